This is an optimization exercise on Yosys and OpenROAD, whose aim is small area, a short achievable clock period and few clock cycles, not a production implementation.
RTL that was checked went through simulation tests only; none was proved equivalent to the original.
Order is by start time. A run may have started before the one above it ended, and the first run may already hold edits.
The series may have gaps, and a smaller design here may also do less where the tests do not look.
Only the layout flow was run in run 3; the RTL was not checked for function there.

$ cat design/flow/design.v
module core #(                              
	parameter ADDR_W = 32,
	parameter INST_W = 32,
	parameter DATA_W = 32
)(
	input                   i_clk,
	input                   i_rst_n,
	output reg [ ADDR_W-1 : 0 ] o_i_addr,
	input  [ INST_W-1 : 0 ] i_i_inst,
	output reg                 o_d_wen,
	output reg [ ADDR_W-1 : 0 ] o_d_addr,
	output reg [ DATA_W-1 : 0 ] o_d_wdata,
	input  [ DATA_W-1 : 0 ] i_d_rdata,
	output  [    1 : 0 ] o_status,
	output               o_status_valid 
);
parameter 	STATE_IDLE 		= 	3'd0, 
			STATE_FETCH		=	3'd1,  
			STATE_DECODE 	=	3'd2,  
			STATE_COMPUTE 	=	3'd3,  
			STATE_LOAD    	=   3'd4,  
			STATE_WRITE		=	3'd5,  
			STATE_PC 		=	3'd6,  
			STATE_FINISH 	=	3'd7;
integer idx;
reg [DATA_W-1:0] reg_file[0:DATA_W-1];
reg [DATA_W-1:0] reg_file_w;
wire [DATA_W-1:0] u_tmp1, u_tmp2;
wire signed[DATA_W-1:0] tmp1, tmp2;
wire [DATA_W:0] overflow ;
assign overflow = u_tmp1 + u_tmp2;
reg [2:0] cur_state, nx_state;
wire [5:0 ] opcode;
wire [4:0 ] rtype_s3, rtype_s2, rtype_s1;
wire [4:0 ] itype_s2, itype_s1;
wire [15:0] itype_im;
reg  [1:0 ] inst_type;
reg [1:0] o_status_w;
reg [ ADDR_W-1 : 0 ] o_i_addr_w;
reg [ ADDR_W-1 : 0 ] o_d_addr_w;
assign opcode = i_i_inst[31:26];
assign rtype_s2 = i_i_inst[25:21];
assign rtype_s3 = i_i_inst[20:16];
assign rtype_s1 = i_i_inst[15:11];
assign itype_s2 = i_i_inst[25:21];
assign itype_s1 = i_i_inst[20:16];
assign itype_im = i_i_inst[15:0];
assign tmp1 = ( inst_type == 0 )? reg_file[rtype_s2] : reg_file[itype_s2];
assign tmp2 = ( inst_type == 0 )? reg_file[rtype_s3] : ( itype_im[15] )? {16'hffff,itype_im} : itype_im ;
assign u_tmp1 = ( inst_type == 0 )? reg_file[rtype_s2] : reg_file[itype_s2];
assign u_tmp2 = ( inst_type == 0 )? reg_file[rtype_s3] : itype_im;
always @( * ) begin
	case( opcode ) 
	1, 2, 3, 4, 8, 9, 10, 13 : 	inst_type = 0;
	5, 6, 7, 11, 12  : 								inst_type = 1;
	14: 																	inst_type = 3;
	default: 																	inst_type = 3;
	endcase
end
always @( * ) begin
	case( opcode )
	1, 5 : reg_file_w = tmp1 + tmp2;
	2 : 			reg_file_w = tmp1 - tmp2;
	3 : 			reg_file_w = u_tmp1 + u_tmp2;
	4 : 			reg_file_w = u_tmp1 - u_tmp2;
	6 : 			reg_file_w = i_d_rdata;
	8 : 			reg_file_w = tmp1 & tmp2;
	9 : 			reg_file_w = tmp1 | tmp2;
	10 : 			reg_file_w = ~(tmp1 | tmp2);
	13 : 			reg_file_w = ( tmp1 < tmp2 )? 1 : 0; 
	default : 			reg_file_w = 0;
	endcase
end
always @( posedge i_clk or negedge i_rst_n ) begin
	if( !i_rst_n ) begin
		for( idx=0 ; idx<DATA_W ; idx=idx+1 ) reg_file[idx] <= 'd0;
	end
	else if( cur_state == STATE_COMPUTE && opcode != 6 && opcode != 7 ) begin
		if( inst_type == 0 ) reg_file[rtype_s1] <= reg_file_w;
		else if( inst_type == 1 ) reg_file[itype_s1] <= reg_file_w;
	end
	else if( cur_state == STATE_WRITE && opcode == 6 ) reg_file[itype_s1] <= reg_file_w;
end
always @( * ) begin
	case( opcode ) 
	11 : o_i_addr_w = ( reg_file[itype_s1] == reg_file[itype_s2] )? o_i_addr + itype_im + 4 : o_i_addr + 4;
	12 : o_i_addr_w = ( reg_file[itype_s1] != reg_file[itype_s2] )? o_i_addr + itype_im + 4 : o_i_addr + 4;
	default: o_i_addr_w = o_i_addr + 4;
	endcase
end
always @( * ) begin
	if( opcode == 6 || opcode == 7 ) o_d_addr_w = tmp1 + tmp2;
	else o_d_addr_w = 0;
end
assign o_status = o_status_w;
assign o_status_valid = ( cur_state == STATE_PC || cur_state == STATE_FINISH );
always @( * ) begin
	if( opcode == 14 ) o_status_w = 3;
	else o_status_w = ( cur_state == STATE_FINISH  )?2 : inst_type;
end
always @( posedge i_clk or negedge i_rst_n ) begin
	if( !i_rst_n ) o_i_addr <= 0;
	else if( cur_state == STATE_PC ) o_i_addr <= o_i_addr_w;
end
always @( posedge i_clk or negedge i_rst_n ) begin
	if( !i_rst_n ) o_d_addr <= 0;
	else if( nx_state == STATE_LOAD ) o_d_addr <= o_d_addr_w[7:0];
end
always @( posedge i_clk or negedge i_rst_n ) begin
	if( !i_rst_n ) begin
		o_d_wdata <= 0;
		o_d_wen <= 0;
	end
	else if( nx_state == STATE_WRITE && opcode == 7 )begin
		o_d_wdata <= reg_file[itype_s1];
		o_d_wen <= 1;
	end
	else begin
		o_d_wdata <= 0;
		o_d_wen <= 0;
	end
end
always @( posedge i_clk or negedge i_rst_n ) begin
	if( !i_rst_n ) cur_state <= STATE_IDLE;
	else cur_state <= nx_state;
end
always @( * ) begin
	case( cur_state )
	STATE_IDLE: 	nx_state = STATE_FETCH;
	STATE_FETCH: 	nx_state = STATE_DECODE;
	STATE_DECODE: 	begin
		case( opcode ) 
		1, 5 : begin
			if( (~tmp1[31] & ~tmp2[31] & reg_file_w[31]) || ( tmp1[31] & tmp2[31] & ~reg_file_w[31] )) 
				nx_state = STATE_FINISH;
			else 
				nx_state = STATE_COMPUTE;
		end
		2 : begin
			if( ( tmp1[31] & ~tmp2[31] & ~reg_file_w[31]) || (~tmp1[31] & tmp2[31] & reg_file_w[31]) ) 
				nx_state = STATE_FINISH;
			else 
				nx_state = STATE_COMPUTE;
		end
		3 : nx_state = ( overflow  > 32'hffffffff )? STATE_FINISH : STATE_COMPUTE;
		4 : nx_state = ( u_tmp1 < u_tmp2 )? STATE_FINISH : STATE_COMPUTE;
		6, 7: nx_state = ( ( u_tmp1 + u_tmp2 ) > 32'd255 )? STATE_FINISH : STATE_LOAD;
		11, 12: nx_state = STATE_PC;
		14: nx_state = STATE_FINISH;
		default: nx_state = STATE_COMPUTE;
		endcase
	end
	STATE_COMPUTE: nx_state = STATE_PC;
	STATE_LOAD: nx_state = STATE_WRITE;   
	STATE_WRITE: nx_state = STATE_PC;	
	STATE_PC: begin
		if( opcode == 11 || opcode == 12 )  nx_state = ( o_i_addr_w > 32'd1023 )? STATE_FINISH : STATE_FETCH;
		else nx_state = STATE_FETCH; 
	end
	STATE_FINISH: nx_state = STATE_FINISH; 
	endcase
end
endmodule
$ cat design/flow/run.sh
#!/bin/bash
# synth_recipe.tcl (not shown) runs the flow's synth.tcl, then flattens the netlist and writes it again
# the make line also repeats each setting of config.mk as NAME=value (left out here)
make -C /OpenROAD-flow-scripts/flow DESIGN_CONFIG=/design/flow/config.mk WORK_HOME=/design/flow/orfs CLKGATE_MAP_FILE= SYNTH_SCRIPT=/design/flow/synth_recipe.tcl finish
$ cat design/flow/config.mk
export PLATFORM = sky130hd
export DESIGN_NAME = core
export DESIGN_NICKNAME = core
export VERILOG_FILES = /design/flow/design.v
export SDC_FILE = /design/flow/constraint.sdc
export NUM_CORES = 4
export LEC_CHECK = 0
export CAP_MARGIN = 20
export CORE_MARGIN = 2
export CORE_UTILIZATION = 40
export SLEW_MARGIN = 20
$ cat design/flow/constraint.sdc
create_clock -name core_clock -period 12.0 [get_ports {i_clk}]
set_input_delay 2.4000 -clock core_clock [delete_from_list [all_inputs] [get_ports {i_clk}]]
set_output_delay 2.4000 -clock core_clock [all_outputs]
set_load 0.01 [all_outputs]
==> results by group, run 1 <==
Drt
  – WL final: roughly 380000 um
  – Drt wl/cell: 38.4 um
  – Vias: roughly 71k
  – Routed vias/inst: approximately 7
  – # DRC: 0
  – Iter 0 DRT Violations: approximately 14k
  – 1st-pass router iterations: 10
  – Antenna-violating nets left: 0

Yosys
  – Post-synth EDFFs: 0
  – Syn_area_per_cell: a little over 8 sq um
  – Flops & latches, synth: around 1.1k
  – Post-synthesis cell type count: 84
  – Synth top area share: roughly 43%
  – Sequential share of the synthesized area: a little over two fifths
  – Ys flop type: dfrtp_1
  – Biggest area consumer among synthesized cells: dfrtp_1
  – Async SR Flop Fraction: 100%
  – YS warnings: 2
  – Synthesized instance count: 7763
  – Mapped cell area: around 64000 sq um
  – Leading post-synthesis cells by cell area: dfrtp_1, a21oi_1, nor2_1, nand3_1, a22oi_1

GRT
  – First-pass GRT wire length: about 520000 um
  – Largest net degree at the start of global routing: ~170
  – Vias in the first global route: ~65k
  – GRT Total Usage: 45.2%
  – Gr ovfl total: 0
  – Initial antenna violation count: 45

CTS
  – Clock-pin slew on the worst setup and hold paths: 0.06 ns
  – H-tree lvl count: 3
  – Clk latency of the worst-skew pair: 0.82 ns
  – Bufs on Longest Clock Path: 3
  – Clock sink count: between 1k and 1.5k
  – Root Driver: clkbuf_16
  – Hold_buf cts: 0
  – Cts bufs inserted: between 100 and 150
  – Setup bufs post-CTS: 0
  – CTS resizes: 0
  – CTS tree: yes

Timing
  – RSZ-0062 raised after global routing: no
  – Final hold violations: 0
  – Worst setup margin: 1.40 ns
  – Period minus WS final: about 11 ns
  – Worst slew pin tran: 1.26 ns
  – Final slew viol count: 0
  – Max-slew headroom: 15.5%
  – Max Clock Skew: approximately 0.058 ns
  – Part of the cycle the worst path needs: between 80% and 90%
  – Fin Setup TNS: 0 ns
  – Setup violators final: 0
  – Achievable clock frequency: roughly 94 MHz

Die
  – Placeable Area: around 160000 sq um
  – I/O pin total: 166
  – Initial core utilization: between 40% and 50%
  – Die Span X: slightly above 400 um
  – Row Count: roughly 150
  – Chip height: a little over 400 um
  – Area of the die: approximately 160000 sq um

Setup path
  – CP endpoint kind: flop
  – Critical path type: in -> reg
  – Startpoint Class: input port
  – CP Cell Sequence: buf_2 > buf_4 > and3b_2 > buf_4 > a22oi_1 > o211ai_1 > o32a_1 > xor2_1 > nor4_2 > buf_4 > nand4_1 > o31ai_1 > a21o_1 > a31oi_1 > or4b_1 > or4_4 > o31ai_4 > o221ai_4 > buf_4 > nor4b_2
  – Most numerous cell on the critical path: buf_4
  – Worst Path Buf+Inv: 5
  – Required time worst endpoint: between 10 and 15 ns
  – Crit path arrival time: between 10 and 15 ns
  – CP peak stage delay: around 0.73 ns
  – CP max stage cell: o211ai_1
  – Family with the most delay on the worst path: compound AO/OA/AOI/OAI gates
  – Critical Path Fanout Max: 31

Placed design
  – Placer Congestion: ~1.1
  – Pre-CTS WS: between 1 and 1.5 ns
  – Number of port buffers: roughly 140
  – Post-DP HPWL: around 250000 um

Cells and area
  – Register area: 27500 sq um
  – P&R area growth vs syn: 14.1%
  – Nets: approximately 7.9k
  – Filler Cell Count: ~16k
  – Multi-input logic area: between 30000 and 40000 sq um
  – Most frequent cells in the layout: dfrtp_1, nor2_1, a21oi_1
  – Ratio of cells with drive above 1 in the final layout: 10.0%
  – Most common cell after layout, fill and taps aside: dfrtp_1

Run status
  – Status: no timing/DRC/antenna violations

Run
  – Max cap viols: 0

Worst hold path
  – Hold Path Class: reg -> reg
-- layer usage --
metal | vias to the layer above | routed length (um) | track usage [%]
met2 | 6707 | 151000 | 62.7
met3 | 2079 | 58900 | 19.8
li1 | 28000 | - | -
met4 | 46 | 35500 | 32.4
met1 | 34100 | 135000 | 55.6
met5 | - | 625 | 1.22
-- Yosys cell counts, types with 38 or more instances --
| library cell | count |
|---|---|
| a221o_1 | 38 |
| dfrtp_1 | 1100 |
| ha_1 | 163 |
| xnor2_1 | 68 |
| a31oi_1 | 66 |
| inv_1 | 163 |
| nand2b_1 | 43 |
| and3_1 | 271 |
| o21ai_0 | 246 |
| a2111oi_0 | 88 |
| nand3_1 | 736 |
| a22o_1 | 48 |
| a22oi_1 | 354 |
| nor2_1 | 1166 |
| buf_2 | 47 |
| nor3_1 | 80 |
| clkbuf_1 | 628 |
| nand2_1 | 340 |
| nand4_1 | 248 |
| a21oi_1 | 1075 |
-- through the flow --
stage	std cells	utilization [%]	hold WS, ns	area, sq um
after floorplan	7786	-	0.455	64500
after global placement	9671	43.1	0.483	69000
after detailed placement	9673	43.1	0.495	69100
after CTS	9893	45.8	0.508	73300
after global routing	9898	45.8	0.516	73400
final	9928	45.9	0.505	73500
-- kinds of logic (layout without fill, tap and decap cells) --
logic type               count (synthesis)  count (layout)  share of synthesized area [%]
AO/OA/AOI/OAI                         2268            2268                           22.1
XOR/XNOR                               100             100                           1.36
adder cells (fa/ha/maj)                166             166                           3.26
buffers and inverters                  904             852                           5.57
flip-flops                            1100            1100                           42.7
multiplexers                            44              44                          0.723
other                                    1              58                        0.00582
AND/OR/NAND/NOR                       3180            3180                           24.2
-- sequential cells by signal (all words and copies together) (netlist names) --
name       count
o_i_addr      32
reg_file    1024
o_d_wen        1
o_d_wdata     32
o_d_addr       8
cur_state      3
-- final cells by class --
type                    count  area share (%)
well taps                2160            3.68
clock inverters            60            1.23
inverters                 164           0.838
flip-flops and latches   1100            37.5
repair buffers            468            5.49
multi-input cells        5782            46.6
diodes                     34           0.116
clock buffers             160            4.58
-- final timing paths --
kind                                        startpoint                    endpoint  slack (ns)  depth (start not counted)
max reg2reg                reg_file[21][5]$_DFFE_PN0P_     o_d_addr[5]$_DFFE_PN0N_        3.94                         26
min                            o_d_addr[2]$_DFFE_PN0N_     o_d_addr[2]$_DFFE_PN0N_        0.50                          1
max in group asynchronous                      i_rst_n  reg_file[4][9]$_DFFE_PN0P_        7.78                          3
min in group asynchronous                      i_rst_n     o_i_addr[6]$_DFFE_PN0P_        1.66                          1
min reg2reg                    o_d_addr[2]$_DFFE_PN0N_     o_d_addr[2]$_DFFE_PN0N_        0.50                          1
max                                       i_i_inst[16]     o_d_wdata[19]$_DFF_PN0_        1.40                         20
-- worst reg2reg max path: cells and delay by family, from the launching register on --
kind / cells / cell delay (ns)
adder cells (fa/ha/maj): 1 / 0.27
multiplexers: 1 / 0.35
AO/OA/AOI/OAI: 10 / 3.08
buffers and inverters: 3 / 0.62
XOR/XNOR: 1 / 0.16
AND/OR/NAND/NOR: 10 / 3.05
flip-flops: 1 / 0.43
Testbench counts, summed over its fixed seeds: cycles 145,171.
Power of run 1 is not shown: the default activity estimate is doubtful for this run.
==> inputs of run 2 (changes only) <==
==> design/flow/design.v (replaced) <==
module core #(                              
	parameter ADDR_W = 32,
	parameter INST_W = 32,
	parameter DATA_W = 32
)(
	input                   i_clk,
	input                   i_rst_n,
	output     [ ADDR_W-1 : 0 ] o_i_addr,
	input      [ INST_W-1 : 0 ] i_i_inst,
	output reg                  o_d_wen,
	output     [ ADDR_W-1 : 0 ] o_d_addr,
	output     [ DATA_W-1 : 0 ] o_d_wdata,
	input      [ DATA_W-1 : 0 ] i_d_rdata,
	output reg [    1 : 0 ] o_status,
	output reg              o_status_valid
);
reg  [9:0]  pc_f;           
reg         f_valid;
reg  [9:0]  pc_i;           
reg         i_valid;
reg         halt;
reg  [31:0] ir;
reg  [9:0]  pc_r;
reg         r_valid;
reg         x_valid;
reg  [31:0] x_a, x_b;
reg  [15:0] x_imm;
reg  [4:0]  x_rd;
reg         x_wr, x_lw, x_sw, x_eof, x_oor, x_itype;
reg         x_add, x_sub, x_addu, x_subu, x_and, x_or, x_nor, x_slt;
reg         x_fwd_a, x_fwd_b;
reg  [31:0] m_res;
reg  [4:0]  m_rd;
reg         m_wen, m_lw;
reg  [5:0]  d_addr;
reg  [31:0] w_res;
reg  [4:0]  w_rd;
reg         w_wen, w_lw;
reg         pend2;
reg  [31:0] rf [0:31];
reg  [31:0] rfv;
assign o_i_addr  = {22'd0, pc_f};
assign o_d_addr  = {24'd0, d_addr, 2'b00};
assign o_d_wdata = m_res;
wire [3:0]  op   = ir[29:26];
wire [4:0]  rs   = ir[25:21];
wire [4:0]  rt   = ir[20:16];
wire [4:0]  rdf  = ir[15:11];
wire [15:0] imm  = ir[15:0];
wire d_add  = (op == 4'd1);
wire d_sub  = (op == 4'd2);
wire d_addu = (op == 4'd3);
wire d_subu = (op == 4'd4);
wire d_addi = (op == 4'd5);
wire d_lw   = (op == 4'd6);
wire d_sw   = (op == 4'd7);
wire d_and  = (op == 4'd8);
wire d_or   = (op == 4'd9);
wire d_nor  = (op == 4'd10);
wire d_beq  = (op == 4'd11);
wire d_bne  = (op == 4'd12);
wire d_slt  = (op == 4'd13);
wire d_eof  = (op == 4'd14);
wire d_rtype  = d_add | d_sub | d_addu | d_subu | d_and | d_or | d_nor | d_slt;
wire d_br     = d_beq | d_bne;
wire d_use_rs = ~d_eof;
wire d_use_rt = d_rtype | d_sw | d_br;
wire d_wr     = d_rtype | d_addi | d_lw;
wire [4:0] d_rd = d_rtype ? rdf : rt;
wire [31:0] rd_rs = rf[rs] & {32{rfv[rs]}};
wire [31:0] rd_rt = rf[rt] & {32{rfv[rt]}};
wire m_hit_s = m_wen & ~m_lw & (m_rd == rs);
wire m_hit_t = m_wen & ~m_lw & (m_rd == rt);
wire w_hit_s = w_wen & (w_rd == rs);
wire w_hit_t = w_wen & (w_rd == rt);
wire [31:0] v_rs = m_hit_s ? m_res : (w_hit_s & ~w_lw) ? w_res : rd_rs;
wire [31:0] v_rt = m_hit_t ? m_res : (w_hit_t & ~w_lw) ? w_res : rd_rt;
wire [31:0] a_rs = (~m_hit_s & w_hit_s & w_lw) ? i_d_rdata : v_rs;
wire [31:0] a_rt = (~m_hit_t & w_hit_t & w_lw) ? i_d_rdata : v_rt;
wire x_hit_s = x_valid & x_wr & (x_rd == rs);
wire x_hit_t = x_valid & x_wr & (x_rd == rt);
wire ml_s    = m_wen & m_lw & (m_rd == rs);
wire ml_t    = m_wen & m_lw & (m_rd == rt);
wire wl_s    = w_wen & w_lw & (w_rd == rs);
wire wl_t    = w_wen & w_lw & (w_rd == rt);
wire hz_s = d_use_rs & ((x_hit_s & (x_lw | d_br)) | ml_s | (wl_s & d_br & ~m_hit_s));
wire hz_t = d_use_rt & ((x_hit_t & (x_lw | d_br)) | ml_t | (wl_t & d_br & ~m_hit_t));
wire stall = r_valid & (hz_s | hz_t);
wire        eq     = (v_rs == v_rt);
wire        taken  = d_beq ? eq : ~eq;
wire [16:0] tgt    = {7'd0, pc_r} + 17'd4 + {1'b0, imm};
wire [10:0] seq    = {1'b0, pc_r} + 11'd4;
wire        oor    = taken ? (tgt[16:10] != 7'd0) : seq[10];
wire [31:0] xa = x_fwd_a ? m_res : x_a;
wire [31:0] xb = x_fwd_b ? m_res : x_b;
wire        x_inv = x_sub | x_subu | x_slt;
wire [31:0] bop   = x_inv ? ~xb : xb;
wire [32:0] sum   = {1'b0, xa} + {1'b0, bop} + {32'd0, x_inv};
wire        sovf  = (xa[31] == bop[31]) & (sum[31] != xa[31]);
wire        lt    = (xa[31] != xb[31]) ? xa[31] : sum[31];
wire [8:0]  alo   = {1'b0, xa[7:0]} + {1'b0, x_imm[7:0]};
wire [31:0] bz    = {16'd0, x_imm};
wire [31:0] axb   = xa ^ bz;
wire [31:0] aob   = xa | bz;
wire        a_ok  = (axb[8] == alo[8]) & (axb[31:9] == aob[30:8]);
wire x_err = (x_add | x_sub) & sovf
           | x_addu & sum[32]
           | x_subu & ~sum[32]
           | (x_lw | x_sw) & ~a_ok;
reg [31:0] x_res;
always @(*) begin
	x_res = sum[31:0];
	if (x_and) x_res = xa & xb;
	if (x_or)  x_res = xa | xb;
	if (x_nor) x_res = ~(xa | xb);
	if (x_slt) x_res = {31'd0, lt};
	if (x_sw)  x_res = xb;
end
wire kill = x_valid & (x_eof | x_err);
wire r_go     = r_valid & ~stall & ~kill;
wire redirect = r_go & d_br & taken & (imm != 16'd0);
wire r_stop   = r_go & (d_eof | (d_br & oor));
wire stop     = kill | r_stop | halt;
wire refetch  = stall & i_valid;
always @(posedge i_clk or negedge i_rst_n) begin
	if (!i_rst_n) begin
		pc_f    <= 10'd0;
		f_valid <= 1'b1;
		pc_i    <= 10'd0;
		i_valid <= 1'b0;
		halt    <= 1'b0;
		r_valid <= 1'b0;
		x_valid <= 1'b0;
		m_wen   <= 1'b0;
		w_wen   <= 1'b0;
		o_d_wen <= 1'b0;
		o_status_valid <= 1'b0;
		pend2   <= 1'b0;
	end else begin
		halt    <= stop;
		f_valid <= ~stop;
		pc_i    <= pc_f;
		if (redirect)      pc_f <= tgt[9:0];
		else if (refetch)  pc_f <= pc_i;
		else               pc_f <= pc_f + 10'd4;
		i_valid <= f_valid & ~stop & ~redirect & ~refetch;
		if (stop)        r_valid <= 1'b0;
		else if (~stall) r_valid <= i_valid & ~redirect;
		x_valid <= r_go;
		m_wen   <= x_valid & x_wr & ~x_err;
		w_wen   <= m_wen;
		o_d_wen <= x_valid & x_sw & ~x_err;
		o_status_valid <= x_valid | pend2;
		pend2   <= x_valid & x_oor;
	end
end
always @(posedge i_clk) begin
	if (~stall) begin
		ir   <= i_i_inst;
		pc_r <= pc_i;
	end
	x_a     <= a_rs;
	x_b     <= d_addi ? {{16{imm[15]}}, imm} : a_rt;
	x_imm   <= imm;
	x_rd    <= d_rd;
	x_wr    <= d_wr;
	x_lw    <= d_lw;
	x_sw    <= d_sw;
	x_eof   <= d_eof;
	x_oor   <= d_br & oor;
	x_itype <= d_addi | d_lw | d_sw | d_br;
	x_add   <= d_add | d_addi;
	x_sub   <= d_sub;
	x_addu  <= d_addu;
	x_subu  <= d_subu;
	x_and   <= d_and;
	x_or    <= d_or;
	x_nor   <= d_nor;
	x_slt   <= d_slt;
	x_fwd_a <= x_hit_s;
	x_fwd_b <= x_hit_t & ~d_addi;
	m_res   <= x_res;
	m_rd    <= x_rd;
	m_lw    <= x_lw;
	d_addr  <= alo[7:2];
	w_res   <= m_res;
	w_rd    <= m_rd;
	w_lw    <= m_lw;
	if (x_valid)
		o_status <= x_err ? 2'd2 : x_eof ? 2'd3 : {1'b0, x_itype};
	else
		o_status <= 2'd2;
end
wire [31:0] w_data = w_lw ? i_d_rdata : w_res;
always @(posedge i_clk) begin
	if (w_wen) rf[w_rd] <= w_data;
end
always @(posedge i_clk or negedge i_rst_n) begin
	if (!i_rst_n) rfv <= 32'd0;
	else if (w_wen) rfv[w_rd] <= 1'b1;
end
endmodule
==> run 2 against run 1 <==
Effect of this change:
- cell area fell by 1.1%
- worst hold slack got worse by 0.13 ns
- count of clock-buffer cells in the layout rose by 40
- die area fell by 0.35%
- core utilization fell by 0.16 points
- synthesized cell count fell by 46%
- sequential cell count rose by 221
- register-to-register slack improved by 1.1 ns
- critical path type is now reg -> reg
- largest cell class is now sequential cells
==> results by group, run 2 <==
CTS
  – Cts bufs inserted: 141 (+18%)
  – Clock-pin slew on the worst setup and hold paths: 0.06 ns (about the same)
  – Setup bufs post-CTS: 0 (unchanged)
  – Hold_buf cts: 0 (unchanged)
  – Clock sink count: 1321 (+20%)
  – Bufs on Longest Clock Path: 3 (unchanged)
  – CTS resizes: 0 (unchanged)
  – CTS tree: yes
  – Root Driver: clkbuf_16
  – H-tree lvl count: 4 (+1)
  – Clk latency of the worst-skew pair: 0.79 ns (-0.03 ns)

Setup path
  – Required time worst endpoint: 12.67 ns (-0.02 ns)
  – CP endpoint kind: flop
  – Crit path arrival time: 7.67 ns (-3.63 ns)
  – R2R cell count: 14 (-46%)
  – Critical path type: reg -> reg
  – Critical Path Fanout Max: 66 (+110%)
  – Startpoint Class: flop

Yosys
  – Mapped cell area: 64200 sq um (-0.35%)
  – Post-synth EDFFs: 1064 (+1064)
  – Post-synthesis cell type count: 86 (+2.4%)
  – Most frequent cells after synthesis: edfxtp_1, mux4_2, mux2i_1
  – Flops & latches, synth: 1321 (+20%)
  – Leading post-synthesis cells by cell area: edfxtp_1, mux4_2, dfxtp_1, mux2i_1, dfrtp_1
  – Most frequent cell after synthesis: edfxtp_1
  – YS warnings: 1 (-1)
  – Biggest area consumer among synthesized cells: edfxtp_1
  – Async SR Flop Fraction: 4.69% (-95 points)
  – Synth top area share: 49.8% (+7.0 points)
  – Syn_area_per_cell: 15.3 sq um (+85%)
  – Synthesized instance count: 4187 (-46%)
  – Sequential share of the synthesized area: 58.3% (+16 points)
  – Ys flop type: edfxtp_1

Drt
  – Routed vias/inst: 6.23 (-13%)
  – # DRC: 0 (unchanged)
  – Drt wl/cell: 31.2 um (-19%)
  – WL final: 202000 um (-47%)
  – Antenna-violating nets left: 0 (unchanged)
  – 1st-pass router iterations: 6 (-4)
  – Vias: 40.3k (-43%)
  – Iter 0 DRT Violations: 4917 (-65%)

Timing
  – WHS: 0.376 ns (-0.128 ns)
  – Final hold violations: 0 (unchanged)
  – Achievable clock frequency: 143 MHz (+51%)
  – Fin Setup TNS: 0 ns (unchanged)
  – Max-slew headroom: 18.3% (+2.8 points)
  – Max Clock Skew: 0.0317 ns (-0.0262 ns)
  – RSZ-0062 raised after global routing: no
  – Period minus WS final: 7.00 ns (-3.60 ns)
  – Setup violators final: 0 (unchanged)
  – Final slew viol count: 0 (unchanged)
  – Part of the cycle the worst path needs: 58.3% (-30 points)
  – Worst slew pin tran: 1.21 ns (-0.0431 ns)

Cells and area
  – Max reg flops: 1024 (unchanged)
  – Multi-input logic area: 25400 sq um (-26%)
  – Register area: 37400 sq um (+36%)
  – Most frequent cells in the layout: edfxtp_1, mux4_2, mux2i_1
  – P&R area growth vs syn: 13.2%
  – Ratio of cells with drive above 1 in the final layout: 22.6% (+13 points)
  – Nets: 4420 (-44%)
  – Most common cell after layout, fill and taps aside: edfxtp_1
  – Fin util: 45.7% (-0.16 points)
  – Reg with most FFs: rf
  – Filler Cell Count: 13.7k (-13%)

Worst hold path
  – Hold path cells: 0 (-1)
  – Hold Path Class: reg -> reg

Die
  – Die Span X: 405 um (-0.17%)
  – Area of the die: 164000 sq um (-0.35%)
  – Initial core utilization: 40.4% (+0.18 points)
  – I/O pin total: 166 (unchanged)
  – Chip height: 405 um (-0.17%)
  – Placeable Area: 159000 sq um (-0.79%)
  – Row Count: 146 (-0.68%)

GRT
  – Initial antenna violation count: 13 (-71%)
  – GRT Total Usage: 24.4% (-21 points)
  – Vias in the first global route: 39.8k (-39%)
  – Gr ovfl total: 0 (unchanged)
  – First-pass GRT wire length: 286000 um (-45%)
  – Largest net degree at the start of global routing: 106 (-39%)

Placed design
  – Post-DP HPWL: 122000 um (-51%)
  – Placer Congestion: 0.885 (-18%)
  – Number of port buffers: 115 (-18%)

Run status
  – Status: no timing/DRC/antenna violations

Run
  – Max cap viols: 0 (unchanged)
-- run 2: cell count changes in the layout (fill, tap and decap cells not counted), sizes merged, moves of 100 or more --
cell / before / now
a21oi: 1075 / 108
and3: 271 / 14
a22oi: 354 / 118
o21ai: 246 / 137
nand2: 340 / 240
dfrtp: 1100 / 61
dfxtp: 0 / 195
edfxtp: 0 / 1064
mux2i: 24 / 311
nand3: 736 / 37
mux4: 0 / 449
buf: 338 / 122
nand4: 248 / 25
nor2: 1166 / 135
-- run 2: critical path, cell delays in order (launching register included) --
cell and delay, ns:
dfxtp_4 0.71, buf_12 0.46, nor2b_2 0.37, buf_4 0.49, a22o_1 0.23, nor3_1 0.06, nor4_1 1.05, o21ai_0 0.29
xor2_1 0.24, nor4_1 0.60, nand4_1 0.27, nor3_4 0.46, xnor2_1 0.19, nor4_4 0.85, mux2_2 0.42
-- run 2: layer usage --
metal / vias to the layer above / global-route usage (%) / share of wire (%)
met4: 10 / 9.93 / 4.0
met2: 2007 / 39.8 / 48
li1: 17000 / - / -
met1: 20900 / 32.3 / 39
met5: - / 0 / 0.032
met3: 416 / 4.43 / 8.4
-- run 2: through the flow --
| step | worst slack (ns) | cells | area [sq um] |
|---|---|---|---|
| detailed placement | 5.15 | 6207 | 67900 |
| floorplan | 6.80 | 4234 | 64300 |
| global placement | 5.16 | 6206 | 67800 |
| CTS | 5.13 | 6462 | 72600 |
| global route | 4.86 | 6464 | 72600 |
| finish | 5.00 | 6465 | 72600 |
-- run 2: logic make-up after synthesis --
family                     count (synthesis)  synth area share [%]
AOI/OAI and AO/OA                        739                  8.23
xor gates and xnor gates                 150                  2.05
adders and majority gates                 76                  1.51
buffers and inverters                    429                  3.11
DFF                                     1321                  58.3
muxes                                    847                  22.2
other                                      1               0.00584
and+or+nand+nor                          624                  4.62
-- run 2: path summary, 6_finish.rpt --
kind / from / end / slack (ns)
setup / recovery: flop / pc_f[1]$_DFFE_PN0P_ / 5.00
hold / removal: m_lw$_DFF_P_ / w_lw$_DFF_P_ / 0.38
setup reg to reg: flop / pc_f[1]$_DFFE_PN0P_ / 5.00
hold reg to reg: m_lw$_DFF_P_ / w_lw$_DFF_P_ / 0.38
max in group asynchronous: i_rst_n / rfv[10]$_DFFE_PN0P_ / 9.62
min in group asynchronous: i_rst_n / o_d_wen$_DFF_PN0_ / 1.80
-- run 2: final cells by class --
cell class	instances	area share [%]
Sequential cell	1321	51.5
Antenna cell	3	0.0103
Inverter	94	0.486
Clock buffer	200	5.62
Tap cell	2072	3.57
Multi-Input combinational cell	2484	35.0
Timing Repair Buffer	236	2.90
Clock inverter	55	0.885
Testbench counts for the RTL of run 2, summed over its fixed seeds: cycles 41,967.
Power of run 2 is not shown: the default activity estimate is doubtful for this run.
==> inputs of run 3 (changes only) <==
==> design/flow/design.v (replaced) <==
module core #(                              
	parameter ADDR_W = 32,
	parameter INST_W = 32,
	parameter DATA_W = 32
)(
	input                   i_clk,
	input                   i_rst_n,
	output     [ ADDR_W-1 : 0 ] o_i_addr,
	input      [ INST_W-1 : 0 ] i_i_inst,
	output reg                  o_d_wen,
	output     [ ADDR_W-1 : 0 ] o_d_addr,
	output     [ DATA_W-1 : 0 ] o_d_wdata,
	input      [ DATA_W-1 : 0 ] i_d_rdata,
	output reg [    1 : 0 ] o_status,
	output reg              o_status_valid
);
reg  [9:0]  pc_f;           
reg  [9:0]  pc_d;           
reg         d_valid;
reg  [9:0]  nxt_r;          
reg         halt;
reg         x_valid;
reg  [31:0] x_a, x_b;
reg  [15:0] x_imm;
reg  [4:0]  x_rd;
reg         x_wr, x_lw, x_sw, x_eof, x_itype;
reg         x_add, x_sub, x_addu, x_subu, x_and, x_or, x_nor, x_slt;
reg         x_br, x_beq;
reg  [9:0]  x_tgt, x_pc4;
reg         x_oor_t, x_oor_n;
reg         x_fwd_a, x_fwd_b;
reg  [31:0] m_res;
reg  [4:0]  m_rd;
reg         m_wen, m_lw;
reg  [5:0]  d_addr;
reg  [31:0] w_res;
reg  [4:0]  w_rd;
reg         w_wen, w_lw;
reg         pend2;
reg  [1023:0] rf;
reg  [31:0]   rfv;
assign o_i_addr  = {22'd0, pc_f};
assign o_d_addr  = {24'd0, d_addr, 2'b00};
assign o_d_wdata = m_res;
wire [3:0]  op   = i_i_inst[29:26];
wire [4:0]  rs   = i_i_inst[25:21];
wire [4:0]  rt   = i_i_inst[20:16];
wire [4:0]  rdf  = i_i_inst[15:11];
wire [15:0] imm  = i_i_inst[15:0];
wire d_add  = (op == 4'd1);
wire d_sub  = (op == 4'd2);
wire d_addu = (op == 4'd3);
wire d_subu = (op == 4'd4);
wire d_addi = (op == 4'd5);
wire d_lw   = (op == 4'd6);
wire d_sw   = (op == 4'd7);
wire d_and  = (op == 4'd8);
wire d_or   = (op == 4'd9);
wire d_nor  = (op == 4'd10);
wire d_beq  = (op == 4'd11);
wire d_bne  = (op == 4'd12);
wire d_slt  = (op == 4'd13);
wire d_eof  = (op == 4'd14);
wire d_rtype  = d_add | d_sub | d_addu | d_subu | d_and | d_or | d_nor | d_slt;
wire d_br     = d_beq | d_bne;
wire d_use_rs = ~d_eof;
wire d_use_rt = d_rtype | d_sw | d_br;
wire d_wr     = d_rtype | d_addi | d_lw;
wire [4:0] d_rd = d_rtype ? rdf : rt;
wire [31:0] sel_s = (32'd1 << rs) & rfv;
wire [31:0] sel_t = (32'd1 << rt) & rfv;
reg  [31:0] rd_rs, rd_rt;
integer k;
always @(*) begin
	rd_rs = 32'd0;
	rd_rt = 32'd0;
	for (k = 0; k < 32; k = k + 1) begin
		rd_rs = rd_rs | (rf[k*32 +: 32] & {32{sel_s[k]}});
		rd_rt = rd_rt | (rf[k*32 +: 32] & {32{sel_t[k]}});
	end
end
wire m_hit_s = m_wen & ~m_lw & (m_rd == rs);
wire m_hit_t = m_wen & ~m_lw & (m_rd == rt);
wire w_hit_s = w_wen & (w_rd == rs);
wire w_hit_t = w_wen & (w_rd == rt);
wire [31:0] w_data = w_lw ? i_d_rdata : w_res;
wire [31:0] a_rs = m_hit_s ? m_res : w_hit_s ? w_data : rd_rs;
wire [31:0] a_rt = m_hit_t ? m_res : w_hit_t ? w_data : rd_rt;
wire x_hit_s = x_valid & x_wr & (x_rd == rs);
wire x_hit_t = x_valid & x_wr & (x_rd == rt);
wire ml_s    = m_wen & m_lw & (m_rd == rs);
wire ml_t    = m_wen & m_lw & (m_rd == rt);
wire hz_s  = d_use_rs & ((x_hit_s & x_lw) | ml_s);
wire hz_t  = d_use_rt & ((x_hit_t & x_lw) | ml_t);
wire [16:0] tgt    = {7'd0, pc_d} + 17'd4 + {1'b0, imm};
wire [10:0] pc4    = {1'b0, pc_d} + 11'd4;
wire        same   = (rs == rt);
wire        guess  = d_br & (d_beq ? same : ~same);
wire [31:0] xa = x_fwd_a ? m_res : x_a;
wire [31:0] xb = x_fwd_b ? m_res : x_b;
wire        x_inv = x_sub | x_subu | x_slt;
wire [31:0] bop   = x_inv ? ~xb : xb;
wire [32:0] sum   = {1'b0, xa} + {1'b0, bop} + {32'd0, x_inv};
wire        sovf  = (xa[31] == bop[31]) & (sum[31] != xa[31]);
wire        lt    = (xa[31] != xb[31]) ? xa[31] : sum[31];
wire [8:0]  alo   = {1'b0, xa[7:0]} + {1'b0, x_imm[7:0]};
wire [31:0] bz    = {16'd0, x_imm};
wire [31:0] axb   = xa ^ bz;
wire [31:0] aob   = xa | bz;
wire        a_ok  = (axb[8] == alo[8]) & (axb[31:9] == aob[30:8]);
wire x_err = (x_add | x_sub) & sovf
           | x_addu & sum[32]
           | x_subu & ~sum[32]
           | (x_lw | x_sw) & ~a_ok;
reg [31:0] x_res;
always @(*) begin
	x_res = sum[31:0];
	if (x_and) x_res = xa & xb;
	if (x_or)  x_res = xa | xb;
	if (x_nor) x_res = ~(xa | xb);
	if (x_slt) x_res = {31'd0, lt};
	if (x_sw)  x_res = xb;
end
wire       eq     = (xa == xb);
wire       taken  = x_br & (x_beq ? eq : ~eq);
wire       x_oor  = x_br & (taken ? x_oor_t : x_oor_n);
wire [9:0] nxt    = ~x_valid ? nxt_r : taken ? x_tgt : x_pc4;
wire       xstop  = x_valid & (x_eof | x_err | x_oor);
wire d_right = d_valid & (pc_d == nxt);
wire stall   = hz_s | hz_t;
wire d_go    = d_right & ~stall & ~xstop & ~halt;
wire stop    = xstop | halt | (d_go & d_eof);
wire [9:0] want = d_go ? (guess ? tgt[9:0] : pc4[9:0])
                : d_right ? pc_d
                : nxt;
always @(posedge i_clk or negedge i_rst_n) begin
	if (!i_rst_n) begin
		pc_f    <= 10'd0;
		pc_d    <= 10'd0;
		d_valid <= 1'b0;
		nxt_r   <= 10'd0;
		halt    <= 1'b0;
		x_valid <= 1'b0;
		m_wen   <= 1'b0;
		w_wen   <= 1'b0;
		o_d_wen <= 1'b0;
		o_status_valid <= 1'b0;
		pend2   <= 1'b0;
	end else begin
		halt    <= stop;
		pc_d    <= pc_f;
		d_valid <= ~stop;
		pc_f    <= (pc_f == want) ? pc_f + 10'd4 : want;
		nxt_r   <= nxt;
		x_valid <= d_go;
		m_wen   <= x_valid & x_wr & ~x_err;
		w_wen   <= m_wen;
		o_d_wen <= x_valid & x_sw & ~x_err;
		o_status_valid <= x_valid | pend2;
		pend2   <= x_valid & x_oor;
	end
end
always @(posedge i_clk) begin
	x_a     <= a_rs;
	x_b     <= d_addi ? {{16{imm[15]}}, imm} : a_rt;
	x_imm   <= imm;
	x_rd    <= d_rd;
	x_wr    <= d_wr;
	x_lw    <= d_lw;
	x_sw    <= d_sw;
	x_eof   <= d_eof;
	x_itype <= d_addi | d_lw | d_sw | d_br;
	x_add   <= d_add | d_addi;
	x_sub   <= d_sub;
	x_addu  <= d_addu;
	x_subu  <= d_subu;
	x_and   <= d_and;
	x_or    <= d_or;
	x_nor   <= d_nor;
	x_slt   <= d_slt;
	x_br    <= d_br;
	x_beq   <= d_beq;
	x_tgt   <= tgt[9:0];
	x_pc4   <= pc4[9:0];
	x_oor_t <= (tgt[16:10] != 7'd0);
	x_oor_n <= pc4[10];
	x_fwd_a <= x_hit_s;
	x_fwd_b <= x_hit_t & ~d_addi;
	m_res   <= x_res;
	m_rd    <= x_rd;
	m_lw    <= x_lw;
	d_addr  <= alo[7:2];
	w_res   <= m_res;
	w_rd    <= m_rd;
	w_lw    <= m_lw;
	if (x_valid)
		o_status <= x_err ? 2'd2 : x_eof ? 2'd3 : {1'b0, x_itype};
	else
		o_status <= 2'd2;
end
genvar g;
generate
	for (g = 0; g < 32; g = g + 1) begin : regs
		always @(posedge i_clk) begin
			if (w_wen && w_rd == g) rf[g*32 +: 32] <= w_data;
		end
	end
endgenerate
always @(posedge i_clk or negedge i_rst_n) begin
	if (!i_rst_n) rfv <= 32'd0;
	else if (w_wen) rfv[w_rd] <= 1'b1;
end
endmodule
--- a/design/flow/config.mk
+++ b/design/flow/config.mk
@@ -6,4 +6,5 @@
 export NUM_CORES = 4
 export LEC_CHECK = 0
+export ABC_CLOCK_PERIOD_IN_PS = 3500
 export CAP_MARGIN = 20
 export CORE_MARGIN = 2
==> run 3 against run 2 <==
Effect of this change:
- still clean on timing, DRC and antenna
- fmax is 13% higher
- wire length up 32%
- worst hold slack better by 0.018 ns
- cell count increased by 3.9%
- first-iteration DRC count grew 130%
- critical path depth is 3 lower
- sequential cell count shrank 19
- count of clock-buffer cells in the layout is 36 lower
- core utilization about the same
- clock skew is 0.0071 ns higher
- synthesized cell count increased by 11%
- area after synthesis down 7.3%
- largest cell class unchanged
==> results by group, run 3 <==
Placed design
  – Number of port buffers: 115 (unchanged)
  – Post-DP HPWL: 147000 um (+21%)
  – Placer Congestion: 0.959 (+8.3%)

Setup path
  – Critical Path Fanout Max: 17 (-74%)
  – Required time worst endpoint: 12.60 ns (-0.07 ns)
  – CP endpoint kind: flop
  – CP peak stage delay: 1.02 ns (-0.03 ns)
  – Worst Path Buf+Inv: 2 (unchanged)
  – Critical path type: in -> reg
  – Startpoint Class: input port
  – Crit path arrival time: 6.82 ns (-0.85 ns)
  – CP Cell Sequence: clkdlybuf4s50_1 > and2_1 > and4b_2 > buf_4 > a22o_1 > a221oi_1 > nand4_1 > nor3_1 > nand2_1 > o211ai_1 > a31oi_1
  – CP max stage cell: nor3_1
  – Family with the most delay on the worst path: simple AND/OR/NAND/NOR gates

CTS
  – CTS tree: yes
  – H-tree lvl count: 4 (unchanged)
  – Clock sink count: 1302 (-1.4%)
  – Cts bufs inserted: 141 (unchanged)
  – Setup bufs post-CTS: 0 (unchanged)
  – Root Driver: clkbuf_16
  – Clock-pin slew on the worst setup and hold paths: 0.06 ns (about the same)
  – Clk latency of the worst-skew pair: 0.80 ns (about the same)
  – Hold_buf cts: 0 (unchanged)
  – CTS resizes: 0 (unchanged)
  – Bufs on Longest Clock Path: 3 (unchanged)

Timing
  – Worst slew pin tran: 1.31 ns (+0.0972 ns)
  – Max-slew headroom: 11.9% (-6.4 points)
  – Period minus WS final: 6.22 ns (-0.780 ns)
  – Final hold violations: 0 (unchanged)
  – Achievable clock frequency: 161 MHz (+13%)
  – Part of the cycle the worst path needs: 51.8% (-6.5 points)
  – Final slew viol count: 0 (unchanged)
  – Max Clock Skew: 0.0388 ns (+0.00709 ns)
  – RSZ-0062 raised after global routing: no
  – Fin Setup TNS: 0 ns (unchanged)
  – Setup violators final: 0 (unchanged)

Yosys
  – Synthesized instance count: 4647 (+11%)
  – Most frequent cells after synthesis: edfxtp_1, a22oi_1, clkbuf_1
  – Biggest area consumer among synthesized cells: edfxtp_1
  – Mapped cell area: 59500 sq um (-7.3%)
  – Most frequent cell after synthesis: edfxtp_1
  – Ys flop type: edfxtp_1
  – Syn_area_per_cell: 12.8 sq um (-16%)
  – Post-synth EDFFs: 1024 (-3.8%)
  – Synth top area share: 51.7% (+1.9 points)
  – Async SR Flop Fraction: 5.38% (+0.68 points)
  – Sequential share of the synthesized area: 61.6% (+3.3 points)
  – Flops & latches, synth: 1302 (-1.4%)
  – Post-synthesis cell type count: 88 (+2.3%)
  – Leading post-synthesis cells by cell area: edfxtp_1, dfxtp_1, a22oi_1, a22o_1, a221oi_1
  – YS warnings: 1 (unchanged)

Drt
  – Antenna-violating nets left: 0 (unchanged)
  – # DRC: 0 (unchanged)
  – Iter 0 DRT Violations: 11.1k (+130%)
  – 1st-pass router iterations: 10 (+4)
  – WL final: 267000 um (+32%)
  – Drt wl/cell: 39.7 um (+27%)
  – Vias: 49.2k (+22%)
  – Routed vias/inst: 7.32 (+18%)

Cells and area
  – Most frequent cells in the layout: edfxtp_1, a22oi_1, a22o_1
  – P&R area growth vs syn: 13.4%
  – Most common cell after layout, fill and taps aside: edfxtp_1
  – Ratio of cells with drive above 1 in the final layout: 11.5% (-11 points)
  – Nets: 4874 (+10%)
  – Reg with most FFs: rf
  – Max reg flops: 1024 (unchanged)

Run
  – Max cap viols: 0 (unchanged)

Die
  – Row Count: 141 (-3.4%)
  – Chip height: 390 um (-3.7%)
  – Placeable Area: 148000 sq um (-7.1%)
  – Die Span X: 390 um (-3.7%)
  – Initial core utilization: 40.3% (-0.090 points)
  – I/O pin total: 166 (unchanged)
  – Area of the die: 152000 sq um (-7.2%)

GRT
  – First-pass GRT wire length: 362000 um (+27%)
  – Vias in the first global route: 45.4k (+14%)
  – GRT Total Usage: 34.1% (+9.7 points)
  – Initial antenna violation count: 12 (-1)
  – Gr ovfl total: 0 (unchanged)
  – Largest net degree at the start of global routing: 71 (-33%)

Run status
  – Status: no timing/DRC/antenna violations

Worst hold path
  – Hold Path Class: reg -> reg
## run 3: cell count changes in the layout (fill, tap and decap cells not counted), sizes merged, moves of 42 or more
cell    delta
mux2      -42
a22oi    +400
nand2     -66
nor3      +48
a221oi   +211
mux2i    -228
and3      +62
mux4     -449
a22o     +208
o221ai    -45
ha        +64
nand4    +179
## run 3: routing by layer
| layer | routed length, um | GRT usage [%] | share of wire [%] |
|---|---|---|---|
| met5 | 406 | 0.797 | 0.15 |
| met4 | 21500 | 21.9 | 8.1 |
| met3 | 43500 | 14.2 | 16 |
| met2 | 111000 | 49.6 | 42 |
| met1 | 90300 | 41.5 | 34 |
## run 3: layout make-up
type                       count  area (sq um)
fill                       13000         80200
sequential                  1302         36700
multi-input combinational   2863         21100
clock buffer                 164          3760
tap                         1930          2410
timing repair buffer         240          2110
clock inverter                85           872
inverter                     120           450
antenna                       14          35.0
## run 3: cell families after synthesis
kind of cell | count (synthesis) | synth area share, %
other | 1 | 0.00630
XOR/XNOR | 136 | 2.00
buffers and inverters | 529 | 3.67
AO/OA/AOI/OAI | 1543 | 19.8
adder cells (fa/ha/maj) | 140 | 2.97
AND/OR/NAND/NOR | 868 | 7.67
multiplexers | 128 | 2.27
flip-flops | 1302 | 61.6
## run 3: path summary, 6_finish.rpt
kind	from	endpoint	slack (ns)	cells after the start
min in group asynchronous	i_rst_n	o_d_wen$_DFF_PN0_	1.50	1
worst min register to register	m_rd[0]$_DFF_P_	w_rd[0]$_DFF_P_	0.39	0
worst min-delay path	m_rd[0]$_DFF_P_	w_rd[0]$_DFF_P_	0.39	0
worst max-delay path	i_i_inst[18]	x_b[27]$_DFF_P_	5.78	11
max in group asynchronous	i_rst_n	rfv[19]$_DFFE_PN0P_	9.93	2
worst max register to register	x_fwd_b$_DFF_P_	pc_f[3]$_DFF_PN0_	5.84	16
## run 3: through the flow
| stage | setup WS (ns) | instance area, sq um | util, % | std cells | hold slack (ns) |
|---|---|---|---|---|---|
| global placement | 5.33 | 62700 | 42.5 | 6454 | 0.388 |
| detailed placement | 5.31 | 62700 | 42.5 | 6454 | 0.383 |
| global route | 5.53 | 67400 | 45.7 | 6705 | 0.405 |
| finish | 5.78 | 67400 | 45.7 | 6718 | 0.394 |
| CTS | 5.89 | 67300 | 45.6 | 6703 | 0.398 |
| floorplan | 6.54 | 59700 | - | 4694 | 0.355 |
## run 3: worst register-to-register path: stages (launching register included)
cell       delay (ns)
dfxtp_2          0.31
buf_4            0.48
mux2i_1          0.45
inv_1            0.16
xnor2_1          0.15
ha_1             0.38
nand3_1          0.22
a2111oi_0        0.48
o31ai_1          0.27
a2111oi_0        0.99
or2_2            0.30
mux2i_1          0.59
o32ai_4          0.20
nand4_2          0.35
o211ai_2         0.20
nand2_4          0.18
mux2_4           0.31
Power of run 3 is not shown: the default activity estimate is doubtful for this run.
==> inputs of run 4 (changes only) <==
--- a/design/flow/design.v
+++ b/design/flow/design.v
@@ -125,13 +125,25 @@
 wire       taken  = x_br & (x_beq ? eq : ~eq);
 wire       x_oor  = x_br & (taken ? x_oor_t : x_oor_n);
-wire [9:0] nxt    = ~x_valid ? nxt_r : taken ? x_tgt : x_pc4;
 wire       xstop  = x_valid & (x_eof | x_err | x_oor);
-wire d_right = d_valid & (pc_d == nxt);
-wire stall   = hz_s | hz_t;
-wire d_go    = d_right & ~stall & ~xstop & ~halt;
-wire stop    = xstop | halt | (d_go & d_eof);
-wire [9:0] want = d_go ? (guess ? tgt[9:0] : pc4[9:0])
-                : d_right ? pc_d
-                : nxt;
+wire [9:0] nxt     = ~x_valid ? nxt_r : taken ? x_tgt : x_pc4;
+wire       dq_tgt  = (pc_d == x_tgt);
+wire       dq_pc4  = (pc_d == x_pc4);
+wire       dq_nxr  = (pc_d == nxt_r);
+wire       d_right = d_valid & (~x_valid ? dq_nxr : taken ? dq_tgt : dq_pc4);
+wire       stall   = hz_s | hz_t;
+wire       d_go    = d_right & ~stall & ~xstop & ~halt;
+wire       stop    = xstop | halt | (d_go & d_eof);
+wire       fq_tgt  = (pc_f == tgt[9:0]);
+wire       fq_pc4  = (pc_f == pc4[9:0]);
+wire       fq_pcd  = (pc_f == pc_d);
+wire       fq_xtgt = (pc_f == x_tgt);
+wire       fq_xpc4 = (pc_f == x_pc4);
+wire       fq_nxr  = (pc_f == nxt_r);
+wire [9:0] pc_f4   = pc_f + 10'd4;
+wire [9:0] nf_a    = guess ? (fq_tgt ? pc_f4 : tgt[9:0]) : (fq_pc4 ? pc_f4 : pc4[9:0]);
+wire [9:0] nf_b    = fq_pcd ? pc_f4 : pc_d;
+wire [9:0] nf_c    = ~x_valid ? (fq_nxr ? pc_f4 : nxt_r)
+                   : taken ? (fq_xtgt ? pc_f4 : x_tgt) : (fq_xpc4 ? pc_f4 : x_pc4);
+wire [9:0] nf      = d_right ? (stall ? nf_b : nf_a) : nf_c;
 always @(posedge i_clk or negedge i_rst_n) begin
 	if (!i_rst_n) begin
@@ -151,5 +163,5 @@
 		pc_d    <= pc_f;
 		d_valid <= ~stop;
-		pc_f    <= (pc_f == want) ? pc_f + 10'd4 : want;
+		pc_f    <= nf;
 		nxt_r   <= nxt;
 		x_valid <= d_go;
==> design/flow/flow/run.sh (new file) <==
#!/bin/bash
# Standard ORFS layout (standard.sh), with repair_timing asked to
# leave extra setup slack so that the design runs well below the clock period.
set -euo pipefail
bash standard.sh SETUP_SLACK_MARGIN=7.5 finish > flow_make.log 2>&1
==> design/flow/standard.sh (new file) <==
#!/bin/bash
# synth_recipe.tcl (not shown) runs the flow's synth.tcl, then flattens the netlist and writes it again
# the make line also repeats each setting of config.mk as NAME=value (left out here)
make -C /OpenROAD-flow-scripts/flow DESIGN_CONFIG=/design/flow/config.mk WORK_HOME=/design/flow/orfs CLKGATE_MAP_FILE= SYNTH_SCRIPT=/design/flow/synth_recipe.tcl "${@:-finish}"
--- a/design/flow/config.mk
+++ b/design/flow/config.mk
@@ -6,5 +6,5 @@
 export NUM_CORES = 4
 export LEC_CHECK = 0
-export ABC_CLOCK_PERIOD_IN_PS = 3500
+export ABC_CLOCK_PERIOD_IN_PS = 4000
 export CAP_MARGIN = 20
 export CORE_MARGIN = 2
removed: design/flow/run.sh
==> run 4 against run 3 <==
Effect of this change:
- still clean on timing, DRC and antenna
- sequential cell count stayed put
- critical path depth is 3 higher
- synthesized cell count is 0.30% lower
- global-route usage is 0.55 points higher
- first-iteration DRC count is 7.8% lower
- worst hold slack worse by 0.029 ns
- area after synthesis is 1.7% higher
- setup slack better by 1.4 ns
- via count is 1.5% higher
- register-to-register slack better by 1.8 ns
- critical path type unchanged
==> results by group, run 4 <==
Yosys
  – Sequential share of the synthesized area: 60.6% (-1.0 points)
  – Synth top area share: 50.8% (-0.85 points)
  – Leading post-synthesis cells by cell area: edfxtp_1, a22o_1, a221oi_1, dfxtp_1, dfrtp_1
  – YS warnings: 1 (unchanged)
  – Post-synthesis cell type count: 91 (+3.4%)
  – Mapped cell area: 60500 sq um (+1.7%)
  – Post-synth EDFFs: 1024 (unchanged)
  – Async SR Flop Fraction: 5.38% (unchanged)
  – Most frequent cells after synthesis: edfxtp_1, a22o_1, a221oi_1
  – Synthesized instance count: 4633 (-0.30%)
  – Flops & latches, synth: 1302 (unchanged)
  – Syn_area_per_cell: 13.1 sq um (+2.0%)
  – Most frequent cell after synthesis: edfxtp_1
  – Biggest area consumer among synthesized cells: edfxtp_1
  – Ys flop type: edfxtp_1

Timing
  – Part of the cycle the worst path needs: 39.9% (-12 points)
  – Achievable clock frequency: 209 MHz (+30%)
  – RSZ-0062 raised after global routing: yes
  – Final slew viol count: 0 (unchanged)
  – Period minus WS final: 4.79 ns (-1.43 ns)
  – Setup violators final: 0 (unchanged)
  – Fin Setup TNS: 0 ns (unchanged)
  – Worst slew pin tran: 1.29 ns (-0.0170 ns)
  – Final hold violations: 0 (unchanged)
  – Max-slew headroom: 11.3% (-0.66 points)
  – Max Clock Skew: 0.0404 ns (+0.00165 ns)

GRT
  – Largest net degree at the start of global routing: 71 (unchanged)
  – Initial antenna violation count: 7 (-5)
  – GRT Total Usage: 34.6% (+0.55 points)
  – First-pass GRT wire length: 372000 um (+2.7%)
  – Gr ovfl total: 0 (unchanged)
  – Vias in the first global route: 46.6k (+2.5%)

Worst hold path
  – Hold Path Class: reg -> reg

Placed design
  – Placer Congestion: 0.950 (-0.95%)
  – Post-DP HPWL: 149000 um (+1.4%)
  – DP Cell Count: 6507 (+0.82%)
  – Number of port buffers: 115 (unchanged)

Cells and area
  – Nets: 4913 (+0.80%)
  – P&R area growth vs syn: 17.2%
  – Most frequent cells in the layout: edfxtp_1, a22o_1, a221oi_1
  – Reg with most FFs: rf
  – Ratio of cells with drive above 1 in the final layout: 16.3% (+4.8 points)
  – Final Non-Filler Cells: 6847 (+1.9%)
  – Max reg flops: 1024 (unchanged)
  – Fin util: 47.3% (+1.6 points)
  – Most common cell after layout, fill and taps aside: edfxtp_1
  – Filler Cell Count: 13.1k (+0.81%)

Setup path
  – Startpoint Class: input port
  – Worst r2r src: x_fwd_a$_DFF_P_
  – Worst setup path startpoint: i_i_inst[0]
  – Worst setup endpoint: pc_f[7]$_DFF_PN0_
  – Critical path type: in -> reg
  – Critical Path Fanout Max: 4 (-13)
  – Required time worst endpoint: 12.65 ns (+0.05 ns)
  – CP endpoint kind: flop
  – R2R Path End: pc_f[7]$_DFF_PN0_
  – Crit path arrival time: 5.44 ns (-1.38 ns)
  – FF-to-FF setup slack: 7.60 ns (+1.76 ns)
  – R2R cell count: 15 (-1)

Drt
  – Drt wl/cell: 40.4 um (+1.8%)
  – 1st-pass router iterations: 13 (+3)
  – WL final: 276000 um (+3.7%)
  – Antenna-violating nets left: 0 (unchanged)
  – # DRC: 0 (unchanged)
  – Iter 0 DRT Violations: 10.2k (-7.8%)
  – Vias: 49.9k (+1.5%)
  – Routed vias/inst: 7.29 (-0.42%)

Die
  – Initial core utilization: 40.3% (+0.045 points)
  – I/O pin total: 166 (unchanged)
  – Row Count: 142 (+0.71%)
  – Chip height: 393 um (+0.82%)
  – Die Span X: 393 um (+0.82%)
  – Placeable Area: 150000 sq um (+1.6%)
  – Area of the die: 154000 sq um (+1.6%)

CTS
  – Clock-pin slew on the worst setup and hold paths: 0.06 ns (about the same)
  – Hold_buf cts: 0 (unchanged)
  – Clock sink count: 1302 (unchanged)
  – Root Driver: clkbuf_16
  – Cts bufs inserted: 138 (-2.1%)
  – CTS tree: yes
  – Bufs on Longest Clock Path: 3 (unchanged)
  – H-tree lvl count: 4 (unchanged)
  – Clk latency of the worst-skew pair: 0.82 ns (+0.02 ns)

Run
  – Max cap viols: 0 (unchanged)

Run status
  – Status: no timing/DRC/antenna violations
run 4: worst max-delay path, cell delays in order:
cell and delay [ns]:
buf_4 0.15, ha_2 0.20, ha_4 0.16, inv_2 0.05, fa_2 0.23, nor2b_2 0.06, o31a_1 0.34, and3_4 0.20
or3b_4 0.36, or4b_1 0.47, nand3b_1 0.29, buf_4 0.21, a32oi_1 0.17, a31oi_1 0.14
run 4: per-layer routing:
metal | vias to the layer above | routed length [um] | GRT usage, % | part of all wire [%]
met4 | 20 | 23500 | 23.1 | 8.5
li1 | 19000 | - | - | -
met1 | 24100 | 93200 | 42.0 | 34
met5 | - | 248 | 0.287 | 0.090
met3 | 1569 | 45800 | 15.6 | 17
met2 | 5241 | 114000 | 49.3 | 41
run 4: worst min path at each step:
stage | to | depth (start not counted) | start
final | w_lw$_DFF_P_ | 0 | m_lw$_DFF_P_
after floorplan | w_lw$_DFF_P_ | 0 | m_lw$_DFF_P_
after detailed placement | w_lw$_DFF_P_ | 0 | m_lw$_DFF_P_
after CTS | w_lw$_DFF_P_ | 0 | m_lw$_DFF_P_
after global routing | w_lw$_DFF_P_ | 0 | m_lw$_DFF_P_
after global placement | w_lw$_DFF_P_ | 0 | m_lw$_DFF_P_
run 4: cells by family after synthesis:
| kind of cell | Yosys count | synth area share, % |
|---|---|---|
| multiplexers | 171 | 2.97 |
| other | 1 | 0.00620 |
| AND/OR/NAND/NOR | 725 | 6.44 |
| buffers and inverters | 568 | 3.92 |
| adder cells (fa/ha/maj) | 140 | 2.92 |
| flip-flops | 1302 | 60.6 |
| AO/OA/AOI/OAI | 1539 | 20.4 |
| XOR/XNOR | 187 | 2.73 |
run 4: layout make-up:
type                            instances  area [sq um]  share of cell area [%]
Multi-Input combinational cell       2813         23200                    32.8
Tap cell                             2016          2520                    3.56
Timing Repair Buffer                  306          3090                    4.37
Inverter                              146           548                   0.773
Antenna cell                            9          22.5                  0.0318
Clock inverter                         92          1140                    1.60
Sequential cell                      1302         36700                    51.8
Clock buffer                          163          3620                    5.11
run 4: through the flow:
stage	setup WS, ns	cell area, sq um	hold slack [ns]
2_1_floorplan	6.82	60800	0.349
3_3_place_gp	5.46	63800	0.359
3_5_place_dp	5.45	63800	0.367
4_1_cts	7.30	69800	0.365
5_1_grt	7.14	70800	0.380
6_report	7.21	70900	0.365
run 4: what timing repair did:
action / 4_1_cts / 5_1_grt
setup buffers: 25 / 45
setup endpoints to repair: 95 / 81
cloned: 2 / 4
gates resized for setup: 319 / 160
pin swaps: 45 / 43
endpoints found under the hold margin: 0 / 0
Testbench counts for the RTL of run 4, summed over its fixed seeds: cycles 39,584.
Power of run 4 is not shown: the default activity estimate is doubtful for this run.
==> inputs of run 5 (changes only) <==
--- a/design/flow/design.v
+++ b/design/flow/design.v
@@ -38,5 +38,5 @@
 reg         w_wen, w_lw;
 reg         pend2;
-reg  [1023:0] rf;
+reg  [31:0] rf [0:31];
 reg  [31:0]   rfv;
 assign o_i_addr  = {22'd0, pc_f};
@@ -68,16 +68,6 @@
 wire d_wr     = d_rtype | d_addi | d_lw;
 wire [4:0] d_rd = d_rtype ? rdf : rt;
-wire [31:0] sel_s = (32'd1 << rs) & rfv;
-wire [31:0] sel_t = (32'd1 << rt) & rfv;
-reg  [31:0] rd_rs, rd_rt;
-integer k;
-always @(*) begin
-	rd_rs = 32'd0;
-	rd_rt = 32'd0;
-	for (k = 0; k < 32; k = k + 1) begin
-		rd_rs = rd_rs | (rf[k*32 +: 32] & {32{sel_s[k]}});
-		rd_rt = rd_rt | (rf[k*32 +: 32] & {32{sel_t[k]}});
-	end
-end
+wire [31:0] rd_rs = rf[rs] & {32{rfv[rs]}};
+wire [31:0] rd_rt = rf[rt] & {32{rfv[rt]}};
 wire m_hit_s = m_wen & ~m_lw & (m_rd == rs);
 wire m_hit_t = m_wen & ~m_lw & (m_rd == rt);
@@ -211,12 +201,7 @@
 		o_status <= 2'd2;
 end
-genvar g;
-generate
-	for (g = 0; g < 32; g = g + 1) begin : regs
-		always @(posedge i_clk) begin
-			if (w_wen && w_rd == g) rf[g*32 +: 32] <= w_data;
-		end
-	end
-endgenerate
+always @(posedge i_clk) begin
+	if (w_wen) rf[w_rd] <= w_data;
+end
 always @(posedge i_clk or negedge i_rst_n) begin
 	if (!i_rst_n) rfv <= 32'd0;
==> run 5 against run 4 <==
Effect of this change:
- synthesized cell count decreased by 13%
- fmax rose by 1.3%
- wire length down 27%
- global-route usage fell by 11 points
- largest cell class unchanged
==> results by group, run 5 <==
Drt
  – Drt wl/cell: 31.2 um (-23%)
  – WL met3: 16900 um (-63%)
  – WL met1: 79600 um (-15%)
  – Antenna-violating nets left: 0 (unchanged)
  – Iter 0 DRT Violations: 4898 (-52%)
  – Vias: 39.6k (-21%)
  – # DRC: 0 (unchanged)
  – Metal2 WL: 97800 um (-14%)
  – Highest routed layer: met5
  – Routed vias/inst: 6.16 (-16%)
  – 1st-pass router iterations: 8 (-5)
  – WL final: 201000 um (-27%)

Die
  – Row Count: 148 (+4.2%)
  – Placeable Area: 162000 sq um (+8.2%)
  – I/O pin total: 166 (unchanged)
  – Chip height: 407 um (+3.7%)
  – Die Span X: 407 um (+3.7%)
  – Area of the die: 166000 sq um (+7.6%)
  – Initial core utilization: 40.1% (-0.19 points)

Setup path
  – Critical path type: in -> reg
  – Worst Path Buf+Inv: 2 (-1)
  – Startpoint Class: input port
  – R2R Path End: pc_f[4]$_DFF_PN0_
  – Family with the most delay on the worst path: adder cells
  – CP peak stage delay: 0.37 ns (-0.10 ns)
  – Required time worst endpoint: 12.65 ns (about the same)
  – Critical Path Fanout Max: 6 (+2)
  – R2R cell count: 15 (unchanged)
  – CP Cell Sequence: dlygate4sd2_1 > ha_1 > ha_4 > and2_1 > o221ai_2 > a31oi_4 > xor2_2 > xnor2_1 > nand4_1 > buf_6 > mux2_4 > a221oi_2 > a21oi_1
  – FF-to-FF setup slack: 7.47 ns (-0.13 ns)
  – Crit path arrival time: 5.38 ns (-0.06 ns)
  – Worst r2r src: x_fwd_a$_DFF_P_
  – CP max stage cell: ha_1
  – CP endpoint kind: flop
  – Worst setup path startpoint: i_i_inst[6]

Yosys
  – Synth top area share: 47.2% (-3.6 points)
  – YS warnings: 1 (unchanged)
  – Post-synthesis cell type count: 86 (-5.5%)
  – Ys flop type: edfxtp_1
  – Mapped cell area: 65100 sq um (+7.7%)
  – Leading post-synthesis cells by cell area: edfxtp_1, mux4_2, dfxtp_1, dfrtp_1, ha_1
  – Most frequent cells after synthesis: edfxtp_1, mux4_2, dfxtp_1
  – Sequential share of the synthesized area: 56.3% (-4.3 points)
  – Most frequent cell after synthesis: edfxtp_1
  – Async SR Flop Fraction: 5.38% (unchanged)
  – Synthesized instance count: 4024 (-13%)
  – Flops & latches, synth: 1302 (unchanged)
  – Biggest area consumer among synthesized cells: edfxtp_1
  – Syn_area_per_cell: 16.2 sq um (+24%)
  – Post-synth EDFFs: 1024 (unchanged)

CTS
  – H-tree lvl count: 4 (unchanged)
  – Clk latency of the worst-skew pair: 0.79 ns (-0.03 ns)
  – Clock sink count: 1302 (unchanged)
  – Clock-pin slew on the worst setup and hold paths: 0.06 ns (about the same)
  – CTS tree: yes
  – Bufs on Longest Clock Path: 3 (unchanged)
  – Hold_buf cts: 0 (unchanged)
  – Cts bufs inserted: 140 (+1.4%)
  – Root Driver: clkbuf_16

GRT
  – Gr ovfl total: 0 (unchanged)
  – GRT Total Usage: 23.8% (-11 points)
  – Largest net degree at the start of global routing: 71 (unchanged)
  – First-pass GRT wire length: 287000 um (-23%)
  – Vias in the first global route: 39.5k (-15%)
  – Initial antenna violation count: 4 (-3)

Worst hold path
  – Worst hold start: m_lw$_DFF_P_
  – Hold Path End: w_lw$_DFF_P_
  – Hold path cells: 0 (unchanged)
  – Hold Path Class: reg -> reg

Cells and area
  – Most frequent cells in the layout: edfxtp_1, mux4_2, dfxtp_1
  – Ratio of cells with drive above 1 in the final layout: 28.5% (+12 points)
  – Reg with most FFs: rf
  – Nets: 4342 (-12%)
  – P&R area growth vs syn: 15.1%
  – Most common cell after layout, fill and taps aside: edfxtp_1
  – Max reg flops: 1024 (unchanged)

Timing
  – Achievable clock frequency: 211 MHz (+1.3%)
  – Setup violators final: 0 (unchanged)
  – Final slew viol count: 0 (unchanged)
  – Fin Setup TNS: 0 ns (unchanged)
  – Max Clock Skew: 0.0273 ns (-0.0132 ns)
  – Max-slew headroom: 13.8% (+2.5 points)
  – Final hold violations: 0 (unchanged)
  – Worst slew pin tran: 1.26 ns (-0.0368 ns)
  – Period minus WS final: 4.73 ns (-0.0595 ns)
  – Part of the cycle the worst path needs: 39.4% (-0.50 points)
  – RSZ-0062 raised after global routing: yes

Run status
  – Status: no timing/DRC/antenna violations

Placed design
  – Placer Congestion: 0.907 (-4.4%)
  – Post-DP HPWL: 116000 um (-22%)
  – Number of port buffers: 115 (unchanged)

Run
  – Max cap viols: 0 (unchanged)
## run 5: cell count changes after synthesis, sizes merged, moves of 22 or more
cell / delta
mux4: +660
a221oi: -510
a22o: -488
clkbuf: -160
nand4: -123
and3: -73
nor3: -71
buf: +64
nor2: +42
o221ai: +39
a21oi: -32
o21a: +28
mux2i: +27
mux2: -22
## run 5: worst register-to-register path, cell delays in order, from the launching register on
cell and delay, ns:
dfxtp_4 0.41, buf_12 0.18, buf_12 0.15, mux2i_4 0.34, ha_4 0.27, nor4_4 0.33, nand4_1 0.35, nor2_4 0.30
mux2_4 0.37, mux2_2 0.31, mux2_4 0.28, a2111oi_4 0.48, and3_4 0.26, buf_2 0.19, a211oi_1 0.07, a21oi_1 0.16
## run 5: worst max-delay path by stage
stage	endpoint	depth (start not counted)
after global placement	x_b[25]$_DFF_P_	10
after detailed placement	x_b[17]$_DFF_P_	10
after global routing	pc_f[5]$_DFF_PN0_	16
after floorplan	pc_f[4]$_DFF_PN0_	14
after CTS	pc_f[5]$_DFF_PN0_	16
final	pc_f[4]$_DFF_PN0_	13
## run 5: cell type report
class                           instances  area (sq um)
Antenna cell                            1          2.50
Clock buffer                          190          3900
Clock inverter                         66           611
Fill cell                           13900         87300
Inverter                              160           603
Multi-Input combinational cell       2283         27400
Sequential cell                      1302         36700
Tap cell                             2175          2720
Timing Repair Buffer                  251          2960
## run 5: per-layer routing
metal	GRT usage (%)	up-vias
met5	0	-
met4	8.13	2
met3	4.67	349
met2	39.0	1931
met1	31.9	20800
li1	-	16400
## run 5: stage by stage
stage / area [sq um] / setup slack (ns) / hold WS [ns] / utilization [%] / std cells
after global placement: 68600 / 5.13 / 0.370 / 42.3 / 6111
final: 74900 / 7.27 / 0.401 / 46.2 / 6428
after floorplan: 66100 / 6.90 / 0.363 / - / 4071
after CTS: 74300 / 7.33 / 0.391 / 45.8 / 6400
after global routing: 74900 / 7.14 / 0.412 / 46.2 / 6428
after detailed placement: 68600 / 5.13 / 0.374 / 42.3 / 6111
## run 5: what timing repair did
action / 4_1_cts / 5_1_grt
pin swaps: 20 / 7
setup buffers: 19 / 22
gates cloned: 14 / 4
gates resized for setup: 157 / 67
setup endpoints to repair: 100 / 58
## run 5: logic make-up after synthesis
group,synth area share (%)
AOI/OAI and AO/OA,6.21
xor gates and xnor gates,2.52
adders and majority gates,2.67
buffers and inverters,3.21
DFF,56.3
and+or+nand+nor,3.49
other,0.00576
muxes,25.6
Testbench counts for the RTL of run 5, summed over its fixed seeds: cycles 39,584.
Power of run 5 is not shown: the default activity estimate is doubtful for this run.
==> inputs of run 6 (changes only) <==
--- a/design/flow/design.v
+++ b/design/flow/design.v
@@ -17,8 +17,11 @@
 reg  [9:0]  pc_f;           
 reg  [9:0]  pc_d;           
+reg  [10:0] d_pc4;          
 reg         d_valid;
 reg  [9:0]  nxt_r;          
-reg         halt;
+reg         stopped;        
 reg         x_valid;
+reg         x_ok_t, x_ok_n;  
+reg         p_br, p_taken;   
 reg  [31:0] x_a, x_b;
 reg  [15:0] x_imm;
@@ -43,4 +46,5 @@
 assign o_d_addr  = {24'd0, d_addr, 2'b00};
 assign o_d_wdata = m_res;
+wire x_live = x_valid & ~stopped & (p_br ? (p_taken ? x_ok_t : x_ok_n) : x_ok_n);
 wire [3:0]  op   = i_i_inst[29:26];
 wire [4:0]  rs   = i_i_inst[25:21];
@@ -77,12 +81,12 @@
 wire [31:0] a_rs = m_hit_s ? m_res : w_hit_s ? w_data : rd_rs;
 wire [31:0] a_rt = m_hit_t ? m_res : w_hit_t ? w_data : rd_rt;
-wire x_hit_s = x_valid & x_wr & (x_rd == rs);
-wire x_hit_t = x_valid & x_wr & (x_rd == rt);
+wire x_hit_s = x_live & x_wr & (x_rd == rs);
+wire x_hit_t = x_live & x_wr & (x_rd == rt);
 wire ml_s    = m_wen & m_lw & (m_rd == rs);
 wire ml_t    = m_wen & m_lw & (m_rd == rt);
 wire hz_s  = d_use_rs & ((x_hit_s & x_lw) | ml_s);
 wire hz_t  = d_use_rt & ((x_hit_t & x_lw) | ml_t);
-wire [16:0] tgt    = {7'd0, pc_d} + 17'd4 + {1'b0, imm};
-wire [10:0] pc4    = {1'b0, pc_d} + 11'd4;
+wire stall = hz_s | hz_t;
+wire [16:0] tgt    = {6'd0, d_pc4} + {1'b0, imm};
 wire        same   = (rs == rt);
 wire        guess  = d_br & (d_beq ? same : ~same);
@@ -90,6 +94,7 @@
 wire [31:0] xb = x_fwd_b ? m_res : x_b;
 wire        x_inv = x_sub | x_subu | x_slt;
-wire [31:0] bop   = x_inv ? ~xb : xb;
-wire [32:0] sum   = {1'b0, xa} + {1'b0, bop} + {32'd0, x_inv};
+wire [31:0] bop   = x_fwd_b ? (m_res ^ {32{x_inv}}) : (x_b ^ {32{x_inv}});
+wire [33:0] sum2  = {1'b0, xa, 1'b1} + {1'b0, bop, x_inv};
+wire [32:0] sum   = sum2[33:1];
 wire        sovf  = (xa[31] == bop[31]) & (sum[31] != xa[31]);
 wire        lt    = (xa[31] != xb[31]) ? xa[31] : sum[31];
@@ -113,35 +118,41 @@
 end
 wire       eq     = (xa == xb);
-wire       taken  = x_br & (x_beq ? eq : ~eq);
+wire       taken  = x_beq ? eq : ~eq;    
 wire       x_oor  = x_br & (taken ? x_oor_t : x_oor_n);
-wire       xstop  = x_valid & (x_eof | x_err | x_oor);
-wire [9:0] nxt     = ~x_valid ? nxt_r : taken ? x_tgt : x_pc4;
+wire       xstop  = x_live & (x_eof | x_err | x_oor);
+wire       xb_live = x_live & x_br;
 wire       dq_tgt  = (pc_d == x_tgt);
 wire       dq_pc4  = (pc_d == x_pc4);
 wire       dq_nxr  = (pc_d == nxt_r);
-wire       d_right = d_valid & (~x_valid ? dq_nxr : taken ? dq_tgt : dq_pc4);
-wire       stall   = hz_s | hz_t;
-wire       d_go    = d_right & ~stall & ~xstop & ~halt;
-wire       stop    = xstop | halt | (d_go & d_eof);
-wire       fq_tgt  = (pc_f == tgt[9:0]);
-wire       fq_pc4  = (pc_f == pc4[9:0]);
+wire       dr_n    = d_valid & (x_live ? dq_pc4 : dq_nxr);
+wire       dr_t    = d_valid & (x_live ? (x_br ? dq_tgt : dq_pc4) : dq_nxr);
+wire [9:0] pc_f4   = pc_f + 10'd4;
+wire [9:0] d_fdiff = pc_f - d_pc4[9:0];
+wire       fq_tgt  = (imm[9:0] == d_fdiff);
+wire       fq_pc4  = (pc_f == d_pc4[9:0]);
 wire       fq_pcd  = (pc_f == pc_d);
 wire       fq_xtgt = (pc_f == x_tgt);
 wire       fq_xpc4 = (pc_f == x_pc4);
 wire       fq_nxr  = (pc_f == nxt_r);
-wire [9:0] pc_f4   = pc_f + 10'd4;
-wire [9:0] nf_a    = guess ? (fq_tgt ? pc_f4 : tgt[9:0]) : (fq_pc4 ? pc_f4 : pc4[9:0]);
+wire [9:0] nf_a    = guess ? (fq_tgt ? pc_f4 : tgt[9:0]) : (fq_pc4 ? pc_f4 : d_pc4[9:0]);
 wire [9:0] nf_b    = fq_pcd ? pc_f4 : pc_d;
-wire [9:0] nf_c    = ~x_valid ? (fq_nxr ? pc_f4 : nxt_r)
-                   : taken ? (fq_xtgt ? pc_f4 : x_tgt) : (fq_xpc4 ? pc_f4 : x_pc4);
-wire [9:0] nf      = d_right ? (stall ? nf_b : nf_a) : nf_c;
+wire [9:0] nf_d    = stall ? nf_b : nf_a;
+wire [9:0] nf_cn   = ~x_live ? (fq_nxr ? pc_f4 : nxt_r) : (fq_xpc4 ? pc_f4 : x_pc4);
+wire [9:0] nf_ct   = ~x_live ? (fq_nxr ? pc_f4 : nxt_r)
+                   : x_br ? (fq_xtgt ? pc_f4 : x_tgt) : (fq_xpc4 ? pc_f4 : x_pc4);
+wire [9:0] nf_n    = dr_n ? nf_d : nf_cn;
+wire [9:0] nf_t    = dr_t ? nf_d : nf_ct;
+wire [9:0] nf      = taken ? nf_t : nf_n;
+wire [9:0] nxt     = ~x_live ? nxt_r : (x_br & taken) ? x_tgt : x_pc4;
 always @(posedge i_clk or negedge i_rst_n) begin
 	if (!i_rst_n) begin
 		pc_f    <= 10'd0;
 		pc_d    <= 10'd0;
+		d_pc4   <= 11'd4;
 		d_valid <= 1'b0;
 		nxt_r   <= 10'd0;
-		halt    <= 1'b0;
+		stopped <= 1'b0;
 		x_valid <= 1'b0;
+		p_br    <= 1'b0;
 		m_wen   <= 1'b0;
 		w_wen   <= 1'b0;
@@ -150,18 +161,23 @@
 		pend2   <= 1'b0;
 	end else begin
-		halt    <= stop;
+		stopped <= stopped | xstop;
+		pc_f    <= nf;
 		pc_d    <= pc_f;
-		d_valid <= ~stop;
-		pc_f    <= nf;
+		d_pc4   <= {1'b0, pc_f} + 11'd4;
+		d_valid <= 1'b1;
 		nxt_r   <= nxt;
-		x_valid <= d_go;
-		m_wen   <= x_valid & x_wr & ~x_err;
+		x_valid <= d_valid & ~stall;
+		p_br    <= xb_live;
+		m_wen   <= x_live & x_wr & ~x_err;
 		w_wen   <= m_wen;
-		o_d_wen <= x_valid & x_sw & ~x_err;
-		o_status_valid <= x_valid | pend2;
-		pend2   <= x_valid & x_oor;
+		o_d_wen <= x_live & x_sw & ~x_err;
+		o_status_valid <= x_live | pend2;
+		pend2   <= x_live & x_oor;
 	end
 end
 always @(posedge i_clk) begin
+	x_ok_t  <= dr_t;
+	x_ok_n  <= dr_n;
+	p_taken <= taken;
 	x_a     <= a_rs;
 	x_b     <= d_addi ? {{16{imm[15]}}, imm} : a_rt;
@@ -184,7 +200,7 @@
 	x_beq   <= d_beq;
 	x_tgt   <= tgt[9:0];
-	x_pc4   <= pc4[9:0];
+	x_pc4   <= d_pc4[9:0];
 	x_oor_t <= (tgt[16:10] != 7'd0);
-	x_oor_n <= pc4[10];
+	x_oor_n <= d_pc4[10];
 	x_fwd_a <= x_hit_s;
 	x_fwd_b <= x_hit_t & ~d_addi;
@@ -196,8 +212,5 @@
 	w_rd    <= m_rd;
 	w_lw    <= m_lw;
-	if (x_valid)
-		o_status <= x_err ? 2'd2 : x_eof ? 2'd3 : {1'b0, x_itype};
-	else
-		o_status <= 2'd2;
+	o_status <= ~x_live ? 2'd2 : x_err ? 2'd2 : x_eof ? 2'd3 : {1'b0, x_itype};
 end
 always @(posedge i_clk) begin
==> design/flow/flow/run.sh (replaced) <==
#!/bin/bash
# Standard ORFS layout (standard.sh) with:
#  - repair_timing asked to leave extra setup slack, so the design runs well
#    below the clock period;
#  - port buffers of a small fast cell (buf_2) rather than the default pick;
#  - a clock tree of clkbuf_8 cells.
set -euo pipefail
bash standard.sh SETUP_SLACK_MARGIN=8.0 \
  "BUFFER_PORTS_ARGS=-buffer_cell sky130_fd_sc_hd__buf_2" \
  finish > flow_make.log 2>&1
--- a/design/flow/config.mk
+++ b/design/flow/config.mk
@@ -10,3 +10,4 @@
 export CORE_MARGIN = 2
 export CORE_UTILIZATION = 40
+export CTS_BUF_LIST = sky130_fd_sc_hd__clkbuf_8
 export SLEW_MARGIN = 20
==> run 6 against run 5 <==
Effect of this change:
- register-to-register slack improved by 0.63 ns
- setup slack improved by 0.69 ns
- non-clock buffer count increased by 63
- wire length increased by 9.1%
- core utilization increased by 0.38 points
- highest routed layer unchanged
- critical endpoint is now x_a[17]$_DFF_P_
- sequential share of layout area decreased by 0.65 points
- clock skew increased by 0.024 ns
- still clean
==> results by group, run 6 <==
Run status
  – Status: no timing/DRC/antenna violations

GRT
  – Busiest grt layer: met2
  – Largest net degree at the start of global routing: 65 (-8.5%)
  – Gr ovfl total: 0 (unchanged)
  – Met1 track demand over resource: 32.2% (+0.37 points)
  – Vias in the first global route: 41.7k (+5.7%)
  – First-pass GRT wire length: 299000 um (+4.3%)
  – Met2 usage: 40.9% (+1.8 points)
  – Initial antenna violation count: 5 (+1)
  – GRT met3 Usage: 4.33% (-0.34 points)
  – GRT Total Usage: 24.7% (+0.83 points)

Placed design
  – Placer Congestion: 0.895 (-1.3%)
  – Number of port buffers: 115 (unchanged)
  – Post-DP HPWL: 118000 um (+2.0%)

Cells and area
  – Most frequent cells in the layout: edfxtp_1, mux4_2, inv_1
  – Max reg flops: 1024 (unchanged)
  – Most common cell after layout, fill and taps aside: edfxtp_1
  – Ratio of cells with drive above 1 in the final layout: 32.9% (+4.5 points)
  – Nets: 4690 (+8.0%)
  – Reg with most FFs: rf
  – P&R area growth vs syn: 15.7%

Setup path
  – Crit path arrival time: 4.88 ns (-0.50 ns)
  – Worst Path Buf+Inv: 2 (unchanged)
  – CP peak stage delay: 0.53 ns (+0.16 ns)
  – Critical Path Fanout Max: 64 (+58)
  – Worst r2r src: x_fwd_b$_DFF_P_
  – CP max stage cell: mux4_2
  – FF-to-FF setup slack: 8.10 ns (+0.63 ns)
  – Family with the most delay on the worst path: multiplexers
  – CP endpoint kind: flop
  – CP Cell Sequence: buf_16 > buf_16 > mux4_2 > mux4_2 > mux2i_1 > o221ai_1 > o21a_1
  – Required time worst endpoint: 12.84 ns (+0.19 ns)
  – Startpoint Class: input port
  – Worst setup path startpoint: i_i_inst[22]
  – Critical path type: in -> reg

CTS
  – Hold_buf cts: 0 (unchanged)
  – Bufs on Longest Clock Path: 3 (unchanged)
  – Clock sink count: 1315 (+1.0%)
  – CTS tree: yes
  – H-tree lvl count: 4 (unchanged)
  – Cts bufs inserted: 209 (+49%)
  – Root Driver: clkbuf_8
  – Clk latency of the worst-skew pair: 0.95 ns (+0.16 ns)
  – Clock-pin slew on the worst setup and hold paths: 0.06 ns (about the same)

Yosys
  – Post-synthesis mux area share: 25.3% (-0.32 points)
  – Async SR Flop Fraction: 6.08% (+0.71 points)
  – Biggest area consumer among synthesized cells: edfxtp_1
  – YS warnings: 1 (unchanged)
  – Post-synthesis compound-gate area fraction: 5.89% (-0.32 points)
  – Post-synthesis adder-cell area fraction: 2.64% (-0.032 points)
  – Flops & latches, synth: 1315 (+1.0%)
  – Syn_area_per_cell: 15.6 sq um (-3.5%)
  – Synth Area in XOR/XNOR: 2.81% (+0.29 points)
  – Mapped cell area: 66400 sq um (+1.9%)
  – Largest family of logic cells by synthesized area: multiplexers
  – Most frequent cells after synthesis: edfxtp_1, mux4_2, nor2_1
  – Simple-gate share of the synthesized area: 4.32% (+0.83 points)
  – Ys flop type: edfxtp_1
  – Most frequent cell after synthesis: edfxtp_1
  – Post-synthesis cell type count: 84 (-2.3%)
  – Synth top area share: 46.3% (-0.89 points)
  – Synthesized instance count: 4252 (+5.7%)
  – Sequential share of the synthesized area: 55.7% (-0.59 points)
  – Post-synth EDFFs: 1024 (unchanged)
  – Leading post-synthesis cells by cell area: edfxtp_1, mux4_2, dfxtp_1, dfrtp_1, ha_1

Timing
  – Max Clock Skew: 0.0510 ns (+0.0237 ns)
  – Max-slew headroom: 24.2% (+10 points)
  – RSZ-0062 raised after global routing: yes
  – Setup violators final: 0 (unchanged)
  – Part of the cycle the worst path needs: 33.7% (-5.7 points)
  – Fin Setup TNS: 0 ns (unchanged)
  – Final slew viol count: 0 (unchanged)
  – Achievable clock frequency: 248 MHz (+17%)
  – Period minus WS final: 4.04 ns (-0.690 ns)
  – Final hold violations: 0 (unchanged)
  – Worst slew pin tran: 1.11 ns (-0.152 ns)

Drt
  – Routed vias/inst: 6.21 (+0.88%)
  – WL final: 219000 um (+9.1%)
  – Iter 0 DRT Violations: 5017 (+2.4%)
  – Drt wl/cell: 32.0 um (+2.4%)
  – Vias: 42.5k (+7.5%)
  – # DRC: 0 (unchanged)
  – Antenna-violating nets left: 0 (unchanged)
  – 1st-pass router iterations: 9 (+1)

Die
  – Chip height: 411 um (+0.95%)
  – Initial core utilization: 40.3% (+0.13 points)
  – Die Span X: 411 um (+0.95%)
  – Area of the die: 169000 sq um (+1.9%)
  – Row Count: 149 (+0.68%)
  – I/O pin total: 166 (unchanged)
  – Placeable Area: 165000 sq um (+1.6%)

Worst hold path
  – Hold Path Class: reg -> reg
  – Worst hold start: m_lw$_DFF_P_

Run
  – Max cap viols: 0 (unchanged)
-- run 6: layout make-up --
type,count,area [sq um]
inverter,174,653
sequential,1315,37100
fill,14100,88000
tap,2189,2740
timing repair buffer,314,3900
clock inverter,152,768
multi-input combinational,2471,28500
clock buffer,227,3120
antenna,6,15.0
-- run 6: metal layers --
metal  wire length, um  part of all wire [%]
met1             83500                    38
met4             11100                   5.1
met5                34                 0.016
met3             19200                   8.7
met2            105000                    48
-- run 6: logic make-up after synthesis --
family,Yosys count
buf+inv,517
mux,842
flops,1315
simple gates,615
xor+xnor,211
other cells,2
compound gates,611
fa+ha+maj,139
-- run 6: repair_timing --
item	4_1_cts	5_1_grt
gates resized for setup	220	121
cloned	30	22
endpoints found under the setup margin	130	79
buffers inserted	33	40
pin swaps	6	35
-- run 6: worst paths after layout --
kind	end	cells after the start
setup / recovery	x_a[17]$_DFF_P_	7
hold / removal	w_lw$_DFF_P_	0
setup reg to reg	o_status[1]$_SDFF_PP1_	14
hold reg to reg	w_lw$_DFF_P_	0
max in group asynchronous	pc_f[9]$_DFF_PN0_	2
min in group asynchronous	pc_f[8]$_DFF_PN0_	1
-- run 6: metrics by stage --
step	worst slack (ns)	cell area, sq um	instances	hold WS [ns]	util [%]
final	7.96	76800	6848	0.378	46.6
after global routing	7.94	76700	6845	0.388	46.6
after CTS	7.91	75400	6780	0.375	45.7
after detailed placement	5.29	69400	6338	0.361	42.1
after global placement	5.28	69400	6338	0.366	42.1
after floorplan	7.57	67400	4299	0.351	-
-- run 6: worst register-to-register path: stages (launching register included) --
cell and delay, ns:
dfxtp_4 0.38, buf_12 0.17, buf_12 0.17, buf_4 0.16
mux2i_2 0.27, xor2_1 0.11, ha_2 0.38, nand4_1 0.15
or3_1 0.39, o21ai_4 0.20, and4_4 0.25, o211ai_2 0.12
and4_1 0.25, or3_4 0.42, or3_4 0.37
Testbench counts for the RTL of run 6, summed over its fixed seeds: cycles 39,584.
Power of run 6 is not shown: the default activity estimate is doubtful for this run.
==> inputs of run 7 (changes only) <==
--- a/design/flow/design.v
+++ b/design/flow/design.v
@@ -32,5 +32,6 @@
 reg  [9:0]  x_tgt, x_pc4;
 reg         x_oor_t, x_oor_n;
-reg         x_fwd_a, x_fwd_b;
+reg         x_sm_a, x_sw_a, x_sb_a, x_sr_a;
+reg         x_sm_b, x_sw_b, x_sb_b, x_sr_b, x_si_b;
 reg  [31:0] m_res;
 reg  [4:0]  m_rd;
@@ -40,4 +41,5 @@
 reg  [4:0]  w_rd;
 reg         w_wen, w_lw;
+reg  [31:0] b_res;
 reg         pend2;
 reg  [31:0] rf [0:31];
@@ -72,13 +74,11 @@
 wire d_wr     = d_rtype | d_addi | d_lw;
 wire [4:0] d_rd = d_rtype ? rdf : rt;
-wire [31:0] rd_rs = rf[rs] & {32{rfv[rs]}};
-wire [31:0] rd_rt = rf[rt] & {32{rfv[rt]}};
-wire m_hit_s = m_wen & ~m_lw & (m_rd == rs);
-wire m_hit_t = m_wen & ~m_lw & (m_rd == rt);
+wire [31:0] rd_rs = rf[rs];
+wire [31:0] rd_rt = rf[rt];
+wire [31:0] w_data = w_lw ? i_d_rdata : w_res;
+wire m_hit_s = m_wen & (m_rd == rs);
+wire m_hit_t = m_wen & (m_rd == rt);
 wire w_hit_s = w_wen & (w_rd == rs);
 wire w_hit_t = w_wen & (w_rd == rt);
-wire [31:0] w_data = w_lw ? i_d_rdata : w_res;
-wire [31:0] a_rs = m_hit_s ? m_res : w_hit_s ? w_data : rd_rs;
-wire [31:0] a_rt = m_hit_t ? m_res : w_hit_t ? w_data : rd_rt;
 wire x_hit_s = x_live & x_wr & (x_rd == rs);
 wire x_hit_t = x_live & x_wr & (x_rd == rt);
@@ -89,10 +89,13 @@
 wire stall = hz_s | hz_t;
 wire [16:0] tgt    = {6'd0, d_pc4} + {1'b0, imm};
-wire        same   = (rs == rt);
+wire        same   = (rs == rt) | ~(rfv[rs] | rfv[rt]);
 wire        guess  = d_br & (d_beq ? same : ~same);
-wire [31:0] xa = x_fwd_a ? m_res : x_a;
-wire [31:0] xb = x_fwd_b ? m_res : x_b;
+wire [31:0] xa = ({32{x_sm_a}} & m_res) | ({32{x_sw_a}} & w_res)
+               | ({32{x_sb_a}} & b_res) | ({32{x_sr_a}} & x_a);
+wire [31:0] xb = ({32{x_sm_b}} & m_res) | ({32{x_sw_b}} & w_res)
+               | ({32{x_sb_b}} & b_res) | ({32{x_sr_b}} & x_b)
+               | ({32{x_si_b}} & {{16{x_imm[15]}}, x_imm});
 wire        x_inv = x_sub | x_subu | x_slt;
-wire [31:0] bop   = x_fwd_b ? (m_res ^ {32{x_inv}}) : (x_b ^ {32{x_inv}});
+wire [31:0] bop   = xb ^ {32{x_inv}};
 wire [33:0] sum2  = {1'b0, xa, 1'b1} + {1'b0, bop, x_inv};
 wire [32:0] sum   = sum2[33:1];
@@ -180,6 +183,6 @@
 	x_ok_n  <= dr_n;
 	p_taken <= taken;
-	x_a     <= a_rs;
-	x_b     <= d_addi ? {{16{imm[15]}}, imm} : a_rt;
+	x_a     <= rd_rs;
+	x_b     <= rd_rt;
 	x_imm   <= imm;
 	x_rd    <= d_rd;
@@ -203,6 +206,13 @@
 	x_oor_t <= (tgt[16:10] != 7'd0);
 	x_oor_n <= d_pc4[10];
-	x_fwd_a <= x_hit_s;
-	x_fwd_b <= x_hit_t & ~d_addi;
+	x_sm_a  <= x_hit_s;
+	x_sw_a  <= ~x_hit_s & m_hit_s;
+	x_sb_a  <= ~x_hit_s & ~m_hit_s & w_hit_s;
+	x_sr_a  <= ~x_hit_s & ~m_hit_s & ~w_hit_s & rfv[rs];
+	x_sm_b  <= ~d_addi & x_hit_t;
+	x_sw_b  <= ~d_addi & ~x_hit_t & m_hit_t;
+	x_sb_b  <= ~d_addi & ~x_hit_t & ~m_hit_t & w_hit_t;
+	x_sr_b  <= ~d_addi & ~x_hit_t & ~m_hit_t & ~w_hit_t & rfv[rt];
+	x_si_b  <= d_addi;
 	m_res   <= x_res;
 	m_rd    <= x_rd;
@@ -212,4 +222,5 @@
 	w_rd    <= m_rd;
 	w_lw    <= m_lw;
+	b_res   <= w_data;
 	o_status <= ~x_live ? 2'd2 : x_err ? 2'd2 : x_eof ? 2'd3 : {1'b0, x_itype};
 end
==> design/flow/flow/run.sh (replaced) <==
#!/bin/bash
# Standard ORFS layout (standard.sh) with:
#  - repair_timing asked to leave extra setup slack, so the design runs well
#    below the clock period;
#  - port buffers of a small fast cell (buf_2) rather than the default pick.
# make's own output goes to flow_make.log; ORFS keeps each step's log under orfs/logs.
set -euo pipefail
bash standard.sh SETUP_SLACK_MARGIN=8.3 \
  "BUFFER_PORTS_ARGS=-buffer_cell sky130_fd_sc_hd__buf_2" \
  finish > flow_make.log 2>&1
--- a/design/flow/config.mk
+++ b/design/flow/config.mk
@@ -10,4 +10,3 @@
 export CORE_MARGIN = 2
 export CORE_UTILIZATION = 40
-export CTS_BUF_LIST = sky130_fd_sc_hd__clkbuf_8
 export SLEW_MARGIN = 20
==> run 7 against run 6 <==
Effect of this change:
- still clean
- via count shrank 2.1%
- clock skew shrank 0.011 ns
- synthesized cell count shrank 5.2%
- cell count shrank 3.2%
- fmax shrank 7.5%
- critical endpoint is now pc_f[1]$_DFFE_PN0P_
- largest cell class unchanged
- highest routed layer is now met4
==> results by group, run 7 <==
Worst hold path
  – Hold Path Class: reg -> reg
  – Hold path cells: 0 (unchanged)
  – Worst hold start: m_lw$_DFF_P_

Cells and area
  – Filler Cell Count: 13.6k (-3.9%)
  – Register area: 37900 sq um (+2.2%)
  – Max reg flops: 1024 (unchanged)
  – Most frequent cells in the layout: edfxtp_1, mux4_2, dfxtp_1
  – Nets: 4527 (-3.5%)
  – Ratio of cells with drive above 1 in the final layout: 37.1% (+4.2 points)
  – Multi-input logic area: 27900 sq um (-1.9%)
  – Reg with most FFs: rf
  – Fin util: 48.3% (+1.7 points)
  – Most common cell after layout, fill and taps aside: edfxtp_1
  – P&R area growth vs syn: 20.3%

Setup path
  – CP endpoint kind: flop
  – Family with the most delay on the worst path: compound AO/OA/AOI/OAI gates
  – R2R cell count: 15 (+1)
  – Worst setup path startpoint: i_i_inst[20]
  – CP Cell Sequence: buf_16 > buf_16 > mux2i_1 > a311o_1 > nor3_2 > a211oi_2 > a21oi_2 > mux2i_4 > nor2b_4 > buf_4 > a221o_1 > o211ai_1 > a22oi_1
  – CP max stage cell: mux2i_4
  – CP peak stage delay: 0.43 ns (-0.10 ns)
  – Worst r2r src: x_si_b$_DFF_P_
  – Most numerous cell on the critical path: buf_16
  – Required time worst endpoint: 12.67 ns (-0.17 ns)
  – Crit path arrival time: 5.04 ns (+0.16 ns)
  – Worst Path Buf+Inv: 3 (+1)
  – Startpoint Class: input port
  – Critical Path Fanout Max: 7 (-89%)
  – Critical path type: in -> reg
  – CP Depth: 13 (+6)

Yosys
  – Post-synth EDFFs: 1024 (unchanged)
  – Mapped cell area: 66000 sq um (-0.58%)
  – Flops & latches, synth: 1354 (+3.0%)
  – Syn_area_per_cell: 16.4 sq um (+4.8%)
  – Leading post-synthesis cells by cell area: edfxtp_1, mux4_2, dfxtp_1, dfrtp_1, ha_1
  – Sequential share of the synthesized area: 57.2% (+1.5 points)
  – YS warnings: 1 (unchanged)
  – Most frequent cell after synthesis: edfxtp_1
  – Async SR Flop Fraction: 5.91% (-0.18 points)
  – Ys flop type: edfxtp_1
  – Post-synthesis cell type count: 86 (+2.4%)
  – Synth top area share: 46.6% (+0.27 points)
  – Synthesized instance count: 4033 (-5.2%)
  – Biggest area consumer among synthesized cells: edfxtp_1
  – Most frequent cells after synthesis: edfxtp_1, mux4_2, dfxtp_1

Drt
  – Iter 0 DRT Violations: 5672 (+13%)
  – 1st-pass router iterations: 6 (-3)
  – Vias: 41.7k (-2.1%)
  – Routed vias/inst: 6.28 (+1.2%)
  – Drt wl/cell: 33.2 um (+3.6%)
  – Antenna-violating nets left: 0 (unchanged)
  – WL final: 220000 um (+0.33%)
  – # DRC: 0 (unchanged)

Timing
  – Max-slew headroom: 26.8% (+2.6 points)
  – RSZ-0062 raised after global routing: yes
  – Final slew viol count: 0 (unchanged)
  – Fin Setup TNS: 0 ns (unchanged)
  – Worst slew pin tran: 1.10 ns (-0.00945 ns)
  – Period minus WS final: 4.37 ns (+0.326 ns)
  – WHS: 0.364 ns (-0.0145 ns)
  – Part of the cycle the worst path needs: 36.4% (+2.7 points)
  – Setup violators final: 0 (unchanged)
  – Achievable clock frequency: 229 MHz (-7.5%)
  – Final hold violations: 0 (unchanged)
  – Worst setup margin: 7.63 ns (-0.326 ns)
  – Max Clock Skew: 0.0398 ns (-0.0112 ns)

GRT
  – Vias in the first global route: 40.5k (-2.9%)
  – Initial antenna violation count: 10 (+5)
  – Largest net degree at the start of global routing: 67 (+3.1%)
  – GRT Total Usage: 25.4% (+0.76 points)
  – First-pass GRT wire length: 304000 um (+1.6%)
  – Gr ovfl total: 0 (unchanged)

CTS
  – Clk latency of the worst-skew pair: 0.80 ns (-0.15 ns)
  – Cts bufs inserted: 141 (-33%)
  – Clock sink count: 1354 (+3.0%)
  – Root Driver: clkbuf_16
  – Hold_buf cts: 0 (unchanged)
  – Bufs on Longest Clock Path: 3 (unchanged)
  – Clock-pin slew on the worst setup and hold paths: 0.06 ns (about the same)
  – H-tree lvl count: 4 (unchanged)
  – CTS tree: yes

Die
  – Row Count: 149 (unchanged)
  – I/O pin total: 166 (unchanged)
  – Chip height: 410 um (-0.28%)
  – Die Span X: 410 um (-0.28%)
  – Initial core utilization: 40.1% (-0.14 points)
  – Placeable Area: 164000 sq um (-0.23%)
  – Area of the die: 168000 sq um (-0.57%)

Placed design
  – Placer Congestion: 0.923 (+3.0%)
  – Pre-CTS WS: 5.01 ns (-0.283 ns)
  – Number of port buffers: 115 (unchanged)
  – Post-DP HPWL: 118000 um (-0.37%)

Run status
  – Status: no timing/DRC/antenna violations

Run
  – Max cap viols: 0 (unchanged)
==> run 7: final cells by class <==
cell class	count	share of cell area (%)
clock buffers	203	5.10
inverters	122	0.621
well taps	2189	3.45
flip-flops and latches	1354	47.8
clock inverters	54	0.782
diodes	3	0.00946
repair buffers	416	7.08
repair inverters	1	0.0110
multi-input cells	2287	35.2
==> run 7: per-layer routing <==
layer / routed length [um] / vias up / track usage [%]
li1: - / 16900 / -
met1: 82300 / 21800 / 34.0
met2: 107000 / 2460 / 41.8
met3: 21900 / 447 / 4.49
met4: 9050 / 0 / 8.97
met5: 0 / - / 0
==> run 7: timing repair <==
| action | in CTS | in global routing |
|---|---|---|
| resized for setup | 379 | 154 |
| endpoints found under the setup margin | 170 | 124 |
| setup buffers | 103 | 49 |
| gates cloned | 57 | 22 |
| pin swaps | 72 | 79 |
==> run 7: metrics by stage <==
step	area (sq um)	cells
global route	79300	6626
detailed placement	69000	6138
finish	79400	6629
global placement	69000	6138
CTS	77700	6555
floorplan	67500	4080
==> run 7: cell families after synthesis <==
group / share of synthesized area (%)
AOI/OAI and AO/OA: 5.67
xor gates and xnor gates: 2.83
adders and majority gates: 2.64
buffers and inverters: 2.84
DFF: 57.2
muxes: 24.9
other: 0.0114
and+or+nand+nor: 3.90
==> run 7: worst paths after layout <==
path,end,slack (ns)
setup / recovery,pc_f[1]$_DFFE_PN0P_,7.63
hold / removal,w_lw$_DFF_P_,0.36
setup reg to reg,pc_f[1]$_DFFE_PN0P_,7.76
hold reg to reg,w_lw$_DFF_P_,0.36
max in group asynchronous,pc_f[2]$_DFF_PN0_,9.30
min in group asynchronous,d_pc4[1]$_DFF_PN0_,1.46
Testbench counts for the RTL of run 7, summed over its fixed seeds: cycles 39,205.
Power of run 7 is not shown: the default activity estimate is doubtful for this run.
==> inputs of run 8 (changes only) <==
--- a/design/flow/design.v
+++ b/design/flow/design.v
@@ -89,5 +89,5 @@
 wire stall = hz_s | hz_t;
 wire [16:0] tgt    = {6'd0, d_pc4} + {1'b0, imm};
-wire        same   = (rs == rt) | ~(rfv[rs] | rfv[rt]);
+wire        same   = (rs == rt);
 wire        guess  = d_br & (d_beq ? same : ~same);
 wire [31:0] xa = ({32{x_sm_a}} & m_res) | ({32{x_sw_a}} & w_res)
==> run 8 against run 7 <==
Effect of this change:
- sequential share of layout area is 0.56 points higher
- setup slack better by 0.36 ns
- area after synthesis hardly changed
- register-to-register slack better by 0.24 ns
- wire length is 1.6% lower
- worst hold slack better by 0.024 ns
- fmax is 9.0% higher
- via count is 0.67% lower
- global-route usage is 0.29 points lower
- first-iteration DRC count is 1.7% lower
- synthesized cell count is 0.22% lower
- critical path type is now reg -> reg
- largest cell class unchanged
==> results by group, run 8 <==
GRT
  – GRT Total Usage: 25.1% (-0.29 points)
  – Initial antenna violation count: 10 (unchanged)
  – Gr ovfl total: 0 (unchanged)
  – Vias in the first global route: 40.6k (+0.17%)
  – Largest net degree at the start of global routing: 61 (-9.0%)
  – First-pass GRT wire length: 301000 um (-0.99%)

Yosys
  – YS warnings: 1 (unchanged)
  – Synth top area share: 46.6% (about the same)
  – Async SR Flop Fraction: 5.91% (unchanged)
  – Biggest area consumer among synthesized cells: edfxtp_1
  – Ys flop type: edfxtp_1
  – Most frequent cells after synthesis: edfxtp_1, mux4_2, dfxtp_1
  – Leading post-synthesis cells by cell area: edfxtp_1, mux4_2, dfxtp_1, dfrtp_1, ha_1
  – Mapped cell area: 66000 sq um (about the same)
  – Sequential share of the synthesized area: 57.2% (about the same)
  – Post-synth EDFFs: 1024 (unchanged)
  – Post-synthesis cell type count: 82 (-4.7%)
  – Synthesized instance count: 4024 (-0.22%)
  – Flops & latches, synth: 1354 (unchanged)
  – Syn_area_per_cell: 16.4 sq um (+0.24%)
  – Most frequent cell after synthesis: edfxtp_1

Drt
  – Vias: 41.4k (-0.67%)
  – 1st-pass router iterations: 7 (+1)
  – Routed vias/inst: 6.27 (-0.15%)
  – Antenna-violating nets left: 0 (unchanged)
  – Drt wl/cell: 32.8 um (-1.1%)
  – # DRC: 0 (unchanged)
  – Iter 0 DRT Violations: 5576 (-1.7%)
  – WL final: 216000 um (-1.6%)

Worst hold path
  – Hold Path Class: reg -> reg

Cells and area
  – Most frequent cells in the layout: edfxtp_1, mux4_2, dfxtp_1
  – Nets: 4489 (-0.84%)
  – Register area: 37900 sq um (about the same)
  – Most common cell after layout, fill and taps aside: edfxtp_1
  – Filler Cell Count: 13.7k (+1.1%)
  – Max reg flops: 1024 (unchanged)
  – Ratio of cells with drive above 1 in the final layout: 36.9% (-0.17 points)
  – P&R area growth vs syn: 18.8%
  – Multi-input logic area: 28000 sq um (+0.17%)
  – Reg with most FFs: rf

Timing
  – RSZ-0062 raised after global routing: yes
  – Max-slew headroom: 22.4% (-4.4 points)
  – Final hold violations: 0 (unchanged)
  – Worst slew pin tran: 1.15 ns (+0.0577 ns)
  – Fin Setup TNS: 0 ns (unchanged)
  – Period minus WS final: 4.00 ns (-0.362 ns)
  – Max Clock Skew: 0.0297 ns (-0.0101 ns)
  – Final slew viol count: 0 (unchanged)
  – Achievable clock frequency: 250 MHz (+9.0%)
  – Setup violators final: 0 (unchanged)
  – Part of the cycle the worst path needs: 33.4% (-3.0 points)

Setup path
  – Startpoint Class: flop
  – Worst Path Buf+Inv: 3 (unchanged)
  – CP endpoint kind: flop
  – Critical path type: reg -> reg
  – Crit path arrival time: 4.71 ns (-0.33 ns)
  – Required time worst endpoint: 12.70 ns (+0.03 ns)
  – CP peak stage delay: 0.37 ns (-0.06 ns)
  – Critical Path Fanout Max: 4 (-3)
  – CP Cell Sequence: buf_12 > a222oi_1 > inv_1 > a221oi_4 > xor2_1 > ha_1 > a211o_1 > a21o_1 > a311o_1 > buf_4 > a21bo_4 > a21oi_4 > xnor2_2 > a222oi_1 > o21ai_1 > a22o_1
  – Most numerous cell on the critical path: a222oi_1
  – CP max stage cell: ha_1
  – Family with the most delay on the worst path: compound AO/OA/AOI/OAI gates

CTS
  – Cts bufs inserted: 144 (+2.1%)
  – Bufs on Longest Clock Path: 3 (unchanged)
  – Clock-pin slew on the worst setup and hold paths: 0.06 ns (about the same)
  – H-tree lvl count: 4 (unchanged)
  – Clk latency of the worst-skew pair: 0.82 ns (+0.02 ns)
  – Root Driver: clkbuf_16
  – Clock sink count: 1354 (unchanged)
  – CTS tree: yes
  – Hold_buf cts: 0 (unchanged)

Die
  – I/O pin total: 166 (unchanged)
  – Chip height: 410 um (about the same)
  – Initial core utilization: 40.1% (about the same)
  – Row Count: 149 (unchanged)
  – Placeable Area: 164000 sq um (unchanged)
  – Area of the die: 168000 sq um (about the same)
  – Die Span X: 410 um (about the same)

Placed design
  – Placer Congestion: 0.920 (-0.23%)
  – Post-DP HPWL: 118000 um (+0.39%)
  – Number of port buffers: 115 (unchanged)

Run
  – Max cap viols: 0 (unchanged)

Run status
  – Status: no timing/DRC/antenna violations
## run 8: changes by cell type after synthesis, moves of 11 or more
| cell | before | now |
|---|---|---|
| a211oi_1 | 26 | 15 |
| a21o_1 | 50 | 23 |
| buf_1 | 84 | 66 |
| buf_2 | 13 | 1 |
| clkbuf_1 | 166 | 197 |
| o21ai_0 | 76 | 94 |
| o21bai_1 | 9 | 40 |
| xnor2_1 | 144 | 132 |
## run 8: logic make-up after synthesis
logic type	share of synthesized area, %
flip-flops	57.2
multiplexers	25.0
AND/OR/NAND/NOR	3.84
AO/OA/AOI/OAI	5.73
buffers and inverters	2.78
XOR/XNOR	2.75
adder cells (fa/ha/maj)	2.66
other	0.0114
## run 8: worst paths after layout
path	startpoint	to	slack [ns]	cells after the start
max in group asynchronous	i_rst_n	pc_f[0]$_DFFE_PN0P_	9.34	2
worst min-delay path	m_lw$_DFF_P_	w_lw$_DFF_P_	0.39	0
min in group asynchronous	i_rst_n	d_pc4[4]$_DFF_PN0_	1.49	1
worst min register to register	m_lw$_DFF_P_	w_lw$_DFF_P_	0.39	0
worst max-delay path	x_sm_b$_DFF_P_	m_res[18]$_DFF_P_	8.00	16
worst max register to register	x_sm_b$_DFF_P_	m_res[18]$_DFF_P_	8.00	16
## run 8: layout make-up
cell class	count	share of cell area, %
repair buffers	382	5.76
flip-flops and latches	1354	48.3
well taps	2189	3.49
inverters	122	0.590
clock buffers	195	5.10
clock inverters	70	1.08
diodes	2	0.00638
multi-input cells	2280	35.7
## run 8: timing repair
| action | in CTS | in global routing |
|---|---|---|
| setup endpoints to repair | 168 | 113 |
| resized for setup | 326 | 150 |
| setup buffers | 95 | 52 |
| gates cloned | 34 | 7 |
| hold endpoints to repair | 0 | 0 |
| pin swaps | 69 | 103 |
## run 8: stage by stage
step	instances	utilization, %	cell area (sq um)	worst slack [ns]	hold WS (ns)
floorplan	4071	-	67200	7.51	0.350
global placement	6139	42.1	69200	5.95	0.360
detailed placement	6139	42.1	69200	5.95	0.360
CTS	6533	46.9	77100	8.04	0.368
global route	6594	47.7	78400	7.88	0.395
finish	6594	47.7	78400	8.00	0.387
## run 8: routing by layer
layer / vias to the layer above / part of all wire (%) / GRT usage [%]
met1: 21900 / 39 / 34.4
met3: 387 / 10 / 4.68
met5: - / 0.018 / 0
li1: 16800 / - / -
met2: 2264 / 47 / 40.1
met4: 6 / 4.0 / 9.11
Testbench counts for the RTL of run 8, summed over its fixed seeds: cycles 39,584.
Power of run 8 is not shown: the default activity estimate is doubtful for this run.
==> inputs of run 9 (changes only) <==
--- a/design/flow/design.v
+++ b/design/flow/design.v
@@ -32,6 +32,5 @@
 reg  [9:0]  x_tgt, x_pc4;
 reg         x_oor_t, x_oor_n;
-reg         x_sm_a, x_sw_a, x_sb_a, x_sr_a;
-reg         x_sm_b, x_sw_b, x_sb_b, x_sr_b, x_si_b;
+reg         x_fwd_a, x_fwd_b;
 reg  [31:0] m_res;
 reg  [4:0]  m_rd;
@@ -41,7 +40,6 @@
 reg  [4:0]  w_rd;
 reg         w_wen, w_lw;
-reg  [31:0] b_res;
 reg         pend2;
-reg  [31:0] rf [0:31];
+reg  [1023:0] rf;
 reg  [31:0]   rfv;
 assign o_i_addr  = {22'd0, pc_f};
@@ -74,11 +72,23 @@
 wire d_wr     = d_rtype | d_addi | d_lw;
 wire [4:0] d_rd = d_rtype ? rdf : rt;
-wire [31:0] rd_rs = rf[rs];
-wire [31:0] rd_rt = rf[rt];
-wire [31:0] w_data = w_lw ? i_d_rdata : w_res;
-wire m_hit_s = m_wen & (m_rd == rs);
-wire m_hit_t = m_wen & (m_rd == rt);
+wire [31:0] sel_s = (32'd1 << rs) & rfv;
+wire [31:0] sel_t = (32'd1 << rt) & rfv;
+reg  [31:0] rd_rs, rd_rt;
+integer k;
+always @(*) begin
+	rd_rs = 32'd0;
+	rd_rt = 32'd0;
+	for (k = 0; k < 32; k = k + 1) begin
+		rd_rs = rd_rs | (rf[k*32 +: 32] & {32{sel_s[k]}});
+		rd_rt = rd_rt | (rf[k*32 +: 32] & {32{sel_t[k]}});
+	end
+end
+wire m_hit_s = m_wen & ~m_lw & (m_rd == rs);
+wire m_hit_t = m_wen & ~m_lw & (m_rd == rt);
 wire w_hit_s = w_wen & (w_rd == rs);
 wire w_hit_t = w_wen & (w_rd == rt);
+wire [31:0] w_data = w_lw ? i_d_rdata : w_res;
+wire [31:0] a_rs = m_hit_s ? m_res : w_hit_s ? w_data : rd_rs;
+wire [31:0] a_rt = m_hit_t ? m_res : w_hit_t ? w_data : rd_rt;
 wire x_hit_s = x_live & x_wr & (x_rd == rs);
 wire x_hit_t = x_live & x_wr & (x_rd == rt);
@@ -91,11 +101,8 @@
 wire        same   = (rs == rt);
 wire        guess  = d_br & (d_beq ? same : ~same);
-wire [31:0] xa = ({32{x_sm_a}} & m_res) | ({32{x_sw_a}} & w_res)
-               | ({32{x_sb_a}} & b_res) | ({32{x_sr_a}} & x_a);
-wire [31:0] xb = ({32{x_sm_b}} & m_res) | ({32{x_sw_b}} & w_res)
-               | ({32{x_sb_b}} & b_res) | ({32{x_sr_b}} & x_b)
-               | ({32{x_si_b}} & {{16{x_imm[15]}}, x_imm});
+wire [31:0] xa = x_fwd_a ? m_res : x_a;
+wire [31:0] xb = x_fwd_b ? m_res : x_b;
 wire        x_inv = x_sub | x_subu | x_slt;
-wire [31:0] bop   = xb ^ {32{x_inv}};
+wire [31:0] bop   = x_fwd_b ? (m_res ^ {32{x_inv}}) : (x_b ^ {32{x_inv}});
 wire [33:0] sum2  = {1'b0, xa, 1'b1} + {1'b0, bop, x_inv};
 wire [32:0] sum   = sum2[33:1];
@@ -183,6 +190,6 @@
 	x_ok_n  <= dr_n;
 	p_taken <= taken;
-	x_a     <= rd_rs;
-	x_b     <= rd_rt;
+	x_a     <= a_rs;
+	x_b     <= d_addi ? {{16{imm[15]}}, imm} : a_rt;
 	x_imm   <= imm;
 	x_rd    <= d_rd;
@@ -206,13 +213,6 @@
 	x_oor_t <= (tgt[16:10] != 7'd0);
 	x_oor_n <= d_pc4[10];
-	x_sm_a  <= x_hit_s;
-	x_sw_a  <= ~x_hit_s & m_hit_s;
-	x_sb_a  <= ~x_hit_s & ~m_hit_s & w_hit_s;
-	x_sr_a  <= ~x_hit_s & ~m_hit_s & ~w_hit_s & rfv[rs];
-	x_sm_b  <= ~d_addi & x_hit_t;
-	x_sw_b  <= ~d_addi & ~x_hit_t & m_hit_t;
-	x_sb_b  <= ~d_addi & ~x_hit_t & ~m_hit_t & w_hit_t;
-	x_sr_b  <= ~d_addi & ~x_hit_t & ~m_hit_t & ~w_hit_t & rfv[rt];
-	x_si_b  <= d_addi;
+	x_fwd_a <= x_hit_s;
+	x_fwd_b <= x_hit_t & ~d_addi;
 	m_res   <= x_res;
 	m_rd    <= x_rd;
@@ -222,10 +222,14 @@
 	w_rd    <= m_rd;
 	w_lw    <= m_lw;
-	b_res   <= w_data;
 	o_status <= ~x_live ? 2'd2 : x_err ? 2'd2 : x_eof ? 2'd3 : {1'b0, x_itype};
 end
-always @(posedge i_clk) begin
-	if (w_wen) rf[w_rd] <= w_data;
-end
+genvar g;
+generate
+	for (g = 0; g < 32; g = g + 1) begin : regs
+		always @(posedge i_clk) begin
+			if (w_wen && w_rd == g) rf[g*32 +: 32] <= w_data;
+		end
+	end
+endgenerate
 always @(posedge i_clk or negedge i_rst_n) begin
 	if (!i_rst_n) rfv <= 32'd0;
==> design/flow/flow/run.sh (replaced) <==
#!/bin/bash
# Standard ORFS layout (standard.sh) with:
#  - repair_timing asked to leave extra setup slack, so the design runs well
#    below the clock period;
#  - port buffers of a small fast cell (buf_2) rather than the default pick;
#  - a clock tree of clkbuf_8 cells.
set -euo pipefail
bash standard.sh SETUP_SLACK_MARGIN=8.0 \
  "BUFFER_PORTS_ARGS=-buffer_cell sky130_fd_sc_hd__buf_2" \
  finish > flow_make.log 2>&1
==> run 9 against run 8 <==
Effect of this change:
- cell count rose by 13%
- synthesized cell count rose by 23%
- fmax fell by 5.0%
- first-iteration DRC count rose by 120%
- sequential share of layout area fell by 0.55 points
- core utilization rose by 3.2 points
- wire length rose by 45%
- non-clock buffer count rose by 184
- area after synthesis fell by 6.9%
- via count rose by 33%
- cell area fell by 1.2%
- global-route usage rose by 11 points
- highest routed layer unchanged
==> results by group, run 9 <==
CTS
  – Hold_buf cts: 0 (unchanged)
  – Clk latency of the worst-skew pair: 0.83 ns (about the same)
  – H-tree lvl count: 4 (unchanged)
  – Clock sink count: 1315 (-2.9%)
  – Cts bufs inserted: 138 (-4.2%)
  – CTS tree: yes
  – Root Driver: clkbuf_16
  – Clock-pin slew on the worst setup and hold paths: 0.06 ns (about the same)
  – Bufs on Longest Clock Path: 3 (unchanged)

Yosys
  – Biggest area consumer among synthesized cells: edfxtp_1
  – Synth top area share: 50.0% (+3.5 points)
  – Post-synth EDFFs: 1024 (unchanged)
  – Most frequent cells after synthesis: edfxtp_1, a22oi_1, clkbuf_1
  – Most frequent cell after synthesis: edfxtp_1
  – Synthesized instance count: 4941 (+23%)
  – Leading post-synthesis cells by cell area: edfxtp_1, dfxtp_1, a22oi_1, a221oi_1, a22o_1
  – Mapped cell area: 61400 sq um (-6.9%)
  – Sequential share of the synthesized area: 60.2% (+3.0 points)
  – Async SR Flop Fraction: 6.08% (+0.18 points)
  – Syn_area_per_cell: 12.4 sq um (-24%)
  – Flops & latches, synth: 1315 (-2.9%)
  – Ys flop type: edfxtp_1
  – YS warnings: 1 (unchanged)
  – Post-synthesis cell type count: 81 (-1.2%)

Cells and area
  – P&R area growth vs syn: 26.1%
  – Max reg flops: 1024 (unchanged)
  – Nets: 5465 (+22%)
  – Most common cell after layout, fill and taps aside: edfxtp_1
  – Reg with most FFs: rf
  – Ratio of cells with drive above 1 in the final layout: 27.6% (-9.3 points)
  – Most frequent cells in the layout: edfxtp_1, a22oi_1, buf_4

Timing
  – Final slew viol count: 0 (unchanged)
  – RSZ-0062 raised after global routing: yes
  – Period minus WS final: 4.22 ns (+0.213 ns)
  – Max Clock Skew: 0.0323 ns (+0.00259 ns)
  – Max-slew headroom: 20.0% (-2.4 points)
  – Setup violators final: 0 (unchanged)
  – Achievable clock frequency: 237 MHz (-5.0%)
  – Part of the cycle the worst path needs: 35.1% (+1.8 points)
  – Worst slew pin tran: 1.20 ns (+0.0460 ns)
  – Final hold violations: 0 (unchanged)
  – Fin Setup TNS: 0 ns (unchanged)

Run
  – Max cap viols: 0 (unchanged)

Setup path
  – Critical path type: in -> reg
  – Critical Path Fanout Max: 64 (+60)
  – Worst Path Buf+Inv: 1 (-2)
  – Required time worst endpoint: 12.65 ns (-0.05 ns)
  – CP max stage cell: o21ai_0
  – R2R cell count: 14 (-2)
  – Most numerous cell on the critical path: o21ai_0
  – Family with the most delay on the worst path: simple AND/OR/NAND/NOR gates
  – Startpoint Class: input port
  – CP peak stage delay: 0.75 ns (+0.38 ns)
  – CP Cell Sequence: buf_16 > xor2_1 > nor4_1 > nand3_4 > o21ai_0 > o21ai_0
  – CP endpoint kind: flop
  – CP Depth: 6 (-10)
  – Crit path arrival time: 4.87 ns (+0.16 ns)

Placed design
  – Number of port buffers: 115 (unchanged)
  – Post-DP HPWL: 152000 um (+28%)
  – Placer Congestion: 0.935 (+1.6%)

Run status
  – Status: no timing/DRC/antenna violations

GRT
  – Initial antenna violation count: 39 (+29)
  – GRT Total Usage: 36.1% (+11 points)
  – Vias in the first global route: 48.5k (+19%)
  – First-pass GRT wire length: 395000 um (+31%)
  – Gr ovfl total: 0 (unchanged)
  – Largest net degree at the start of global routing: 65 (+6.6%)

Drt
  – Drt wl/cell: 42.0 um (+28%)
  – Antenna-violating nets left: 0 (unchanged)
  – # DRC: 0 (unchanged)
  – Vias: 54.8k (+33%)
  – Iter 0 DRT Violations: 12.4k (+120%)
  – Routed vias/inst: 7.38 (+18%)
  – 1st-pass router iterations: 17 (+10)
  – WL final: 312000 um (+45%)

Die
  – Initial core utilization: 40.4% (+0.22 points)
  – Row Count: 143 (-4.0%)
  – Placeable Area: 152000 sq um (-7.4%)
  – I/O pin total: 166 (unchanged)
  – Chip height: 396 um (-3.5%)
  – Area of the die: 157000 sq um (-6.8%)
  – Die Span X: 396 um (-3.5%)

Worst hold path
  – Hold Path Class: reg -> reg
  – Hold path cells: 0 (unchanged)
==> run 9: metrics by stage <==
step	setup slack, ns	area, sq um	util (%)	instances	hold slack, ns
after global routing	7.79	77400	50.9	7407	0.400
after floorplan	7.53	64300	-	4988	0.351
after global placement	6.01	65300	42.9	6810	0.390
final	7.78	77500	50.9	7432	0.392
after detailed placement	6.00	65300	42.9	6810	0.386
after CTS	7.87	73200	48.0	7169	0.397
==> run 9: cells by family after synthesis <==
logic type,after synthesis,synth area share [%]
multiplexers,147,2.54
AO/OA/AOI/OAI,1582,19.4
XOR/XNOR,208,2.96
AND/OR/NAND/NOR,982,8.21
adder cells (fa/ha/maj),140,2.88
flip-flops,1315,60.2
other,2,0.0122
buffers and inverters,565,3.83
==> run 9: layer usage <==
layer	track usage [%]	vias up	wire length, um
li1	-	20400	-
met1	42.8	26100	101000
met2	51.9	6136	124000
met3	16.3	2137	53600
met4	25.5	30	33200
met5	1.35	-	850
==> run 9: cell type report <==
type / count / area [sq um]
Antenna cell: 31 / 77.6
Clock buffer: 167 / 3630
Clock inverter: 85 / 816
Fill cell: 12700 / 74800
Inverter: 124 / 469
Multi-Input combinational cell: 3114 / 26200
Sequential cell: 1315 / 37000
Tap cell: 2030 / 2540
Timing Repair Buffer: 566 / 6710
==> run 9: worst reg2reg max path, stage by stage (launching register included) <==
cell and delay (ns):
dfxtp_4 0.40, buf_12 0.19, mux2i_4 0.32, inv_1 0.12
xnor2_1 0.14, ha_1 0.36, a21o_1 0.22, a211oi_1 0.31
o21ai_1 0.17, and3_1 0.25, o21a_1 0.18, o21ai_1 0.25
nand2_1 0.18, or3_4 0.43, or3_1 0.32
==> run 9: worst paths after layout <==
kind / startpoint / end / slack (ns)
max in group asynchronous: i_rst_n / pc_f[9]$_DFF_PN0_ / 9.35
min in group asynchronous: i_rst_n / o_status_valid$_DFF_PN0_ / 1.51
hold / removal: m_rd[3]$_DFF_P_ / w_rd[3]$_DFF_P_ / 0.39
setup / recovery: i_i_inst[23] / x_a[6]$_DFF_P_ / 7.78
hold reg to reg: m_rd[3]$_DFF_P_ / w_rd[3]$_DFF_P_ / 0.39
setup reg to reg: x_fwd_b$_DFF_P_ / o_status[1]$_SDFF_PP1_ / 8.06
==> run 9: what timing repair did <==
action	4_1_cts	5_1_grt
hold endpoints to repair	0	0
resized for setup	442	368
endpoints found under the setup margin	124	98
gates cloned	23	38
setup buffers	84	194
pin swaps	53	186
Testbench counts for the RTL of run 9, summed over its fixed seeds: cycles 39,584.
Power of run 9 is not shown: the default activity estimate is doubtful for this run.
==> inputs of run 10 (changes only) <==
--- a/design/flow/design.v
+++ b/design/flow/design.v
@@ -41,5 +41,5 @@
 reg         w_wen, w_lw;
 reg         pend2;
-reg  [1023:0] rf;
+reg  [31:0] rf [0:31];
 reg  [31:0]   rfv;
 assign o_i_addr  = {22'd0, pc_f};
@@ -72,16 +72,6 @@
 wire d_wr     = d_rtype | d_addi | d_lw;
 wire [4:0] d_rd = d_rtype ? rdf : rt;
-wire [31:0] sel_s = (32'd1 << rs) & rfv;
-wire [31:0] sel_t = (32'd1 << rt) & rfv;
-reg  [31:0] rd_rs, rd_rt;
-integer k;
-always @(*) begin
-	rd_rs = 32'd0;
-	rd_rt = 32'd0;
-	for (k = 0; k < 32; k = k + 1) begin
-		rd_rs = rd_rs | (rf[k*32 +: 32] & {32{sel_s[k]}});
-		rd_rt = rd_rt | (rf[k*32 +: 32] & {32{sel_t[k]}});
-	end
-end
+wire [31:0] rd_rs = rf[rs] & {32{rfv[rs]}};
+wire [31:0] rd_rt = rf[rt] & {32{rfv[rt]}};
 wire m_hit_s = m_wen & ~m_lw & (m_rd == rs);
 wire m_hit_t = m_wen & ~m_lw & (m_rd == rt);
@@ -224,12 +214,7 @@
 	o_status <= ~x_live ? 2'd2 : x_err ? 2'd2 : x_eof ? 2'd3 : {1'b0, x_itype};
 end
-genvar g;
-generate
-	for (g = 0; g < 32; g = g + 1) begin : regs
-		always @(posedge i_clk) begin
-			if (w_wen && w_rd == g) rf[g*32 +: 32] <= w_data;
-		end
-	end
-endgenerate
+always @(posedge i_clk) begin
+	if (w_wen) rf[w_rd] <= w_data;
+end
 always @(posedge i_clk or negedge i_rst_n) begin
 	if (!i_rst_n) rfv <= 32'd0;
--- a/design/flow/config.mk
+++ b/design/flow/config.mk
@@ -10,3 +10,5 @@
 export CORE_MARGIN = 2
 export CORE_UTILIZATION = 40
+export CTS_CLUSTER_DIAMETER = 100
+export CTS_CLUSTER_SIZE = 30
 export SLEW_MARGIN = 20
==> run 10 against run 9 <==
Effect of this change:
- critical endpoint is now x_b[15]$_DFF_P_
- die area rose by 7.9%
- core utilization down 5.1 points
- via count fell by 24%
- non-clock buffer count shrank 238
- wire length down 31%
- fmax up 0.22%
- global-route usage fell by 11 points
- first-iteration DRC count down 57%
- highest routed layer unchanged
- sequential cell count unchanged
- clock skew shrank 0.0081 ns
==> results by group, run 10 <==
Run status
  – Status: no timing/DRC/antenna violations

Cells and area
  – Max reg flops: 1024 (unchanged)
  – Final Non-Filler Cells: 6571 (-12%)
  – Nets: 4549 (-17%)
  – Ratio of cells with drive above 1 in the final layout: 31.6% (+4.0 points)
  – P&R area growth vs syn: 13.7%
  – Filler Cell Count: 14.1k (+11%)
  – Most common cell after layout, fill and taps aside: edfxtp_1
  – Reg with most FFs: rf
  – Most frequent cells in the layout: edfxtp_1, mux4_2, nor2_1

GRT
  – Largest net degree at the start of global routing: 65 (unchanged)
  – Vias in the first global route: 40.7k (-16%)
  – First-pass GRT wire length: 302000 um (-24%)
  – GRT Total Usage: 24.9% (-11 points)
  – Gr ovfl total: 0 (unchanged)
  – Initial antenna violation count: 5 (-87%)

Drt
  – WL final: 217000 um (-31%)
  – Vias: 41.6k (-24%)
  – # DRC: 0 (unchanged)
  – Routed vias/inst: 6.32 (-14%)
  – Iter 0 DRT Violations: 5294 (-57%)
  – 1st-pass router iterations: 6 (-11)
  – Drt wl/cell: 33.0 um (-22%)
  – Antenna-violating nets left: 0 (unchanged)

Setup path
  – CP endpoint kind: flop
  – Crit path arrival time: 4.79 ns (-0.08 ns)
  – Required time worst endpoint: 12.59 ns (-0.06 ns)
  – CP max stage cell: mux4_2
  – CP peak stage delay: 0.50 ns (-0.25 ns)
  – CP Cell Sequence: buf_16 > buf_12 > mux4_2 > mux4_2 > buf_12 > nand3_2 > o21ai_2 > a21oi_2 > nor2_1 > a21oi_1 > a21oi_1
  – Worst Path Buf+Inv: 3 (+2)
  – Startpoint Class: input port
  – Critical Path Fanout Max: 32 (-50%)
  – CP Depth: 11 (+5)
  – Family with the most delay on the worst path: multiplexers
  – Worst r2r src: x_fwd_b$_DFF_P_
  – R2R cell count: 13 (-1)
  – Worst setup path startpoint: i_i_inst[16]
  – Critical path type: in -> reg

Die
  – I/O pin total: 166 (unchanged)
  – Chip height: 411 um (+3.9%)
  – Placeable Area: 165000 sq um (+8.2%)
  – Die Span X: 411 um (+3.9%)
  – Row Count: 149 (+4.2%)
  – Initial core utilization: 40.3% (-0.085 points)
  – Area of the die: 169000 sq um (+7.9%)

Yosys
  – Most frequent cell after synthesis: edfxtp_1
  – YS warnings: 1 (unchanged)
  – Post-synthesis cell type count: 84 (+3.7%)
  – Ys flop type: edfxtp_1
  – Biggest area consumer among synthesized cells: edfxtp_1
  – Syn_area_per_cell: 15.6 sq um (+26%)
  – Async SR Flop Fraction: 6.08% (unchanged)
  – Post-synth EDFFs: 1024 (unchanged)
  – Mapped cell area: 66400 sq um (+8.0%)
  – Sequential share of the synthesized area: 55.7% (-4.5 points)
  – Most frequent cells after synthesis: edfxtp_1, mux4_2, nor2_1
  – Leading post-synthesis cells by cell area: edfxtp_1, mux4_2, dfxtp_1, dfrtp_1, ha_1
  – Flops & latches, synth: 1315 (unchanged)
  – Synthesized instance count: 4252 (-14%)
  – Synth top area share: 46.3% (-3.7 points)

CTS
  – Clock-pin slew on the worst setup and hold paths: 0.11 ns (+0.05 ns)
  – Cts bufs inserted: 52 (-62%)
  – Root Driver: clkbuf_16
  – Clk latency of the worst-skew pair: 0.73 ns (-0.10 ns)
  – H-tree lvl count: 2 (-2)
  – CTS tree: yes
  – Clock sink count: 1315 (unchanged)
  – Hold_buf cts: 0 (unchanged)
  – Bufs on Longest Clock Path: 3 (unchanged)

Timing
  – Setup violators final: 0 (unchanged)
  – Final hold violations: 0 (unchanged)
  – Part of the cycle the worst path needs: 35.1% (-0.078 points)
  – Period minus WS final: 4.21 ns (-0.00940 ns)
  – Fin Setup TNS: 0 ns (unchanged)
  – Max-slew headroom: 25.4% (+5.4 points)
  – Worst slew pin tran: 1.09 ns (-0.112 ns)
  – Max Clock Skew: 0.0242 ns (-0.00808 ns)
  – RSZ-0062 raised after global routing: yes
  – Final slew viol count: 0 (unchanged)
  – Achievable clock frequency: 238 MHz (+0.22%)

Placed design
  – Post-DP HPWL: 118000 um (-22%)
  – Placer Congestion: 0.895 (-4.2%)
  – DP Cell Count: 6338 (-6.9%)
  – Number of port buffers: 115 (unchanged)

Run
  – Max cap viols: 0 (unchanged)

Worst hold path
  – Hold path cells: 0 (unchanged)
  – Worst hold start: m_lw$_DFF_P_
  – Hold Path Class: reg -> reg
## run 10: cell count changes in the layout (fill, tap and decap cells not counted), sizes merged, moves of 96 or more
cell	delta
buf	-227
a22o	-248
a22oi	-523
a221oi	-266
mux4	+660
a21oi	+96
clkbuf	-113
nand4	-185
## run 10: cells by family after synthesis
group	share of synthesized area [%]
simple gates	4.32
other cells	0.0113
compound gates	5.89
flops	55.7
mux	25.3
fa+ha+maj	2.64
buf+inv	3.35
xor+xnor	2.81
## run 10: worst paths after layout
| kind | end | slack [ns] |
|---|---|---|
| setup / recovery | x_b[15]$_DFF_P_ | 7.79 |
| max in group asynchronous | pc_f[9]$_DFF_PN0_ | 9.26 |
| hold / removal | w_lw$_DFF_P_ | 0.38 |
| setup reg to reg | o_status[1]$_SDFF_PP1_ | 8.06 |
| min in group asynchronous | o_d_wen$_DFF_PN0_ | 1.55 |
| hold reg to reg | w_lw$_DFF_P_ | 0.38 |
## run 10: stage by stage
stage | util (%) | instance area, sq um | hold slack [ns] | setup slack [ns]
6_report | 45.8 | 75500 | 0.382 | 7.79
5_1_grt | 45.8 | 75500 | 0.392 | 7.80
4_1_cts | 45.0 | 74200 | 0.377 | 7.84
3_5_place_dp | 42.1 | 69400 | 0.361 | 5.29
3_3_place_gp | 42.1 | 69400 | 0.366 | 5.28
2_1_floorplan | - | 67400 | 0.351 | 7.57
## run 10: cell type report
cell class,count,area (sq um),area share (%)
clock buffers,77,1480,1.96
diodes,4,10.0,0.0133
repair buffers,328,4350,5.76
flip-flops and latches,1315,37000,49.0
clock inverters,11,153,0.202
inverters,174,653,0.865
well taps,2189,2740,3.63
multi-input cells,2473,29100,38.5
## run 10: worst reg2reg max path, cell delays in order, from the launching register on
cell      delay [ns]
dfxtp_4         0.41
buf_12          0.19
buf_4           0.17
mux2_2          0.37
xnor2_1         0.14
ha_1            0.35
nand4_1         0.16
or3_1           0.39
o21ai_4         0.20
and4_4          0.25
o211ai_2        0.13
and4_1          0.25
or3_4           0.41
or3_1           0.40
## run 10: layer usage
layer | vias to the layer above | part of all wire, % | track usage [%]
met1 | 22000 | 39 | 33.1
met2 | 2165 | 48 | 41.5
li1 | 17000 | - | -
met5 | - | 0.0060 | 0
met4 | 2 | 4.8 | 9.92
met3 | 416 | 8.3 | 3.48
## run 10: repair_timing
item / in CTS / in global routing
cloned: 53 / 11
hold endpoints to repair: 0 / 0
endpoints found under the setup margin: 110 / 84
resized for setup: 278 / 135
buffers inserted: 36 / 41
pin swaps: 30 / 46
Testbench counts for the RTL of run 10, summed over its fixed seeds: cycles 39,584.
Power of run 10 is not shown: the default activity estimate is doubtful for this run.
==> inputs of run 11 (changes only) <==
==> design/flow/design.v: back to that of run 8 <==
==> design/flow/flow/run.sh (replaced) <==
#!/bin/bash
# Standard ORFS layout (standard.sh) with:
#  - repair_timing asked to leave extra setup slack, so the design runs well
#    below the clock period;
#  - port buffers of a small fast cell (buf_2) rather than the default pick.
# Clock tree sink clusters are set in config.mk.
# make's own output goes to flow_make.log; ORFS keeps each step's log under orfs/logs.
set -euo pipefail
bash standard.sh SETUP_SLACK_MARGIN=8.3 \
  "BUFFER_PORTS_ARGS=-buffer_cell sky130_fd_sc_hd__buf_2" \
  finish > flow_make.log 2>&1
--- a/design/flow/config.mk
+++ b/design/flow/config.mk
@@ -10,5 +10,5 @@
 export CORE_MARGIN = 2
 export CORE_UTILIZATION = 40
-export CTS_CLUSTER_DIAMETER = 100
-export CTS_CLUSTER_SIZE = 30
+export CTS_CLUSTER_DIAMETER = 80
+export CTS_CLUSTER_SIZE = 20
 export SLEW_MARGIN = 20
==> run 11 against run 10 <==
Effect of this change:
- still clean on timing, DRC and antenna
- area after synthesis fell by 0.56%
- critical path depth is the same
- setup slack better by 0.11 ns
- first-iteration DRC count up 16%
- fmax is 2.7% higher
- wire length grew 1.7%
- clock skew grew 0.017 ns
- cell area is 2.3% higher
- critical endpoint is now pc_f[9]$_DFF_PN0_
==> results by group, run 11 <==
GRT
  – First-pass GRT wire length: 302000 um (-0.14%)
  – GRT Total Usage: 25.1% (+0.19 points)
  – Vias in the first global route: 40.2k (-1.1%)
  – Initial antenna violation count: 8 (+3)
  – Largest net degree at the start of global routing: 61 (-6.2%)
  – Gr ovfl total: 0 (unchanged)

Cells and area
  – Reg with most FFs: rf
  – Nets: 4470 (-1.7%)
  – Max reg flops: 1024 (unchanged)
  – Most frequent cells in the layout: edfxtp_1, mux4_2, dfxtp_1
  – P&R area growth vs syn: 16.9%
  – Filler Cell Count: 13.9k (-1.5%)
  – Ratio of cells with drive above 1 in the final layout: 36.1% (+4.6 points)
  – Most common cell after layout, fill and taps aside: edfxtp_1
  – Register area: 37900 sq um (+2.3%)
  – Multi-input logic area: 28000 sq um (-3.5%)

Placed design
  – Placer Congestion: 0.920 (+2.8%)
  – Number of port buffers: 115 (unchanged)
  – Post-DP HPWL: 118000 um (about the same)

Timing
  – Achievable clock frequency: 244 MHz (+2.7%)
  – Fin Setup TNS: 0 ns (unchanged)
  – Period minus WS final: 4.10 ns (-0.110 ns)
  – RSZ-0062 raised after global routing: yes
  – Max-slew headroom: 26.6% (+1.2 points)
  – Final slew viol count: 0 (unchanged)
  – Part of the cycle the worst path needs: 34.1% (-0.92 points)
  – Setup violators final: 0 (unchanged)
  – Final hold violations: 0 (unchanged)
  – Worst slew pin tran: 1.10 ns (+0.0130 ns)
  – Max Clock Skew: 0.0414 ns (+0.0172 ns)

Die
  – Placeable Area: 164000 sq um (-0.23%)
  – Initial core utilization: 40.1% (-0.13 points)
  – I/O pin total: 166 (unchanged)
  – Die Span X: 410 um (-0.28%)
  – Chip height: 410 um (-0.28%)
  – Area of the die: 168000 sq um (-0.55%)
  – Row Count: 149 (unchanged)

Setup path
  – Crit path arrival time: 4.71 ns (-0.08 ns)
  – Startpoint Class: input port
  – Required time worst endpoint: 12.61 ns (+0.02 ns)
  – Critical path type: in -> reg
  – CP endpoint kind: flop
  – Critical Path Fanout Max: 4 (-88%)

Yosys
  – Flops & latches, synth: 1354 (+3.0%)
  – Most frequent cells after synthesis: edfxtp_1, mux4_2, dfxtp_1
  – Most frequent cell after synthesis: edfxtp_1
  – Post-synthesis cell type count: 82 (-2.4%)
  – Post-synth EDFFs: 1024 (unchanged)
  – Async SR Flop Fraction: 5.91% (-0.18 points)
  – Leading post-synthesis cells by cell area: edfxtp_1, mux4_2, dfxtp_1, dfrtp_1, ha_1
  – Biggest area consumer among synthesized cells: edfxtp_1
  – Syn_area_per_cell: 16.4 sq um (+5.1%)
  – Mapped cell area: 66000 sq um (-0.56%)
  – Ys flop type: edfxtp_1
  – Synth top area share: 46.6% (+0.26 points)
  – YS warnings: 1 (unchanged)
  – Synthesized instance count: 4024 (-5.4%)
  – Sequential share of the synthesized area: 57.2% (+1.5 points)

CTS
  – Root Driver: clkbuf_16
  – Clk latency of the worst-skew pair: 0.72 ns (about the same)
  – Clock sink count: 1354 (+3.0%)
  – Clock-pin slew on the worst setup and hold paths: 0.09 ns (-0.02 ns)
  – CTS tree: yes
  – Cts bufs inserted: 82 (+58%)
  – Bufs on Longest Clock Path: 3 (unchanged)
  – H-tree lvl count: 3 (+1)

Drt
  – 1st-pass router iterations: 6 (unchanged)
  – WL met3: 21400 um (+19%)
  – Drt wl/cell: 33.7 um (+2.4%)
  – # DRC: 0 (unchanged)
  – Iter 0 DRT Violations: 6145 (+16%)
  – Metal2 WL: 104000 um (-0.68%)
  – WL final: 220000 um (+1.7%)
  – Highest routed layer: met5
  – Routed vias/inst: 6.35 (+0.39%)
  – Antenna-violating nets left: 0 (unchanged)
  – Vias: 41.4k (-0.30%)
  – WL met1: 85400 um (+2.2%)

Run status
  – Status: no timing/DRC/antenna violations

Run
  – Max cap viols: 0 (unchanged)

Worst hold path
  – Hold Path Class: reg -> reg
## run 11: cells by family (layout without fill, tap and decap cells)
| family | count (synthesis) | after routing | share of synthesized area (%) |
|---|---|---|---|
| adder cells (fa/ha/maj) | 139 | 139 | 2.66 |
| buffers and inverters | 437 | 698 | 2.78 |
| flip-flops | 1354 | 1354 | 57.2 |
| other | 2 | 54 | 0.0114 |
| multiplexers | 811 | 811 | 25.0 |
| AND/OR/NAND/NOR | 539 | 539 | 3.84 |
| AO/OA/AOI/OAI | 538 | 538 | 5.73 |
| XOR/XNOR | 204 | 204 | 2.75 |
## run 11: critical path: stages
cell and delay [ns]:
buf_12 0.12, ha_4 0.23, a21o_1 0.20, a21oi_2 0.18, o22ai_2 0.09, or4_4 0.49, a41o_1 0.26, a21oi_2 0.19
xnor2_2 0.12, o21a_1 0.19, o31a_1 0.23
## run 11: path summary, 6_finish.rpt
kind | start | to | slack (ns) | cells after the start
max in group asynchronous | i_rst_n | pc_f[0]$_DFFE_PN0P_ | 9.27 | 2
min in group asynchronous | i_rst_n | d_pc4[4]$_DFF_PN0_ | 1.58 | 1
max reg2reg | x_sm_b$_DFF_P_ | m_res[18]$_DFF_P_ | 8.04 | 15
max | i_i_inst[1] | pc_f[9]$_DFF_PN0_ | 7.90 | 11
min reg2reg | m_lw$_DFF_P_ | w_lw$_DFF_P_ | 0.36 | 0
min | m_lw$_DFF_P_ | w_lw$_DFF_P_ | 0.36 | 0
## run 11: repair_timing
| item | in CTS | in global routing |
|---|---|---|
| buffers inserted | 89 | 56 |
| resized for setup | 324 | 178 |
| pin swaps | 71 | 87 |
| gates cloned | 45 | 41 |
| hold buffers | 0 | 0 |
| setup endpoints to repair | 163 | 115 |
## run 11: cell type report
type | count | share of cell area, %
inverter | 122 | 0.593
clock buffer | 130 | 2.97
clock inverter | 21 | 0.293
tap | 2189 | 3.55
sequential | 1354 | 49.1
timing repair buffer | 425 | 7.16
antenna | 5 | 0.0162
multi-input combinational | 2280 | 36.3
## run 11: stage by stage
step           cells  cell area (sq um)  util, %  worst slack (ns)  hold slack, ns
2_1_floorplan   4071              67200        -              7.51           0.350
3_3_place_gp    6139              69200     42.1              5.95           0.360
3_5_place_dp    6139              69200     42.1              5.95           0.360
4_1_cts         6424              75100     45.6              7.94           0.373
5_1_grt         6522              77200     46.9              7.88           0.373
6_report        6526              77200     46.9              7.90           0.362
## run 11: per-layer routing
metal / vias to the layer above / global-route usage, %
met3: 368 / 4.26
met2: 2372 / 39.8
li1: 16700 / -
met1: 22000 / 34.7
met4: 6 / 9.86
met5: - / 0
Testbench counts for the RTL of run 11, summed over its fixed seeds: cycles 39,584.
Power of run 11 is not shown: the default activity estimate is doubtful for this run.
==> inputs of run 12 (changes only) <==
==> design/flow/design.v: back to that of run 6 <==
--- a/design/flow/flow/run.sh
+++ b/design/flow/flow/run.sh
@@ -7,5 +7,5 @@
 # make's own output goes to flow_make.log; ORFS keeps each step's log under orfs/logs.
 set -euo pipefail
-bash standard.sh SETUP_SLACK_MARGIN=8.3 \
+bash standard.sh SETUP_SLACK_MARGIN=8.2 \
   "BUFFER_PORTS_ARGS=-buffer_cell sky130_fd_sc_hd__buf_2" \
   finish > flow_make.log 2>&1
==> run 12 against run 11 <==
Effect of this change:
- still clean
- area after synthesis rose by 0.56%
- cell area increased by 1.1%
- count of clock-buffer cells in the layout fell by 22
- synthesized cell count rose by 5.7%
- setup slack worse by 0.25 ns
- sequential cell count decreased by 39
- critical path type unchanged
- critical endpoint is now x_b[13]$_DFF_P_
==> results by group, run 12 <==
Placed design
  – DP Cell Count: 6343 (+3.3%)
  – Number of port buffers: 115 (unchanged)
  – Post-DP HPWL: 117000 um (-1.4%)
  – Placer Congestion: 0.900 (-2.3%)

Drt
  – # DRC: 0 (unchanged)
  – Highest routed layer: met5
  – WL met3: 19700 um (-7.9%)
  – Routed vias/inst: 6.31 (-0.57%)
  – Drt wl/cell: 33.1 um (-1.9%)
  – Vias: 42.1k (+1.7%)
  – Antenna-violating nets left: 0 (unchanged)
  – 1st-pass router iterations: 5 (-1)
  – Metal2 WL: 107000 um (+2.5%)
  – WL final: 221000 um (+0.36%)
  – Iter 0 DRT Violations: 5745 (-6.5%)
  – WL met1: 83900 um (-1.7%)

CTS
  – Clock-pin slew on the worst setup and hold paths: 0.10 ns (about the same)
  – Clock sink count: 1315 (-2.9%)
  – Hold_buf cts: 0 (unchanged)
  – Root Driver: clkbuf_16
  – Clk latency of the worst-skew pair: 0.72 ns (about the same)
  – H-tree lvl count: 3 (unchanged)
  – CTS tree: yes
  – Cts bufs inserted: 81 (-1.2%)
  – Bufs on Longest Clock Path: 3 (unchanged)

Setup path
  – Startpoint Class: input port
  – Required time worst endpoint: 12.58 ns (-0.03 ns)
  – CP Cell Sequence: buf_16 > buf_12 > buf_4 > mux4_2 > mux4_2 > buf_12 > nand3_1 > o21ai_1 > a21oi_1 > nor2_1 > a21oi_2 > a21oi_1
  – Worst Path Buf+Inv: 4 (+3)
  – Crit path arrival time: 4.93 ns (+0.22 ns)
  – FF-to-FF setup slack: 8.22 ns (+0.18 ns)
  – CP peak stage delay: 0.52 ns (+0.03 ns)
  – Family with the most delay on the worst path: multiplexers
  – CP endpoint kind: flop
  – Critical path type: in -> reg
  – Critical Path Fanout Max: 32 (+28)
  – CP max stage cell: mux4_2

GRT
  – Initial antenna violation count: 6 (-2)
  – GRT Total Usage: 25.7% (+0.54 points)
  – Vias in the first global route: 41.4k (+2.9%)
  – Largest net degree at the start of global routing: 65 (+6.6%)
  – First-pass GRT wire length: 309000 um (+2.5%)
  – Gr ovfl total: 0 (unchanged)

Cells and area
  – Ratio of cells with drive above 1 in the final layout: 35.5% (-0.62 points)
  – Filler Cell Count: 13.9k (+0.079%)
  – Multi-input logic area: 29900 sq um (+6.7%)
  – Reg with most FFs: rf
  – Max reg flops: 1024 (unchanged)
  – Nets: 4641 (+3.8%)
  – Final Non-Filler Cells: 6674 (+2.3%)
  – Most frequent cells in the layout: edfxtp_1, mux4_2, nor2_1
  – Register area: 37100 sq um (-2.1%)
  – P&R area growth vs syn: 17.6%
  – Most common cell after layout, fill and taps aside: edfxtp_1

Yosys
  – Biggest area consumer among synthesized cells: edfxtp_1
  – Synthesized instance count: 4252 (+5.7%)
  – Synth top area share: 46.3% (-0.26 points)
  – Most frequent cell after synthesis: edfxtp_1
  – Flops & latches, synth: 1315 (-2.9%)
  – Sequential share of the synthesized area: 55.7% (-1.5 points)
  – Most frequent cells after synthesis: edfxtp_1, mux4_2, nor2_1
  – Async SR Flop Fraction: 6.08% (+0.18 points)
  – Mapped cell area: 66400 sq um (+0.56%)
  – Post-synth EDFFs: 1024 (unchanged)
  – YS warnings: 1 (unchanged)
  – Syn_area_per_cell: 15.6 sq um (-4.8%)
  – Post-synthesis cell type count: 84 (+2.4%)
  – Ys flop type: edfxtp_1
  – Leading post-synthesis cells by cell area: edfxtp_1, mux4_2, dfxtp_1, dfrtp_1, ha_1

Timing
  – Fin Setup TNS: 0 ns (unchanged)
  – Part of the cycle the worst path needs: 36.2% (+2.1 points)
  – Period minus WS final: 4.35 ns (+0.250 ns)
  – Max Clock Skew: 0.0430 ns (+0.00158 ns)
  – Achievable clock frequency: 230 MHz (-5.8%)
  – Final slew viol count: 0 (unchanged)
  – Worst slew pin tran: 1.10 ns (+0.00377 ns)
  – RSZ-0062 raised after global routing: yes
  – Final hold violations: 0 (unchanged)
  – Setup violators final: 0 (unchanged)
  – Max-slew headroom: 24.3% (-2.4 points)

Die
  – Placeable Area: 165000 sq um (+0.23%)
  – Initial core utilization: 40.3% (+0.13 points)
  – Row Count: 149 (unchanged)
  – Die Span X: 411 um (+0.28%)
  – I/O pin total: 166 (unchanged)
  – Chip height: 411 um (+0.28%)
  – Area of the die: 169000 sq um (+0.55%)

Worst hold path
  – Hold Path Class: reg -> reg

Run
  – Max cap viols: 0 (unchanged)

Run status
  – Status: no timing/DRC/antenna violations
-- run 12: cell count changes after synthesis, sizes merged, moves of 54 or more --
cell / change
a21oi: +118
a22oi: -113
nor2: +88
mux2i: +85
mux2: -54
-- run 12: cells by family after synthesis --
logic type / after synthesis / synth area share [%]
flops: 1315 / 55.7
mux: 842 / 25.3
simple gates: 615 / 4.32
compound gates: 611 / 5.89
buf+inv: 517 / 3.35
xor+xnor: 211 / 2.81
fa+ha+maj: 139 / 2.64
other cells: 2 / 0.0113
-- run 12: cell type report --
type,instances,area share (%)
antenna,2,0.00641
clock buffer,108,2.80
clock inverter,22,0.351
inverter,174,0.837
multi-input combinational,2471,38.4
sequential,1315,47.5
tap,2189,3.51
timing repair buffer,393,6.63
-- run 12: layer usage --
metal / vias to the layer above / track usage (%)
met1: 22200 / 34.0
met5: - / 0
met2: 2289 / 42.2
met3: 433 / 3.83
li1: 17200 / -
met4: 4 / 11.2
-- run 12: stage by stage --
step | setup WS (ns) | instance area [sq um] | utilization, % | hold WS, ns
5_1_grt | 7.65 | 78000 | 47.3 | 0.386
2_1_floorplan | 7.57 | 67500 | - | 0.351
4_1_cts | 7.73 | 76800 | 46.6 | 0.379
6_report | 7.65 | 78000 | 47.3 | 0.385
3_5_place_dp | 5.03 | 69500 | 42.1 | 0.358
3_3_place_gp | 5.00 | 69400 | 42.1 | 0.366
-- run 12: final timing paths --
path                                  from                      to  depth (start not counted)
max in group asynchronous          i_rst_n       pc_f[8]$_DFF_PN0_                          2
min reg2reg                   m_lw$_DFF_P_            w_lw$_DFF_P_                          0
max reg2reg                x_fwd_b$_DFF_P_  o_status[1]$_SDFF_PP1_                         14
min in group asynchronous          i_rst_n       o_d_wen$_DFF_PN0_                          1
min                           m_lw$_DFF_P_            w_lw$_DFF_P_                          0
max                           i_i_inst[16]         x_b[13]$_DFF_P_                         12
-- run 12: repair_timing --
| item | in CTS | in global routing |
|---|---|---|
| endpoints found under the setup margin | 143 | 127 |
| resized for setup | 508 | 132 |
| gates cloned | 58 | 12 |
| setup buffers | 98 | 30 |
| pin swaps | 119 | 82 |
-- run 12: worst reg2reg max path: stages, from the launching register on --
cell	delay, ns
dfxtp_4	0.37
buf_12	0.14
buf_12	0.16
buf_12	0.13
mux2i_4	0.29
xor2_2	0.13
ha_4	0.32
nand4_1	0.17
or3_4	0.43
o21ai_4	0.17
and4_4	0.27
o211ai_4	0.09
and4_4	0.22
or3_4	0.41
or3_4	0.36
Testbench counts for the RTL of run 12, summed over its fixed seeds: cycles 39,584.
Power of run 12 is not shown: the default activity estimate is doubtful for this run.
==> inputs of run 13 (changes only) <==
--- a/design/flow/design.v
+++ b/design/flow/design.v
@@ -16,4 +16,5 @@
 );
 reg  [9:0]  pc_f;           
+reg  [9:0]  pc_on;          
 reg  [9:0]  pc_d;           
 reg  [10:0] d_pc4;          
@@ -32,19 +33,29 @@
 reg  [9:0]  x_tgt, x_pc4;
 reg         x_oor_t, x_oor_n;
-reg         x_fwd_a, x_fwd_b;
+reg         x_sm_a, x_sw_a, x_sb_a, x_sr_a;
+reg         x_sm_b, x_sw_b, x_sb_b, x_sr_b, x_si_b;
 reg  [31:0] m_res;
 reg  [4:0]  m_rd;
-reg         m_wen, m_lw;
+reg         m_valid, m_wr, m_lw;
+reg         m_eof, m_oor, m_itype;
+reg         m_sgn, m_addu, m_subu, m_aerr, m_a31, m_b31, m_c32;
 reg  [5:0]  d_addr;
 reg  [31:0] w_res;
 reg  [4:0]  w_rd;
 reg         w_wen, w_lw;
+reg  [31:0] b_res;
 reg         pend2;
 reg  [31:0] rf [0:31];
 reg  [31:0]   rfv;
-assign o_i_addr  = {22'd0, pc_f};
+assign o_i_addr  = {22'd0, ~pc_on};
 assign o_d_addr  = {24'd0, d_addr, 2'b00};
 assign o_d_wdata = m_res;
 wire x_live = x_valid & ~stopped & (p_br ? (p_taken ? x_ok_t : x_ok_n) : x_ok_n);
+wire m_err  = m_sgn & (m_a31 == m_b31) & (m_res[31] != m_a31)
+            | m_addu & m_c32
+            | m_subu & ~m_c32
+            | m_aerr;
+wire m_stop = m_valid & (m_err | m_eof | m_oor);
+wire m_wen  = m_valid & m_wr;
 wire [3:0]  op   = i_i_inst[29:26];
 wire [4:0]  rs   = i_i_inst[25:21];
@@ -72,13 +83,11 @@
 wire d_wr     = d_rtype | d_addi | d_lw;
 wire [4:0] d_rd = d_rtype ? rdf : rt;
-wire [31:0] rd_rs = rf[rs] & {32{rfv[rs]}};
-wire [31:0] rd_rt = rf[rt] & {32{rfv[rt]}};
-wire m_hit_s = m_wen & ~m_lw & (m_rd == rs);
-wire m_hit_t = m_wen & ~m_lw & (m_rd == rt);
+wire [31:0] rd_rs = rf[rs];
+wire [31:0] rd_rt = rf[rt];
+wire [31:0] w_data = w_lw ? i_d_rdata : w_res;
+wire m_hit_s = m_wen & (m_rd == rs);
+wire m_hit_t = m_wen & (m_rd == rt);
 wire w_hit_s = w_wen & (w_rd == rs);
 wire w_hit_t = w_wen & (w_rd == rt);
-wire [31:0] w_data = w_lw ? i_d_rdata : w_res;
-wire [31:0] a_rs = m_hit_s ? m_res : w_hit_s ? w_data : rd_rs;
-wire [31:0] a_rt = m_hit_t ? m_res : w_hit_t ? w_data : rd_rt;
 wire x_hit_s = x_live & x_wr & (x_rd == rs);
 wire x_hit_t = x_live & x_wr & (x_rd == rt);
@@ -91,8 +100,11 @@
 wire        same   = (rs == rt);
 wire        guess  = d_br & (d_beq ? same : ~same);
-wire [31:0] xa = x_fwd_a ? m_res : x_a;
-wire [31:0] xb = x_fwd_b ? m_res : x_b;
+wire [31:0] xa = ({32{x_sm_a}} & m_res) | ({32{x_sw_a}} & w_res)
+               | ({32{x_sb_a}} & b_res) | ({32{x_sr_a}} & x_a);
+wire [31:0] xb = ({32{x_sm_b}} & m_res) | ({32{x_sw_b}} & w_res)
+               | ({32{x_sb_b}} & b_res) | ({32{x_sr_b}} & x_b)
+               | ({32{x_si_b}} & {{16{x_imm[15]}}, x_imm});
 wire        x_inv = x_sub | x_subu | x_slt;
-wire [31:0] bop   = x_fwd_b ? (m_res ^ {32{x_inv}}) : (x_b ^ {32{x_inv}});
+wire [31:0] bop   = xb ^ {32{x_inv}};
 wire [33:0] sum2  = {1'b0, xa, 1'b1} + {1'b0, bop, x_inv};
 wire [32:0] sum   = sum2[33:1];
@@ -104,21 +116,12 @@
 wire [31:0] aob   = xa | bz;
 wire        a_ok  = (axb[8] == alo[8]) & (axb[31:9] == aob[30:8]);
-wire x_err = (x_add | x_sub) & sovf
-           | x_addu & sum[32]
-           | x_subu & ~sum[32]
-           | (x_lw | x_sw) & ~a_ok;
-reg [31:0] x_res;
-always @(*) begin
-	x_res = sum[31:0];
-	if (x_and) x_res = xa & xb;
-	if (x_or)  x_res = xa | xb;
-	if (x_nor) x_res = ~(xa | xb);
-	if (x_slt) x_res = {31'd0, lt};
-	if (x_sw)  x_res = xb;
-end
+wire x_aerr = (x_lw | x_sw) & ~a_ok;
+wire [31:0] x_lres = ({32{x_and}} & (xa & xb)) | ({32{x_or}} & (xa | xb))
+                   | ({32{x_nor}} & ~(xa | xb)) | ({32{x_sw}} & xb);
+wire        x_sel_sum = x_add | x_sub | x_addu | x_subu;
+wire [31:0] x_res  = x_sel_sum ? sum[31:0] : x_slt ? {31'd0, lt} : x_lres;
 wire       eq     = (xa == xb);
 wire       taken  = x_beq ? eq : ~eq;    
 wire       x_oor  = x_br & (taken ? x_oor_t : x_oor_n);
-wire       xstop  = x_live & (x_eof | x_err | x_oor);
 wire       xb_live = x_live & x_br;
 wire       dq_tgt  = (pc_d == x_tgt);
@@ -148,4 +151,5 @@
 	if (!i_rst_n) begin
 		pc_f    <= 10'd0;
+		pc_on   <= 10'h3ff;
 		pc_d    <= 10'd0;
 		d_pc4   <= 11'd4;
@@ -155,5 +159,5 @@
 		x_valid <= 1'b0;
 		p_br    <= 1'b0;
-		m_wen   <= 1'b0;
+		m_valid <= 1'b0;
 		w_wen   <= 1'b0;
 		o_d_wen <= 1'b0;
@@ -161,6 +165,7 @@
 		pend2   <= 1'b0;
 	end else begin
-		stopped <= stopped | xstop;
+		stopped <= stopped | m_stop;
 		pc_f    <= nf;
+		pc_on   <= ~nf;
 		pc_d    <= pc_f;
 		d_pc4   <= {1'b0, pc_f} + 11'd4;
@@ -169,9 +174,9 @@
 		x_valid <= d_valid & ~stall;
 		p_br    <= xb_live;
-		m_wen   <= x_live & x_wr & ~x_err;
-		w_wen   <= m_wen;
-		o_d_wen <= x_live & x_sw & ~x_err;
-		o_status_valid <= x_live | pend2;
-		pend2   <= x_live & x_oor;
+		m_valid <= x_live & ~m_stop;
+		w_wen   <= m_wen & ~m_err;
+		o_d_wen <= x_live & x_sw & ~x_aerr & ~m_stop;
+		o_status_valid <= m_valid | pend2;
+		pend2   <= m_valid & m_oor;
 	end
 end
@@ -180,6 +185,6 @@
 	x_ok_n  <= dr_n;
 	p_taken <= taken;
-	x_a     <= a_rs;
-	x_b     <= d_addi ? {{16{imm[15]}}, imm} : a_rt;
+	x_a     <= rd_rs;
+	x_b     <= rd_rt;
 	x_imm   <= imm;
 	x_rd    <= d_rd;
@@ -203,14 +208,33 @@
 	x_oor_t <= (tgt[16:10] != 7'd0);
 	x_oor_n <= d_pc4[10];
-	x_fwd_a <= x_hit_s;
-	x_fwd_b <= x_hit_t & ~d_addi;
+	x_sm_a  <= x_hit_s;
+	x_sw_a  <= ~x_hit_s & m_hit_s;
+	x_sb_a  <= ~x_hit_s & ~m_hit_s & w_hit_s;
+	x_sr_a  <= ~x_hit_s & ~m_hit_s & ~w_hit_s & rfv[rs];
+	x_sm_b  <= ~d_addi & x_hit_t;
+	x_sw_b  <= ~d_addi & ~x_hit_t & m_hit_t;
+	x_sb_b  <= ~d_addi & ~x_hit_t & ~m_hit_t & w_hit_t;
+	x_sr_b  <= ~d_addi & ~x_hit_t & ~m_hit_t & ~w_hit_t & rfv[rt];
+	x_si_b  <= d_addi;
 	m_res   <= x_res;
 	m_rd    <= x_rd;
+	m_wr    <= x_wr;
 	m_lw    <= x_lw;
+	m_eof   <= x_eof;
+	m_oor   <= x_oor;
+	m_itype <= x_itype;
+	m_sgn   <= x_add | x_sub;
+	m_addu  <= x_addu;
+	m_subu  <= x_subu;
+	m_aerr  <= x_aerr;
+	m_a31   <= xa[31];
+	m_b31   <= bop[31];
+	m_c32   <= sum[32];
 	d_addr  <= alo[7:2];
 	w_res   <= m_res;
 	w_rd    <= m_rd;
 	w_lw    <= m_lw;
-	o_status <= ~x_live ? 2'd2 : x_err ? 2'd2 : x_eof ? 2'd3 : {1'b0, x_itype};
+	b_res   <= w_data;
+	o_status <= ~m_valid ? 2'd2 : m_err ? 2'd2 : m_eof ? 2'd3 : {1'b0, m_itype};
 end
 always @(posedge i_clk) begin
--- a/design/flow/flow/run.sh
+++ b/design/flow/flow/run.sh
@@ -7,5 +7,5 @@
 # make's own output goes to flow_make.log; ORFS keeps each step's log under orfs/logs.
 set -euo pipefail
-bash standard.sh SETUP_SLACK_MARGIN=8.2 \
+bash standard.sh SETUP_SLACK_MARGIN=8.3 \
   "BUFFER_PORTS_ARGS=-buffer_cell sky130_fd_sc_hd__buf_2" \
   finish > flow_make.log 2>&1
--- a/design/flow/config.mk
+++ b/design/flow/config.mk
@@ -12,3 +12,4 @@
 export CTS_CLUSTER_DIAMETER = 80
 export CTS_CLUSTER_SIZE = 20
+export PLACE_DENSITY = 0.72
 export SLEW_MARGIN = 20
==> run 13 against run 12 <==
Effect of this change:
- sequential cell count up 60
- non-clock buffer count down 28
- fmax up 0.41%
- via count down 1.1%
- sequential share of layout area up 2.6 points
- highest routed layer unchanged
- critical path type unchanged
- largest cell class unchanged
==> results by group, run 13 <==
Timing
  – Worst setup margin: 7.67 ns (+0.0179 ns)
  – Achievable clock frequency: 231 MHz (+0.41%)
  – RSZ-0062 raised after global routing: yes
  – Final hold violations: 0 (unchanged)
  – Final slew viol count: 0 (unchanged)
  – Worst slew pin tran: 1.23 ns (+0.122 ns)
  – Period minus WS final: 4.33 ns (-0.0179 ns)
  – Setup violators final: 0 (unchanged)
  – Max Clock Skew: 0.0409 ns (-0.00203 ns)
  – Fin Setup TNS: 0 ns (unchanged)
  – Part of the cycle the worst path needs: 36.1% (-0.15 points)
  – Max-slew headroom: 18.2% (-6.0 points)

Setup path
  – Crit path arrival time: 4.99 ns (+0.06 ns)
  – CP Depth: 12 (unchanged)
  – FF-to-FF setup slack: 7.99 ns (-0.23 ns)
  – CP max stage cell: or3_4
  – Required time worst endpoint: 12.66 ns (+0.08 ns)
  – CP endpoint kind: flop
  – CP Cell Sequence: buf_16 > buf_4 > buf_6 > xor2_1 > nor4_1 > nand3_1 > o22a_1 > and3_4 > mux2_4 > or3_4 > nand3_2 > a32o_2
  – Critical path type: in -> reg
  – Worst r2r src: x_sb_a$_DFF_P_
  – Startpoint Class: input port
  – Worst setup path startpoint: i_i_inst[22]
  – Worst setup endpoint: pc_on[3]$_DFF_PN1_
  – R2R Path End: pc_on[9]$_DFF_PN1_
  – Worst Path Buf+Inv: 3 (-1)
  – R2R cell count: 14 (unchanged)
  – Family with the most delay on the worst path: simple AND/OR/NAND/NOR gates
  – CP peak stage delay: 0.34 ns (-0.18 ns)
  – Critical Path Fanout Max: 5 (-84%)

Yosys
  – Ys flop type: edfxtp_1
  – Most frequent cells after synthesis: edfxtp_1, mux4_2, dfxtp_1
  – Most frequent cell after synthesis: edfxtp_1
  – Synthesized instance count: 3972 (-6.6%)
  – Sequential share of the synthesized area: 57.7% (+2.0 points)
  – Flops & latches, synth: 1375 (+4.6%)
  – Post-synth EDFFs: 1024 (unchanged)
  – Mapped cell area: 66200 sq um (-0.21%)
  – Leading post-synthesis cells by cell area: edfxtp_1, mux4_2, dfxtp_1, dfrtp_1, ha_1
  – Synth top area share: 46.4% (+0.096 points)
  – Syn_area_per_cell: 16.7 sq um (+6.8%)
  – Biggest area consumer among synthesized cells: edfxtp_1
  – Async SR Flop Fraction: 6.55% (+0.46 points)
  – Post-synthesis cell type count: 79 (-6.0%)
  – YS warnings: 1 (unchanged)

CTS
  – Clock sink count: 1375 (+4.6%)
  – Clk latency of the worst-skew pair: 0.74 ns (+0.02 ns)
  – Cts bufs inserted: 80 (-1.2%)
  – CTS tree: yes
  – H-tree lvl count: 3 (unchanged)
  – Clock-pin slew on the worst setup and hold paths: 0.09 ns (about the same)
  – Root Driver: clkbuf_16
  – Bufs on Longest Clock Path: 3 (unchanged)

Cells and area
  – Reg with most FFs: rf
  – Post-route cell area: 76400 sq um (-2.0%)
  – Max reg flops: 1024 (unchanged)
  – P&R area growth vs syn: 15.4%
  – Ratio of cells with drive above 1 in the final layout: 35.2% (-0.37 points)
  – Most frequent cells in the layout: edfxtp_1, mux4_2, dfxtp_1
  – Final Non-Filler Cells: 6413 (-3.9%)
  – Filler Cell Count: 13.6k (-2.5%)
  – Nets: 4360 (-6.1%)
  – Most common cell after layout, fill and taps aside: edfxtp_1

Die
  – Initial core utilization: 40.2% (about the same)
  – Die Span X: 411 um (-0.10%)
  – Area of the die: 169000 sq um (-0.20%)
  – Placeable Area: 165000 sq um (-0.11%)
  – I/O pin total: 166 (unchanged)
  – Row Count: 149 (unchanged)
  – Chip height: 411 um (-0.10%)

Placed design
  – Placer Congestion: 0.899 (about the same)
  – Post-DP HPWL: 113000 um (-3.3%)
  – Number of port buffers: 115 (unchanged)
  – Placed cell areas: 69400 sq um (about the same)
  – Pre-CTS WS: 5.95 ns (+0.918 ns)
  – DP Cell Count: 6088 (-4.0%)

GRT
  – Gr ovfl total: 0 (unchanged)
  – Largest net degree at the start of global routing: 72 (+11%)
  – Initial antenna violation count: 3 (-3)
  – Vias in the first global route: 39.9k (-3.5%)
  – GRT Total Usage: 23.5% (-2.1 points)
  – First-pass GRT wire length: 288000 um (-6.9%)

Drt
  – WL final: 213000 um (-3.4%)
  – Routed vias/inst: 6.50 (+3.0%)
  – Drt wl/cell: 33.3 um (+0.51%)
  – Iter 0 DRT Violations: 6602 (+15%)
  – Antenna-violating nets left: 0 (unchanged)
  – 1st-pass router iterations: 6 (+1)
  – # DRC: 0 (unchanged)
  – Vias: 41.7k (-1.1%)

Run
  – Max cap viols: 0 (unchanged)

Worst hold path
  – Hold Path Class: reg -> reg

Run status
  – Status: no timing/DRC/antenna violations
run 13: metrics by stage:
step	util [%]	hold slack, ns
floorplan	-	0.310
global placement	42.2	0.311
detailed placement	42.2	0.313
CTS	45.2	0.333
global route	46.4	0.335
finish	46.4	0.333
run 13: logic make-up after synthesis:
| group | share of synthesized area (%) |
|---|---|
| DFF | 57.7 |
| muxes | 25.4 |
| AOI/OAI and AO/OA | 5.26 |
| and+or+nand+nor | 3.48 |
| buffers and inverters | 2.73 |
| xor gates and xnor gates | 2.75 |
| adders and majority gates | 2.63 |
| other | 0.0113 |
run 13: final cells by class:
type	count	area, sq um	area share, %
diodes	1	2.50	0.00327
clock buffers	138	2260	2.96
clock inverters	11	133	0.173
inverters	117	439	0.574
multi-input cells	2217	27500	36.0
flip-flops and latches	1375	38300	50.1
well taps	2189	2740	3.58
repair buffers	365	5020	6.57
run 13: worst min path at each step:
| stage | start | slack (ns) | depth (start not counted) | endpoint |
|---|---|---|---|---|
| 6_report | x_eof$_DFF_P_ | 0.33 | 0 | m_eof$_DFF_P_ |
| 5_1_grt | x_eof$_DFF_P_ | 0.34 | 0 | m_eof$_DFF_P_ |
| 4_1_cts | x_eof$_DFF_P_ | 0.33 | 0 | m_eof$_DFF_P_ |
| 3_5_place_dp | x_eof$_DFF_P_ | 0.31 | 0 | m_eof$_DFF_P_ |
| 3_3_place_gp | x_eof$_DFF_P_ | 0.31 | 0 | m_eof$_DFF_P_ |
| 2_1_floorplan | x_eof$_DFF_P_ | 0.31 | 0 | m_eof$_DFF_P_ |
run 13: per-layer routing:
metal,share of wire (%),vias to the layer above,global-route usage [%],wire [um]
met2,48,3177,39.0,103000
met5,0.0061,-,0,13
li1,-,16400,-,-
met3,11,531,4.06,24300
met1,35,21500,30.7,73700
met4,5.6,2,9.69,12000
run 13: what timing repair did:
action	4_1_cts	5_1_grt
endpoints found under the setup margin	160	120
gates resized for setup	265	146
setup buffers	46	46
cloned	39	44
hold buffers	0	0
pin swaps	33	40
Testbench counts for the RTL of run 13, summed over its fixed seeds: cycles 39,776.
Power of run 13 is not shown: the default activity estimate is doubtful for this run.
==> inputs of run 14 (changes only) <==
--- a/design/flow/design.v
+++ b/design/flow/design.v
@@ -121,6 +121,6 @@
 wire        x_sel_sum = x_add | x_sub | x_addu | x_subu;
 wire [31:0] x_res  = x_sel_sum ? sum[31:0] : x_slt ? {31'd0, lt} : x_lres;
-wire       eq     = (xa == xb);
-wire       taken  = x_beq ? eq : ~eq;    
+wire       taken;
+core_brcmp u_brcmp (.a(xa), .b(xb), .beq(x_beq), .taken(taken));
 wire       x_oor  = x_br & (taken ? x_oor_t : x_oor_n);
 wire       xb_live = x_live & x_br;
@@ -146,5 +146,6 @@
 wire [9:0] nf_n    = dr_n ? nf_d : nf_cn;
 wire [9:0] nf_t    = dr_t ? nf_d : nf_ct;
-wire [9:0] nf      = taken ? nf_t : nf_n;
+wire [9:0] nf, nf_c;
+core_pcsel u_pcsel (.taken(taken), .t(nf_t), .n(nf_n), .pc(nf), .pc_c(nf_c));
 wire [9:0] nxt     = ~x_live ? nxt_r : (x_br & taken) ? x_tgt : x_pc4;
 always @(posedge i_clk or negedge i_rst_n) begin
@@ -167,5 +168,5 @@
 		stopped <= stopped | m_stop;
 		pc_f    <= nf;
-		pc_on   <= ~nf;
+		pc_on   <= nf_c;
 		pc_d    <= pc_f;
 		d_pc4   <= {1'b0, pc_f} + 11'd4;
@@ -246,2 +247,21 @@
 end
 endmodule
+module core_brcmp (
+	input  [31:0] a,
+	input  [31:0] b,
+	input         beq,
+	output        taken
+);
+wire eq = (a == b);
+assign taken = beq ? eq : ~eq;
+endmodule
+module core_pcsel (
+	input        taken,
+	input  [9:0] t,
+	input  [9:0] n,
+	output [9:0] pc,
+	output [9:0] pc_c
+);
+assign pc   = taken ? t : n;
+assign pc_c = taken ? ~t : ~n;
+endmodule
--- a/design/flow/config.mk
+++ b/design/flow/config.mk
@@ -12,4 +12,4 @@
 export CTS_CLUSTER_DIAMETER = 80
 export CTS_CLUSTER_SIZE = 20
-export PLACE_DENSITY = 0.72
 export SLEW_MARGIN = 20
+export SYNTH_HIERARCHICAL = 1
==> run 14 against run 13 <==
Effect of this change:
- non-clock buffer count increased by 45
- first-iteration DRC count decreased by 10%
- clock skew increased by 0.0041 ns
- sequential cell count unchanged
- highest routed layer unchanged
- sequential share of layout area decreased by 0.65 points
- critical path depth increased by 2
- still clean on timing, DRC and antenna
- critical endpoint is now pc_f[3]$_DFF_PN0_
- via count decreased by 0.99%
==> results by group, run 14 <==
Drt
  – # DRC: 0 (unchanged)
  – Vias: 41.3k (-0.99%)
  – WL final: 220000 um (+3.1%)
  – Iter 0 DRT Violations: 5922 (-10%)
  – Antenna-violating nets left: 0 (unchanged)
  – Routed vias/inst: 6.36 (-2.2%)
  – 1st-pass router iterations: 7 (+1)
  – Drt wl/cell: 33.9 um (+1.9%)

Setup path
  – Crit path arrival time: 4.95 ns (-0.04 ns)
  – Worst r2r src: d_pc4[1]$_DFF_PN0_
  – Critical path type: in -> reg
  – Most numerous cell on the critical path: buf_16
  – Required time worst endpoint: 12.61 ns (-0.05 ns)
  – Startpoint Class: input port
  – CP endpoint kind: flop
  – CP Cell Sequence: buf_16 > buf_16 > xor2_2 > nor4_2 > nand4_1 > o22ai_2 > a22oi_2 > buf_12 > inv_2 > a211oi_4 > buf_4 > nor4_1 > nor2_1 > mux2_4
  – CP peak stage delay: 0.27 ns (-0.07 ns)
  – CP max stage cell: mux2_4
  – FF-to-FF setup slack: 8.03 ns (+0.04 ns)
  – Critical Path Fanout Max: 7 (+2)
  – R2R cell count: 11 (-3)
  – R2R Path End: pc_f[3]$_DFF_PN0_

Yosys
  – Synth Area in XOR/XNOR: 3.12% (+0.37 points)
  – Post-synth EDFFs: 1024 (unchanged)
  – Mapped cell area: 66200 sq um (about the same)
  – Syn_area_per_cell: 16.6 sq um (-0.67%)
  – Post-synthesis cell type count: 85 (+7.6%)
  – Leading post-synthesis cells by cell area: edfxtp_1, mux4_2, dfxtp_1, dfrtp_1, mux2_2
  – Ys flop type: edfxtp_1
  – Post-synthesis mux area share: 25.8% (+0.42 points)
  – Flops & latches, synth: 1375 (unchanged)
  – Most frequent cells after synthesis: edfxtp_1, mux4_2, dfxtp_1
  – Post-synthesis compound-gate area fraction: 5.18% (-0.080 points)
  – Most frequent cell after synthesis: edfxtp_1
  – Sequential share of the synthesized area: 57.8% (about the same)
  – Post-synthesis adder-cell area fraction: 1.46% (-1.2 points)
  – Synthesized instance count: 3995 (+0.58%)
  – Largest family of logic cells by synthesized area: multiplexers
  – Biggest area consumer among synthesized cells: edfxtp_1
  – YS warnings: 7 (+6)
  – Async SR Flop Fraction: 6.55% (unchanged)
  – Simple-gate share of the synthesized area: 4.12% (+0.65 points)
  – Synth top area share: 46.5% (about the same)

GRT
  – Largest net degree at the start of global routing: 60 (-17%)
  – First-pass GRT wire length: 304000 um (+5.4%)
  – Vias in the first global route: 40.0k (+0.23%)
  – GRT Total Usage: 25.3% (+1.7 points)
  – Gr ovfl total: 0 (unchanged)
  – Initial antenna violation count: 12 (+9)

Placed design
  – Post-DP HPWL: 117000 um (+3.5%)
  – Placer Congestion: 0.942 (+4.7%)
  – Placed cell areas: 69300 sq um (about the same)
  – Number of port buffers: 115 (unchanged)

Run
  – Max cap viols: 0 (unchanged)

Cells and area
  – Nets: 4370 (+0.23%)
  – P&R area growth vs syn: 17.2%
  – Post-route cell area: 77500 sq um (+1.4%)
  – Max reg flops: 1024 (unchanged)
  – Most common cell after layout, fill and taps aside: edfxtp_1
  – Ratio of cells with drive above 1 in the final layout: 36.2% (+1.1 points)
  – Reg with most FFs: rf
  – Most frequent cells in the layout: edfxtp_1, mux4_2, dfxtp_1
  – Filler Cell Count: 13.8k (+1.7%)

Die
  – Initial core utilization: 40.2% (about the same)
  – Die Span X: 411 um (about the same)
  – I/O pin total: 166 (unchanged)
  – Area of the die: 169000 sq um (about the same)
  – Placeable Area: 165000 sq um (unchanged)
  – Chip height: 411 um (about the same)
  – Row Count: 149 (unchanged)

CTS
  – Clock sink count: 1375 (unchanged)
  – Clock-pin slew on the worst setup and hold paths: 0.08 ns (about the same)
  – Hold_buf cts: 0 (unchanged)
  – Bufs on Longest Clock Path: 3 (unchanged)
  – H-tree lvl count: 3 (unchanged)
  – Clk latency of the worst-skew pair: 0.73 ns (about the same)
  – Root Driver: clkbuf_16
  – Cts bufs inserted: 85 (+6.3%)
  – CTS tree: yes

Timing
  – RSZ-0062 raised after global routing: yes
  – Fin Setup TNS: 0 ns (unchanged)
  – Part of the cycle the worst path needs: 36.1% (about the same)
  – Setup violators final: 0 (unchanged)
  – Max-slew headroom: 25.5% (+7.2 points)
  – Final slew viol count: 0 (unchanged)
  – Worst slew pin tran: 1.12 ns (-0.108 ns)
  – Max Clock Skew: 0.0450 ns (+0.00406 ns)
  – Period minus WS final: 4.33 ns (+0.00178 ns)
  – Final hold violations: 0 (unchanged)
  – Achievable clock frequency: 231 MHz (about the same)

Worst hold path
  – Worst hold start: x_itype$_DFF_P_
  – Hold Path End: m_itype$_DFF_P_
  – Hold path cells: 0 (unchanged)
  – Hold Path Class: reg -> reg

Run status
  – Status: no timing/DRC/antenna violations
## run 14: metrics by stage
step	util [%]	setup WS [ns]	std cells	hold slack (ns)
after floorplan	-	7.41	4042	0.310
after global placement	42.1	5.71	6111	0.310
after detailed placement	42.1	5.66	6111	0.313
after CTS	46.1	7.72	6427	0.332
after global routing	47.1	7.64	6491	0.340
final	47.1	7.67	6492	0.331
## run 14: repair_timing
action,in CTS,in global routing
cloned,56,25
buffers inserted,100,38
gates resized for setup,348,163
pin swaps,63,65
endpoints found under the setup margin,159,116
## run 14: final cells by class
cell class                      count  area [sq um]  area share [%]
Multi-Input combinational cell   2285         27800            35.9
Antenna cell                        2          5.00         0.00646
Tap cell                         2189          2740            3.53
Inverter                           71           269           0.347
Timing Repair Buffer              410          5620            7.25
Clock inverter                     25           312           0.402
Sequential cell                  1375         38400            49.5
Clock buffer                      135          2390            3.08
## run 14: routing by layer
layer  track usage (%)  part of all wire [%]  vias to the layer above  wire, um
met5                 0                 0.015                        -        33
met4              7.67                   3.4                        4      7390
met3              4.81                    10                      347     23100
met2              40.3                    47                     2310    104000
met1              35.2                    39                    21900     85900
li1                  -                     -                    16700         -
## run 14: worst max path at each step
stage | depth (start not counted) | slack (ns) | startpoint | to
2_1_floorplan | 11 | 7.41 | i_i_inst[23] | pc_f[1]$_DFF_PN0_
3_3_place_gp | 6 | 5.71 | i_i_inst[21] | x_a[28]$_DFF_P_
3_5_place_dp | 6 | 5.66 | i_i_inst[21] | x_a[17]$_DFF_P_
4_1_cts | 13 | 7.72 | i_i_inst[19] | pc_f[3]$_DFF_PN0_
5_1_grt | 12 | 7.64 | i_i_inst[20] | pc_f[3]$_DFF_PN0_
6_report | 14 | 7.67 | i_i_inst[19] | pc_f[3]$_DFF_PN0_
## run 14: cells by family (layout without fill, tap and decap cells)
| group | count (synthesis) | count (layout) |
|---|---|---|
| other | 2 | 51 |
| buffers and inverters | 382 | 641 |
| AND/OR/NAND/NOR | 564 | 564 |
| XOR/XNOR | 235 | 235 |
| flip-flops | 1375 | 1375 |
| adder cells (fa/ha/maj) | 76 | 76 |
| multiplexers | 863 | 863 |
| AO/OA/AOI/OAI | 498 | 498 |
## run 14: critical path, delay by kind of cell
| kind | cells | cell delay, ns |
|---|---|---|
| buffers and inverters | 5 | 0.83 |
| AND/OR/NAND/NOR | 4 | 0.79 |
| AO/OA/AOI/OAI | 3 | 0.49 |
| multiplexers | 1 | 0.27 |
| XOR/XNOR | 1 | 0.15 |
## run 14: per-module statistics from Yosys, one instance, submodules excluded
module | flip-flops and latches | cells | area, sq um
core_pcsel | 0 | 22 | 269
core | 1375 | 3929 | 65500
core_brcmp | 0 | 44 | 355
Testbench counts for the RTL of run 14, summed over its fixed seeds: cycles 39,776.
Power of run 14 is not shown: the default activity estimate is doubtful for this run.
==> inputs of run 15 (changes only) <==
--- a/design/flow/flow/run.sh
+++ b/design/flow/flow/run.sh
@@ -7,5 +7,5 @@
 # make's own output goes to flow_make.log; ORFS keeps each step's log under orfs/logs.
 set -euo pipefail
-bash standard.sh SETUP_SLACK_MARGIN=8.3 \
+bash standard.sh SETUP_SLACK_MARGIN=8.5 \
   "BUFFER_PORTS_ARGS=-buffer_cell sky130_fd_sc_hd__buf_2" \
   finish > flow_make.log 2>&1
==> run 15 against run 14 <==
Effect of this change:
- still clean
- fmax is 0.15% lower
- via count up 1.0%
- count of clock-buffer cells in the layout fell by 4
- critical path type unchanged
- highest routed layer unchanged
==> results by group, run 15 <==
Timing
  – Fin Setup TNS: 0 ns (unchanged)
  – Setup violators final: 0 (unchanged)
  – Period minus WS final: 4.34 ns (+0.00652 ns)
  – Max Clock Skew: 0.0348 ns (-0.0102 ns)
  – Worst slew pin tran: 1.02 ns (-0.101 ns)
  – Max-slew headroom: 32.2% (+6.7 points)
  – Final hold violations: 0 (unchanged)
  – Achievable clock frequency: 231 MHz (-0.15%)
  – Final slew viol count: 0 (unchanged)
  – Part of the cycle the worst path needs: 36.1% (+0.054 points)
  – RSZ-0062 raised after global routing: yes

GRT
  – GRT Total Usage: 25.7% (+0.44 points)
  – Vias in the first global route: 40.9k (+2.2%)
  – Largest net degree at the start of global routing: 71 (+18%)
  – First-pass GRT wire length: 308000 um (+1.5%)
  – Initial antenna violation count: 6 (-6)
  – Gr ovfl total: 0 (unchanged)

Setup path
  – Critical path type: in -> reg
  – FF-to-FF setup slack: 7.91 ns (-0.12 ns)
  – Startpoint Class: input port
  – Required time worst endpoint: 12.62 ns (about the same)
  – Worst Path Buf+Inv: 6 (+1)
  – CP endpoint kind: flop
  – CP peak stage delay: 0.37 ns (+0.10 ns)
  – R2R Path End: pc_f[1]$_DFF_PN0_
  – Crit path arrival time: 4.96 ns (about the same)
  – R2R cell count: 10 (-1)
  – Critical Path Fanout Max: 4 (-3)
  – CP max stage cell: o41ai_4
  – Worst r2r src: d_pc4[1]$_DFF_PN0_
  – CP Cell Sequence: buf_16 > buf_16 > buf_12 > xor2_2 > nor3_2 > buf_4 > buf_6 > a31oi_4 > o21ai_4 > and2_4 > buf_4 > mux2_4 > nor2_4 > o41ai_4 > a21oi_2 > mux2_4
  – Family with the most delay on the worst path: compound AO/OA/AOI/OAI gates

Placed design
  – Post-DP HPWL: 115000 um (-1.3%)
  – Number of port buffers: 115 (unchanged)
  – Placer Congestion: 0.911 (-3.3%)

Cells and area
  – P&R area growth vs syn: 20.3%
  – Most common cell after layout, fill and taps aside: edfxtp_1
  – Reg with most FFs: rf
  – Nets: 4474 (+2.4%)
  – Most frequent cells in the layout: edfxtp_1, mux4_2, dfxtp_1
  – Ratio of cells with drive above 1 in the final layout: 38.9% (+2.7 points)
  – Max reg flops: 1024 (unchanged)

Die
  – Row Count: 149 (unchanged)
  – Area of the die: 169000 sq um (unchanged)
  – I/O pin total: 166 (unchanged)
  – Die Span X: 411 um (unchanged)
  – Chip height: 411 um (unchanged)
  – Placeable Area: 165000 sq um (unchanged)
  – Initial core utilization: 40.2% (unchanged)

Yosys
  – YS warnings: 7 (unchanged)
  – Synthesized instance count: 3995 (unchanged)
  – Post-synthesis compound-gate area fraction: 5.18% (unchanged)
  – Most frequent cells after synthesis: edfxtp_1, mux4_2, dfxtp_1
  – Post-synth EDFFs: 1024 (unchanged)
  – Post-synthesis cell type count: 85 (unchanged)
  – Post-synthesis mux area share: 25.8% (unchanged)
  – Synth Area in XOR/XNOR: 3.12% (unchanged)
  – Ys flop type: edfxtp_1
  – Simple-gate share of the synthesized area: 4.12% (unchanged)
  – Async SR Flop Fraction: 6.55% (unchanged)
  – Sequential share of the synthesized area: 57.8% (unchanged)
  – Syn_area_per_cell: 16.6 sq um (unchanged)
  – Largest family of logic cells by synthesized area: multiplexers
  – Leading post-synthesis cells by cell area: edfxtp_1, mux4_2, dfxtp_1, dfrtp_1, mux2_2
  – Most frequent cell after synthesis: edfxtp_1
  – Synth top area share: 46.5% (unchanged)
  – Biggest area consumer among synthesized cells: edfxtp_1
  – Flops & latches, synth: 1375 (unchanged)
  – Mapped cell area: 66200 sq um (unchanged)
  – Post-synthesis adder-cell area fraction: 1.46% (unchanged)

Drt
  – Routed vias/inst: 6.33 (-0.40%)
  – 1st-pass router iterations: 8 (+1)
  – Iter 0 DRT Violations: 5613 (-5.2%)
  – Antenna-violating nets left: 0 (unchanged)
  – WL final: 221000 um (+0.36%)
  – Drt wl/cell: 33.6 um (-1.1%)
  – Vias: 41.7k (+1.0%)
  – # DRC: 0 (unchanged)

CTS
  – H-tree lvl count: 3 (unchanged)
  – Hold_buf cts: 0 (unchanged)
  – Clock sink count: 1375 (unchanged)
  – Clk latency of the worst-skew pair: 0.74 ns (about the same)
  – Bufs on Longest Clock Path: 3 (unchanged)
  – Clock-pin slew on the worst setup and hold paths: 0.09 ns (about the same)
  – CTS tree: yes
  – Root Driver: clkbuf_16
  – Cts bufs inserted: 82 (-3.5%)

Worst hold path
  – Hold path cells: 0 (unchanged)
  – Worst hold start: x_eof$_DFF_P_
  – Hold Path Class: reg -> reg
  – Hold Path End: m_eof$_DFF_P_

Run status
  – Status: no timing/DRC/antenna violations

Run
  – Max cap viols: 0 (unchanged)
[run 15: cell type report]
class                           instances  area (sq um)
Sequential cell                      1375         38400
Timing Repair Buffer                  516          7410
Clock buffer                          131          2330
Antenna cell                            1          2.50
Inverter                               71           269
Fill cell                           13600         85000
Tap cell                             2189          2740
Multi-Input combinational cell       2286         28300
Clock inverter                         16           213
[run 15: worst reg2reg max path, stage by stage (launching register included)]
cell	delay [ns]
dfrtp_1	0.65
inv_1	0.24
ha_1	0.35
nand2_1	0.16
nor3_1	0.39
nand4_1	0.78
mux2i_4	0.62
nor2_4	0.09
o41ai_4	0.37
a21oi_2	0.09
mux2_4	0.27
[run 15: routing by layer]
| metal | up-vias | global-route usage (%) | share of wire, % |
|---|---|---|---|
| li1 | 16900 | - | - |
| met1 | 22100 | 34.7 | 39 |
| met3 | 408 | 4.51 | 9.0 |
| met5 | - | 0 | 0.0091 |
| met2 | 2260 | 42.0 | 48 |
| met4 | 4 | 8.99 | 3.7 |
[run 15: through the flow]
stage	hold slack [ns]	util, %	cells	setup slack [ns]	cell area (sq um)
floorplan	0.310	-	4042	7.41	67600
global placement	0.312	42.1	6115	5.61	69400
detailed placement	0.315	42.1	6115	5.59	69400
CTS	0.334	47.4	6525	7.71	78000
global route	0.351	48.3	6584	7.62	79600
finish	0.333	48.3	6585	7.66	79600
[run 15: kinds of logic after synthesis]
logic type      count (synthesis)
other cells                     2
compound gates                498
simple gates                  564
buf+inv                       382
xor+xnor                      235
mux                           863
flops                        1375
fa+ha+maj                      76
[run 15: worst max-delay path by stage]
| stage | startpoint | to | depth (start not counted) |
|---|---|---|---|
| 2_1_floorplan | i_i_inst[23] | pc_f[1]$_DFF_PN0_ | 11 |
| 3_3_place_gp | i_i_inst[21] | pc_f[8]$_DFF_PN0_ | 12 |
| 3_5_place_dp | i_i_inst[21] | pc_f[8]$_DFF_PN0_ | 12 |
| 4_1_cts | i_i_inst[19] | pc_f[3]$_DFF_PN0_ | 13 |
| 5_1_grt | i_i_inst[18] | pc_f[3]$_DFF_PN0_ | 12 |
| 6_report | i_i_inst[19] | pc_f[1]$_DFF_PN0_ | 16 |
[run 15: modules after synthesis, one instance, submodules excluded]
module	flops+latches	area (sq um)
core_pcsel	0	269
core	1375	65500
core_brcmp	0	355
[run 15: timing repair]
action                                 4_1_cts  5_1_grt
gates cloned                                86       12
endpoints found under the hold margin        0        0
setup endpoints to repair                  179      166
setup buffers                              177       47
pin swaps                                   87       72
resized for setup                          497      189
Power of run 15 is not shown: the default activity estimate is doubtful for this run.
==> inputs of run 16 (changes only) <==
--- a/design/flow/design.v
+++ b/design/flow/design.v
@@ -16,5 +16,4 @@
 );
 reg  [9:0]  pc_f;           
-reg  [9:0]  pc_on;          
 reg  [9:0]  pc_d;           
 reg  [10:0] d_pc4;          
@@ -48,5 +47,5 @@
 reg  [31:0] rf [0:31];
 reg  [31:0]   rfv;
-assign o_i_addr  = {22'd0, ~pc_on};
+assign o_i_addr  = {22'd0, pc_f};
 assign o_d_addr  = {24'd0, d_addr, 2'b00};
 assign o_d_wdata = m_res;
@@ -131,6 +130,5 @@
 wire       dr_t    = d_valid & (x_live ? (x_br ? dq_tgt : dq_pc4) : dq_nxr);
 wire [9:0] pc_f4   = pc_f + 10'd4;
-wire [9:0] d_fdiff = pc_f - d_pc4[9:0];
-wire       fq_tgt  = (imm[9:0] == d_fdiff);
+wire       fq_tgt  = (imm[9:0] == 10'd0);
 wire       fq_pc4  = (pc_f == d_pc4[9:0]);
 wire       fq_pcd  = (pc_f == pc_d);
@@ -146,11 +144,10 @@
 wire [9:0] nf_n    = dr_n ? nf_d : nf_cn;
 wire [9:0] nf_t    = dr_t ? nf_d : nf_ct;
-wire [9:0] nf, nf_c;
-core_pcsel u_pcsel (.taken(taken), .t(nf_t), .n(nf_n), .pc(nf), .pc_c(nf_c));
+wire [9:0] nf;
+core_pcsel u_pcsel (.taken(taken), .t(nf_t), .n(nf_n), .pc(nf));
 wire [9:0] nxt     = ~x_live ? nxt_r : (x_br & taken) ? x_tgt : x_pc4;
 always @(posedge i_clk or negedge i_rst_n) begin
 	if (!i_rst_n) begin
 		pc_f    <= 10'd0;
-		pc_on   <= 10'h3ff;
 		pc_d    <= 10'd0;
 		d_pc4   <= 11'd4;
@@ -168,5 +165,4 @@
 		stopped <= stopped | m_stop;
 		pc_f    <= nf;
-		pc_on   <= nf_c;
 		pc_d    <= pc_f;
 		d_pc4   <= {1'b0, pc_f} + 11'd4;
@@ -260,8 +256,6 @@
 	input  [9:0] t,
 	input  [9:0] n,
-	output [9:0] pc,
-	output [9:0] pc_c
+	output [9:0] pc
 );
-assign pc   = taken ? t : n;
-assign pc_c = taken ? ~t : ~n;
+assign pc = taken ? t : n;
 endmodule
--- a/design/flow/flow/run.sh
+++ b/design/flow/flow/run.sh
@@ -7,5 +7,5 @@
 # make's own output goes to flow_make.log; ORFS keeps each step's log under orfs/logs.
 set -euo pipefail
-bash standard.sh SETUP_SLACK_MARGIN=8.5 \
+bash standard.sh SETUP_SLACK_MARGIN=8.3 \
   "BUFFER_PORTS_ARGS=-buffer_cell sky130_fd_sc_hd__buf_2" \
   finish > flow_make.log 2>&1
==> run 16 against run 15 <==
Effect of this change:
- still clean
- non-clock buffer count fell by 90
- sequential share of layout area rose by 1.8 points
- global-route usage fell by 0.16 points
- clock skew fell by 0.0039 ns
- cell area fell by 4.5%
- first-iteration DRC count rose by 2.7%
- die area fell by 1.8%
- wire length fell by 3.4%
- register-to-register slack improved by 0.44 ns
- count of clock-buffer cells in the layout rose by 5
- worst hold slack barely moved
- fmax rose by 5.4%
- critical path type unchanged
- highest routed layer unchanged
==> results by group, run 16 <==
Run status
  – Status: no timing/DRC/antenna violations

Cells and area
  – Diodes inserted: 0 (-1)
  – Most common cell after layout, fill and taps aside: edfxtp_1
  – Multi-input logic area: 26700 sq um (-5.6%)
  – Post-route cell area: 76000 sq um (-4.5%)
  – P&R area growth vs syn: 17.1%
  – Register area: 38100 sq um (-0.82%)
  – Most frequent cells in the layout: edfxtp_1, mux4_2, dfxtp_1
  – Max reg flops: 1024 (unchanged)
  – Final Non-Filler Cells: 6293 (-4.4%)
  – Nets: 4200 (-6.1%)
  – Ratio of cells with drive above 1 in the final layout: 35.8% (-3.1 points)
  – Filler Cell Count: 13.4k (-1.7%)
  – Reg with most FFs: rf

Yosys
  – Post-synthesis cell type count: 82 (-3.5%)
  – Biggest area consumer among synthesized cells: edfxtp_1
  – Sequential share of the synthesized area: 58.5% (+0.68 points)
  – Mapped cell area: 64900 sq um (-1.8%)
  – Post-synth EDFFs: 1024 (unchanged)
  – Synthesized instance count: 3829 (-4.2%)
  – Ys flop type: edfxtp_1
  – Flops & latches, synth: 1365 (-0.73%)
  – Leading post-synthesis cells by cell area: edfxtp_1, mux4_2, dfxtp_1, dfrtp_1, mux2_2
  – YS warnings: 7 (unchanged)
  – Syn_area_per_cell: 17.0 sq um (+2.4%)
  – Async SR Flop Fraction: 5.86% (-0.68 points)
  – Most frequent cells after synthesis: edfxtp_1, mux4_2, dfxtp_1
  – Synth top area share: 47.3% (+0.87 points)
  – Most frequent cell after synthesis: edfxtp_1

Placed design
  – DP Cell Count: 5912 (-3.3%)
  – Placer Congestion: 0.906 (-0.46%)
  – Number of port buffers: 115 (unchanged)
  – Placed cell areas: 68100 sq um (-1.8%)
  – Post-DP HPWL: 113000 um (-2.1%)

CTS
  – Root Driver: clkbuf_16
  – Hold_buf cts: 0 (unchanged)
  – Bufs on Longest Clock Path: 3 (unchanged)
  – CTS tree: yes
  – Cts bufs inserted: 81 (-1.2%)
  – Clock sink count: 1365 (-0.73%)
  – H-tree lvl count: 3 (unchanged)
  – Clk latency of the worst-skew pair: 0.72 ns (-0.02 ns)
  – Clock-pin slew on the worst setup and hold paths: 0.08 ns (about the same)

Timing
  – Setup violators final: 0 (unchanged)
  – Period minus WS final: 4.12 ns (-0.221 ns)
  – Max Clock Skew: 0.0310 ns (-0.00387 ns)
  – Part of the cycle the worst path needs: 34.3% (-1.8 points)
  – RSZ-0062 raised after global routing: yes
  – Final hold violations: 0 (unchanged)
  – Max-slew headroom: 20.0% (-12 points)
  – Fin Setup TNS: 0 ns (unchanged)
  – Worst slew pin tran: 1.19 ns (+0.174 ns)
  – Achievable clock frequency: 243 MHz (+5.4%)
  – Final slew viol count: 0 (unchanged)

Setup path
  – CP endpoint kind: flop
  – Required time worst endpoint: 12.60 ns (-0.02 ns)
  – Critical Path Fanout Max: 3 (-1)
  – Worst setup path startpoint: i_i_inst[0]
  – Startpoint Class: input port
  – R2R cell count: 12 (+2)
  – Critical path type: in -> reg
  – Worst r2r src: x_sb_a$_DFF_P_
  – Crit path arrival time: 4.71 ns (-0.25 ns)

Drt
  – WL final: 214000 um (-3.4%)
  – Iter 0 DRT Violations: 5762 (+2.7%)
  – Vias: 39.9k (-4.3%)
  – # DRC: 0 (unchanged)
  – Antenna-violating nets left: 0 (unchanged)
  – 1st-pass router iterations: 7 (-1)
  – Routed vias/inst: 6.34 (+0.15%)
  – Drt wl/cell: 33.9 um (+1.1%)

Die
  – Area of the die: 166000 sq um (-1.8%)
  – Die Span X: 407 um (-0.91%)
  – Initial core utilization: 40.4% (+0.16 points)
  – Row Count: 147 (-1.3%)
  – I/O pin total: 166 (unchanged)
  – Placeable Area: 161000 sq um (-2.2%)
  – Chip height: 407 um (-0.91%)

GRT
  – Largest net degree at the start of global routing: 58 (-18%)
  – Initial antenna violation count: 9 (+3)
  – Gr ovfl total: 0 (unchanged)
  – Vias in the first global route: 38.9k (-4.8%)
  – GRT Total Usage: 25.5% (-0.16 points)
  – First-pass GRT wire length: 297000 um (-3.5%)

Worst hold path
  – Hold path cells: 0 (unchanged)
  – Hold Path Class: reg -> reg
  – Worst hold start: x_eof$_DFF_P_

Run
  – Max cap viols: 0 (unchanged)
## run 16: cell types whose count changed after synthesis, sizes merged, moves of 9 or more
cell,delta
xor2,+25
nor2,-10
nand4,-15
buf,-11
xnor2,-24
dfstp,-10
o31ai,-10
nand2,-30
clkbuf,+17
inv,-34
ha,-9
nand3,-16
## run 16: final timing paths
path	endpoint	slack, ns
worst max-delay path	pc_f[8]$_DFF_PN0_	7.88
worst min-delay path	m_eof$_DFF_P_	0.33
worst max register to register	m_res[30]$_DFF_P_	8.35
worst min register to register	m_eof$_DFF_P_	0.33
max in group asynchronous	pc_f[2]$_DFF_PN0_	9.25
min in group asynchronous	nxt_r[8]$_DFFE_PN0P_	1.59
## run 16: modules after synthesis, one instance, submodules excluded
| module | area (sq um) | flops+latches | copies in the design | cells |
|---|---|---|---|---|
| core | 64400 | 1365 | 1 | 3774 |
| core_brcmp | 355 | 0 | 1 | 44 |
| core_pcsel | 161 | 0 | 1 | 11 |
## run 16: stage by stage
stage | hold WS (ns) | util [%] | setup slack, ns
3_3_place_gp | 0.312 | 42.3 | 5.64
5_1_grt | 0.335 | 47.2 | 7.81
6_report | 0.333 | 47.2 | 7.88
3_5_place_dp | 0.313 | 42.3 | 5.66
4_1_cts | 0.333 | 46.6 | 7.92
2_1_floorplan | 0.310 | - | 7.42
## run 16: logic make-up after synthesis
logic type | count (synthesis) | synth area share, %
other | 2 | 0.0116
and+or+nand+nor | 473 | 3.45
buffers and inverters | 355 | 2.37
adders and majority gates | 66 | 1.28
xor gates and xnor gates | 236 | 3.18
muxes | 850 | 26.1
AOI/OAI and AO/OA | 482 | 5.14
DFF | 1365 | 58.5
## run 16: repair_timing
action                     CTS  global route
gates resized for setup    323           111
gates cloned                82            11
pin swaps                   38            28
setup endpoints to repair  147           109
hold endpoints to repair     0             0
setup buffers              114            26
## run 16: layout make-up
class / instances / share of cell area, %
clock buffer: 136 / 2.99
clock inverter: 12 / 0.158
inverter: 38 / 0.188
multi-input combinational: 2156 / 35.1
sequential: 1365 / 50.1
tap: 2160 / 3.55
timing repair buffer: 426 / 7.97
## run 16: critical path: stages
cell and delay (ns):
buf_12 0.11, ha_4 0.16, inv_2 0.05, fa_2 0.22
nor2b_1 0.05, o21a_1 0.18, o21a_1 0.21, o31a_1 0.29
o21ai_2 0.19, nor3b_4 0.23, o21bai_1 0.11, a31oi_2 0.17
a21oi_1 0.09, mux2_4 0.27
## run 16: per-layer routing
layer,up-vias,routed length (um),GRT usage [%]
li1,16100,-,-
met1,21200,82500,34.9
met2,2250,104000,41.9
met3,337,19600,3.56
met4,2,7700,8.91
met5,-,13,0
Testbench counts for the RTL of run 16, summed over its fixed seeds: cycles 39,787.
Power of run 16 is not shown: the default activity estimate is doubtful for this run.
==> inputs of run 17 (changes only) <==
--- a/design/flow/flow/run.sh
+++ b/design/flow/flow/run.sh
@@ -7,5 +7,5 @@
 # make's own output goes to flow_make.log; ORFS keeps each step's log under orfs/logs.
 set -euo pipefail
-bash standard.sh SETUP_SLACK_MARGIN=8.3 \
+bash standard.sh SETUP_SLACK_MARGIN=8.1 \
   "BUFFER_PORTS_ARGS=-buffer_cell sky130_fd_sc_hd__buf_2" \
   finish > flow_make.log 2>&1
==> run 17 against run 16 <==
Effect of this change:
- sequential share of layout area grew 1.9 points
- clock skew grew 0.0096 ns
- count of clock-buffer cells in the layout grew 2
- register-to-register slack lost 0.16 ns
- sequential cell count is the same
- first-iteration DRC count shrank 14%
- core utilization shrank 1.8 points
- setup slack gained 0.0081 ns
- critical path type unchanged
- largest cell class unchanged
- highest routed layer is now met4
==> results by group, run 17 <==
Yosys
  – Mapped cell area: 64900 sq um (unchanged)
  – YS warnings: 7 (unchanged)
  – Ys flop type: edfxtp_1
  – Most frequent cells after synthesis: edfxtp_1, mux4_2, dfxtp_1
  – Leading post-synthesis cells by cell area: edfxtp_1, mux4_2, dfxtp_1, dfrtp_1, mux2_2
  – Synth top area share: 47.3% (unchanged)
  – Syn_area_per_cell: 17.0 sq um (unchanged)
  – Post-synthesis cell type count: 82 (unchanged)
  – Synthesized instance count: 3829 (unchanged)
  – Most frequent cell after synthesis: edfxtp_1
  – Biggest area consumer among synthesized cells: edfxtp_1
  – Sequential share of the synthesized area: 58.5% (unchanged)
  – Post-synth EDFFs: 1024 (unchanged)
  – Flops & latches, synth: 1365 (unchanged)
  – Async SR Flop Fraction: 5.86% (unchanged)

Cells and area
  – Nets: 4082 (-2.8%)
  – Register area: 38000 sq um (-0.13%)
  – Filler Cell Count: 13.7k (+2.7%)
  – Fin util: 45.5% (-1.8 points)
  – Most common cell after layout, fill and taps aside: edfxtp_1
  – Multi-input logic area: 26400 sq um (-1.2%)
  – Ratio of cells with drive above 1 in the final layout: 32.7% (-3.1 points)
  – Most frequent cells in the layout: edfxtp_1, mux4_2, dfxtp_1
  – Post-route cell area: 73200 sq um (-3.7%)
  – P&R area growth vs syn: 12.7%
  – Reg with most FFs: rf
  – Max reg flops: 1024 (unchanged)

CTS
  – Clock-pin slew on the worst setup and hold paths: 0.09 ns (about the same)
  – Hold_buf cts: 0 (unchanged)
  – CTS tree: yes
  – Clock sink count: 1365 (unchanged)
  – Clk latency of the worst-skew pair: 0.72 ns (about the same)
  – Cts bufs inserted: 83 (+2.5%)
  – H-tree lvl count: 3 (unchanged)
  – Bufs on Longest Clock Path: 3 (unchanged)
  – Root Driver: clkbuf_16

Setup path
  – Most numerous cell on the critical path: o21a_1
  – CP max stage cell: o31a_1
  – Critical path type: in -> reg
  – CP endpoint kind: flop
  – R2R cell count: 12 (unchanged)
  – Worst Path Buf+Inv: 2 (unchanged)
  – CP Cell Sequence: buf_12 > ha_4 > inv_2 > fa_2 > nor2b_1 > o21a_1 > o21a_1 > o31a_1 > o21ai_2 > nor3b_4 > o21bai_1 > a31oi_2 > a21oi_1 > mux2_4
  – Startpoint Class: input port
  – Worst r2r src: x_sm_a$_DFF_P_
  – FF-to-FF setup slack: 8.19 ns (-0.16 ns)
  – Required time worst endpoint: 12.62 ns (+0.02 ns)
  – Crit path arrival time: 4.72 ns (about the same)
  – CP peak stage delay: 0.29 ns (about the same)
  – Critical Path Fanout Max: 3 (unchanged)
  – Family with the most delay on the worst path: compound AO/OA/AOI/OAI gates
  – R2R Path End: nxt_r[8]$_DFFE_PN0P_

GRT
  – Busiest grt layer: met2
  – Met2 usage: 39.0% (-2.9 points)
  – Vias in the first global route: 38.0k (-2.3%)
  – GRT met3 Usage: 3.89% (+0.33 points)
  – Largest net degree at the start of global routing: 66 (+14%)
  – Gr ovfl total: 0 (unchanged)
  – First-pass GRT wire length: 284000 um (-4.6%)
  – Met1 track demand over resource: 33.3% (-1.6 points)
  – Initial antenna violation count: 4 (-5)
  – GRT Total Usage: 24.1% (-1.4 points)

Timing
  – Part of the cycle the worst path needs: 34.2% (-0.068 points)
  – Fin Setup TNS: 0 ns (unchanged)
  – Achievable clock frequency: 243 MHz (+0.20%)
  – Period minus WS final: 4.11 ns (-0.00815 ns)
  – RSZ-0062 raised after global routing: yes
  – Worst slew pin tran: 1.16 ns (-0.0306 ns)
  – WHS: 0.328 ns (-0.00495 ns)
  – Max-slew headroom: 22.4% (+2.5 points)
  – Final slew viol count: 0 (unchanged)
  – Max Clock Skew: 0.0406 ns (+0.00960 ns)
  – Setup violators final: 0 (unchanged)
  – Final hold violations: 0 (unchanged)

Drt
  – WL final: 202000 um (-5.4%)
  – Antenna-violating nets left: 0 (unchanged)
  – Iter 0 DRT Violations: 4948 (-14%)
  – # DRC: 0 (unchanged)
  – Drt wl/cell: 32.7 um (-3.7%)
  – 1st-pass router iterations: 6 (-1)
  – Routed vias/inst: 6.25 (-1.4%)
  – Vias: 38.6k (-3.1%)

Worst hold path
  – Hold path cells: 0 (unchanged)
  – Hold Path End: m_itype$_DFF_P_
  – Hold Path Class: reg -> reg
  – Worst hold start: x_itype$_DFF_P_

Die
  – Placeable Area: 161000 sq um (unchanged)
  – Chip height: 407 um (unchanged)
  – Row Count: 147 (unchanged)
  – Initial core utilization: 40.4% (unchanged)
  – Area of the die: 166000 sq um (unchanged)
  – Die Span X: 407 um (unchanged)
  – I/O pin total: 166 (unchanged)

Placed design
  – Placer Congestion: 0.916 (+1.0%)
  – Number of port buffers: 115 (unchanged)
  – Placed cell areas: 68100 sq um (about the same)
  – Post-DP HPWL: 113000 um (+0.55%)

Run status
  – Status: no timing/DRC/antenna violations

Run
  – Max cap viols: 0 (unchanged)
## run 17: cell types whose count changed in the layout (fill, tap and decap cells not counted), moves of 5 or more
cell | before | now
buf_16 | 85 | 26
mux2_2 | 55 | 105
mux2_4 | 60 | 10
dfxtp_1 | 228 | 256
buf_12 | 43 | 16
dfxtp_2 | 23 | 1
buf_6 | 27 | 10
buf_4 | 139 | 125
a22oi_1 | 106 | 115
a22oi_2 | 10 | 1
buf_2 | 92 | 98
dfxtp_4 | 10 | 4
a21oi_1 | 85 | 90
## run 17: area by class of cell
cell class              instances  area share, %
clock buffers                 138           3.22
multi-input cells            2156           36.0
flip-flops and latches       1365           51.9
repair buffers                306           4.64
diodes                          1        0.00342
inverters                      38          0.195
clock inverters                16          0.291
well taps                    2160           3.69
## run 17: cells by family (layout without fill, tap and decap cells)
| family | count (synthesis) | count (layout) | share of synthesized area [%] |
|---|---|---|---|
| other | 2 | 50 | 0.0116 |
| adders and majority gates | 66 | 66 | 1.28 |
| xor gates and xnor gates | 236 | 236 | 3.18 |
| DFF | 1365 | 1365 | 58.5 |
| and+or+nand+nor | 473 | 473 | 3.45 |
| buffers and inverters | 355 | 498 | 2.37 |
| muxes | 850 | 850 | 26.1 |
| AOI/OAI and AO/OA | 482 | 482 | 5.14 |
## run 17: Yosys stat by module, one instance, submodules excluded
module / flip-flops and latches / cells inside
core_pcsel: 0 / 11
core: 1365 / 3774
core_brcmp: 0 / 44
## run 17: how the worst max path moves through the flow
| stage | from | endpoint | cells past startpoint |
|---|---|---|---|
| 2_1_floorplan | i_i_inst[27] | pc_f[6]$_DFF_PN0_ | 12 |
| 3_3_place_gp | i_i_inst[16] | x_b[29]$_DFF_P_ | 6 |
| 3_5_place_dp | i_i_inst[16] | x_b[29]$_DFF_P_ | 6 |
| 4_1_cts | i_i_inst[21] | pc_f[6]$_DFF_PN0_ | 12 |
| 5_1_grt | i_i_inst[0] | pc_f[8]$_DFF_PN0_ | 14 |
| 6_report | i_i_inst[0] | pc_f[8]$_DFF_PN0_ | 14 |
## run 17: metrics by stage
stage,cells,worst slack [ns]
6_report,6180,7.89
5_1_grt,6179,7.74
4_1_cts,6136,7.96
3_5_place_dp,5916,5.53
3_3_place_gp,5916,5.53
2_1_floorplan,3876,7.42
## run 17: routing by layer
| metal | share of wire [%] | vias to the layer above |
|---|---|---|
| li1 | - | 15800 |
| met4 | 3.5 | 0 |
| met3 | 9.0 | 301 |
| met1 | 40 | 20600 |
| met2 | 48 | 1906 |
| met5 | 0 | - |
## run 17: what timing repair did
action,4_1_cts,5_1_grt
cloned,25,6
gates resized for setup,166,43
endpoints found under the setup margin,101,49
buffers inserted,41,37
pin swaps,31,27
Power of run 17 is not shown: the default activity estimate is doubtful for this run.
==> inputs of run 18 (changes only) <==
--- a/design/flow/design.v
+++ b/design/flow/design.v
@@ -96,5 +96,8 @@
 wire hz_t  = d_use_rt & ((x_hit_t & x_lw) | ml_t);
 wire stall = hz_s | hz_t;
-wire [16:0] tgt    = {6'd0, d_pc4} + {1'b0, imm};
+wire [9:0]  tgt_lo;
+wire        tgt_co;
+core_add10 u_tgt (.a(d_pc4[9:0]), .b(imm[9:0]), .s(tgt_lo), .co(tgt_co));
+wire [16:0] tgt    = {tgt_co | d_pc4[10] | (imm[15:10] != 6'd0), 6'd0, tgt_lo};
 wire        same   = (rs == rt);
 wire        guess  = d_br & (d_beq ? same : ~same);
@@ -203,5 +206,5 @@
 	x_tgt   <= tgt[9:0];
 	x_pc4   <= d_pc4[9:0];
-	x_oor_t <= (tgt[16:10] != 7'd0);
+	x_oor_t <= tgt[16];
 	x_oor_n <= d_pc4[10];
 	x_sm_a  <= x_hit_s;
@@ -260,2 +263,45 @@
 assign pc = taken ? t : n;
 endmodule
+module core_add10 (
+	input  [9:0] a,
+	input  [9:0] b,
+	output [9:0] s,
+	output       co
+);
+wire [9:0] g0 = a & b;
+wire [9:0] p0 = a ^ b;
+wire [9:0] g1, p1, g2, p2, g3, p3, g4;
+genvar i;
+generate
+	for (i = 0; i < 10; i = i + 1) begin : ks
+		if (i >= 1) begin : l1
+			assign g1[i] = g0[i] | (p0[i] & g0[i-1]);
+			assign p1[i] = p0[i] & p0[i-1];
+		end else begin : l1n
+			assign g1[i] = g0[i];
+			assign p1[i] = p0[i];
+		end
+		if (i >= 2) begin : l2
+			assign g2[i] = g1[i] | (p1[i] & g1[i-2]);
+			assign p2[i] = p1[i] & p1[i-2];
+		end else begin : l2n
+			assign g2[i] = g1[i];
+			assign p2[i] = p1[i];
+		end
+		if (i >= 4) begin : l3
+			assign g3[i] = g2[i] | (p2[i] & g2[i-4]);
+			assign p3[i] = p2[i] & p2[i-4];
+		end else begin : l3n
+			assign g3[i] = g2[i];
+			assign p3[i] = p2[i];
+		end
+		if (i >= 8) begin : l4
+			assign g4[i] = g3[i] | (p3[i] & g3[i-8]);
+		end else begin : l4n
+			assign g4[i] = g3[i];
+		end
+	end
+endgenerate
+assign s  = p0 ^ {g4[8:0], 1'b0};
+assign co = g4[9];
+endmodule
==> run 18 against run 17 <==
Effect of this change:
- non-clock buffer count shrank 16
- worst hold slack better by 0.0053 ns
- sequential share of layout area increased by 0.22 points
- register-to-register slack lost 0.04 ns
- core utilization fell by 0.19 points
- synthesized cell count is essentially flat
==> results by group, run 18 <==
Run status
  – Status: no timing/DRC/antenna violations

Yosys
  – Synth top area share: 47.4% (about the same)
  – Async SR Flop Fraction: 5.86% (unchanged)
  – Post-synthesis cell type count: 77 (-6.1%)
  – Post-synth EDFFs: 1024 (unchanged)
  – Syn_area_per_cell: 17.0 sq um (about the same)
  – Flops & latches, synth: 1365 (unchanged)
  – Sequential share of the synthesized area: 58.5% (about the same)
  – Mapped cell area: 64900 sq um (about the same)
  – Most frequent cell after synthesis: edfxtp_1
  – Most frequent cells after synthesis: edfxtp_1, mux4_2, dfxtp_1
  – Biggest area consumer among synthesized cells: edfxtp_1
  – Leading post-synthesis cells by cell area: edfxtp_1, mux4_2, dfxtp_1, dfrtp_1, mux2_2
  – Synthesized instance count: 3826 (-0.078%)
  – YS warnings: 7 (unchanged)
  – Ys flop type: edfxtp_1

Drt
  – Vias: 38.3k (-0.88%)
  – Routed vias/inst: 6.23 (-0.43%)
  – Iter 0 DRT Violations: 4908 (-0.81%)
  – Antenna-violating nets left: 0 (unchanged)
  – # DRC: 0 (unchanged)
  – WL final: 198000 um (-1.8%)
  – 1st-pass router iterations: 6 (unchanged)
  – Drt wl/cell: 32.2 um (-1.4%)

Die
  – Row Count: 147 (unchanged)
  – Die Span X: 407 um (about the same)
  – I/O pin total: 166 (unchanged)
  – Chip height: 407 um (about the same)
  – Placeable Area: 161000 sq um (unchanged)
  – Initial core utilization: 40.3% (about the same)
  – Area of the die: 166000 sq um (about the same)

Setup path
  – FF-to-FF setup slack: 8.15 ns (-0.04 ns)
  – Family with the most delay on the worst path: compound AO/OA/AOI/OAI gates
  – CP peak stage delay: 0.53 ns (+0.24 ns)
  – R2R Path End: m_res[30]$_DFF_P_
  – Startpoint Class: input port
  – CP max stage cell: or4_4
  – R2R cell count: 14 (+2)
  – Worst r2r src: x_sb_b$_DFF_P_
  – Critical path type: in -> reg
  – CP endpoint kind: flop
  – Critical Path Fanout Max: 3 (unchanged)
  – CP Cell Sequence: buf_12 > ha_4 > a21o_4 > a2111oi_4 > nor3_1 > or4_4 > nor3_2 > a21oi_1 > o22a_1 > o21ai_2 > o21ai_1 > mux2_4
  – CP Depth: 12 (-2)
  – Required time worst endpoint: 12.60 ns (-0.02 ns)
  – Worst Path Buf+Inv: 1 (-1)
  – Worst setup endpoint: pc_f[9]$_DFF_PN0_
  – Crit path arrival time: 4.76 ns (+0.04 ns)
  – Worst setup path startpoint: i_i_inst[1]

Cells and area
  – Ratio of cells with drive above 1 in the final layout: 33.1% (+0.41 points)
  – Most frequent cells in the layout: edfxtp_1, mux4_2, dfxtp_1
  – P&R area growth vs syn: 12.3%
  – Reg with most FFs: rf
  – Most common cell after layout, fill and taps aside: edfxtp_1
  – Max reg flops: 1024 (unchanged)
  – Filler Cell Count: 13.7k (+0.21%)
  – Nets: 4059 (-0.56%)

Timing
  – Final slew viol count: 0 (unchanged)
  – Worst slew pin tran: 1.06 ns (-0.0970 ns)
  – Part of the cycle the worst path needs: 34.7% (+0.44 points)
  – Final hold violations: 0 (unchanged)
  – RSZ-0062 raised after global routing: yes
  – Setup violators final: 0 (unchanged)
  – Period minus WS final: 4.16 ns (+0.0523 ns)
  – Achievable clock frequency: 240 MHz (-1.3%)
  – Max Clock Skew: 0.0367 ns (-0.00388 ns)
  – Fin Setup TNS: 0 ns (unchanged)
  – Max-slew headroom: 29.1% (+6.6 points)

CTS
  – Cts bufs inserted: 81 (-2.4%)
  – Root Driver: clkbuf_16
  – H-tree lvl count: 3 (unchanged)
  – Clk latency of the worst-skew pair: 0.73 ns (about the same)
  – Clock-pin slew on the worst setup and hold paths: 0.09 ns (about the same)
  – Bufs on Longest Clock Path: 3 (unchanged)
  – Clock sink count: 1365 (unchanged)
  – CTS tree: yes

Worst hold path
  – Hold Path Class: reg -> reg

GRT
  – Vias in the first global route: 37.6k (-1.2%)
  – Gr ovfl total: 0 (unchanged)
  – First-pass GRT wire length: 278000 um (-2.0%)
  – Largest net degree at the start of global routing: 63 (-4.5%)
  – GRT Total Usage: 23.6% (-0.58 points)
  – Initial antenna violation count: 5 (+1)

Placed design
  – Post-DP HPWL: 113000 um (-0.19%)
  – Placer Congestion: 0.920 (+0.48%)
  – Number of port buffers: 115 (unchanged)

Run
  – Max cap viols: 0 (unchanged)
run 18: cell types whose count changed in the layout (fill, tap and decap cells not counted), moves of 7 or more:
cell	previous run	this run
buf_6	10	17
o21bai_1	35	5
nor3_1	36	18
nand2_1	120	111
mux2i_1	73	62
nor2_1	106	126
a21o_1	23	47
buf_12	16	8
xor2_1	127	119
buf_4	125	115
nand3_1	37	44
a21oi_1	90	98
run 18: layer usage:
metal	up-vias	global-route usage, %	share of wire [%]
met1	20400	32.7	40
li1	15700	-	-
met5	-	0	0
met4	0	6.36	2.5
met2	1887	38.8	49
met3	241	3.63	8.6
run 18: modules after synthesis (local to each module, per instance):
module	copies in the design	cell area, sq um	flip-flops and latches	cells inside
core	1	64000	1365	3719
core_add10	1	433	0	52
core_brcmp	1	355	0	44
core_pcsel	1	161	0	11
run 18: area by class of cell:
class | count | area, sq um | area share (%)
Multi-Input combinational cell | 2153 | 26400 | 36.2
Tap cell | 2160 | 2700 | 3.71
Antenna cell | 2 | 5.00 | 0.00687
Clock buffer | 134 | 2310 | 3.17
Sequential cell | 1365 | 38000 | 52.2
Inverter | 36 | 135 | 0.185
Timing Repair Buffer | 290 | 3170 | 4.35
Clock inverter | 12 | 163 | 0.223
run 18: cell families after synthesis:
logic type                 synth area share [%]
AOI/OAI and AO/OA                          5.08
xor gates and xnor gates                   3.21
adders and majority gates                  1.28
buffers and inverters                      2.43
DFF                                        58.5
muxes                                      26.0
other                                    0.0116
and+or+nand+nor                            3.46
run 18: through the flow:
step / area [sq um] / setup slack (ns) / util [%] / hold slack [ns] / std cells
floorplan: 66300 / 7.34 / - / 0.310 / 3873
global placement: 68000 / 5.84 / 42.3 / 0.314 / 5903
detailed placement: 68000 / 5.86 / 42.3 / 0.312 / 5903
CTS: 72000 / 7.88 / 44.7 / 0.332 / 6097
global route: 72900 / 7.76 / 45.3 / 0.343 / 6151
finish: 72900 / 7.84 / 45.3 / 0.334 / 6152
run 18: worst min-delay path by stage:
stage	startpoint	cells after the start	slack [ns]	endpoint
floorplan	x_eof$_DFF_P_	0	0.31	m_eof$_DFF_P_
global placement	x_eof$_DFF_P_	0	0.31	m_eof$_DFF_P_
detailed placement	x_eof$_DFF_P_	0	0.31	m_eof$_DFF_P_
CTS	x_eof$_DFF_P_	0	0.33	m_eof$_DFF_P_
global route	x_eof$_DFF_P_	0	0.34	m_eof$_DFF_P_
finish	x_eof$_DFF_P_	0	0.33	m_eof$_DFF_P_
run 18: timing repair:
action | CTS | global route
setup endpoints to repair | 113 | 57
setup buffers | 26 | 47
pin swaps | 14 | 45
hold buffers | 0 | 0
resized for setup | 141 | 77
gates cloned | 22 | 6
Testbench counts for the RTL of run 18, summed over its fixed seeds: cycles 39,787.
Power of run 18 is not shown: the default activity estimate is doubtful for this run.
==> inputs of run 19 (changes only) <==
--- a/design/flow/design.v
+++ b/design/flow/design.v
@@ -96,8 +96,5 @@
 wire hz_t  = d_use_rt & ((x_hit_t & x_lw) | ml_t);
 wire stall = hz_s | hz_t;
-wire [9:0]  tgt_lo;
-wire        tgt_co;
-core_add10 u_tgt (.a(d_pc4[9:0]), .b(imm[9:0]), .s(tgt_lo), .co(tgt_co));
-wire [16:0] tgt    = {tgt_co | d_pc4[10] | (imm[15:10] != 6'd0), 6'd0, tgt_lo};
+wire [16:0] tgt    = {6'd0, d_pc4} + {1'b0, imm};
 wire        same   = (rs == rt);
 wire        guess  = d_br & (d_beq ? same : ~same);
@@ -206,5 +203,5 @@
 	x_tgt   <= tgt[9:0];
 	x_pc4   <= d_pc4[9:0];
-	x_oor_t <= tgt[16];
+	x_oor_t <= (tgt[16:10] != 7'd0);
 	x_oor_n <= d_pc4[10];
 	x_sm_a  <= x_hit_s;
@@ -263,45 +260,2 @@
 assign pc = taken ? t : n;
 endmodule
-module core_add10 (
-	input  [9:0] a,
-	input  [9:0] b,
-	output [9:0] s,
-	output       co
-);
-wire [9:0] g0 = a & b;
-wire [9:0] p0 = a ^ b;
-wire [9:0] g1, p1, g2, p2, g3, p3, g4;
-genvar i;
-generate
-	for (i = 0; i < 10; i = i + 1) begin : ks
-		if (i >= 1) begin : l1
-			assign g1[i] = g0[i] | (p0[i] & g0[i-1]);
-			assign p1[i] = p0[i] & p0[i-1];
-		end else begin : l1n
-			assign g1[i] = g0[i];
-			assign p1[i] = p0[i];
-		end
-		if (i >= 2) begin : l2
-			assign g2[i] = g1[i] | (p1[i] & g1[i-2]);
-			assign p2[i] = p1[i] & p1[i-2];
-		end else begin : l2n
-			assign g2[i] = g1[i];
-			assign p2[i] = p1[i];
-		end
-		if (i >= 4) begin : l3
-			assign g3[i] = g2[i] | (p2[i] & g2[i-4]);
-			assign p3[i] = p2[i] & p2[i-4];
-		end else begin : l3n
-			assign g3[i] = g2[i];
-			assign p3[i] = p2[i];
-		end
-		if (i >= 8) begin : l4
-			assign g4[i] = g3[i] | (p3[i] & g3[i-8]);
-		end else begin : l4n
-			assign g4[i] = g3[i];
-		end
-	end
-endgenerate
-assign s  = p0 ^ {g4[8:0], 1'b0};
-assign co = g4[9];
-endmodule
--- a/design/flow/flow/run.sh
+++ b/design/flow/flow/run.sh
@@ -7,5 +7,5 @@
 # make's own output goes to flow_make.log; ORFS keeps each step's log under orfs/logs.
 set -euo pipefail
-bash standard.sh SETUP_SLACK_MARGIN=8.1 \
+bash standard.sh SETUP_SLACK_MARGIN=7.9 \
   "BUFFER_PORTS_ARGS=-buffer_cell sky130_fd_sc_hd__buf_2" \
   finish > flow_make.log 2>&1
==> run 19 against run 18 <==
Effect of this change:
- non-clock buffer count shrank 46
- critical path depth is the same
- cell area shrank 1.3%
- die area is essentially flat
- clock skew shrank 0.0036 ns
- via count is essentially flat
- wire length grew 0.33%
- register-to-register slack lost 0.12 ns
- worst hold slack gained 0.0076 ns
- critical path type unchanged
==> results by group, run 19 <==
Yosys
  – Post-synthesis cell type count: 82 (+6.5%)
  – Synthesized instance count: 3829 (+0.078%)
  – Sequential share of the synthesized area: 58.5% (about the same)
  – Post-synthesis adder-cell area fraction: 1.28% (about the same)
  – Synth Area in XOR/XNOR: 3.18% (-0.028 points)
  – Flops & latches, synth: 1365 (unchanged)
  – Syn_area_per_cell: 17.0 sq um (about the same)
  – Post-synthesis mux area share: 26.1% (+0.071 points)
  – Post-synthesis compound-gate area fraction: 5.14% (+0.055 points)
  – Mapped cell area: 64900 sq um (about the same)
  – YS warnings: 7 (unchanged)
  – Largest family of logic cells by synthesized area: multiplexers
  – Async SR Flop Fraction: 5.86% (unchanged)
  – Synth top area share: 47.3% (about the same)
  – Simple-gate share of the synthesized area: 3.45% (-0.0035 points)
  – Most frequent cell after synthesis: edfxtp_1
  – Biggest area consumer among synthesized cells: edfxtp_1
  – Most frequent cells after synthesis: edfxtp_1, mux4_2, dfxtp_1
  – Leading post-synthesis cells by cell area: edfxtp_1, mux4_2, dfxtp_1, dfrtp_1, mux2_2
  – Post-synth EDFFs: 1024 (unchanged)
  – Ys flop type: edfxtp_1

Setup path
  – Crit path arrival time: 4.74 ns (-0.02 ns)
  – CP endpoint kind: flop
  – Required time worst endpoint: 12.60 ns (about the same)
  – FF-to-FF setup slack: 8.03 ns (-0.12 ns)
  – R2R Path End: nxt_r[6]$_DFFE_PN0P_
  – Critical path type: in -> reg
  – Startpoint Class: input port
  – Worst r2r src: x_sm_b$_DFF_P_
  – Critical Path Fanout Max: 20 (+17)
  – R2R cell count: 12 (-2)

Drt
  – 1st-pass router iterations: 6 (unchanged)
  – Routed vias/inst: 6.26 (+0.60%)
  – Vias: 38.3k (-0.055%)
  – Antenna-violating nets left: 0 (unchanged)
  – Iter 0 DRT Violations: 5283 (+7.6%)
  – # DRC: 0 (unchanged)
  – Drt wl/cell: 32.5 um (+0.99%)
  – WL final: 199000 um (+0.33%)

Timing
  – Worst slew pin tran: 1.12 ns (+0.0587 ns)
  – Max-slew headroom: 25.2% (-3.9 points)
  – Fin Setup TNS: 0 ns (unchanged)
  – Achievable clock frequency: 242 MHz (+0.52%)
  – Part of the cycle the worst path needs: 34.5% (-0.18 points)
  – WHS: 0.341 ns (+0.00764 ns)
  – RSZ-0062 raised after global routing: yes
  – Final slew viol count: 0 (unchanged)
  – Max Clock Skew: 0.0331 ns (-0.00362 ns)
  – Final hold violations: 0 (unchanged)
  – Period minus WS final: 4.14 ns (-0.0215 ns)
  – Setup violators final: 0 (unchanged)

GRT
  – Largest net degree at the start of global routing: 59 (-6.3%)
  – Vias in the first global route: 37.8k (+0.52%)
  – First-pass GRT wire length: 282000 um (+1.4%)
  – Gr ovfl total: 0 (unchanged)
  – Initial antenna violation count: 9 (+4)
  – GRT Total Usage: 23.9% (+0.35 points)

Placed design
  – Number of port buffers: 115 (unchanged)
  – Post-DP HPWL: 113000 um (-0.24%)
  – Placer Congestion: 0.890 (-3.3%)

Die
  – I/O pin total: 166 (unchanged)
  – Initial core utilization: 40.4% (about the same)
  – Area of the die: 166000 sq um (about the same)
  – Row Count: 147 (unchanged)
  – Die Span X: 407 um (about the same)
  – Chip height: 407 um (about the same)
  – Placeable Area: 161000 sq um (unchanged)

Cells and area
  – Diodes inserted: 0 (-2)
  – Ratio of cells with drive above 1 in the final layout: 31.1% (-2.0 points)
  – Most frequent cells in the layout: edfxtp_1, mux4_2, dfxtp_1
  – Reg with most FFs: rf
  – Nets: 4017 (-1.0%)
  – Max reg flops: 1024 (unchanged)
  – Most common cell after layout, fill and taps aside: edfxtp_1
  – Filler Cell Count: 13.8k (+0.52%)
  – P&R area growth vs syn: 10.7%

Run status
  – Status: no timing/DRC/antenna violations

CTS
  – Clock-pin slew on the worst setup and hold paths: 0.09 ns (about the same)
  – Root Driver: clkbuf_16
  – Hold_buf cts: 0 (unchanged)
  – H-tree lvl count: 3 (unchanged)
  – CTS tree: yes
  – Cts bufs inserted: 80 (-1.2%)
  – Bufs on Longest Clock Path: 3 (unchanged)
  – Clock sink count: 1365 (unchanged)
  – Clk latency of the worst-skew pair: 0.73 ns (about the same)

Worst hold path
  – Hold Path End: m_eof$_DFF_P_
  – Worst hold start: x_eof$_DFF_P_
  – Hold path cells: 0 (unchanged)
  – Hold Path Class: reg -> reg

Run
  – Max cap viols: 0 (unchanged)
## run 19: cell types whose count changed in the layout (fill, tap and decap cells not counted), moves of 7 or more
cell / previous run / this run
buf_4: 115 / 91
buf_16: 24 / 13
a21o_1: 47 / 23
mux2i_1: 62 / 73
nor3_1: 18 / 37
xor2_1: 119 / 129
nor2_1: 126 / 107
nand2_1: 111 / 122
a21oi_1: 98 / 91
o21bai_1: 5 / 34
## run 19: worst max-delay path by stage
| stage | from | endpoint | slack, ns |
|---|---|---|---|
| finish | i_i_inst[23] | pc_f[6]$_DFF_PN0_ | 7.86 |
| global route | i_i_inst[16] | pc_f[6]$_DFF_PN0_ | 7.77 |
| CTS | i_i_inst[0] | pc_f[8]$_DFF_PN0_ | 7.78 |
| detailed placement | i_i_inst[22] | x_a[27]$_DFF_P_ | 5.87 |
| global placement | i_i_inst[22] | x_a[27]$_DFF_P_ | 5.89 |
| floorplan | i_i_inst[27] | pc_f[6]$_DFF_PN0_ | 7.42 |
## run 19: area by class of cell
| cell class | instances | area (sq um) | area share (%) |
|---|---|---|---|
| sequential | 1365 | 38000 | 52.8 |
| tap | 2160 | 2700 | 3.76 |
| multi-input combinational | 2156 | 26300 | 36.5 |
| clock buffer | 136 | 2240 | 3.12 |
| timing repair buffer | 244 | 2420 | 3.37 |
| clock inverter | 13 | 148 | 0.205 |
| inverter | 38 | 143 | 0.198 |
## run 19: worst max-delay path: stages
cell	delay, ns
buf_16	0.16
xor2_1	0.19
nor3_1	0.21
and4_4	0.28
o2bb2a_4	0.17
a2bb2oi_4	0.15
buf_8	0.14
or2_4	0.31
mux2i_2	0.20
o21ai_1	0.09
o31a_1	0.17
mux2_4	0.26
## run 19: cell families (layout without fill, tap and decap cells)
kind of cell	Yosys count	count (layout)
XOR/XNOR	236	236
adder cells (fa/ha/maj)	66	66
buffers and inverters	355	431
multiplexers	850	850
flip-flops	1365	1365
AND/OR/NAND/NOR	473	473
AO/OA/AOI/OAI	482	482
other	2	49
## run 19: timing repair
action                     CTS  global route
pin swaps                   19            32
resized for setup           85            49
setup buffers               15            22
cloned                      14             5
setup endpoints to repair   89            33
## run 19: per-stage QoR
stage / utilization, % / area [sq um] / worst slack, ns / std cells
finish: 44.7 / 71900 / 7.86 / 6112
floorplan: - / 66300 / 7.42 / 3876
global route: 44.7 / 71900 / 7.77 / 6112
CTS: 44.4 / 71400 / 7.78 / 6085
detailed placement: 42.3 / 68100 / 5.87 / 5907
global placement: 42.3 / 68100 / 5.89 / 5907
## run 19: routing by layer
layer	global-route usage, %	vias up	share of wire, %
li1	-	15700	-
met1	33.3	20400	40
met2	38.8	1972	48
met3	3.89	276	9.3
met4	6.87	2	3.0
met5	0	-	0.0075
## run 19: modules after synthesis, one instance, submodules excluded
module,copies in the design,cell area [sq um]
core,1,64400
core_brcmp,1,355
core_pcsel,1,161
Testbench counts for the RTL of run 19, summed over its fixed seeds: cycles 39,787.
Power of run 19 is not shown: the default activity estimate is doubtful for this run.
==> inputs of run 20 (changes only) <==
--- a/design/flow/flow/run.sh
+++ b/design/flow/flow/run.sh
@@ -7,5 +7,5 @@
 # make's own output goes to flow_make.log; ORFS keeps each step's log under orfs/logs.
 set -euo pipefail
-bash standard.sh SETUP_SLACK_MARGIN=7.9 \
+bash standard.sh SETUP_SLACK_MARGIN=7.6 \
   "BUFFER_PORTS_ARGS=-buffer_cell sky130_fd_sc_hd__buf_2" \
   finish > flow_make.log 2>&1
==> run 20 against run 19 <==
Effect of this change:
- still clean
- core utilization shrank 0.48 points
- largest cell class unchanged
- cell area shrank 1.1%
- highest routed layer unchanged
- wire length shrank 2.7%
==> results by group, run 20 <==
CTS
  – Root Driver: clkbuf_16
  – Clock sink count: 1365 (unchanged)
  – Clk latency of the worst-skew pair: 0.73 ns (about the same)
  – CTS tree: yes
  – H-tree lvl count: 3 (unchanged)
  – Cts bufs inserted: 82 (+2.5%)
  – Bufs on Longest Clock Path: 3 (unchanged)
  – Clock-pin slew on the worst setup and hold paths: 0.08 ns (about the same)
  – Hold_buf cts: 0 (unchanged)

Timing
  – Setup violators final: 0 (unchanged)
  – Max Clock Skew: 0.0538 ns (+0.0208 ns)
  – Worst slew pin tran: 1.06 ns (-0.0620 ns)
  – Max-slew headroom: 28.8% (+3.6 points)
  – Final hold violations: 0 (unchanged)
  – Final slew viol count: 0 (unchanged)
  – RSZ-0062 raised after global routing: yes
  – Period minus WS final: 4.38 ns (+0.239 ns)
  – Fin Setup TNS: 0 ns (unchanged)
  – Achievable clock frequency: 228 MHz (-5.5%)
  – Part of the cycle the worst path needs: 36.5% (+2.0 points)

Yosys
  – Async SR Flop Fraction: 5.86% (unchanged)
  – Most frequent cell after synthesis: edfxtp_1
  – Syn_area_per_cell: 17.0 sq um (unchanged)
  – Post-synthesis cell type count: 82 (unchanged)
  – Mapped cell area: 64900 sq um (unchanged)
  – Post-synthesis adder-cell area fraction: 1.28% (unchanged)
  – Biggest area consumer among synthesized cells: edfxtp_1
  – YS warnings: 7 (unchanged)
  – Synthesized instance count: 3829 (unchanged)
  – Most frequent cells after synthesis: edfxtp_1, mux4_2, dfxtp_1
  – Post-synth EDFFs: 1024 (unchanged)
  – Sequential share of the synthesized area: 58.5% (unchanged)
  – Simple-gate share of the synthesized area: 3.45% (unchanged)
  – Flops & latches, synth: 1365 (unchanged)
  – Post-synthesis compound-gate area fraction: 5.14% (unchanged)
  – Synth Area in XOR/XNOR: 3.18% (unchanged)
  – Largest family of logic cells by synthesized area: multiplexers
  – Synth top area share: 47.3% (unchanged)
  – Ys flop type: edfxtp_1
  – Post-synthesis mux area share: 26.1% (unchanged)
  – Leading post-synthesis cells by cell area: edfxtp_1, mux4_2, dfxtp_1, dfrtp_1, mux2_2

Setup path
  – Required time worst endpoint: 12.60 ns (about the same)
  – FF-to-FF setup slack: 7.88 ns (-0.15 ns)
  – R2R Path End: m_c32$_DFF_P_
  – CP endpoint kind: flop
  – Critical path type: in -> reg
  – CP Cell Sequence: buf_12 > buf_8 > buf_12 > mux4_2 > mux4_2 > mux2_2
  – R2R cell count: 13 (+1)
  – CP max stage cell: mux4_2
  – Crit path arrival time: 4.97 ns (+0.23 ns)
  – Worst r2r src: x_si_b$_DFF_P_
  – CP peak stage delay: 0.53 ns (+0.22 ns)
  – Startpoint Class: input port
  – Critical Path Fanout Max: 66 (+230%)

Cells and area
  – Reg with most FFs: rf
  – P&R area growth vs syn: 9.54%
  – Most common cell after layout, fill and taps aside: edfxtp_1
  – Fin util: 44.2% (-0.48 points)
  – Max reg flops: 1024 (unchanged)
  – Nets: 3988 (-0.72%)
  – Most frequent cells in the layout: edfxtp_1, mux4_2, dfxtp_1
  – Ratio of cells with drive above 1 in the final layout: 30.0% (-1.1 points)

GRT
  – First-pass GRT wire length: 274000 um (-2.7%)
  – GRT met3 Usage: 3.42% (-0.46 points)
  – Vias in the first global route: 37.5k (-0.75%)
  – GRT Total Usage: 23.2% (-0.66 points)
  – Initial antenna violation count: 8 (-1)
  – Met1 track demand over resource: 32.8% (-0.48 points)
  – Busiest grt layer: met2
  – Largest net degree at the start of global routing: 98 (+66%)
  – Gr ovfl total: 0 (unchanged)
  – Met2 usage: 37.2% (-1.6 points)

Die
  – I/O pin total: 166 (unchanged)
  – Row Count: 147 (unchanged)
  – Area of the die: 166000 sq um (unchanged)
  – Chip height: 407 um (unchanged)
  – Initial core utilization: 40.4% (unchanged)
  – Die Span X: 407 um (unchanged)
  – Placeable Area: 161000 sq um (unchanged)

Drt
  – Iter 0 DRT Violations: 5103 (-3.4%)
  – Vias: 37.8k (-1.4%)
  – WL final: 194000 um (-2.7%)
  – Antenna-violating nets left: 0 (unchanged)
  – Routed vias/inst: 6.21 (-0.80%)
  – 1st-pass router iterations: 7 (+1)
  – Drt wl/cell: 31.9 um (-2.1%)
  – # DRC: 0 (unchanged)

Worst hold path
  – Hold Path End: m_itype$_DFF_P_
  – Hold path cells: 0 (unchanged)
  – Hold Path Class: reg -> reg
  – Worst hold start: x_itype$_DFF_P_

Placed design
  – Number of port buffers: 115 (unchanged)
  – Post-DP HPWL: 112000 um (-0.90%)
  – Placer Congestion: 0.916 (+2.8%)

Run
  – Max cap viols: 0 (unchanged)

Run status
  – Status: no timing/DRC/antenna violations
==> run 20: cell counts after synthesis <==
Identical to the previous run, type by type.
==> run 20: stage by stage <==
step | setup WS (ns) | cell area, sq um | hold WS (ns) | cells
final | 7.62 | 71100 | 0.332 | 6075
after global routing | 7.57 | 71100 | 0.351 | 6074
after CTS | 7.60 | 70900 | 0.333 | 6059
after detailed placement | 5.62 | 68100 | 0.315 | 5912
after global placement | 5.62 | 68100 | 0.316 | 5912
after floorplan | 7.43 | 65500 | 0.310 | 3876
==> run 20: cell families after synthesis <==
group                    count (synthesis)
adder cells (fa/ha/maj)                 66
AND/OR/NAND/NOR                        473
multiplexers                           850
XOR/XNOR                               236
flip-flops                            1365
other                                    2
AO/OA/AOI/OAI                          482
buffers and inverters                  355
==> run 20: worst max-delay path by stage <==
stage / from / endpoint / slack, ns
2_1_floorplan: i_i_inst[27] / pc_f[6]$_DFF_PN0_ / 7.43
5_1_grt: i_i_inst[21] / x_a[7]$_DFF_P_ / 7.57
3_5_place_dp: i_i_inst[24] / pc_f[4]$_DFF_PN0_ / 5.62
3_3_place_gp: i_i_inst[24] / pc_f[6]$_DFF_PN0_ / 5.62
4_1_cts: i_i_inst[16] / x_b[27]$_DFF_P_ / 7.60
6_report: i_i_inst[17] / x_b[18]$_DFF_P_ / 7.62
==> run 20: cell type report <==
class	instances	area, sq um
fillers	13900	89800
multi-input cells	2156	26100
diodes	1	2.50
repair buffers	213	1780
well taps	2160	2700
clock buffers	126	2280
flip-flops and latches	1365	38000
inverters	38	143
clock inverters	16	185
==> run 20: per-module statistics from Yosys (local to each module, per instance) <==
module / flip-flops and latches / cell area [sq um]
core: 1365 / 64400
core_brcmp: 0 / 355
core_pcsel: 0 / 161
==> run 20: worst max-delay path, delay by kind of cell <==
| kind | cells | cell delay, ns |
|---|---|---|
| multiplexers | 3 | 1.19 |
| buffers and inverters | 3 | 1.16 |
==> run 20: repair_timing <==
| action | 4_1_cts | 5_1_grt |
|---|---|---|
| resized for setup | 57 | 29 |
| endpoints found under the setup margin | 74 | 55 |
| cloned | 2 | 4 |
| buffers inserted | 3 | 11 |
| pin swaps | 1 | 5 |
==> run 20: metal layers <==
metal,vias up,part of all wire [%]
li1,15600,-
met1,20000,41
met2,1846,47
met3,279,8.5
met4,4,3.2
met5,-,0.017
Power of run 20 is not shown: the default activity estimate is doubtful for this run.
==> inputs of run 21 (changes only) <==
--- a/design/flow/flow/run.sh
+++ b/design/flow/flow/run.sh
@@ -7,5 +7,5 @@
 # make's own output goes to flow_make.log; ORFS keeps each step's log under orfs/logs.
 set -euo pipefail
-bash standard.sh SETUP_SLACK_MARGIN=7.6 \
+bash standard.sh SETUP_SLACK_MARGIN=7.3 \
   "BUFFER_PORTS_ARGS=-buffer_cell sky130_fd_sc_hd__buf_2" \
   finish > flow_make.log 2>&1
==> run 21 against run 20 <==
Effect of this change:
- fmax down 5.9%
- register-to-register slack worse by 0.37 ns
- cell count about the same
- non-clock buffer count down 12
- count of clock-buffer cells in the layout up 7
- highest routed layer is now met4
- still clean
- global-route usage down 0.23 points
- critical path type unchanged
- critical endpoint is now x_b[26]$_DFF_P_
==> results by group, run 21 <==
Yosys
  – Post-synthesis mux area share: 26.1% (unchanged)
  – Post-synthesis cell type count: 82 (unchanged)
  – Simple-gate share of the synthesized area: 3.45% (unchanged)
  – Synthesized instance count: 3829 (unchanged)
  – Mapped cell area: 64900 sq um (unchanged)
  – Largest family of logic cells by synthesized area: multiplexers
  – Synth Area in XOR/XNOR: 3.18% (unchanged)
  – Most frequent cell after synthesis: edfxtp_1
  – Syn_area_per_cell: 17.0 sq um (unchanged)
  – Leading post-synthesis cells by cell area: edfxtp_1, mux4_2, dfxtp_1, dfrtp_1, mux2_2
  – Async SR Flop Fraction: 5.86% (unchanged)
  – Most frequent cells after synthesis: edfxtp_1, mux4_2, dfxtp_1
  – Post-synth EDFFs: 1024 (unchanged)
  – Synth top area share: 47.3% (unchanged)
  – Biggest area consumer among synthesized cells: edfxtp_1
  – Post-synthesis adder-cell area fraction: 1.28% (unchanged)
  – Post-synthesis compound-gate area fraction: 5.14% (unchanged)
  – Flops & latches, synth: 1365 (unchanged)
  – YS warnings: 7 (unchanged)
  – Sequential share of the synthesized area: 58.5% (unchanged)
  – Ys flop type: edfxtp_1

Setup path
  – Worst r2r src: x_si_b$_DFF_P_
  – CP endpoint kind: flop
  – Crit path arrival time: 5.25 ns (+0.28 ns)
  – Worst setup path startpoint: i_i_inst[17]
  – FF-to-FF setup slack: 7.51 ns (-0.37 ns)
  – R2R cell count: 13 (unchanged)
  – R2R Path End: m_c32$_DFF_P_
  – Startpoint Class: input port
  – Required time worst endpoint: 12.60 ns (about the same)
  – Critical Path Fanout Max: 73 (+11%)
  – Critical path type: in -> reg

GRT
  – Initial antenna violation count: 3 (-5)
  – Gr ovfl total: 0 (unchanged)
  – GRT Total Usage: 23.0% (-0.23 points)
  – First-pass GRT wire length: 272000 um (-0.72%)
  – Vias in the first global route: 37.5k (-0.0053%)
  – Largest net degree at the start of global routing: 74 (-24%)

CTS
  – Clock-pin slew on the worst setup and hold paths: 0.08 ns (about the same)
  – CTS tree: yes
  – Bufs on Longest Clock Path: 3 (unchanged)
  – Setup bufs post-CTS: 0 (-3)
  – H-tree lvl count: 3 (unchanged)
  – Root Driver: clkbuf_16
  – Cts bufs inserted: 82 (unchanged)
  – Hold_buf cts: 0 (unchanged)
  – Clk latency of the worst-skew pair: 0.71 ns (-0.02 ns)
  – Clock sink count: 1365 (unchanged)

Drt
  – Vias: 37.6k (-0.38%)
  – WL final: 192000 um (-0.87%)
  – Routed vias/inst: 6.19 (-0.33%)
  – # DRC: 0 (unchanged)
  – Iter 0 DRT Violations: 4946 (-3.1%)
  – Drt wl/cell: 31.6 um (-0.82%)
  – Antenna-violating nets left: 0 (unchanged)
  – 1st-pass router iterations: 6 (-1)

Cells and area
  – Ratio of cells with drive above 1 in the final layout: 29.2% (-0.75 points)
  – Diodes inserted: 0 (-1)
  – P&R area growth vs syn: 9.05%
  – Max reg flops: 1024 (unchanged)
  – Most common cell after layout, fill and taps aside: edfxtp_1
  – Nets: 3976 (-0.30%)
  – Reg with most FFs: rf
  – Most frequent cells in the layout: edfxtp_1, mux4_2, dfxtp_1

Timing
  – Fin Setup TNS: 0 ns (unchanged)
  – Max-slew headroom: 26.1% (-2.7 points)
  – Part of the cycle the worst path needs: 38.8% (+2.3 points)
  – Worst slew pin tran: 1.11 ns (+0.0485 ns)
  – RSZ-0062 raised after global routing: yes
  – Final slew viol count: 0 (unchanged)
  – Achievable clock frequency: 215 MHz (-5.9%)
  – Worst setup margin: 7.35 ns (-0.274 ns)
  – Period minus WS final: 4.65 ns (+0.274 ns)
  – Final hold violations: 0 (unchanged)
  – Max Clock Skew: 0.0364 ns (-0.0175 ns)
  – Setup violators final: 0 (unchanged)

Placed design
  – Placer Congestion: 0.912 (-0.44%)
  – Post-DP HPWL: 111000 um (-1.1%)
  – Pre-CTS WS: 5.57 ns (-0.0533 ns)
  – Number of port buffers: 115 (unchanged)

Die
  – Chip height: 407 um (unchanged)
  – Row Count: 147 (unchanged)
  – I/O pin total: 166 (unchanged)
  – Die Span X: 407 um (unchanged)
  – Placeable Area: 161000 sq um (unchanged)
  – Area of the die: 166000 sq um (unchanged)
  – Initial core utilization: 40.4% (unchanged)

Worst hold path
  – Worst hold start: x_itype$_DFF_P_
  – Hold Path End: m_itype$_DFF_P_
  – Hold path cells: 0 (unchanged)
  – Hold Path Class: reg -> reg

Run
  – Max cap viols: 0 (unchanged)

Run status
  – Status: no timing/DRC/antenna violations
run 21: cell type report:
class	instances	area, sq um
fill	14000	90100
sequential	1365	38000
multi-input combinational	2156	25900
tap	2160	2700
clock buffer	133	2300
timing repair buffer	201	1600
clock inverter	19	181
inverter	38	143
run 21: worst max-delay path by stage:
stage	depth (start not counted)	end	slack [ns]
floorplan	11	pc_f[9]$_DFF_PN0_	7.31
global placement	6	x_b[21]$_DFF_P_	5.55
detailed placement	6	x_b[21]$_DFF_P_	5.57
CTS	12	pc_f[2]$_DFF_PN0_	7.31
global route	12	pc_f[9]$_DFF_PN0_	7.27
finish	5	x_b[26]$_DFF_P_	7.35
run 21: cell families after synthesis:
family          count (synthesis)
compound gates                482
xor+xnor                      236
fa+ha+maj                      66
buf+inv                       355
flops                        1365
mux                           850
other cells                     2
simple gates                  473
run 21: metal layers:
metal / track usage (%) / vias to the layer above / routed length (um)
met5: 0 / - / 0
met4: 5.56 / 0 / 4270
met3: 4.11 / 222 / 17500
met2: 37.4 / 1794 / 91900
met1: 32.2 / 20000 / 78200
li1: - / 15600 / -
run 21: per-module statistics from Yosys, one instance, submodules excluded:
module      flip-flops and latches  copies in the design
core_pcsel                       0                     1
core_brcmp                       0                     1
core                          1365                     1
run 21: per-stage QoR:
| stage | hold WS (ns) | util (%) | instance area [sq um] | instances |
|---|---|---|---|---|
| finish | 0.335 | 44.0 | 70800 | 6072 |
| global route | 0.337 | 44.0 | 70800 | 6072 |
| CTS | 0.333 | 43.9 | 70700 | 6068 |
| detailed placement | 0.312 | 42.2 | 68000 | 5914 |
| global placement | 0.311 | 42.2 | 68000 | 5914 |
| floorplan | 0.310 | - | 65200 | 3876 |
run 21: worst max-delay path: stages:
cell and delay [ns]:
buf_8 0.46, buf_4 0.86, mux4_2 0.43, mux4_2 0.55
mux2_2 0.30
run 21: repair_timing:
item,4_1_cts,5_1_grt
gates cloned,2,4
endpoints found under the setup margin,45,25
resized for setup,32,14
Power of run 21 is not shown: the default activity estimate is doubtful for this run.

## static timing again, ports no longer ideal
How much do the figures lean on ideal ports? The routed layouts below were timed once more, with nothing changed but the port constraints. Step 1: set_driving_cell puts a clkbuf_16 on i_clk and a buf_2 on each other input, an assumption about the parent block. Step 2 times the ports against the registers' clock, not the clock port: input delays grow and output delays shrink by t, the midpoint of the rising clock arrivals with the driver on. a / b / c = ideal ports / drivers / drivers and shift; a / b = the first two.
| run | t (ns) | slack for setup (ns) | worst slew at a driven data input, ns |
|---|---|---|---|
| run 1 | 0.871 | 1.399 / 1.325 / 0.454 | 0.20 |
| run 2 | 0.857 | 4.998 / 4.998 / 4.998 | 0.20 |
| run 3 | 0.854 | 5.778 / 5.832 / 4.978 | 0.06 |
| run 4 | 0.885 | 7.212 / 7.252 / 6.367 | 0.09 |
| run 5 | 0.853 | 7.271 / 7.307 / 6.454 | 0.34 |
| run 6 | 1.011 | 7.961 / 7.742 / 6.731 | 0.38 |
| run 7 | 0.857 | 7.635 / 7.441 / 6.584 | 0.39 |
| run 8 | 0.877 | 7.996 / 7.870 / 6.992 | 0.35 |
| run 9 | 0.896 | 7.784 / 7.743 / 6.847 | 0.16 |
| run 10 | 0.800 | 7.793 / 7.529 / 6.729 | 0.42 |
| run 11 | 0.788 | 7.903 / 7.793 / 7.006 | 0.36 |
| run 12 | 0.782 | 7.653 / 7.467 / 6.684 | 0.38 |
| run 13 | 0.800 | 7.671 / 7.591 / 6.791 | 0.27 |
| run 14 | 0.798 | 7.669 / 7.561 / 6.763 | 0.35 |
| run 15 | 0.806 | 7.663 / 7.528 / 6.722 | 0.45 |
| run 16 | 0.785 | 7.883 / 7.801 / 7.016 | 0.39 |
| run 17 | 0.789 | 7.892 / 7.834 / 7.044 | 0.32 |
| run 18 | 0.790 | 7.839 / 7.867 / 7.078 | 0.40 |
| run 19 | 0.788 | 7.861 / 7.687 / 6.898 | 0.40 |
| run 20 | 0.784 | 7.622 / 7.509 / 6.725 | 0.37 |
| run 21 | 0.772 | 7.348 / 7.332 / 6.560 | 0.28 |
After both steps setup and hold are still met in every run listed. For run 6, which loses most, drivers alone change the setup slack by -0.219 ns; drivers and shift together by -1.230 ns.
